This is an optimization exercise on Yosys and OpenROAD, whose aim is small area and a short achievable clock period, not a production implementation.
At most, simulation tests tie the RTL to the original design; equivalence was not proved.
The runs stand in the order in which they began. Some may have run side by side, so a run need not build on the results above it, and the first need not be the original design.
Some runs may be left out. An edit can pass the tests and still lose a function that they never use.
Only the layout flow was run in runs 2 to 11, 14 to 16 and 23; the RTL was not checked for function there.
Power figures rest on the tool's default switching activity, not on a simulated workload.

File: flow/design.v
module PulseSignal #(
    parameter int DELAY = 1,
    parameter bit RZ    = 1   
)
(
    input  logic clk,
    input  logic ena,
    input  logic rst_n,
    output logic dout
);
    localparam int CNTWIDTH = $clog2(DELAY + 2);
    logic [CNTWIDTH-1:0] count;
    always_ff @(posedge clk) begin
        if (!rst_n) begin
            count <= '0;
            dout  <= 1'b0;
        end
        else if (ena) begin
            if (count <= DELAY)
                count <= count + 1'b1;
            if (count == DELAY)
                dout <= 1'b1;          
            else if (RZ && (count > DELAY))
                dout <= 1'b0;          
        end
    end
endmodule
module CIC_Decimation #(
    parameter int WIDTH_IN  = 16,
    parameter int NUM_STAGE = 5,
    parameter int MAX_RATE  = 16,
    parameter int WIDTH_OUT = WIDTH_IN + NUM_STAGE * $clog2(MAX_RATE)
)
(
    input  clk, ena, rst_n,
    input  logic signed [WIDTH_IN-1:0]  din_odd, din_even,
    input  [7:0] rate,
    output logic signed [WIDTH_OUT-1:0] dout,
    output vld, rdy
);
    generate
        if (NUM_STAGE < 1) begin : gen_error_NUM_STAGE
            initial begin
                $error("NUM_STAGE must be > 0");
            end
        end
    endgenerate
    localparam int BITEXTENSION = WIDTH_IN + NUM_STAGE * $clog2(MAX_RATE);
    logic signed  [BITEXTENSION-1:0] acc_stage_integrator   [NUM_STAGE];
    logic signed  [BITEXTENSION-1:0] integrator_stage_i_odd [NUM_STAGE];
    logic signed  [BITEXTENSION-1:0] integrator_stage_i_eve [NUM_STAGE];
    logic signed  [BITEXTENSION-1:0] integrator_stage_o_odd [NUM_STAGE];
    logic signed  [BITEXTENSION-1:0] integrator_stage_o_eve [NUM_STAGE];
    logic signed  [BITEXTENSION-1:0] integrator_o_eve, integrator_o_odd;
    assign integrator_stage_i_odd[0] = {{(BITEXTENSION-WIDTH_IN){din_odd [WIDTH_IN-1]}}, din_odd };
    assign integrator_stage_i_eve[0] = {{(BITEXTENSION-WIDTH_IN){din_even[WIDTH_IN-1]}}, din_even};
    genvar i;
    generate
        for (i=1; i<NUM_STAGE; i++) begin : gen_wiring_integrator_stage_out_in
            assign integrator_stage_i_odd[i] = integrator_stage_o_odd[i-1];
            assign integrator_stage_i_eve[i] = integrator_stage_o_eve[i-1];
        end
    endgenerate
    generate
        for (i=0; i<NUM_STAGE; i++) begin : gen_integrator_stage
            assign integrator_stage_o_eve[i] = acc_stage_integrator[i]  +integrator_stage_i_eve[i];
            assign integrator_stage_o_odd[i] = integrator_stage_o_eve[i]+integrator_stage_i_odd[i];
            always_ff @(posedge clk) begin
                if (!rst_n) begin
                    acc_stage_integrator[i] <= '0;
                end
                else if (ena) begin
                    acc_stage_integrator[i] <= integrator_stage_o_odd[i];
                end
            end
        end
    endgenerate
    assign integrator_o_eve = integrator_stage_o_eve[NUM_STAGE-1];
    assign integrator_o_odd = integrator_stage_o_odd[NUM_STAGE-1];
    logic integrator_o_rdy;
    PulseSignal #(.DELAY(NUM_STAGE), .RZ(0))
        u_pulse_signal (.clk(clk), .ena(ena), .rst_n(rst_n), .dout(integrator_o_rdy));
    logic downsample_i_ena;
    assign downsample_i_ena = ena & integrator_o_rdy;
    logic [8:0] count_down;
    logic down_valid;
    logic signed [BITEXTENSION-1:0] down_o;
    logic [8:0] next_count_down;
    assign next_count_down = count_down + 2;
    always_ff @(posedge clk) begin
        if (!rst_n) begin
            count_down  <= 9'd0;
            down_valid  <= 1'b0;
            down_o      <= '0;
        end
        else if (downsample_i_ena) begin
            if (count_down == 0) begin
                down_o      <= integrator_stage_o_eve[NUM_STAGE-1];
                down_valid  <= 1;
            end
            else if (next_count_down > rate) begin
                down_valid <= 1;
                down_o     <= integrator_stage_o_odd[NUM_STAGE-1];
            end
            else
                down_valid <= 0;
            if (next_count_down >= rate)
                count_down <= next_count_down - rate;
            else
                count_down <= next_count_down;
        end
        else
            down_valid <= 0;
    end
    logic signed  [BITEXTENSION-1:0] acc_stage_comb[NUM_STAGE];
    logic signed  [BITEXTENSION-1:0] comb_stage_i  [NUM_STAGE];
    logic signed  [BITEXTENSION-1:0] comb_stage_o  [NUM_STAGE];
    logic signed  [BITEXTENSION-1:0] comb_o;
    logic                            comb_valid;
    logic                            comb_o_rdy;
    assign comb_stage_i[0] = down_o;
    generate
        for (i=1; i<NUM_STAGE; i++) begin : gen_wiring_comb_stage_out_in
            assign comb_stage_i[i] = comb_stage_o[i-1];
        end
        for (i=0; i<NUM_STAGE; i++) begin : gen_comb_stage
            assign comb_stage_o[i] = comb_stage_i[i] - acc_stage_comb[i];
            always_ff @(posedge clk) begin
                if (~rst_n) begin
                    acc_stage_comb[i] <= '0;
                end
                else if (down_valid) begin
                    acc_stage_comb[i] <= comb_stage_i[i];
                end
            end
        end
    endgenerate
    assign comb_o = comb_stage_o[NUM_STAGE-1];
    PulseSignal #(.DELAY(NUM_STAGE), .RZ(0))
        u_pulse_signal_comb (.clk(clk), .ena(down_valid), .rst_n(rst_n), .dout(comb_o_rdy));
    assign comb_valid = comb_o_rdy & down_valid;
    assign dout = comb_o;
    assign vld  = comb_valid;
    assign rdy  = comb_o_rdy;
endmodule
File: flow/constraint.sdc
create_clock -name core_clock -period 14.0 [get_ports {clk}]
set_input_delay 2.8000 -clock core_clock [delete_from_list [all_inputs] [get_ports {clk}]]
set_output_delay 2.8000 -clock core_clock [all_outputs]
set_load 0.01 [all_outputs]
File: flow/run.sh
#!/bin/bash
# synth_recipe.tcl (not shown) runs the flow's synth.tcl, then flattens the netlist and writes it again
# the make line also repeats each setting of config.mk as NAME=value (left out here)
make -C /OpenROAD-flow-scripts/flow DESIGN_CONFIG=/design/flow/config.mk WORK_HOME=/design/flow/orfs CLKGATE_MAP_FILE= SYNTH_SCRIPT=/design/flow/synth_recipe.tcl finish
File: flow/config.mk
export PLATFORM = sky130hd
export DESIGN_NAME = CIC_Decimation
export DESIGN_NICKNAME = CIC_Decimation
export VERILOG_FILES = /design/flow/design.v
export SDC_FILE = /design/flow/constraint.sdc
export NUM_CORES = 4
export LEC_CHECK = 0
export CAP_MARGIN = 20
export CORE_MARGIN = 2
export CORE_UTILIZATION = 40
export SLEW_MARGIN = 20
==> metrics.md, run 1 <==
| Metric | Value |
|---|---|
| Largest net degree at the start of global routing | `161` |
| Sequential share of the synthesized area | `0.207` |
| Layout Cells excl Fill | `6438` |
| Worst Path Required | `14520 ps` |
| Simple-gate share of the synthesized area | `0.168` |
| PortBufs | `80` |
| Root Driver | `clkbuf_16` |
| Critical path start-end classification | `input pin to flop` |
| GP Congestion | `0.891` |
| Clock tree buffer depth | `3` |
| Compound-Gate Fraction of Synth Area | `0.206` |
| Ys Warns | `10` |
| Final slew viol count | `0` |
| DP Cell Count | `6329` |
| Worst reg2reg path depth | `54` |
| Worst Skew | `28.8 ps` |
| Asr flop ratio synth | `0` |
| CP Capture Type | `flop` |
| Largest family of logic cells by synthesized area | `compound AO/OA/AOI/OAI gates` |
| Clock Latency Late Sink | `640 ps` |
| Vias in the first global route | `32600` |
| Synthesized area per cell | `8.00 µm²` |
| Final hold viol count | `0` |
| Synth Register Bits | `414` |
| DR WL/cell | `14.1 µm` |
| Vias | `33900` |
| Clock Pin Slew Worst Setup and Hold Paths | `60 ps` |
| Distinct cells, synth | `105` |
| Max-Cap Viols | `0` |
| Adder-cell share of the synthesized area | `0.180` |
| Gr ovfl total | `0` |
| Worst Path Max Fanout | `5` |
| Core footprint | `0.0996 mm²` |
| Top Ports | `81` |
| Antenna-violating nets left | `0` |
| Xor/xnor share of the synthesized area | `0.116` |
| Slew HR | `0.210` |
| # diodes | `0` |
| Mux cell area share after synthesis | `0.0776` |
| Crit path top cell by count | `a21oi_1` |
| Area growth syn-to-layout | `11.6%` |
| WL final | `91.0 mm` |
| # clock sinks | `414` |
| Hold crit path type | `flop to flop` |
| Most common cell after layout, fill and taps aside | `nor2_1` |
| CP arrival | `13790 ps` |
| Initial antenna violation count | `0` |
| Total die area | `0.103 mm²` |
| CTS tree | `built` |
| Initial Utilization | `0.402` |
| Post-synth EDFFs | `0` |
| Synth Flop Type | `dfxtp_1` |
| H-Tree Depth | `2` |
| Hold Path Depth | `2` |
| Crit share post-route | `0.948` |
| Residual DRC count | `0` |
| Rows | `116` |
| DR pass1 iterations | `5` |
| Die height | `320 µm` |
| Chip width | `320 µm` |
| Max stage delay on crit path | `410 ps` |
| All-Layer GR Usage | `0.175` |
| Fin area | `0.0447 mm²` |
| Outcome | `timing/DRC/antenna clean` |
| Minimum clock period | `13270 ps` |
| DP Area | `0.0426 mm²` |
| Post-Syn Area | `0.0400 mm²` |
| Highest-delay cell along the critical path | `clkdlybuf4s50_1` |
| First-pass GRT wire length | `155 mm` |
| Share of layout cells above drive strength 1 | `0.0586` |
| Most frequent cells in the layout | `685 x nor2_1, 547 x ha_1, 413 x dfxtp_1` |
| Mapped Nets | `5610` |
| Fmax | `0.0753 GHz` |
| Post-Syn Instances | `5002` |
| Hpwl dp | `69.5 mm` |
| Clock buffers created by TritonCTS | `53` |
| Final setup fails | `0` |
| Vias per Instance | `5.26` |
| DRT iter0 DRCs | `1375` |
| CTS Hold Bufs | `0` |
| Worst Setup Start Kind | `input pin` |
| Worst slew pin tran | `1180 ps` |
| Nets | `5705` |
-- area by class of cell --
type	instances	area [µm²]
Clock buffer	73	1520
Clock inverter	25	253
Fill cell	9894	54900
Inverter	356	1340
Multi-Input combinational cell	4112	30200
Sequential cell	414	8290
Tap cell	1298	1620
Timing Repair Buffer	160	1450
-- sequential cells by signal, summed over array words and instances, names as in the netlist --
register and flops:
acc_stage_comb 180, acc_stage_integrator 180, down_o 36, count_down 9, down_valid 1, u_pulse_signal.dout 1
u_pulse_signal.count 3, u_pulse_signal_comb.count 3, u_pulse_signal_comb.dout 1
-- kinds of logic after synthesis --
| family | count (synthesis) |
|---|---|
| simple gates | 1489 |
| fa+ha+maj | 566 |
| flops | 414 |
| xor+xnor | 508 |
| mux | 310 |
| compound gates | 1239 |
| buf+inv | 476 |
-- per-layer routing --
metal | up-vias | global-route usage | share of wire
met5 | - | 0 | 0
met4 | 0 | 0.0326 | 0.014
met3 | 100 | 0.0189 | 0.030
met2 | 424 | 0.297 | 0.44
met1 | 15400 | 0.241 | 0.51
li1 | 18000 | - | -
-- final timing paths --
check | from | to | slack, ps
max | din_even[0] | down_o[35]$_SDFFE_PN0P_ | 730
min | acc_stage_comb[2][26]$_SDFFE_PN0P_ | acc_stage_comb[2][26]$_SDFFE_PN0P_ | 470
max reg2reg | acc_stage_integrator[0][0]$_SDFFE_PN0P_ | down_o[35]$_SDFFE_PN0P_ | 3020
min reg2reg | acc_stage_comb[2][26]$_SDFFE_PN0P_ | acc_stage_comb[2][26]$_SDFFE_PN0P_ | 470
-- synth_stat cells, drive strengths merged, types with 50 or more instances --
cell type / instances / area (µm²)
xnor2: 351 / 3090
dfxtp: 414 / 8290
nor3: 119 / 601
inv: 356 / 1340
nand3: 80 / 400
a211oi: 69 / 528
ha: 549 / 6870
a31oi: 53 / 398
a21oi: 407 / 2060
mux2i: 309 / 3090
a21o: 144 / 1080
o21a: 50 / 375
xor2: 144 / 1270
nor2: 689 / 2590
o21ai: 198 / 1020
clkbuf: 95 / 357
o21bai: 62 / 465
nor2b: 53 / 332
nand2b: 52 / 325
nand2: 290 / 1090
-- critical path: cells and delay by family --
kind | cells | cell delay, ps
AOI/OAI and AO/OA | 28 | 5000
adders and majority gates | 7 | 2230
and+or+nand+nor | 12 | 2140
xor gates and xnor gates | 5 | 980
buffers and inverters | 2 | 510
muxes | 1 | 150
-- repair_timing --
action,in CTS,in global routing
buffers inserted,0,11
pin swaps,0,14
setup endpoints to repair,2,20
resized for setup,2,56
-- through the flow --
stage          worst slack [ps]  utilization  hold slack [ps]  TNS (ps)
4_1_cts                    88.3        0.445              473         0
6_report                    728        0.449              471         0
3_3_place_gp              -51.3        0.428              459      -150
2_1_floorplan              1210            -              445         0
3_5_place_dp               -206        0.428              459      -769
5_1_grt                   -60.1        0.449              485     -82.3
Power of run 1 is not shown: default switching activity piles up to over one toggle a cycle in this logic, so the estimate is an artifact.
==> inputs of run 2 (changes only) <==
==> flow/design.v (replaced) <==
module PulseSignal #(
    parameter int DELAY = 1,
    parameter bit RZ    = 1   
)
(
    input  logic clk,
    input  logic ena,
    input  logic rst_n,
    output logic dout
);
    localparam int CNTWIDTH = $clog2(DELAY + 2);
    logic [CNTWIDTH-1:0] count;
    always_ff @(posedge clk) begin
        if (!rst_n) begin
            count <= '0;
            dout  <= 1'b0;
        end
        else if (ena) begin
            if (count <= DELAY)
                count <= count + 1'b1;
            if (count == DELAY)
                dout <= 1'b1;          
            else if (RZ && (count > DELAY))
                dout <= 1'b0;          
        end
    end
endmodule
module CIC_Decimation #(
    parameter int WIDTH_IN  = 16,
    parameter int NUM_STAGE = 5,
    parameter int MAX_RATE  = 16,
    parameter int WIDTH_OUT = WIDTH_IN + NUM_STAGE * $clog2(MAX_RATE)
)
(
    input  clk, ena, rst_n,
    input  logic signed [WIDTH_IN-1:0]  din_odd, din_even,
    input  [7:0] rate,
    output logic signed [WIDTH_OUT-1:0] dout,
    output vld, rdy
);
    localparam int BW = WIDTH_OUT;              
    localparam int NST = NUM_STAGE;             
    localparam int SW = 6;                      
    localparam int NS = (BW + SW - 1) / SW;     
    localparam logic [NST-1:0] CPIPE = 5'b11010;
    localparam int NCG = $countones(CPIPE);     
    localparam int NV = NST + NS + 1;
    logic [NV-1:0] tok;
    always_ff @(posedge clk) begin
        if (!rst_n) tok <= '0;
        else        tok <= {tok[NV-2:0], ena};
    end
    logic [WIDTH_IN-1:0] xe_d [NS];    
    logic [WIDTH_IN-1:0] xo_d [NS];
    always_ff @(posedge clk) begin
        xe_d[0] <= din_even;
        xo_d[0] <= din_odd;
        for (int k = 1; k < NS; k++) begin
            xe_d[k] <= xe_d[k-1];
            xo_d[k] <= xo_d[k-1];
        end
    end
    logic [BW-1:0] xe_s, xo_s;
    always_comb begin
        for (int b = 0; b < BW; b++) begin
            xe_s[b] = xe_d[b / SW][(b < WIDTH_IN) ? b : WIDTH_IN-1];
            xo_s[b] = xo_d[b / SW][(b < WIDTH_IN) ? b : WIDTH_IN-1];
        end
    end
    logic [BW-1:0] acc [NST];    
    logic [BW-1:0] evn [NST];    
    logic [BW-1:0] i_a [NST], i_b [NST], i_e [NST], i_o [NST];
    logic [NS-1:0] ce_q [NST], co_q [NST];    
    logic [NS:0]   ce_c [NST], co_c [NST];    
    logic [NS-1:0] sel_e;
    logic [BW-1:0] dn;           
    genvar i, j, b;
    generate
        for (i = 0; i < NST; i++) begin : g_int
            if (i == 0) begin : g_in
                assign i_a[i] = xe_s;
                assign i_b[i] = xo_s;
            end else begin : g_mid
                assign i_a[i] = evn[i-1];
                assign i_b[i] = acc[i-1];
            end
            for (j = 0; j < NS; j++) begin : g_sl
                localparam int LO = j * SW;
                localparam int HI = ((j + 1) * SW < BW ? (j + 1) * SW : BW) - 1;
                logic [HI-LO+1:0] ce, co;
                assign ce[0] = (j == 0) ? 1'b0 : ce_q[i][j-1];
                assign co[0] = (j == 0) ? 1'b0 : co_q[i][j-1];
                for (b = LO; b <= HI; b++) begin : g_b
                    assign i_e[i][b]    = acc[i][b] ^ i_a[i][b] ^ ce[b-LO];
                    assign ce[b-LO+1]   = (acc[i][b] & i_a[i][b]) | (acc[i][b] & ce[b-LO]) | (i_a[i][b] & ce[b-LO]);
                    assign i_o[i][b]    = i_e[i][b] ^ i_b[i][b] ^ co[b-LO];
                    assign co[b-LO+1]   = (i_e[i][b] & i_b[i][b]) | (i_e[i][b] & co[b-LO]) | (i_b[i][b] & co[b-LO]);
                end
                if (j < NS - 1) begin : g_cq
                    always_ff @(posedge clk) begin
                        ce_q[i][j] <= ce[HI-LO+1];
                        co_q[i][j] <= co[HI-LO+1];
                    end
                end
                always_ff @(posedge clk) begin
                    if (!rst_n)
                        acc[i][HI:LO] <= '0;
                    else if (tok[i+j])
                        acc[i][HI:LO] <= i_o[i][HI:LO];
                end
                if (i < NST - 1) begin : g_ev
                    always_ff @(posedge clk) evn[i][HI:LO] <= i_e[i][HI:LO];
                end else begin : g_dn
                    always_ff @(posedge clk)
                        dn[HI:LO] <= sel_e[j] ? i_e[i][HI:LO] : i_o[i][HI:LO];
                end
            end
        end
    endgenerate
    logic [4:0] rate_q;
    always_ff @(posedge clk) rate_q <= rate[4:0];
    logic       ctl_tok;
    assign ctl_tok = tok[NST-1];
    logic [2:0] pcnt;            
    logic [2:0] dcnt;            
    logic [4:0] cd;              
    logic [5:0] cd2;
    logic       take_e, take_o, take;
    assign cd2    = {1'b0, cd} + 6'd2;
    assign take_e = ctl_tok && (pcnt == 3'd6) && (cd == 5'd0);
    assign take_o = ctl_tok && (pcnt == 3'd6) && (cd != 5'd0) && (cd2 > {1'b0, rate_q});
    assign take   = take_e | take_o;
    always_ff @(posedge clk) begin
        if (!rst_n) begin
            pcnt <= '0;
            dcnt <= '0;
            cd   <= '0;
        end else if (ctl_tok) begin
            if (pcnt != 3'd6) pcnt <= pcnt + 3'd1;
            if (take && dcnt != 3'd6) dcnt <= dcnt + 3'd1;
            if (pcnt == 3'd6)
                cd <= (cd2 >= {1'b0, rate_q}) ? 5'(cd2 - {1'b0, rate_q}) : cd2[4:0];
        end
    end
    logic [NS-1:0] sel_q;
    always_ff @(posedge clk) sel_q <= {sel_q[NS-2:0], take_e};
    assign sel_e = {sel_q[NS-2:0], take_e};
    localparam int ND = NS + NCG - 1;
    logic [ND-1:0] dtok, otok;
    always_ff @(posedge clk) begin
        if (!rst_n) begin
            dtok <= '0;
            otok <= '0;
        end else begin
            dtok <= {dtok[ND-2:0], take};
            otok <= {otok[ND-2:0], take && (dcnt == 3'd6)};
        end
    end
    logic [BW-1:0] c_x [NST], c_y [NST], c_d [NST];
    logic [BW-1:0] c_p [NST];           
    logic [NS-1:0] cc_q [NST];
    generate
        for (i = 0; i < NST; i++) begin : g_comb
            if (i == 0) begin : g_in
                assign c_x[i] = dn;
            end else if (CPIPE[i-1]) begin : g_reg
                assign c_x[i] = c_p[i-1];
            end else begin : g_wire
                assign c_x[i] = c_y[i-1];
            end
            localparam int CG = $countones(CPIPE & ((5'd1 << i) - 5'd1));
            for (j = 0; j < NS; j++) begin : g_sl
                localparam int LO = j * SW;
                localparam int HI = ((j + 1) * SW < BW ? (j + 1) * SW : BW) - 1;
                logic [HI-LO+1:0] cc;
                assign cc[0] = (j == 0) ? 1'b1 : cc_q[i][j-1];
                for (b = LO; b <= HI; b++) begin : g_b
                    assign c_y[i][b]  = c_x[i][b] ^ ~c_d[i][b] ^ cc[b-LO];
                    assign cc[b-LO+1] = (c_x[i][b] & ~c_d[i][b]) | (c_x[i][b] & cc[b-LO]) | (~c_d[i][b] & cc[b-LO]);
                end
                if (j < NS - 1) begin : g_cq
                    always_ff @(posedge clk) cc_q[i][j] <= cc[HI-LO+1];
                end
                always_ff @(posedge clk)
                    if (dtok[j + CG]) c_d[i][HI:LO] <= c_x[i][HI:LO];
                if (CPIPE[i] && i < NST - 1) begin : g_p
                    always_ff @(posedge clk) c_p[i][HI:LO] <= c_y[i][HI:LO];
                end
            end
        end
    endgenerate
    logic [BW-1:0] dq;
    generate
        for (j = 0; j < NS; j++) begin : g_dsk
            localparam int LO = j * SW;
            localparam int HI = ((j + 1) * SW < BW ? (j + 1) * SW : BW) - 1;
            localparam int DL = NS - 1 - j;
            if (DL == 0) begin : g_0
                assign dq[HI:LO] = c_y[NST-1][HI:LO];
            end else begin : g_n
                logic [HI-LO:0] sh [DL];
                always_ff @(posedge clk) begin
                    sh[0] <= c_y[NST-1][HI:LO];
                    for (int k = 1; k < DL; k++) sh[k] <= sh[k-1];
                end
                assign dq[HI:LO] = sh[DL-1];
            end
        end
    endgenerate
    logic vld_q, rdy_q;
    logic [BW-1:0] dout_q;
    always_ff @(posedge clk) begin
        dout_q <= dq;
        if (!rst_n) begin
            vld_q <= 1'b0;
            rdy_q <= 1'b0;
        end else begin
            vld_q <= otok[ND-1];
            rdy_q <= rdy_q | otok[ND-1];
        end
    end
    assign dout = dout_q;
    assign vld  = vld_q;
    assign rdy  = rdy_q;
endmodule
==> run 2 against run 1 <==
Net effect: critical path type unchanged; sequential share of layout area grew 29 points; worst hold slack worse by 150 ps; first-iteration DRC count down 55%; synthesized area is 6.7% lower; die area decreased by 6.6%; critical path depth down 50; fmax grew to 2.9 times the previous value; clock-buffer cell count grew 71.
==> metrics.md, run 2 <==
| Metric | Value |
|---|---|
| Outcome | `timing/DRC/antenna clean` |
| Nets | `3412 (-40%)` |
| Setup TNS | `0 ps (unchanged)` |
| DR WL/cell | `12.4 µm (-12%)` |
| Area growth syn-to-layout | `14.5%` |
| Worst setup startpoint | `rst_n` |
| Clock Pin Slew Worst Setup and Hold Paths | `60 ps (about the same)` |
| Antenna-violating nets left | `0 (unchanged)` |
| Clock buffers created by TritonCTS | `97 (+83%)` |
| Final hold viol count | `0 (unchanged)` |
| Top Metal Used | `met4` |
| Top flop regs | `acc x180, c_d x180, evn x144` |
| Crit path max-delay family | `buffers and inverters` |
| Hpwl dp | `37.1 mm (-47%)` |
| Peak supply drop | `0.104 mV` |
| Distinct cells, synth | `47 (-55%)` |
| Top Ports | `81 (unchanged)` |
| First-pass GRT wire length | `93.0 mm (-40%)` |
| CTS tree | `built` |
| Worst Path Buf+Inv | `4 (+2)` |
| Asr flop ratio synth | `0 (unchanged)` |
| Min Hold Slack | `323 ps (-148 ps)` |
| Synth Flop Type | `dfxtp_1` |
| Worst Path Required | `14480 ps (-40 ps)` |
| Mapped Nets | `3283 (-41%)` |
| H-Tree Depth | `3 (+1)` |
| Worst Setup Start Kind | `input pin` |
| CTS Hold Bufs | `0 (unchanged)` |
| Slew HR | `0.349 (+0.139)` |
| Post-synth top area share | `0.401 (+0.194)` |
| Initial antenna violation count | `1 (+1)` |
| P per Cell Area | `183 mW/mm²` |
| Gr ovfl total | `0 (unchanged)` |
| Largest net degree at the start of global routing | `120 (-25%)` |
| Fmax | `0.220 GHz (+190%)` |
| Die height | `310 µm (-3.3%)` |
| Vias | `17600 (-48%)` |
| Postcts setup bufs | `0 (unchanged)` |
| Rows | `112 (-3.4%)` |
| Leading area contributor after synthesis | `dfxtp_1` |
| DRT iter0 DRCs | `616 (-55%)` |
| Crit share post-route | `0.325 (-0.623)` |
| Clock Latency Late Sink | `630 ps (about the same)` |
| GP Congestion | `0.745 (-16%)` |
| Xor/xnor share of the synthesized area | `0.0251 (-0.0913)` |
| Leak Pwr | `17.8 nW` |
| Crit-path cells | `buf_2, buf_4, inv_6, buf_4, nor2_1` |
| Place WS | `8800 ps (+9000 ps)` |
| Most frequent cells in the layout | `745 x dfxtp_1, 441 x fa_1, 408 x inv_1` |
| Worst Skew | `19.7 ps (-9.09 ps)` |
| Simple-gate share of the synthesized area | `0.0395 (-0.129)` |
| Vias per Instance | `4.23 (-20%)` |
| Synth Register Bits | `928 (+120%)` |
| Worst reg2reg path depth | `12 (-78%)` |
| All-Layer GR Usage | `0.116 (-0.0594)` |
| Most common cell in the synthesized netlist | `dfxtp_1` |
| CP Capture Type | `flop` |
| Met2 Routed Length | `24.8 mm (-38%)` |
| RSZ-0062 raised after global routing | `no` |
| M1 WL | `23.6 mm (-49%)` |
| WL met3 | `2.15 mm (-23%)` |
| Post-Syn Instances | `2704 (-46%)` |
| Flop2flop setup slack | `10210 ps (+7190 ps)` |
| Highest-delay cell along the critical path | `inv_6` |
| Crit path top cell by count | `buf_4` |
| Post-CTS Resized | `0 (-2)` |
| CP arrival | `5030 ps (-8760 ps)` |
| Share of layout cells above drive strength 1 | `0.0739 (+0.0153)` |
| Clock tree buffer depth | `3 (unchanged)` |
| Adder-cell share of the synthesized area | `0.268 (+0.0882)` |
| Final setup margin | `9460 ps (+8730 ps)` |
| Max-Cap Viols | `0 (unchanged)` |
| # clock sinks | `928 (+120%)` |
| Max stage delay on crit path | `770 ps (+360 ps)` |
| Hold Crit Start | `g_dsk[3].g_n.sh[0][1]$_DFF_P_` |
| DR pass1 iterations | `7 (+2)` |
| Synthesized area per cell | `13.8 µm² (+73%)` |
| Worst slew pin tran | `976 ps (-208 ps)` |
| Largest cells by area after synthesis | `dfxtp_1 40%, fa_1 24%, edfxtp_1 14%` |
| Commonest cells in the synthesized netlist | `748 x dfxtp_1, 441 x fa_1, 408 x inv_1` |
| Mux cell area share after synthesis | `0.0478 (-0.0297)` |
| Chip width | `310 µm (-3.3%)` |
| Critical path start-end classification | `input pin to flop` |
| Post-Syn Area | `0.0374 mm² (-6.7%)` |
| Hold Path Depth | `0 (-2)` |
| Minimum clock period | `4540 ps (-8730 ps)` |
| Post-synth EDFFs | `180 (+180)` |
| # diodes | `0 (unchanged)` |
| Worst Path Max Fanout | `119 (+114)` |
| Root Driver | `clkbuf_16` |
| Hold Path End | `g_dsk[3].g_n.sh[1][1]$_DFF_P_` |
| Sequential share of the synthesized area | `0.546 (+0.338)` |
| Most common cell after layout, fill and taps aside | `dfxtp_1` |
| Compound-Gate Fraction of Synth Area | `0.0268 (-0.179)` |
| Core footprint | `0.0929 mm² (-6.7%)` |
| Reg2reg end | `acc[0][35]$_SDFFE_PN0P_` |
| Final slew viol count | `0 (unchanged)` |
| Hold crit path type | `flop to flop` |
| Initial Utilization | `0.402 (about the same)` |
| PortBufs | `77 (-3.8%)` |
| Total die area | `0.0958 mm² (-6.6%)` |
| Vias in the first global route | `19900 (-39%)` |
| Worst reg2reg startpoint | `xe_d[5][15]$_DFF_P_` |
| Largest family of logic cells by synthesized area | `adder cells` |
| Final setup fails | `0 (unchanged)` |
| Residual DRC count | `0 (unchanged)` |
| WL final | `51.8 mm (-43%)` |
| Ys Warns | `21 (+11)` |
-- run 2: cell types whose count changed in the layout (fill, tap and decap cells not counted), sizes merged, moves of 180 or more --
cell | previous run | this run
fa | 16 | 441
xnor2 | 351 | 78
nor2 | 689 | 214
a21oi | 407 | 46
ha | 549 | 95
edfxtp | 0 | 180
dfxtp | 414 | 748
nand2 | 290 | 26
-- run 2: how the worst max path moves through the flow --
stage / cells past startpoint / slack, ps / end
after floorplan: 4 / 10390 / acc[0][35]$_SDFFE_PN0P_
after global placement: 5 / 8900 / cd[4]$_SDFFE_PN0P_
after detailed placement: 5 / 8800 / acc[0][3]$_SDFFE_PN0P_
after CTS: 5 / 9500 / acc[0][3]$_SDFFE_PN0P_
after global routing: 5 / 9300 / acc[0][3]$_SDFFE_PN0P_
final: 5 / 9460 / acc[0][3]$_SDFFE_PN0P_
-- run 2: cells by family after synthesis --
| kind of cell | count (synthesis) |
|---|---|
| fa+ha+maj | 536 |
| xor+xnor | 107 |
| compound gates | 161 |
| simple gates | 331 |
| flops | 928 |
| buf+inv | 467 |
| mux | 174 |
-- run 2: routing by layer --
metal,vias to the layer above,GRT usage
met5,-,0
met3,103,0.0264
met4,0,0.0377
li1,8798,-
met2,241,0.197
met1,8468,0.146
-- run 2: stage by stage --
stage | utilization | cell area, µm² | total power (W) | instances
global placement | 0.426 | 39600 | 0.00530 | 3988
CTS | 0.460 | 42800 | 0.00797 | 4164
floorplan | - | 37400 | 0.00490 | 2704
finish | 0.460 | 42800 | 0.00781 | 4164
global route | 0.460 | 42800 | 0.00840 | 4164
detailed placement | 0.426 | 39600 | 0.00541 | 3988
-- run 2: layout make-up --
type | count | area (µm²)
inverter | 409 | 1540
clock inverter | 32 | 285
sequential | 928 | 20400
timing repair buffer | 88 | 848
fill | 8165 | 50100
multi-input combinational | 1309 | 15200
tap | 1254 | 1570
clock buffer | 144 | 2930
-- run 2: worst register-to-register path: cells and delay by family (launching register included) --
kind	cells	cell delay, ps
flops	1	350
fa+ha+maj	6	2570
simple gates	2	220
buf+inv	1	80
xor+xnor	3	440
-- run 2: where the power goes --
| group | internal (W) | switching, W | leakage, nW |
|---|---|---|---|
| combinational | 0.000848 | 0.000882 | 8.33 |
| clock | 0.00150 | 0.00102 | 1.60 |
| sequential | 0.00335 | 0.000208 | 7.83 |
| total | 0.00571 | 0.00211 | 17.8 |
==> inputs of run 3 (changes only) <==
--- a/flow/design.v
+++ b/flow/design.v
@@ -46,6 +46,8 @@
     localparam int NCG = $countones(CPIPE);     
     localparam int NV = NST + NS + 1;
     logic [NV-1:0] tok;
+    logic clr_q;
+    always_ff @(posedge clk) clr_q <= !rst_n;
     always_ff @(posedge clk) begin
         if (!rst_n) tok <= '0;
         else        tok <= {tok[NV-2:0], ena};
@@ -91,10 +93,15 @@
                 assign ce[0] = (j == 0) ? 1'b0 : ce_q[i][j-1];
                 assign co[0] = (j == 0) ? 1'b0 : co_q[i][j-1];
                 for (b = LO; b <= HI; b++) begin : g_b
-                    assign i_e[i][b]    = acc[i][b] ^ i_a[i][b] ^ ce[b-LO];
-                    assign ce[b-LO+1]   = (acc[i][b] & i_a[i][b]) | (acc[i][b] & ce[b-LO]) | (i_a[i][b] & ce[b-LO]);
-                    assign i_o[i][b]    = i_e[i][b] ^ i_b[i][b] ^ co[b-LO];
-                    assign co[b-LO+1]   = (i_e[i][b] & i_b[i][b]) | (i_e[i][b] & co[b-LO]) | (i_b[i][b] & co[b-LO]);
+                    if (b == 0) begin : g_h
+                        assign i_e[i][b]    = acc[i][b] ^ i_a[i][b];
+                        assign ce[b-LO+1]   = acc[i][b] & i_a[i][b];
+                        assign i_o[i][b]    = i_e[i][b] ^ i_b[i][b];
+                        assign co[b-LO+1]   = i_e[i][b] & i_b[i][b];
+                    end else begin : g_f
+                        cic_fa u_fe (.a(acc[i][b]), .b(i_a[i][b]), .c(ce[b-LO]), .s(i_e[i][b]), .co(ce[b-LO+1]));
+                        cic_fa u_fo (.a(i_e[i][b]), .b(i_b[i][b]), .c(co[b-LO]), .s(i_o[i][b]), .co(co[b-LO+1]));
+                    end
                 end
                 if (j < NS - 1) begin : g_cq
                     always_ff @(posedge clk) begin
@@ -103,7 +110,7 @@
                     end
                 end
                 always_ff @(posedge clk) begin
-                    if (!rst_n)
+                    if (clr_q)
                         acc[i][HI:LO] <= '0;
                     else if (tok[i+j])
                         acc[i][HI:LO] <= i_o[i][HI:LO];
@@ -175,8 +182,12 @@
                 logic [HI-LO+1:0] cc;
                 assign cc[0] = (j == 0) ? 1'b1 : cc_q[i][j-1];
                 for (b = LO; b <= HI; b++) begin : g_b
-                    assign c_y[i][b]  = c_x[i][b] ^ ~c_d[i][b] ^ cc[b-LO];
-                    assign cc[b-LO+1] = (c_x[i][b] & ~c_d[i][b]) | (c_x[i][b] & cc[b-LO]) | (~c_d[i][b] & cc[b-LO]);
+                    if (b == 0) begin : g_h
+                        assign c_y[i][b]  = c_x[i][b] ^ c_d[i][b];
+                        assign cc[b-LO+1] = c_x[i][b] | ~c_d[i][b];
+                    end else begin : g_f
+                        cic_fa u_fc (.a(c_x[i][b]), .b(~c_d[i][b]), .c(cc[b-LO]), .s(c_y[i][b]), .co(cc[b-LO+1]));
+                    end
                 end
                 if (j < NS - 1) begin : g_cq
                     always_ff @(posedge clk) cc_q[i][j] <= cc[HI-LO+1];
@@ -223,3 +234,10 @@
     assign vld  = vld_q;
     assign rdy  = rdy_q;
 endmodule
+module cic_fa (
+    input  logic a, b, c,
+    output logic s, co
+);
+    assign s  = a ^ b ^ c;
+    assign co = (a & b) | (a & c) | (b & c);
+endmodule
--- a/flow/config.mk
+++ b/flow/config.mk
@@ -9,3 +9,5 @@
 export CORE_MARGIN = 2
 export CORE_UTILIZATION = 40
 export SLEW_MARGIN = 20
+export SYNTH_HIERARCHICAL = 1
+export SYNTH_MINIMUM_KEEP_SIZE = 0
==> run 3 against run 2 <==
Net effect: largest power group unchanged; non-clock buffer count unchanged; combinational power decreased by 28%; clock power about the same; critical path depth decreased by 4; still clean; highest routed layer unchanged.
==> metrics.md, run 3 <==
| Metric | Value |
|---|---|
| Worst Setup Start Kind | `flop` |
| P per Cell Area | `180 mW/mm² (-1.5%)` |
| Root Driver | `clkbuf_16` |
| Post-Syn Instances | `2223 (-18%)` |
| Flop2flop setup slack | `9980 ps (-230 ps)` |
| Internal power | `0.00552 W (-3.3%)` |
| Max-Cap Viols | `0 (unchanged)` |
| Synth Flop Type | `dfxtp_1` |
| Initial Utilization | `0.404 (+0.00163)` |
| Top flop regs | `acc x180, c_d x180, evn x144` |
| Minimum clock period | `4310 ps (-238 ps)` |
| Leak Pwr | `16.6 nW (-6.5%)` |
| Final setup fails | `0 (unchanged)` |
| PortBufs | `77 (unchanged)` |
| Fmax | `0.232 GHz (+5.5%)` |
| Total power | `0.00739 W (-5.4%)` |
| Fin area | `0.0411 mm² (-3.9%)` |
| Min Hold Slack | `309 ps (-13.8 ps)` |
| CP Capture Type | `output port` |
| GP Congestion | `0.718 (-3.6%)` |
| Vias | `15300 (-13%)` |
| Clock buffers created by TritonCTS | `97 (unchanged)` |
| Reg2reg end | `acc[0][29]$_SDFFE_PP0P_` |
| DR WL/cell | `13.0 µm (+4.9%)` |
| Top Ports | `81 (unchanged)` |
| Hpwl dp | `33.3 mm (-10%)` |
| Die height | `303 µm (-2.2%)` |
| Worst reg2reg startpoint | `xe_d[4][15]$_DFF_P_` |
| Post-Syn Area | `0.0357 mm² (-4.3%)` |
| Share of layout cells above drive strength 1 | `0.0854 (+0.0115)` |
| Crit-path cells | `clkdlybuf4s50_1` |
| Clock Pin Slew Worst Setup and Hold Paths | `60 ps (about the same)` |
| Postcts setup bufs | `0 (unchanged)` |
| Clock tree buffer depth | `3 (unchanged)` |
| DP Cell Count | `3421 (-14%)` |
| CTS Hold Bufs | `0 (unchanged)` |
| Largest net degree at the start of global routing | `93 (-23%)` |
| # diodes | `0 (unchanged)` |
| Total die area | `0.0917 mm² (-4.3%)` |
| Max stage delay on crit path | `540 ps (-230 ps)` |
| Mapped Nets | `2817 (-14%)` |
| Final slew viol count | `0 (unchanged)` |
| Worst Path Required | `11200 ps (-3280 ps)` |
| WL final | `47.0 mm (-9.3%)` |
| Worst Path Max Fanout | `2 (-98%)` |
| First-pass GRT wire length | `83.9 mm (-9.8%)` |
| Sequential share of the synthesized area | `0.571 (+0.0254)` |
| RSZ-0062 raised after global routing | `no` |
| Core footprint | `0.0885 mm² (-4.7%)` |
| Initial antenna violation count | `1 (unchanged)` |
| Residual DRC count | `0 (unchanged)` |
| Synthesized area per cell | `16.1 µm² (+16%)` |
| CP arrival | `1510 ps (-3520 ps)` |
| Multi-input logic area | `0.0144 mm² (-5.6%)` |
| Chip width | `303 µm (-2.2%)` |
| Gr ovfl total | `0 (unchanged)` |
| Largest cells by area after synthesis | `dfxtp_1 42%, fa_1 29%, edfxtp_1 15%` |
| Area growth syn-to-layout | `15.0%` |
| Hold Path End | `g_dsk[1].g_n.sh[2][4]$_DFF_P_` |
| Worst reg2reg path depth | `9 (-3)` |
| Post-synth EDFFs | `180 (unchanged)` |
| DP Area | `0.0378 mm² (-4.4%)` |
| Highest-delay cell along the critical path | `clkdlybuf4s50_1` |
| H-Tree Depth | `3 (unchanged)` |
| # clock sinks | `929 (+0.11%)` |
| Commonest cells in the synthesized netlist | `749 x dfxtp_1, 526 x fa_1, 197 x inv_1` |
| Post-synth top area share | `0.420 (+0.0188)` |
| Seq pwr share | `0.486 (+0.030)` |
| Worst Skew | `25.2 ps (+5.48 ps)` |
| Final hold viol count | `0 (unchanged)` |
| Ys Warns | `47 (+120%)` |
| CTS tree | `built` |
| Asr flop ratio synth | `0 (unchanged)` |
| Distinct cells, synth | `47 (unchanged)` |
| Most common cell after layout, fill and taps aside | `dfxtp_1` |
| Leading area contributor after synthesis | `dfxtp_1` |
| Critical path start-end classification | `flop to output port` |
| DR pass1 iterations | `20 (+13)` |
| DRT iter0 DRCs | `726 (+18%)` |
| Crit path max-delay family | `buffers and inverters` |
| Worst slew pin tran | `1020 ps (+41.0 ps)` |
| Hold Path Depth | `0 (unchanged)` |
| Worst Path Buf+Inv | `1 (-3)` |
| Gate power share | `0.169 (-0.052)` |
| Sw frac | `0.254 (-0.0160)` |
| Vias per Instance | `4.25 (+0.39%)` |
| Post-CTS Resized | `0 (unchanged)` |
| Vias in the first global route | `17300 (-13%)` |
| Clock Latency Late Sink | `640 ps (about the same)` |
| Peak supply drop | `0.0931 mV (-11%)` |
| Switching Power | `0.00187 W (-11%)` |
| Crit share post-route | `0.308 (-0.0170)` |
| Most frequent cells in the layout | `744 x dfxtp_1, 526 x fa_1, 197 x inv_1` |
| Outcome | `timing/DRC/antenna clean` |
| Fillers | `7486 (-8.3%)` |
| FF+latch area | `0.0204 mm² (+0.12%)` |
| Setup TNS | `0 ps (unchanged)` |
| Nets | `2950 (-14%)` |
| Layout Cells excl Fill | `3601 (-14%)` |
| Most common cell in the synthesized netlist | `dfxtp_1` |
| Clock power share | `0.346 (+0.023)` |
| Antenna-violating nets left | `0 (unchanged)` |
| Slew HR | `0.322 (-0.0273)` |
| Hold Crit Start | `g_dsk[1].g_n.sh[1][4]$_DFF_P_` |
| All-Layer GR Usage | `0.111 (-0.00523)` |
| Rows | `109 (-2.7%)` |
| Hold crit path type | `flop to flop` |
| Synth Register Bits | `929 (+0.11%)` |
==> run 3: changes by cell type after synthesis, moves of 10 or more <==
cell and change:
inv_1 -211, fa_1 +85, xnor2_1 -75, ha_1 -70, mux2i_1 +46, a21oi_1 -40, o21ai_0 -37, a211oi_1 -34
nor2_1 -30, nand2b_1 -28, xor2_1 -26, nand2_1 -20, o21bai_1 -10
==> run 3: modules after synthesis (local to each module, per instance) <==
module          copies in the design  flip-flops and latches  cell area [µm²]  cells inside
CIC_Decimation                     1                     929            25200          1698
cic_fa                           525                       0             20.0             1
==> run 3: logic make-up after synthesis <==
family,count (synthesis),share of synthesized area
AND/OR/NAND/NOR,241,0.0296
flip-flops,929,0.571
multiplexers,220,0.0629
buffers and inverters,252,0.0271
AO/OA/AOI/OAI,24,0.00459
adder cells (fa/ha/maj),551,0.303
XOR/XNOR,6,0.00147
==> run 3: routing by layer <==
layer	vias up	global-route usage	share of wire
li1	7353	-	-
met1	7642	0.150	0.46
met2	201	0.175	0.48
met4	0	0.0411	0.025
met3	92	0.0242	0.039
met5	-	0	0
==> run 3: cell type report <==
cell class | count | area share
Tap cell | 1165 | 0.0355
Clock buffer | 143 | 0.0705
Multi-Input combinational cell | 1042 | 0.349
Sequential cell | 929 | 0.496
Inverter | 198 | 0.0181
Clock inverter | 36 | 0.00901
Timing Repair Buffer | 88 | 0.0211
==> run 3: worst max-delay path by stage <==
stage,from,endpoint,slack [ps],cells after the start
floorplan,xe_d[3][15]$_DFF_P_,acc[0][23]$_SDFFE_PP0P_,10280,9
global placement,rst_n,dcnt[1]$_SDFFE_PN0P_,9460,4
detailed placement,rst_n,cd[0]$_SDFFE_PN0P_,9360,4
CTS,dout_q[27]$_DFF_P_,dout[27],9600,1
global route,rdy_q$_SDFF_PN0_,rdy,9600,1
finish,rdy_q$_SDFF_PN0_,rdy,9690,1
==> run 3: through the flow <==
step	utilization	worst slack, ps
after floorplan	-	10280
after global placement	0.427	9460
after detailed placement	0.427	9360
after CTS	0.464	9600
after global routing	0.464	9600
final	0.464	9690
==> run 3: power by group through the flow <==
stage | Clock [W] | Combinational, W | Sequential [W]
finish | 0.00255 | 0.00125 | 0.00359
global route | 0.00276 | 0.00149 | 0.00366
CTS | 0.00265 | 0.00130 | 0.00361
detailed placement | 0 | 0.00128 | 0.00367
global placement | 0 | 0.00121 | 0.00366
floorplan | 0 | 0.000877 | 0.00363
==> inputs of run 4 (changes only) <==
--- a/flow/config.mk
+++ b/flow/config.mk
@@ -7,7 +7,8 @@
 export LEC_CHECK = 0
 export CAP_MARGIN = 20
 export CORE_MARGIN = 2
-export CORE_UTILIZATION = 40
+export CORE_UTILIZATION = 70
+export CTS_BUF_LIST = sky130_fd_sc_hd__clkbuf_4 sky130_fd_sc_hd__clkbuf_8
 export SLEW_MARGIN = 20
 export SYNTH_HIERARCHICAL = 1
 export SYNTH_MINIMUM_KEEP_SIZE = 0
==> run 4 against run 3 <==
Net effect: sequential power about the same; first-iteration DRC count decreased by 13%; highest routed layer unchanged; largest power group unchanged; still clean; cell area decreased by 1.8%; worst hold slack gained 10 ps; global-route usage is 8.7 points higher; clock-buffer cell count up 85; fmax decreased by 2.9%.
==> metrics.md, run 4 <==
| Metric | Value |
|---|---|
| Outcome | `timing/DRC/antenna clean` |
| Initial antenna violation count | `0 (-1)` |
| Vias | `15600 (+1.7%)` |
| Crit path max-delay family | `buffers and inverters` |
| Max-Cap Viols | `0 (unchanged)` |
| Share of layout cells above drive strength 1 | `0.126 (+0.0405)` |
| Final setup margin | `9560 ps (-129 ps)` |
| Largest cells by area after synthesis | `dfxtp_1 42%, fa_1 29%, edfxtp_1 15%` |
| Synth Register Bits | `929 (unchanged)` |
| Gr ovfl total | `0 (unchanged)` |
| Worst Path Required | `11200 ps (about the same)` |
| Hold crit path type | `flop to flop` |
| Worst Path Buf+Inv | `1 (unchanged)` |
| Core footprint | `0.0503 mm² (-43%)` |
| H-Tree Depth | `4 (+1)` |
| Top flop regs | `acc x180, c_d x180, evn x144` |
| Seq pwr share | `0.499 (+0.013)` |
| CTS Hold Bufs | `0 (unchanged)` |
| RSZ-0062 raised after global routing | `no` |
| Critical path start-end classification | `flop to output port` |
| Rows | `82 (-25%)` |
| Top Ports | `81 (unchanged)` |
| Worst Setup Start Kind | `flop` |
| Synthesized area per cell | `16.1 µm² (unchanged)` |
| DR WL/cell | `14.4 µm (+10%)` |
| DP Cell Count | `2928 (-14%)` |
| Antenna-violating nets left | `0 (unchanged)` |
| CP arrival | `1640 ps (+130 ps)` |
| Clock Latency Late Sink | `770 ps (+130 ps)` |
| Clock Pin Slew Worst Setup and Hold Paths | `60 ps (about the same)` |
| Met2 GRT Util | `0.304 (+0.129)` |
| Total die area | `0.0529 mm² (-42%)` |
| Fmax | `0.225 GHz (-2.9%)` |
| DRT iter0 DRCs | `628 (-13%)` |
| Internal power | `0.00536 W (-2.8%)` |
| Distinct cells, synth | `47 (unchanged)` |
| Most common cell in the synthesized netlist | `dfxtp_1` |
| Asr flop ratio synth | `0 (unchanged)` |
| Leading area contributor after synthesis | `dfxtp_1` |
| Switching Power | `0.00184 W (-1.9%)` |
| WL final | `46.0 mm (-2.1%)` |
| PortBufs | `77 (unchanged)` |
| DR pass1 iterations | `4 (-80%)` |
| Nets | `2995 (+1.5%)` |
| Setup TNS | `0 ps (unchanged)` |
| Clock power share | `0.327 (-0.019)` |
| Vias per Instance | `4.87 (+15%)` |
| Post-layout util | `0.803 (+0.338)` |
| First-pass GRT wire length | `84.0 mm (about the same)` |
| Crit share post-route | `0.317 (+0.00921)` |
| Most frequent cells in the layout | `745 x dfxtp_1, 526 x fa_1, 197 x inv_1` |
| Commonest cells in the synthesized netlist | `749 x dfxtp_1, 526 x fa_1, 197 x inv_1` |
| Final hold viol count | `0 (unchanged)` |
| Leak Pwr | `16.7 nW (+0.27%)` |
| Most common cell after layout, fill and taps aside | `dfxtp_1` |
| Peak supply drop | `0.131 mV (+41%)` |
| Die height | `230 µm (-24%)` |
| Met1 Use GR | `0.278 (+0.128)` |
| Post-CTS Resized | `0 (unchanged)` |
| All-Layer GR Usage | `0.197 (+0.0867)` |
| Ys Warns | `47 (unchanged)` |
| Highest-delay cell along the critical path | `clkdlybuf4s50_1` |
| Layout Cells excl Fill | `3190 (-11%)` |
| # diodes | `0 (unchanged)` |
| Post-synth top area share | `0.420 (unchanged)` |
| # clock sinks | `929 (unchanged)` |
| Crit-path cells | `clkdlybuf4s50_1` |
| Clock buffers created by TritonCTS | `143 (+47%)` |
| Final slew viol count | `0 (unchanged)` |
| Post-Syn Instances | `2223 (unchanged)` |
| Max stage delay on crit path | `540 ps (about the same)` |
| Synth Flop Type | `dfxtp_1` |
| Root Driver | `clkbuf_8` |
| Sw frac | `0.255 (+0.00175)` |
| Mapped Nets | `2817 (unchanged)` |
| Global-route met3 utilization | `0.0441 (+0.0199)` |
| Largest net degree at the start of global routing | `96 (+3.2%)` |
| Clock tree buffer depth | `3 (unchanged)` |
| GP Congestion | `0.757 (+5.5%)` |
| CTS tree | `built` |
| Post-synth EDFFs | `180 (unchanged)` |
| CP Capture Type | `output port` |
| Final setup fails | `0 (unchanged)` |
| Place WS | `9510 ps (+141 ps)` |
| Hpwl dp | `33.0 mm (-0.90%)` |
| Grt peak-use layer | `met2` |
| Worst slew pin tran | `1120 ps (+103 ps)` |
| Post-Syn Area | `0.0357 mm² (unchanged)` |
| Initial Utilization | `0.711 (+0.307)` |
| Worst Path Max Fanout | `2 (unchanged)` |
| Sequential share of the synthesized area | `0.571 (unchanged)` |
| Vias in the first global route | `17700 (+2.5%)` |
| Slew HR | `0.253 (-0.0688)` |
| Residual DRC count | `0 (unchanged)` |
| P per Cell Area | `178 mW/mm² (-0.77%)` |
| Fillers | `2762 (-63%)` |
| Minimum clock period | `4440 ps (+129 ps)` |
| Gate power share | `0.174 (+0.005)` |
| Chip width | `230 µm (-24%)` |
| Postcts setup bufs | `0 (unchanged)` |
| Area growth syn-to-layout | `13.0%` |
| Worst Skew | `28.5 ps (+3.34 ps)` |
[run 4: cell counts after synthesis]
Identical to the previous run, type by type.
[run 4: area by class of cell]
class | count | area, µm² | share of cell area
inverters | 198 | 743 | 0.0184
well taps | 672 | 841 | 0.0208
repair buffers | 87 | 846 | 0.0210
flip-flops and latches | 929 | 20400 | 0.506
clock inverters | 34 | 308 | 0.00763
multi-input cells | 1042 | 14400 | 0.356
clock buffers | 228 | 2850 | 0.0706
[run 4: logic make-up after synthesis]
kind of cell    share of synthesized area
flops                               0.571
mux                                0.0629
xor+xnor                          0.00147
buf+inv                            0.0271
simple gates                       0.0296
fa+ha+maj                           0.303
compound gates                    0.00459
[run 4: power groups by stage]
stage	clock [W]	combinational, W	sequential, W
after floorplan	0	0.000877	0.00363
after global placement	0	0.00118	0.00364
after detailed placement	0	0.00129	0.00367
after CTS	0.00242	0.00130	0.00361
after global routing	0.00255	0.00149	0.00366
final	0.00235	0.00125	0.00359
[run 4: path summary, 6_finish.rpt]
kind / cells past startpoint / slack (ps) / from / end
setup / recovery: 1 / 9560 / rdy_q$_SDFF_PN0_ / rdy
hold / removal: 0 / 320 / g_dsk[3].g_n.sh[0][3]$_DFF_P_ / g_dsk[3].g_n.sh[1][3]$_DFF_P_
setup reg to reg: 9 / 9990 / xe_d[4][15]$_DFF_P_ / acc[0][29]$_SDFFE_PP0P_
hold reg to reg: 0 / 320 / g_dsk[3].g_n.sh[0][3]$_DFF_P_ / g_dsk[3].g_n.sh[1][3]$_DFF_P_
[run 4: metrics by stage]
| step | total power, W | hold WS (ps) | area [µm²] |
|---|---|---|---|
| global placement | 0.00482 | 310 | 37200 |
| detailed placement | 0.00495 | 312 | 37200 |
| floorplan | 0.00451 | 310 | 35700 |
| CTS | 0.00733 | 321 | 40400 |
| finish | 0.00720 | 320 | 40400 |
| global route | 0.00769 | 325 | 40400 |
[run 4: per-module statistics from Yosys (local to each module, per instance)]
module / cell area (µm²) / cells inside / flops+latches / copies in the design
cic_fa: 20.0 / 1 / 0 / 525
CIC_Decimation: 25200 / 1698 / 929 / 1
[run 4: metal layers]
layer  up-vias  part of all wire
met5         -                 0
met4         0             0.023
met3        93             0.034
met2       207              0.48
met1      7786              0.46
li1       7465                 -
==> inputs of run 5 (changes only) <==
--- a/flow/config.mk
+++ b/flow/config.mk
@@ -8,7 +8,8 @@
 export CAP_MARGIN = 20
 export CORE_MARGIN = 2
 export CORE_UTILIZATION = 70
-export CTS_BUF_LIST = sky130_fd_sc_hd__clkbuf_4 sky130_fd_sc_hd__clkbuf_8
+export CTS_CLUSTER_DIAMETER = 60
+export CTS_CLUSTER_SIZE = 30
 export SLEW_MARGIN = 20
 export SYNTH_HIERARCHICAL = 1
 export SYNTH_MINIMUM_KEEP_SIZE = 0
==> run 5 against run 4 <==
Net effect: sequential share of layout area grew 1.9 points; final cell count shrank 5.5%; clock skew shrank 12 ps; sequential power is essentially flat; largest power group unchanged; highest routed layer unchanged.
==> metrics.md, run 5 <==
| Metric | Value |
|---|---|
| Post-Syn Instances | `2223 (unchanged)` |
| Vias | `14900 (-3.9%)` |
| Chip width | `230 µm (unchanged)` |
| Hpwl dp | `33.0 mm (unchanged)` |
| Worst Path Max Fanout | `2 (unchanged)` |
| Adder-cell share of the synthesized area | `0.303 (unchanged)` |
| Mux cell area share after synthesis | `0.0629 (unchanged)` |
| Highest-delay cell along the critical path | `clkdlybuf4s50_1` |
| Largest net degree at the start of global routing | `96 (unchanged)` |
| Clock tree buffer depth | `3 (unchanged)` |
| Residual DRC count | `0 (unchanged)` |
| Most common cell in the synthesized netlist | `dfxtp_1` |
| All-Layer GR Usage | `0.189 (-0.00794)` |
| CP Capture Type | `output port` |
| Synth Flop Type | `dfxtp_1` |
| Synthesized area per cell | `16.1 µm² (unchanged)` |
| Max stage delay on crit path | `540 ps (about the same)` |
| Hold crit path type | `flop to flop` |
| Total die area | `0.0529 mm² (unchanged)` |
| Post-Syn Area | `0.0357 mm² (unchanged)` |
| Die height | `230 µm (unchanged)` |
| Fin area | `0.0389 mm² (-3.7%)` |
| Clock buffers created by TritonCTS | `48 (-66%)` |
| Peak supply drop | `0.137 mV (+4.4%)` |
| Switching Power | `0.00176 W (-4.4%)` |
| Crit path max-delay family | `buffers and inverters` |
| Met2 Routed Length | `21.6 mm (-2.0%)` |
| WL final | `45.0 mm (-2.1%)` |
| Simple-gate share of the synthesized area | `0.0296 (unchanged)` |
| Post-synth top area share | `0.420 (unchanged)` |
| Fmax | `0.234 GHz (+3.6%)` |
| Vias per Instance | `4.95 (+1.6%)` |
| Share of layout cells above drive strength 1 | `0.0597 (-0.0662)` |
| Gr ovfl total | `0 (unchanged)` |
| Leading area contributor after synthesis | `dfxtp_1` |
| Internal power | `0.00471 W (-12%)` |
| Worst Skew | `16.4 ps (-12.1 ps)` |
| CTS tree | `built` |
| Compound-Gate Fraction of Synth Area | `0.00459 (unchanged)` |
| Final hold viol count | `0 (unchanged)` |
| CP arrival | `1480 ps (-160 ps)` |
| Core footprint | `0.0503 mm² (unchanged)` |
| Post-synth EDFFs | `180 (unchanged)` |
| DR WL/cell | `14.9 µm (+3.6%)` |
| Most common cell after layout, fill and taps aside | `dfxtp_1` |
| DP Area | `0.0372 mm² (unchanged)` |
| # diodes | `0 (unchanged)` |
| First-pass GRT wire length | `81.8 mm (-2.5%)` |
| Crit share post-route | `0.306 (-0.0109)` |
| Worst Path Required | `11200 ps (about the same)` |
| Worst Setup Start Kind | `flop` |
| Distinct cells, synth | `47 (unchanged)` |
| Clock Latency Late Sink | `610 ps (-160 ps)` |
| Worst slew pin tran | `1100 ps (-22.3 ps)` |
| Mapped Nets | `2817 (unchanged)` |
| Seq pwr share | `0.555 (+0.056)` |
| Sw frac | `0.272 (+0.0166)` |
| Antenna-violating nets left | `0 (unchanged)` |
| P per Cell Area | `166 mW/mm² (-6.8%)` |
| PortBufs | `77 (unchanged)` |
| Sequential share of the synthesized area | `0.571 (unchanged)` |
| Largest family of logic cells by synthesized area | `adder cells` |
| Vias in the first global route | `16700 (-5.6%)` |
| Top flop regs | `acc x180, c_d x180, evn x144` |
| GP Congestion | `0.757 (unchanged)` |
| Xor/xnor share of the synthesized area | `0.00147 (unchanged)` |
| Nets | `2900 (-3.2%)` |
| Gate power share | `0.196 (+0.022)` |
| Postcts setup bufs | `0 (unchanged)` |
| Most frequent cells in the layout | `745 x dfxtp_1, 526 x fa_1, 197 x inv_1` |
| Minimum clock period | `4280 ps (-153 ps)` |
| RSZ-0062 raised after global routing | `no` |
| DRT iter0 DRCs | `697 (+11%)` |
| Root Driver | `clkbuf_16` |
| Top Metal Used | `met4` |
| Post-layout util | `0.773 (-0.0296)` |
| Ys Warns | `47 (unchanged)` |
| Final setup fails | `0 (unchanged)` |
| # clock sinks | `929 (unchanged)` |
| Rows | `82 (unchanged)` |
| Synth Register Bits | `929 (unchanged)` |
| Worst Path Buf+Inv | `1 (unchanged)` |
| M1 WL | `21.1 mm (-0.62%)` |
| Commonest cells in the synthesized netlist | `749 x dfxtp_1, 526 x fa_1, 197 x inv_1` |
| Setup TNS | `0 ps (unchanged)` |
| Top Ports | `81 (unchanged)` |
| Clock power share | `0.249 (-0.078)` |
| Outcome | `timing/DRC/antenna clean` |
| Slew HR | `0.268 (+0.0149)` |
| WL met3 | `1.27 mm (-19%)` |
| DR pass1 iterations | `4 (unchanged)` |
| Post-CTS Resized | `0 (unchanged)` |
| Max-Cap Viols | `0 (unchanged)` |
| Largest cells by area after synthesis | `dfxtp_1 42%, fa_1 29%, edfxtp_1 15%` |
| Leak Pwr | `15.8 nW (-5.3%)` |
| Initial Utilization | `0.711 (unchanged)` |
| Initial antenna violation count | `0 (unchanged)` |
| Critical path start-end classification | `flop to output port` |
| Clock Pin Slew Worst Setup and Hold Paths | `100 ps (+40 ps)` |
| CTS Hold Bufs | `0 (unchanged)` |
| Area growth syn-to-layout | `8.79%` |
| Asr flop ratio synth | `0 (unchanged)` |
| Crit-path cells | `clkdlybuf4s50_1` |
| Final slew viol count | `0 (unchanged)` |
| H-Tree Depth | `2 (-2)` |
==> run 5: changes by cell type in the layout (fill, tap and decap cells not counted), moves of 3 or more <==
cell	previous run	this run
bufinv_16	4	1
clkbuf_4	46	0
clkbuf_16	0	49
clkinv_2	15	0
clkinv_4	0	3
clkinv_8	0	9
inv_12	0	3
clkbuf_8	182	1
clkbuf_1	0	4
inv_8	0	7
==> run 5: stage by stage <==
| step | hold WS (ps) | power [W] | cells | worst slack, ps |
|---|---|---|---|---|
| after floorplan | 310 | 0.00451 | 2223 | 10280 |
| after global placement | 310 | 0.00482 | 2928 | 9560 |
| after detailed placement | 312 | 0.00495 | 2928 | 9510 |
| after CTS | 333 | 0.00657 | 3016 | 9650 |
| after global routing | 333 | 0.00691 | 3016 | 9640 |
| final | 330 | 0.00647 | 3016 | 9720 |
==> run 5: final cells by class <==
class	instances	area, µm²
clock inverters	34	414
multi-input cells	1042	14400
well taps	672	841
repair buffers	87	846
clock buffers	54	1250
fillers	2942	11400
flip-flops and latches	929	20400
inverters	198	743
==> run 5: worst paths after layout <==
check / start / depth (start not counted) / end / slack (ps)
hold reg to reg: g_dsk[1].g_n.sh[3][5]$_DFF_P_ / 0 / dout_q[11]$_DFF_P_ / 330
hold / removal: g_dsk[1].g_n.sh[3][5]$_DFF_P_ / 0 / dout_q[11]$_DFF_P_ / 330
setup / recovery: rdy_q$_SDFF_PN0_ / 1 / rdy / 9720
setup reg to reg: xe_d[4][15]$_DFF_P_ / 9 / acc[0][29]$_SDFFE_PP0P_ / 9960
==> run 5: cell families (layout without fill, tap and decap cells) <==
group | Yosys count | in the layout
compound gates | 24 | 24
simple gates | 241 | 241
buf+inv | 252 | 373
mux | 220 | 220
xor+xnor | 6 | 6
fa+ha+maj | 551 | 551
flops | 929 | 929
==> run 5: power groups by stage <==
stage / combinational, W / sequential, W / clock [W]
3_3_place_gp: 0.00118 / 0.00364 / 0
4_1_cts: 0.00131 / 0.00360 / 0.00166
6_report: 0.00127 / 0.00359 / 0.00161
5_1_grt: 0.00150 / 0.00365 / 0.00176
2_1_floorplan: 0.000877 / 0.00363 / 0
3_5_place_dp: 0.00129 / 0.00367 / 0
==> run 5: per-layer routing <==
metal  global-route usage  up-vias
met5                    0        -
met4               0.0504        0
met3               0.0279       69
met2                0.301      136
met1                0.281     7529
li1                     -     7207
==> run 5: per-module statistics from Yosys, one instance, submodules excluded <==
module | times used | cells inside
CIC_Decimation | 1 | 1698
cic_fa | 525 | 1
==> inputs of run 6 (changes only) <==
--- a/flow/config.mk
+++ b/flow/config.mk
@@ -8,8 +8,9 @@
 export CAP_MARGIN = 20
 export CORE_MARGIN = 2
 export CORE_UTILIZATION = 70
-export CTS_CLUSTER_DIAMETER = 60
-export CTS_CLUSTER_SIZE = 30
+export CTS_BUF_LIST = sky130_fd_sc_hd__clkbuf_8 sky130_fd_sc_hd__clkbuf_16
+export CTS_CLUSTER_DIAMETER = 50
+export CTS_CLUSTER_SIZE = 20
 export SLEW_MARGIN = 20
 export SYNTH_HIERARCHICAL = 1
 export SYNTH_MINIMUM_KEEP_SIZE = 0
==> run 6 against run 5 <==
Net effect: sequential power about the same; combinational power about the same; sequential cell count unchanged; critical path depth unchanged; cell area increased by 1.6%; global-route usage increased by 0.58 points; fmax increased by 0.24%; setup slack improved by 10 ps; largest cell class unchanged; via count increased by 1.3%; utilization increased by 1.2 points; clock power increased by 22%; highest routed layer unchanged.
==> metrics.md, run 6 <==
| Metric | Value |
|---|---|
| Worst Path Required | `11200 ps (about the same)` |
| H-Tree Depth | `3 (+1)` |
| Rows | `82 (unchanged)` |
| Hpwl dp | `33.0 mm (unchanged)` |
| Worst Path Buf+Inv | `1 (unchanged)` |
| Crit share post-route | `0.305 (-0.000736)` |
| Leak Pwr | `16.2 nW (+2.4%)` |
| Post-synth EDFFs | `180 (unchanged)` |
| Asr flop ratio synth | `0 (unchanged)` |
| Max stage delay on crit path | `540 ps (about the same)` |
| Initial Utilization | `0.711 (unchanged)` |
| Commonest cells in the synthesized netlist | `749 x dfxtp_1, 526 x fa_1, 197 x inv_1` |
| Clock Latency Late Sink | `590 ps (-20 ps)` |
| Top Ports | `81 (unchanged)` |
| Synth Flop Type | `dfxtp_1` |
| Multi-input logic area | `0.0144 mm² (unchanged)` |
| Chip width | `230 µm (unchanged)` |
| Fillers | `2851 (-3.1%)` |
| Gr ovfl total | `0 (unchanged)` |
| Max-Cap Viols | `0 (unchanged)` |
| Residual DRC count | `0 (unchanged)` |
| Final slew viol count | `0 (unchanged)` |
| Postcts setup bufs | `0 (unchanged)` |
| Vias in the first global route | `17100 (+2.0%)` |
| Most frequent cells in the layout | `745 x dfxtp_1, 526 x fa_1, 209 x inv_1` |
| Setup TNS | `0 ps (unchanged)` |
| Post-CTS Resized | `0 (unchanged)` |
| Leading area contributor after synthesis | `dfxtp_1` |
| WL final | `45.9 mm (+2.1%)` |
| Highest-delay cell along the critical path | `clkdlybuf4s50_1` |
| Hold crit path type | `flop to flop` |
| Most common cell after layout, fill and taps aside | `dfxtp_1` |
| Final hold viol count | `0 (unchanged)` |
| Vias per Instance | `4.97 (+0.23%)` |
| Largest cells by area after synthesis | `dfxtp_1 42%, fa_1 29%, edfxtp_1 15%` |
| Largest net degree at the start of global routing | `96 (unchanged)` |
| Post-synth top area share | `0.420 (unchanged)` |
| Clock buffers created by TritonCTS | `67 (+40%)` |
| Fmax | `0.234 GHz (+0.24%)` |
| # diodes | `0 (unchanged)` |
| Crit path max-delay family | `buffers and inverters` |
| Ys Warns | `47 (unchanged)` |
| Worst slew pin tran | `1120 ps (+21.3 ps)` |
| Minimum clock period | `4270 ps (-10.3 ps)` |
| Top flop regs | `acc x180, c_d x180, evn x144` |
| Most common cell in the synthesized netlist | `dfxtp_1` |
| Clock Pin Slew Worst Setup and Hold Paths | `80 ps (-20 ps)` |
| Clock tree buffer depth | `3 (unchanged)` |
| GP Congestion | `0.757 (unchanged)` |
| CP arrival | `1470 ps (about the same)` |
| Area growth syn-to-layout | `10.5%` |
| Worst Skew | `18.1 ps (+1.68 ps)` |
| Total die area | `0.0529 mm² (unchanged)` |
| Peak supply drop | `0.119 mV (-13%)` |
| Critical path start-end classification | `flop to output port` |
| Final setup fails | `0 (unchanged)` |
| Die height | `230 µm (unchanged)` |
| Distinct cells, synth | `47 (unchanged)` |
| Synthesized area per cell | `16.1 µm² (unchanged)` |
| Post-Syn Instances | `2223 (unchanged)` |
| Initial antenna violation count | `0 (unchanged)` |
| FF+latch area | `0.0204 mm² (unchanged)` |
| CTS Hold Bufs | `0 (unchanged)` |
| Vias | `15100 (+1.3%)` |
| Outcome | `timing/DRC/antenna clean` |
| DRT iter0 DRCs | `683 (-2.0%)` |
| Synth Register Bits | `929 (unchanged)` |
| First-pass GRT wire length | `83.7 mm (+2.2%)` |
| Slew HR | `0.254 (-0.0142)` |
| Crit-path cells | `clkdlybuf4s50_1` |
| Nets | `2919 (+0.66%)` |
| Root Driver | `clkbuf_16` |
| Post-Syn Area | `0.0357 mm² (unchanged)` |
| PortBufs | `77 (unchanged)` |
| P per Cell Area | `173 mW/mm² (+4.0%)` |
| DR WL/cell | `15.1 µm (+0.95%)` |
| Worst Path Max Fanout | `2 (unchanged)` |
| CP Capture Type | `output port` |
| Sequential share of the synthesized area | `0.571 (unchanged)` |
| # clock sinks | `929 (unchanged)` |
| Share of layout cells above drive strength 1 | `0.0698 (+0.0101)` |
| RSZ-0062 raised after global routing | `no` |
| Antenna-violating nets left | `0 (unchanged)` |
| Core footprint | `0.0503 mm² (unchanged)` |
| Worst Setup Start Kind | `flop` |
| All-Layer GR Usage | `0.195 (+0.00580)` |
| Post-layout util | `0.785 (+0.0122)` |
| Mapped Nets | `2817 (unchanged)` |
| DR pass1 iterations | `4 (unchanged)` |
| CTS tree | `built` |
run 6: cell types whose count changed in the layout (fill, tap and decap cells not counted), moves of 2 or more:
cell	change
clkinv_2	+3
inv_8	-2
clkbuf_8	+5
clkinv_8	-7
clkinvlp_4	-3
clkbuf_16	+25
inv_12	-3
inv_1	+12
inv_4	+3
clkbuf_1	-4
inv_6	+4
run 6: routing by layer:
| metal | wire [µm] | up-vias | track usage |
|---|---|---|---|
| met2 | 22500 | 147 | 0.313 |
| met1 | 21400 | 7658 | 0.283 |
| met5 | 0 | - | 0 |
| met3 | 1280 | 70 | 0.0305 |
| met4 | 818 | 0 | 0.0571 |
| li1 | - | 7264 | - |
run 6: cell families (layout without fill, tap and decap cells):
kind of cell | Yosys count | after routing | share of synthesized area
AO/OA/AOI/OAI | 24 | 24 | 0.00459
XOR/XNOR | 6 | 6 | 0.00147
adder cells (fa/ha/maj) | 551 | 551 | 0.303
buffers and inverters | 252 | 406 | 0.0271
flip-flops | 929 | 929 | 0.571
multiplexers | 220 | 220 | 0.0629
AND/OR/NAND/NOR | 241 | 241 | 0.0296
run 6: power breakdown:
part / internal (W) / switching, W / total (W) / leakage [nW]
Combinational: 0.000657 / 0.000616 / 0.00127 / 7.15
Sequential: 0.00334 / 0.000256 / 0.00359 / 7.84
Clock: 0.00105 / 0.000919 / 0.00197 / 1.17
Total: 0.00504 / 0.00179 / 0.00683 / 16.2
run 6: final cells by class:
type                            count  area share
Sequential cell                   929       0.517
Multi-Input combinational cell   1042       0.364
Clock buffer                       80      0.0490
Timing Repair Buffer               87      0.0214
Tap cell                          672      0.0213
Inverter                          198      0.0188
Clock inverter                     41     0.00878
run 6: modules after synthesis, one instance, submodules excluded:
module | copies in the design | flip-flops and latches | cells | cell area [µm²]
CIC_Decimation | 1 | 929 | 1698 | 25200
cic_fa | 525 | 0 | 1 | 20.0
run 6: per-stage QoR:
| step | hold WS [ps] | worst slack [ps] | instance area (µm²) | cells | power, W |
|---|---|---|---|---|---|
| 4_1_cts | 317 | 9670 | 39500 | 3049 | 0.00695 |
| 5_1_grt | 324 | 9660 | 39500 | 3049 | 0.00729 |
| 6_report | 316 | 9730 | 39500 | 3049 | 0.00683 |
| 3_5_place_dp | 312 | 9510 | 37200 | 2928 | 0.00495 |
| 3_3_place_gp | 310 | 9560 | 37200 | 2928 | 0.00482 |
| 2_1_floorplan | 310 | 10280 | 35700 | 2223 | 0.00451 |
run 6: final timing paths:
path,to,startpoint,slack (ps),cells after the start
min reg2reg,g_dsk[2].g_n.sh[1][3]$_DFF_P_,g_dsk[2].g_n.sh[0][3]$_DFF_P_,320,0
max reg2reg,acc[0][29]$_SDFFE_PP0P_,xe_d[4][15]$_DFF_P_,9980,9
min,g_dsk[2].g_n.sh[1][3]$_DFF_P_,g_dsk[2].g_n.sh[0][3]$_DFF_P_,320,0
max,rdy,rdy_q$_SDFF_PN0_,9730,1
==> inputs of run 7 (changes only) <==
==> flow/flow/run.sh (new file) <==
#!/bin/bash
# The standard layout (standard.sh), with the input and output port
# buffers made of sky130_fd_sc_hd__buf_2 instead of the cell buffer_ports
# picks by default. make's output goes to standard.log; ORFS keeps each
# tool's own log under orfs/logs/.
set -euo pipefail
export BUFFER_PORTS_ARGS="-buffer_cell sky130_fd_sc_hd__buf_2"
bash standard.sh > standard.log 2>&1
==> flow/standard.sh (new file) <==
#!/bin/bash
# synth_recipe.tcl (not shown) runs the flow's synth.tcl, then flattens the netlist and writes it again
# the make line also repeats each setting of config.mk as NAME=value (left out here)
make -C /OpenROAD-flow-scripts/flow DESIGN_CONFIG=/design/flow/config.mk WORK_HOME=/design/flow/orfs CLKGATE_MAP_FILE= SYNTH_SCRIPT=/design/flow/synth_recipe.tcl "${@:-finish}"
--- a/flow/config.mk
+++ b/flow/config.mk
@@ -8,9 +8,8 @@
 export CAP_MARGIN = 20
 export CORE_MARGIN = 2
 export CORE_UTILIZATION = 70
-export CTS_BUF_LIST = sky130_fd_sc_hd__clkbuf_8 sky130_fd_sc_hd__clkbuf_16
-export CTS_CLUSTER_DIAMETER = 50
-export CTS_CLUSTER_SIZE = 20
+export CTS_CLUSTER_DIAMETER = 60
+export CTS_CLUSTER_SIZE = 30
 export SLEW_MARGIN = 20
 export SYNTH_HIERARCHICAL = 1
 export SYNTH_MINIMUM_KEEP_SIZE = 0
removed: flow/run.sh
==> run 7 against run 6 <==
Net effect: cell area fell by 2.5%; still clean; critical path depth up 8; synthesized area did not move; fmax increased by 6.4%; critical path type is now flop to flop; synthesized cell count is the same; sequential share of layout area is 1.3 points higher; non-clock buffer count down 1.
==> metrics.md, run 7 <==
| Metric | Value |
|---|---|
| Core footprint | `0.0503 mm² (unchanged)` |
| Vias per Instance | `4.95 (-0.25%)` |
| Fmax | `0.249 GHz (+6.4%)` |
| Root Driver | `clkbuf_16` |
| CTS Hold Bufs | `0 (unchanged)` |
| Mapped Nets | `2817 (unchanged)` |
| Post-synth EDFFs | `180 (unchanged)` |
| RSZ-0062 raised after global routing | `no` |
| Top Ports | `81 (unchanged)` |
| Leak Pwr | `15.8 nW (-2.2%)` |
| Post-CTS Resized | `0 (unchanged)` |
| Synth Register Bits | `929 (unchanged)` |
| Synth Flop Type | `dfxtp_1` |
| Synthesized area per cell | `16.1 µm² (unchanged)` |
| Max-Cap Viols | `0 (unchanged)` |
| Crit share post-route | `0.287 (-0.0184)` |
| Multi-input logic area | `0.0144 mm² (unchanged)` |
| Worst Skew | `27.2 ps (+9.10 ps)` |
| Leading area contributor after synthesis | `dfxtp_1` |
| Total die area | `0.0529 mm² (unchanged)` |
| Global-route met3 utilization | `0.0268 (-0.00372)` |
| Most common cell in the synthesized netlist | `dfxtp_1` |
| Final setup fails | `0 (unchanged)` |
| Nets | `2898 (-0.72%)` |
| DRT iter0 DRCs | `642 (-6.0%)` |
| Initial Utilization | `0.711 (unchanged)` |
| Rows | `82 (unchanged)` |
| H-Tree Depth | `2 (-1)` |
| Setup TNS | `0 ps (unchanged)` |
| # diodes | `0 (unchanged)` |
| Critical path start-end classification | `flop to flop` |
| Most common cell after layout, fill and taps aside | `dfxtp_1` |
| Top flop regs | `acc x180, c_d x180, evn x144` |
| Clock Latency Late Sink | `620 ps (+30 ps)` |
| Asr flop ratio synth | `0 (unchanged)` |
| Hold Crit Start | `g_dsk[0].g_n.sh[0][3]$_DFF_P_` |
| FF+latch area | `0.0204 mm² (about the same)` |
| Peak supply drop | `0.122 mV (+2.3%)` |
| Worst Path Required | `14450 ps (+3250 ps)` |
| Final slew viol count | `0 (unchanged)` |
| Most frequent cells in the layout | `744 x dfxtp_1, 526 x fa_1, 197 x inv_1` |
| Vias in the first global route | `16800 (-1.5%)` |
| Clock tree buffer depth | `3 (unchanged)` |
| Minimum clock period | `4010 ps (-258 ps)` |
| Sequential share of the synthesized area | `0.571 (unchanged)` |
| Worst reg2reg path depth | `9 (unchanged)` |
| Worst Path Max Fanout | `7 (+5)` |
| Outcome | `timing/DRC/antenna clean` |
| Met1 Use GR | `0.277 (-0.00643)` |
| Antenna-violating nets left | `0 (unchanged)` |
| P per Cell Area | `167 mW/mm² (-3.8%)` |
| PortBufs | `77 (unchanged)` |
| Worst slew pin tran | `1030 ps (-88.6 ps)` |
| Worst setup startpoint | `xe_d[4][15]$_DFF_P_` |
| CTS tree | `built` |
| DR pass1 iterations | `4 (unchanged)` |
| Post-synth top area share | `0.420 (unchanged)` |
| Clock Pin Slew Worst Setup and Hold Paths | `100 ps (+20 ps)` |
| Final setup margin | `9990 ps (+258 ps)` |
| Distinct cells, synth | `47 (unchanged)` |
| Chip width | `230 µm (unchanged)` |
| Share of layout cells above drive strength 1 | `0.0935 (+0.0237)` |
| Met2 GRT Util | `0.303 (-0.0101)` |
| Slew HR | `0.313 (+0.0591)` |
| DR WL/cell | `14.9 µm (-0.79%)` |
| Initial antenna violation count | `0 (unchanged)` |
| All-Layer GR Usage | `0.188 (-0.00722)` |
| Grt peak-use layer | `met2` |
| Ys Warns | `47 (unchanged)` |
| Post-Syn Instances | `2223 (unchanged)` |
| Residual DRC count | `0 (unchanged)` |
| # clock sinks | `929 (unchanged)` |
| CP Capture Type | `flop` |
| Largest cells by area after synthesis | `dfxtp_1 42%, fa_1 29%, edfxtp_1 15%` |
| First-pass GRT wire length | `81.3 mm (-2.8%)` |
| CP arrival | `4460 ps (+2990 ps)` |
| Clock buffers created by TritonCTS | `47 (-30%)` |
| Final hold viol count | `0 (unchanged)` |
| Worst Setup Start Kind | `flop` |
| Place WS | `9410 ps (-95.5 ps)` |
| Worst reg2reg startpoint | `xe_d[4][15]$_DFF_P_` |
| Fillers | `3013 (+5.7%)` |
| WL final | `45.1 mm (-1.9%)` |
| Gr ovfl total | `0 (unchanged)` |
| Post-Syn Area | `0.0357 mm² (unchanged)` |
| Largest net degree at the start of global routing | `94 (-2.1%)` |
| Hold Path Depth | `0 (unchanged)` |
| Vias | `14900 (-1.4%)` |
| Hpwl dp | `32.9 mm (-0.24%)` |
| Area growth syn-to-layout | `7.69%` |
| GP Congestion | `0.758 (about the same)` |
| Commonest cells in the synthesized netlist | `749 x dfxtp_1, 526 x fa_1, 197 x inv_1` |
| Hold crit path type | `flop to flop` |
| Postcts setup bufs | `0 (unchanged)` |
| Die height | `230 µm (unchanged)` |
run 7: power breakdown:
| part | leakage [nW] | switching [W] | internal, W |
|---|---|---|---|
| registers | 7.84 | 0.000256 | 0.00333 |
| clock network | 0.805 | 0.000903 | 0.000710 |
| logic | 7.15 | 0.000612 | 0.000595 |
run 7: worst paths after layout:
check | end | slack, ps
min reg2reg | g_dsk[0].g_n.sh[1][3]$_DFF_P_ | 330
min | g_dsk[0].g_n.sh[1][3]$_DFF_P_ | 330
max reg2reg | acc[0][29]$_SDFFE_PP0P_ | 9990
max | acc[0][29]$_SDFFE_PP0P_ | 9990
run 7: layout make-up:
type / instances / share of cell area
Clock buffer: 52 / 0.0324
Sequential cell: 929 / 0.530
Tap cell: 672 / 0.0219
Multi-Input combinational cell: 1042 / 0.373
Timing Repair Buffer: 86 / 0.0118
Clock inverter: 35 / 0.0110
Inverter: 198 / 0.0193
run 7: logic make-up after synthesis:
logic type	share of synthesized area
AO/OA/AOI/OAI	0.00459
multiplexers	0.0629
XOR/XNOR	0.00147
adder cells (fa/ha/maj)	0.303
buffers and inverters	0.0271
flip-flops	0.571
AND/OR/NAND/NOR	0.0296
run 7: metrics by stage:
stage	util	cells	total power (W)	hold WS, ps	cell area, µm²
after global placement	0.732	2927	0.00476	309	36800
final	0.765	3014	0.00641	326	38500
after global routing	0.765	3014	0.00686	335	38500
after floorplan	-	2223	0.00451	310	35700
after CTS	0.765	3014	0.00652	327	38500
after detailed placement	0.732	2927	0.00490	312	36800
run 7: modules after synthesis (local to each module, per instance):
module,cells,flops+latches
CIC_Decimation,1698,929
cic_fa,1,0
run 7: layer usage:
metal / vias to the layer above / wire length (µm)
li1: 7202 / -
met1: 7521 / 21400
met2: 139 / 21500
met3: 66 / 1280
met4: 0 / 858
met5: - / 0
run 7: worst max-delay path, stage by stage, from the launching register on:
cell and delay (ps):
dfxtp_1 590, fa_1 540, fa_1 460, fa_1 400, fa_1 410, fa_1 420
fa_1 400, fa_1 430, mux2i_1 140, nor2_1 60
==> inputs of run 8 (changes only) <==
==> flow/run.sh (new file) <==
#!/bin/bash
# synth_recipe.tcl (not shown) runs the flow's synth.tcl, then flattens the netlist and writes it again
# the make line also repeats each setting of config.mk as NAME=value (left out here)
make -C /OpenROAD-flow-scripts/flow DESIGN_CONFIG=/design/flow/config.mk WORK_HOME=/design/flow/orfs CLKGATE_MAP_FILE= SYNTH_SCRIPT=/design/flow/synth_recipe.tcl finish
--- a/flow/config.mk
+++ b/flow/config.mk
@@ -8,8 +8,8 @@
 export CAP_MARGIN = 20
 export CORE_MARGIN = 2
 export CORE_UTILIZATION = 70
-export CTS_CLUSTER_DIAMETER = 60
-export CTS_CLUSTER_SIZE = 30
+export CTS_CLUSTER_DIAMETER = 80
+export CTS_CLUSTER_SIZE = 40
 export SLEW_MARGIN = 20
 export SYNTH_HIERARCHICAL = 1
 export SYNTH_MINIMUM_KEEP_SIZE = 0
removed: flow/flow/run.sh
removed: flow/standard.sh
==> run 8 against run 7 <==
Net effect: register-to-register slack about the same; via count down 0.86%; cell area about the same; critical path depth down 8; setup slack worse by 280 ps; utilization about the same; routed wire length down 2.7%; first-iteration DRC count up 16%; combinational power up 3%; sequential share of layout area about the same; critical path type is now flop to output port.
==> metrics.md, run 8 <==
| Metric | Value |
|---|---|
| All-Layer GR Usage | `0.185 (-0.00249)` |
| Worst slew pin tran | `1130 ps (+102 ps)` |
| Ys Warns | `47 (unchanged)` |
| Crit share post-route | `0.307 (+0.0199)` |
| Chip width | `230 µm (unchanged)` |
| Distinct cells, synth | `47 (unchanged)` |
| Worst Setup Start Kind | `flop` |
| GP Congestion | `0.757 (about the same)` |
| Post-CTS Resized | `0 (unchanged)` |
| Post-synth top area share | `0.420 (unchanged)` |
| FF+latch area | `0.0204 mm² (about the same)` |
| Highest-delay cell along the critical path | `clkdlybuf4s50_1` |
| Leading area contributor after synthesis | `dfxtp_1` |
| Die height | `230 µm (unchanged)` |
| Vias in the first global route | `16500 (-1.8%)` |
| Crit path max-delay family | `buffers and inverters` |
| DR WL/cell | `14.6 µm (-2.1%)` |
| Largest cells by area after synthesis | `dfxtp_1 42%, fa_1 29%, edfxtp_1 15%` |
| Slew HR | `0.245 (-0.0682)` |
| Rows | `82 (unchanged)` |
| Worst Path Buf+Inv | `1 (+1)` |
| P per Cell Area | `162 mW/mm² (-2.6%)` |
| CP arrival | `1490 ps (-2970 ps)` |
| Reg2reg end | `acc[0][29]$_SDFFE_PP0P_` |
| Most frequent cells in the layout | `745 x dfxtp_1, 526 x fa_1, 197 x inv_1` |
| Core footprint | `0.0503 mm² (unchanged)` |
| Worst Path Required | `11200 ps (-3250 ps)` |
| Hold Path End | `g_dsk[2].g_n.sh[1][3]$_DFF_P_` |
| Flop2flop setup slack | `9990 ps (about the same)` |
| Vias | `14800 (-0.86%)` |
| Leak Pwr | `15.6 nW (-1.1%)` |
| Clock buffers created by TritonCTS | `36 (-23%)` |
| Top flop regs | `acc x180, c_d x180, evn x144` |
| Post-layout util | `0.765 (about the same)` |
| DRT iter0 DRCs | `747 (+16%)` |
| Largest net degree at the start of global routing | `96 (+2.1%)` |
| Post-Syn Area | `0.0357 mm² (unchanged)` |
| Final setup margin | `9710 ps (-279 ps)` |
| Worst reg2reg startpoint | `xe_d[4][15]$_DFF_P_` |
| Post-Syn Instances | `2223 (unchanged)` |
| CTS Hold Bufs | `0 (unchanged)` |
| Final setup fails | `0 (unchanged)` |
| Nets | `2888 (-0.35%)` |
| Hold Path Depth | `0 (unchanged)` |
| Final hold viol count | `0 (unchanged)` |
| Worst reg2reg path depth | `9 (unchanged)` |
| Max stage delay on crit path | `540 ps (-50 ps)` |
| Outcome | `timing/DRC/antenna clean` |
| Area growth syn-to-layout | `7.70% (about the same)` |
| Clock tree buffer depth | `3 (unchanged)` |
| Clock Pin Slew Worst Setup and Hold Paths | `120 ps (+20 ps)` |
| Worst Skew | `17.6 ps (-9.57 ps)` |
| Commonest cells in the synthesized netlist | `749 x dfxtp_1, 526 x fa_1, 197 x inv_1` |
| Top Ports | `81 (unchanged)` |
| PortBufs | `77 (unchanged)` |
| Sequential share of the synthesized area | `0.571 (unchanged)` |
| Peak supply drop | `0.145 mV (+19%)` |
| Multi-input logic area | `0.0144 mm² (unchanged)` |
| Fmax | `0.233 GHz (-6.5%)` |
| Residual DRC count | `0 (unchanged)` |
| Place WS | `9510 ps (+95.5 ps)` |
| Gr ovfl total | `0 (unchanged)` |
| Share of layout cells above drive strength 1 | `0.0517 (-0.0418)` |
| Root Driver | `clkbuf_16` |
| Max-Cap Viols | `0 (unchanged)` |
| Initial Utilization | `0.711 (unchanged)` |
| Final slew viol count | `0 (unchanged)` |
| Synth Flop Type | `dfxtp_1` |
| Total power | `0.00624 W (-2.6%)` |
| Mapped Nets | `2817 (unchanged)` |
| Hold crit path type | `flop to flop` |
| Postcts setup bufs | `0 (unchanged)` |
| DR pass1 iterations | `4 (unchanged)` |
| Antenna-violating nets left | `0 (unchanged)` |
| RSZ-0062 raised after global routing | `no` |
| CP Capture Type | `output port` |
| Hpwl dp | `33.0 mm (+0.24%)` |
| Crit-path cells | `clkdlybuf4s50_1` |
| H-Tree Depth | `2 (unchanged)` |
| Asr flop ratio synth | `0 (unchanged)` |
| Most common cell after layout, fill and taps aside | `dfxtp_1` |
| Total die area | `0.0529 mm² (unchanged)` |
| Setup TNS | `0 ps (unchanged)` |
| # clock sinks | `929 (unchanged)` |
| Critical path start-end classification | `flop to output port` |
| Synthesized area per cell | `16.1 µm² (unchanged)` |
| Initial antenna violation count | `0 (unchanged)` |
| Most common cell in the synthesized netlist | `dfxtp_1` |
| First-pass GRT wire length | `80.4 mm (-1.1%)` |
| Worst Path Max Fanout | `2 (-5)` |
| WL final | `43.8 mm (-2.7%)` |
| Vias per Instance | `4.94 (-0.17%)` |
| Post-synth EDFFs | `180 (unchanged)` |
| Fillers | `2981 (-1.1%)` |
| Clock Latency Late Sink | `590 ps (-30 ps)` |
| Synth Register Bits | `929 (unchanged)` |
| CTS tree | `built` |
| Minimum clock period | `4290 ps (+279 ps)` |
| Hold Crit Start | `g_dsk[2].g_n.sh[0][3]$_DFF_P_` |
-- run 8: cell counts after synthesis --
No cell type changed its count.
-- run 8: area by class of cell --
cell class,count,share of cell area
Tap cell,672,0.0219
Inverter,198,0.0193
Clock inverter,24,0.00836
Timing Repair Buffer,87,0.0220
Clock buffer,40,0.0249
Antenna cell,1,0.0000650
Multi-Input combinational cell,1042,0.373
Sequential cell,929,0.530
-- run 8: metrics by stage --
stage,std cells,hold WS [ps],instance area (µm²)
5_1_grt,2992,337,38500
2_1_floorplan,2223,310,35700
6_report,2993,330,38500
4_1_cts,2992,338,38500
3_3_place_gp,2928,310,37200
3_5_place_dp,2928,312,37200
-- run 8: logic make-up after synthesis --
group | Yosys count | synth area share
simple gates | 241 | 0.0296
mux | 220 | 0.0629
compound gates | 24 | 0.00459
buf+inv | 252 | 0.0271
flops | 929 | 0.571
fa+ha+maj | 551 | 0.303
xor+xnor | 6 | 0.00147
-- run 8: worst max path at each step --
stage,startpoint,endpoint,cells after the start
floorplan,xe_d[3][15]$_DFF_P_,acc[0][23]$_SDFFE_PP0P_,9
global placement,rst_n,dcnt[1]$_SDFFE_PN0P_,4
detailed placement,rst_n,cd[0]$_SDFFE_PN0P_,4
CTS,rdy_q$_SDFF_PN0_,rdy,1
global route,rdy_q$_SDFF_PN0_,rdy,1
finish,rdy_q$_SDFF_PN0_,rdy,1
-- run 8: where the power goes --
part | internal [W] | switching (W) | leakage, nW
logic | 0.000649 | 0.000603 | 7.15
clock network | 0.000567 | 0.000838 | 0.627
registers | 0.00333 | 0.000251 | 7.84
total | 0.00455 | 0.00169 | 15.6
-- run 8: Yosys stat by module, one instance, submodules excluded --
module / copies in the design / cells inside / flip-flops and latches
CIC_Decimation: 1 / 1698 / 929
cic_fa: 525 / 1 / 0
-- run 8: metal layers --
metal,vias to the layer above,GRT usage,routed length [µm]
met5,-,0,0
met1,7465,0.280,20900
li1,7177,-,-
met3,45,0.0242,1060
met2,112,0.295,21100
met4,0,0.0442,758
==> inputs of run 9 (changes only) <==
--- a/flow/design.v
+++ b/flow/design.v
@@ -46,11 +46,15 @@
     localparam int NCG = $countones(CPIPE);     
     localparam int NV = NST + NS + 1;
     logic [NV-1:0] tok;
-    logic clr_q;
-    always_ff @(posedge clk) clr_q <= !rst_n;
-    always_ff @(posedge clk) begin
-        if (!rst_n) tok <= '0;
-        else        tok <= {tok[NV-2:0], ena};
+    logic rst_q, clr_q;
+    always_ff @(posedge clk) begin
+        rst_q <= rst_n;
+        clr_q <= !rst_n;
+    end
+    always_ff @(posedge clk) begin
+        tok[0] <= ena & rst_n;
+        if (!rst_q) tok[NV-1:1] <= '0;
+        else        tok[NV-1:1] <= tok[NV-2:0];
     end
     logic [WIDTH_IN-1:0] xe_d [NS];    
     logic [WIDTH_IN-1:0] xo_d [NS];
@@ -138,7 +142,7 @@
     assign take_o = ctl_tok && (pcnt == 3'd6) && (cd != 5'd0) && (cd2 > {1'b0, rate_q});
     assign take   = take_e | take_o;
     always_ff @(posedge clk) begin
-        if (!rst_n) begin
+        if (!rst_q) begin
             pcnt <= '0;
             dcnt <= '0;
             cd   <= '0;
@@ -155,7 +159,7 @@
     localparam int ND = NS + NCG - 1;
     logic [ND-1:0] dtok, otok;
     always_ff @(posedge clk) begin
-        if (!rst_n) begin
+        if (!rst_q) begin
             dtok <= '0;
             otok <= '0;
         end else begin
@@ -226,8 +230,8 @@
             vld_q <= 1'b0;
             rdy_q <= 1'b0;
         end else begin
-            vld_q <= otok[ND-1];
-            rdy_q <= rdy_q | otok[ND-1];
+            vld_q <= otok[ND-1] & rst_q;
+            rdy_q <= rdy_q | (otok[ND-1] & rst_q);
         end
     end
     assign dout = dout_q;
==> flow/flow/run.sh (new file) <==
#!/bin/bash
# The standard layout (standard.sh), with the input and output port
# buffers made of sky130_fd_sc_hd__buf_2 instead of the cell buffer_ports
# picks by default. make's output goes to standard.log; ORFS keeps each
# tool's own log under orfs/logs/.
set -euo pipefail
export BUFFER_PORTS_ARGS="-buffer_cell sky130_fd_sc_hd__buf_2"
bash standard.sh > standard.log 2>&1
==> flow/standard.sh (new file) <==
#!/bin/bash
# synth_recipe.tcl (not shown) runs the flow's synth.tcl, then flattens the netlist and writes it again
# the make line also repeats each setting of config.mk as NAME=value (left out here)
make -C /OpenROAD-flow-scripts/flow DESIGN_CONFIG=/design/flow/config.mk WORK_HOME=/design/flow/orfs CLKGATE_MAP_FILE= SYNTH_SCRIPT=/design/flow/synth_recipe.tcl "${@:-finish}"
--- a/flow/config.mk
+++ b/flow/config.mk
@@ -8,8 +8,8 @@
 export CAP_MARGIN = 20
 export CORE_MARGIN = 2
 export CORE_UTILIZATION = 70
-export CTS_CLUSTER_DIAMETER = 80
-export CTS_CLUSTER_SIZE = 40
+export CTS_CLUSTER_DIAMETER = 60
+export CTS_CLUSTER_SIZE = 30
 export SLEW_MARGIN = 20
 export SYNTH_HIERARCHICAL = 1
 export SYNTH_MINIMUM_KEEP_SIZE = 0
removed: flow/run.sh
==> run 9 against run 8 <==
Net effect: still clean on timing, DRC and antenna; setup slack better by 300 ps; clock power up 21%; critical path depth up 8; clock-buffer cell count up 16; non-clock buffer count up 1; synthesized area about the same.
==> metrics.md, run 9 <==
| Metric | Value |
|---|---|
| Outcome | `timing/DRC/antenna clean` |
| Synthesized area per cell | `16.1 µm² (about the same)` |
| Leak Pwr | `15.9 nW (+1.8%)` |
| Vias in the first global route | `16700 (+1.1%)` |
| Top flop regs | `acc x180, c_d x180, evn x144` |
| Sequential share of the synthesized area | `0.571 (about the same)` |
| Final slew viol count | `0 (unchanged)` |
| Die height | `230 µm (about the same)` |
| Setup TNS | `0 ps (unchanged)` |
| Crit share post-route | `0.285 (-0.0217)` |
| Vias | `15000 (+1.2%)` |
| # diodes | `0 (-1)` |
| Min Hold Slack | `325 ps (-4.49 ps)` |
| CP Capture Type | `flop` |
| Rows | `82 (unchanged)` |
| Clock Pin Slew Worst Setup and Hold Paths | `100 ps (-20 ps)` |
| Antenna-violating nets left | `0 (unchanged)` |
| Gr ovfl total | `0 (unchanged)` |
| Largest net degree at the start of global routing | `104 (+8.3%)` |
| Post-Syn Area | `0.0358 mm² (about the same)` |
| Area growth syn-to-layout | `8.10%` |
| Post-Syn Instances | `2225 (+0.090%)` |
| Synth Register Bits | `930 (+0.11%)` |
| Worst reg2reg startpoint | `xe_d[3][15]$_DFF_P_` |
| Postcts setup bufs | `0 (unchanged)` |
| Asr flop ratio synth | `0 (unchanged)` |
| Final setup fails | `0 (unchanged)` |
| Fillers | `2972 (-0.30%)` |
| FF+latch area | `0.0204 mm² (about the same)` |
| Share of layout cells above drive strength 1 | `0.0937 (+0.0420)` |
| Worst Setup Start Kind | `flop` |
| Distinct cells, synth | `46 (-2.1%)` |
| Most common cell in the synthesized netlist | `dfxtp_1` |
| Top Ports | `81 (unchanged)` |
| H-Tree Depth | `2 (unchanged)` |
| CTS Hold Bufs | `0 (unchanged)` |
| Nets | `2903 (+0.52%)` |
| CP arrival | `4450 ps (+2960 ps)` |
| First-pass GRT wire length | `80.7 mm (+0.35%)` |
| Total die area | `0.0529 mm² (about the same)` |
| Clock tree buffer depth | `3 (unchanged)` |
| CTS tree | `built` |
| RSZ-0062 raised after global routing | `no` |
| Fmax | `0.251 GHz (+7.6%)` |
| Multi-input logic area | `0.0144 mm² (about the same)` |
| Worst Skew | `20.9 ps (+3.27 ps)` |
| All-Layer GR Usage | `0.187 (+0.00116)` |
| Peak supply drop | `0.123 mV (-15%)` |
| Post-synth top area share | `0.420 (about the same)` |
| DR pass1 iterations | `4 (unchanged)` |
| Most frequent cells in the layout | `746 x dfxtp_1, 526 x fa_1, 199 x inv_1` |
| Core footprint | `0.0503 mm² (unchanged)` |
| Leading area contributor after synthesis | `dfxtp_1` |
| Chip width | `230 µm (about the same)` |
| Clock Latency Late Sink | `610 ps (+20 ps)` |
| Initial antenna violation count | `0 (unchanged)` |
| Hold Crit Start | `g_dsk[0].g_n.sh[0][3]$_DFF_P_` |
| GP Congestion | `0.750 (-0.96%)` |
| WL final | `45.0 mm (+2.6%)` |
| Slew HR | `0.259 (+0.0145)` |
| Hpwl dp | `33.4 mm (+1.1%)` |
| Highest-delay cell along the critical path | `dfxtp_1` |
| Most common cell after layout, fill and taps aside | `dfxtp_1` |
| PortBufs | `77 (unchanged)` |
| Worst Path Max Fanout | `7 (+5)` |
| Worst slew pin tran | `1110 ps (-23.2 ps)` |
| DR WL/cell | `14.9 µm (+1.7%)` |
| Max stage delay on crit path | `590 ps (+50 ps)` |
| DRT iter0 DRCs | `580 (-22%)` |
| Synth Flop Type | `dfxtp_1` |
| Mapped Nets | `2819 (+0.071%)` |
| Crit-path cells | `fa_1, fa_1, fa_1, fa_1, fa_1, fa_1, fa_1, mux2i_1, nor2_1` |
| Minimum clock period | `3990 ps (-303 ps)` |
| Post-synth EDFFs | `180 (unchanged)` |
| Worst setup startpoint | `xe_d[3][15]$_DFF_P_` |
| Post-CTS Resized | `0 (unchanged)` |
| Vias per Instance | `4.96 (+0.35%)` |
| Max-Cap Viols | `0 (unchanged)` |
| P per Cell Area | `169 mW/mm² (+4.2%)` |
| Critical path start-end classification | `flop to flop` |
| Crit path top cell by count | `fa_1` |
| # clock sinks | `930 (+0.11%)` |
| Final hold viol count | `0 (unchanged)` |
| Hold crit path type | `flop to flop` |
| Worst Path Required | `14460 ps (+3260 ps)` |
| Initial Utilization | `0.711 (about the same)` |
| Commonest cells in the synthesized netlist | `750 x dfxtp_1, 526 x fa_1, 199 x inv_1` |
| Ys Warns | `47 (unchanged)` |
| Root Driver | `clkbuf_16` |
| Clock buffers created by TritonCTS | `48 (+33%)` |
| Largest cells by area after synthesis | `dfxtp_1 42%, fa_1 29%, edfxtp_1 15%` |
| Residual DRC count | `0 (unchanged)` |
## run 9: layout make-up
type                       instances  share of cell area
timing repair buffer              88              0.0124
tap                              672              0.0218
multi-input combinational       1042               0.372
clock buffer                      56              0.0337
clock inverter                    32              0.0127
sequential                       930               0.528
inverter                         199              0.0193
## run 9: per-module statistics from Yosys (local to each module, per instance)
module | cells | flip-flops and latches | copies in the design
CIC_Decimation | 1700 | 930 | 1
cic_fa | 1 | 0 | 525
## run 9: worst max-delay path, delay by kind of cell (launching register included)
kind / cells / cell delay [ps]
fa+ha+maj: 7 / 3050
flops: 1 / 590
mux: 1 / 160
simple gates: 1 / 60
## run 9: path summary, 6_finish.rpt
kind,end,slack [ps],depth (start not counted)
hold / removal,g_dsk[0].g_n.sh[1][3]$_DFF_P_,330,0
setup reg to reg,acc[0][23]$_SDFFE_PP0P_,10010,9
setup / recovery,acc[0][23]$_SDFFE_PP0P_,10010,9
hold reg to reg,g_dsk[0].g_n.sh[1][3]$_DFF_P_,330,0
## run 9: through the flow
stage / cells / instance area, µm² / setup WS (ps) / total power, W / utilization
finish: 3019 / 38700 / 10010 / 0.00653 / 0.769
floorplan: 2225 / 35800 / 10280 / 0.00455 / -
detailed placement: 2930 / 36800 / 10010 / 0.00494 / 0.733
global placement: 2930 / 36800 / 10130 / 0.00481 / 0.733
global route: 3019 / 38700 / 9830 / 0.00698 / 0.769
CTS: 3018 / 38600 / 9990 / 0.00664 / 0.768
## run 9: cells by family (layout without fill, tap and decap cells)
kind of cell	count (synthesis)	count (layout)	synth area share
AO/OA/AOI/OAI	25	25	0.00472
buffers and inverters	253	375	0.0272
multiplexers	220	220	0.0629
adder cells (fa/ha/maj)	551	551	0.303
flip-flops	930	930	0.571
AND/OR/NAND/NOR	240	240	0.0294
XOR/XNOR	6	6	0.00147
## run 9: per-layer routing
| layer | global-route usage | up-vias | share of wire |
|---|---|---|---|
| li1 | - | 7201 | - |
| met1 | 0.274 | 7591 | 0.47 |
| met2 | 0.304 | 130 | 0.48 |
| met3 | 0.0295 | 58 | 0.029 |
| met4 | 0.0381 | 0 | 0.017 |
| met5 | 0 | - | 0 |
## run 9: power by group
part / internal [W] / switching (W)
clock: 0.000813 / 0.000892
combinational: 0.000605 / 0.000620
sequential: 0.00335 / 0.000257
total: 0.00476 / 0.00177
==> inputs of run 10 (changes only) <==
--- a/flow/design.v
+++ b/flow/design.v
@@ -40,9 +40,9 @@
 );
     localparam int BW = WIDTH_OUT;              
     localparam int NST = NUM_STAGE;             
-    localparam int SW = 6;                      
-    localparam int NS = (BW + SW - 1) / SW;     
-    localparam logic [NST-1:0] CPIPE = 5'b11010;
+    localparam int NS = 7;                      
+    localparam logic [8*(NS+1)-1:0] SB = {8'd36, 8'd31, 8'd26, 8'd21, 8'd16, 8'd11, 8'd6, 8'd0};
+    localparam logic [NST-1:0] CPIPE = 5'b10100;
     localparam int NCG = $countones(CPIPE);     
     localparam int NV = NST + NS + 1;
     logic [NV-1:0] tok;
@@ -67,12 +67,15 @@
         end
     end
     logic [BW-1:0] xe_s, xo_s;
-    always_comb begin
-        for (int b = 0; b < BW; b++) begin
-            xe_s[b] = xe_d[b / SW][(b < WIDTH_IN) ? b : WIDTH_IN-1];
-            xo_s[b] = xo_d[b / SW][(b < WIDTH_IN) ? b : WIDTH_IN-1];
-        end
-    end
+    genvar i, j, b;
+    generate
+        for (j = 0; j < NS; j++) begin : g_isk
+            for (b = SB[8*j +: 8]; b < SB[8*(j+1) +: 8]; b++) begin : g_b
+                assign xe_s[b] = xe_d[j][(b < WIDTH_IN) ? b : WIDTH_IN-1];
+                assign xo_s[b] = xo_d[j][(b < WIDTH_IN) ? b : WIDTH_IN-1];
+            end
+        end
+    endgenerate
     logic [BW-1:0] acc [NST];    
     logic [BW-1:0] evn [NST];    
     logic [BW-1:0] i_a [NST], i_b [NST], i_e [NST], i_o [NST];
@@ -80,7 +83,6 @@
     logic [NS:0]   ce_c [NST], co_c [NST];    
     logic [NS-1:0] sel_e;
     logic [BW-1:0] dn;           
-    genvar i, j, b;
     generate
         for (i = 0; i < NST; i++) begin : g_int
             if (i == 0) begin : g_in
@@ -91,8 +93,8 @@
                 assign i_b[i] = acc[i-1];
             end
             for (j = 0; j < NS; j++) begin : g_sl
-                localparam int LO = j * SW;
-                localparam int HI = ((j + 1) * SW < BW ? (j + 1) * SW : BW) - 1;
+                localparam int LO = SB[8*j +: 8];
+                localparam int HI = SB[8*(j+1) +: 8] - 1;
                 logic [HI-LO+1:0] ce, co;
                 assign ce[0] = (j == 0) ? 1'b0 : ce_q[i][j-1];
                 assign co[0] = (j == 0) ? 1'b0 : co_q[i][j-1];
@@ -181,8 +183,8 @@
             end
             localparam int CG = $countones(CPIPE & ((5'd1 << i) - 5'd1));
             for (j = 0; j < NS; j++) begin : g_sl
-                localparam int LO = j * SW;
-                localparam int HI = ((j + 1) * SW < BW ? (j + 1) * SW : BW) - 1;
+                localparam int LO = SB[8*j +: 8];
+                localparam int HI = SB[8*(j+1) +: 8] - 1;
                 logic [HI-LO+1:0] cc;
                 assign cc[0] = (j == 0) ? 1'b1 : cc_q[i][j-1];
                 for (b = LO; b <= HI; b++) begin : g_b
@@ -207,8 +209,8 @@
     logic [BW-1:0] dq;
     generate
         for (j = 0; j < NS; j++) begin : g_dsk
-            localparam int LO = j * SW;
-            localparam int HI = ((j + 1) * SW < BW ? (j + 1) * SW : BW) - 1;
+            localparam int LO = SB[8*j +: 8];
+            localparam int HI = SB[8*(j+1) +: 8] - 1;
             localparam int DL = NS - 1 - j;
             if (DL == 0) begin : g_0
                 assign dq[HI:LO] = c_y[NST-1][HI:LO];
==> run 10 against run 9 <==
Net effect: utilization fell by 0.082 points; global-route usage is 0.57 points higher; sequential cell count increased by 6; fmax grew 3.0%; via count rose by 0.83%; still clean on timing, DRC and antenna.
==> metrics.md, run 10 <==
| Metric | Value |
|---|---|
| Synth Flop Type | `dfxtp_1` |
| Post-Syn Area | `0.0359 mm² (+0.29%)` |
| Clock buffers created by TritonCTS | `48 (unchanged)` |
| Clock tree buffer depth | `3 (unchanged)` |
| Distinct cells, synth | `46 (unchanged)` |
| Top Ports | `81 (unchanged)` |
| Final slew viol count | `0 (unchanged)` |
| CP Capture Type | `output port` |
| Critical path start-end classification | `flop to output port` |
| Rows | `82 (unchanged)` |
| Leading area contributor after synthesis | `dfxtp_1` |
| Crit path max-delay family | `flip-flops` |
| Crit share post-route | `0.277 (-0.00838)` |
| All-Layer GR Usage | `0.192 (+0.00567)` |
| Core footprint | `0.0504 mm² (+0.20%)` |
| Post-CTS Resized | `0 (unchanged)` |
| Vias in the first global route | `16900 (+1.4%)` |
| Most frequent cells in the layout | `750 x dfxtp_1, 526 x fa_1, 198 x inv_1` |
| DR WL/cell | `15.2 µm (+1.8%)` |
| Total die area | `0.0530 mm² (+0.28%)` |
| Largest cells by area after synthesis | `dfxtp_1 42%, fa_1 29%, edfxtp_1 15%` |
| Initial antenna violation count | `0 (unchanged)` |
| Worst Setup Start Kind | `flop` |
| Hold Path End | `g_dsk[0].g_n.sh[1][3]$_DFF_P_` |
| # diodes | `0 (unchanged)` |
| First-pass GRT wire length | `83.1 mm (+2.9%)` |
| Hold crit path type | `flop to flop` |
| RSZ-0062 raised after global routing | `no` |
| P per Cell Area | `172 mW/mm² (+1.6%)` |
| CTS tree | `built` |
| Share of layout cells above drive strength 1 | `0.0936 (-0.000120)` |
| Hold Path Depth | `0 (unchanged)` |
| CP arrival | `1070 ps (-3380 ps)` |
| Area growth syn-to-layout | `7.90%` |
| DR pass1 iterations | `6 (+2)` |
| Post-layout util | `0.768 (-0.000821)` |
| Clock Latency Late Sink | `610 ps (about the same)` |
| Max-Cap Viols | `0 (unchanged)` |
| Residual DRC count | `0 (unchanged)` |
| Commonest cells in the synthesized netlist | `756 x dfxtp_1, 526 x fa_1, 198 x inv_1` |
| CTS Hold Bufs | `0 (unchanged)` |
| Top flop regs | `acc x180, c_d x180, evn x144` |
| Fin area | `0.0387 mm² (about the same)` |
| Fmax | `0.258 GHz (+3.0%)` |
| Worst Path Buf+Inv | `1 (+1)` |
| Antenna-violating nets left | `0 (unchanged)` |
| Final setup fails | `0 (unchanged)` |
| Hold Crit Start | `g_dsk[0].g_n.sh[0][3]$_DFF_P_` |
| Setup TNS | `0 ps (unchanged)` |
| # clock sinks | `936 (+0.65%)` |
| Worst Path Required | `11200 ps (-3260 ps)` |
| Synthesized area per cell | `16.1 µm² (+0.24%)` |
| Max stage delay on crit path | `340 ps (-250 ps)` |
| Initial Utilization | `0.712 (about the same)` |
| Most common cell in the synthesized netlist | `dfxtp_1` |
| Post-synth top area share | `0.422 (+0.00215)` |
| Gr ovfl total | `0 (unchanged)` |
| Worst slew pin tran | `982 ps (-128 ps)` |
| Most common cell after layout, fill and taps aside | `dfxtp_1` |
| Outcome | `timing/DRC/antenna clean` |
| Largest net degree at the start of global routing | `78 (-25%)` |
| Worst Path Max Fanout | `1 (-6)` |
| Hpwl dp | `33.6 mm (+0.66%)` |
| Reg2reg end | `c_p[2][5]$_DFF_P_` |
| Worst reg2reg startpoint | `dn[0]$_DFF_P_` |
| Root Driver | `clkbuf_16` |
| DP Area | `0.0369 mm² (+0.30%)` |
| Vias | `15100 (+0.83%)` |
| Synth Register Bits | `936 (+0.65%)` |
| Leak Pwr | `15.9 nW (about the same)` |
| Final hold viol count | `0 (unchanged)` |
| Die height | `230 µm (+0.14%)` |
| Mapped Nets | `2820 (+0.035%)` |
| Place WS | `10200 ps (+181 ps)` |
| H-Tree Depth | `2 (unchanged)` |
| Peak supply drop | `0.153 mV (+24%)` |
| Sequential share of the synthesized area | `0.573 (+0.00172)` |
| Worst Skew | `26.6 ps (+5.66 ps)` |
| Final setup margin | `10130 ps (+117 ps)` |
| Post-synth EDFFs | `180 (unchanged)` |
| PortBufs | `77 (unchanged)` |
| Crit-path cells | `buf_2` |
| Vias per Instance | `5.00 (+0.73%)` |
| Highest-delay cell along the critical path | `dfxtp_1` |
| Slew HR | `0.345 (+0.0856)` |
| Flop2flop setup slack | `10190 ps (+180 ps)` |
| Stages on the worst setup path | `1 (-8)` |
| Clock Pin Slew Worst Setup and Hold Paths | `100 ps (about the same)` |
| Chip width | `230 µm (+0.14%)` |
| Min Hold Slack | `329 ps (+3.66 ps)` |
| Asr flop ratio synth | `0 (unchanged)` |
| WL final | `45.8 mm (+1.9%)` |
| Worst reg2reg path depth | `10 (+1)` |
| Postcts setup bufs | `0 (unchanged)` |
| GP Congestion | `0.756 (+0.76%)` |
| Post-Syn Instances | `2226 (+0.045%)` |
| Ys Warns | `49 (+4.3%)` |
| Nets | `2907 (+0.14%)` |
| Minimum clock period | `3870 ps (-117 ps)` |
| DRT iter0 DRCs | `695 (+20%)` |
-- run 10: Yosys stat by module, one instance, submodules excluded --
module | flip-flops and latches | cells inside | area, µm² | copies in the design
CIC_Decimation | 936 | 1701 | 25300 | 1
cic_fa | 0 | 1 | 20.0 | 525
-- run 10: how the worst max path moves through the flow --
| stage | startpoint | end | slack [ps] |
|---|---|---|---|
| floorplan | c_d[0][0]$_DFFE_PP_ | c_p[2][5]$_DFF_P_ | 10320 |
| global placement | dn[0]$_DFF_P_ | c_p[2][5]$_DFF_P_ | 10220 |
| detailed placement | dn[0]$_DFF_P_ | c_p[2][5]$_DFF_P_ | 10200 |
| CTS | dout_q[0]$_DFF_P_ | dout[0] | 10070 |
| global route | dn[0]$_DFF_P_ | c_p[2][5]$_DFF_P_ | 10020 |
| finish | dout_q[0]$_DFF_P_ | dout[0] | 10130 |
-- run 10: cell families after synthesis --
kind of cell	share of synthesized area
DFF	0.573
adders and majority gates	0.302
buffers and inverters	0.0265
and+or+nand+nor	0.0293
muxes	0.0627
AOI/OAI and AO/OA	0.00485
xor gates and xnor gates	0.00147
-- run 10: area by class of cell --
type,instances,area [µm²]
Sequential cell,936,20500
Inverter,198,743
Clock buffer,55,1310
Tap cell,672,841
Multi-Input combinational cell,1043,14400
Fill cell,2951,11700
Clock inverter,32,424
Timing Repair Buffer,86,453
-- run 10: where the power goes --
group / total (W) / internal [W] / switching (W)
combinational: 0.00139 / 0.000676 / 0.000714
clock: 0.00167 / 0.000751 / 0.000918
sequential: 0.00359 / 0.00336 / 0.000225
-- run 10: metrics by stage --
step	power [W]	cells
3_3_place_gp	0.00491	2935
5_1_grt	0.00711	3022
3_5_place_dp	0.00507	2935
4_1_cts	0.00676	3022
2_1_floorplan	0.00465	2226
6_report	0.00665	3022
-- run 10: per-layer routing --
metal  global-route usage  share of wire
met1                0.286           0.48
met2                0.309           0.48
met3               0.0246          0.026
met4               0.0484          0.019
met5                    0              0
==> inputs of run 11 (changes only) <==
--- a/flow/design.v
+++ b/flow/design.v
@@ -41,7 +41,7 @@
     localparam int BW = WIDTH_OUT;              
     localparam int NST = NUM_STAGE;             
     localparam int NS = 7;                      
-    localparam logic [8*(NS+1)-1:0] SB = {8'd36, 8'd31, 8'd26, 8'd21, 8'd16, 8'd11, 8'd6, 8'd0};
+    localparam logic [8*(NS+1)-1:0] SB = {8'd36, 8'd30, 8'd25, 8'd20, 8'd15, 8'd10, 8'd5, 8'd0};
     localparam logic [NST-1:0] CPIPE = 5'b10100;
     localparam int NCG = $countones(CPIPE);     
     localparam int NV = NST + NS + 1;
==> run 11 against run 10 <==
Net effect: combinational power fell by 4%; critical endpoint is now c_p[2][35]$_DFF_P_; non-clock buffer count fell by 1; utilization fell by 0.26 points; power fell by 2.1%; setup slack got worse by 210 ps; synthesized area fell by 0.14%; worst hold slack got worse by 12 ps; global-route usage fell by 0.24 points; fmax fell by 5.2%.
==> metrics.md, run 11 <==
| Metric | Value |
|---|---|
| Commonest cells in the synthesized netlist | `754 x dfxtp_1, 526 x fa_1, 198 x inv_1` |
| Hold Crit Start | `xe_d[1][14]$_DFF_P_` |
| Die height | `230 µm (about the same)` |
| Ys Warns | `49 (unchanged)` |
| H-Tree Depth | `2 (unchanged)` |
| Synthesized area per cell | `16.1 µm² (about the same)` |
| Total die area | `0.0530 mm² (-0.13%)` |
| Clock Latency Late Sink | `620 ps (about the same)` |
| Setup TNS | `0 ps (unchanged)` |
| Final setup fails | `0 (unchanged)` |
| Worst reg2reg startpoint | `c_d[0][30]$_DFFE_PP_` |
| Post-CTS Resized | `0 (unchanged)` |
| Post-Syn Instances | `2224 (-0.090%)` |
| Final slew viol count | `0 (unchanged)` |
| Initial Utilization | `0.711 (-0.000969)` |
| Leak Pwr | `15.8 nW (-0.43%)` |
| Peak supply drop | `0.130 mV (-15%)` |
| Residual DRC count | `0 (unchanged)` |
| DRT iter0 DRCs | `648 (-6.8%)` |
| Distinct cells, synth | `45 (-2.2%)` |
| Critical path start-end classification | `flop to flop` |
| Mapped Nets | `2818 (-0.071%)` |
| Chip width | `230 µm (about the same)` |
| Share of layout cells above drive strength 1 | `0.0908 (-0.00279)` |
| Final hold viol count | `0 (unchanged)` |
| Minimum clock period | `4090 ps (+214 ps)` |
| WL final | `45.4 mm (-0.90%)` |
| Nets | `2903 (-0.14%)` |
| # diodes | `0 (unchanged)` |
| Worst slew pin tran | `1110 ps (+126 ps)` |
| Asr flop ratio synth | `0 (unchanged)` |
| Root Driver | `clkbuf_16` |
| Max-Cap Viols | `0 (unchanged)` |
| Synth Register Bits | `934 (-0.21%)` |
| Synth Flop Type | `dfxtp_1` |
| DR WL/cell | `15.0 µm (-0.73%)` |
| Leading area contributor after synthesis | `dfxtp_1` |
| Worst setup startpoint | `c_d[0][30]$_DFFE_PP_` |
| Crit share post-route | `0.292 (+0.0153)` |
| Top Ports | `81 (unchanged)` |
| Hold crit path type | `flop to flop` |
| Gr ovfl total | `0 (unchanged)` |
| # clock sinks | `934 (-0.21%)` |
| Clock Pin Slew Worst Setup and Hold Paths | `100 ps (about the same)` |
| Area growth syn-to-layout | `7.68%` |
| Most common cell in the synthesized netlist | `dfxtp_1` |
| Antenna-violating nets left | `0 (unchanged)` |
| Worst Skew | `34.1 ps (+7.48 ps)` |
| Post-Syn Area | `0.0358 mm² (-0.14%)` |
| Postcts setup bufs | `0 (unchanged)` |
| Largest net degree at the start of global routing | `95 (+22%)` |
| Hpwl dp | `33.0 mm (-1.9%)` |
| P per Cell Area | `169 mW/mm² (-1.7%)` |
| Top flop regs | `acc x180, c_d x180, evn x144` |
| Clock buffers created by TritonCTS | `47 (-2.1%)` |
| Worst Path Max Fanout | `2 (+1)` |
| Slew HR | `0.261 (-0.0833)` |
| CP Capture Type | `flop` |
| Most common cell after layout, fill and taps aside | `dfxtp_1` |
| CTS tree | `built` |
| CTS Hold Bufs | `0 (unchanged)` |
| Min Hold Slack | `317 ps (-12.4 ps)` |
| CP arrival | `4590 ps (+3520 ps)` |
| Vias per Instance | `4.99 (-0.17%)` |
| Largest cells by area after synthesis | `dfxtp_1 42%, fa_1 29%, edfxtp_1 15%` |
| Post-synth top area share | `0.422 (-0.000543)` |
| Worst Path Required | `14500 ps (+3300 ps)` |
| Vias | `15100 (-0.33%)` |
| Clock tree buffer depth | `3 (unchanged)` |
| Rows | `82 (unchanged)` |
| Vias in the first global route | `16900 (-0.25%)` |
| Most frequent cells in the layout | `748 x dfxtp_1, 526 x fa_1, 198 x inv_1` |
| All-Layer GR Usage | `0.190 (-0.00245)` |
| GP Congestion | `0.756 (about the same)` |
| RSZ-0062 raised after global routing | `no` |
| Worst Setup Start Kind | `flop` |
| Fmax | `0.245 GHz (-5.2%)` |
| DR pass1 iterations | `4 (-2)` |
| PortBufs | `77 (unchanged)` |
| Outcome | `timing/DRC/antenna clean` |
| Initial antenna violation count | `0 (unchanged)` |
| Core footprint | `0.0504 mm² (unchanged)` |
| First-pass GRT wire length | `82.2 mm (-1.0%)` |
| Sequential share of the synthesized area | `0.572 (about the same)` |
| Post-synth EDFFs | `180 (unchanged)` |
-- run 11: power by group --
part	switching, W	leakage [nW]	total, W	internal (W)
registers	0.000217	7.88	0.00355	0.00333
clock network	0.000905	0.797	0.00162	0.000716
logic	0.000690	7.15	0.00134	0.000647
-- run 11: cell families (layout without fill, tap and decap cells) --
kind of cell | Yosys count | after routing | share of synthesized area
flops | 934 | 934 | 0.572
mux | 220 | 220 | 0.0628
compound gates | 26 | 26 | 0.00482
simple gates | 240 | 240 | 0.0294
xor+xnor | 6 | 6 | 0.00147
fa+ha+maj | 551 | 551 | 0.303
buf+inv | 247 | 368 | 0.0263
-- run 11: final timing paths --
path	to	cells after the start	slack (ps)
hold / removal	xe_d[2][14]$_DFF_P_	0	320
setup / recovery	c_p[2][35]$_DFF_P_	9	9910
hold reg to reg	xe_d[2][14]$_DFF_P_	0	320
setup reg to reg	c_p[2][35]$_DFF_P_	9	9910
-- run 11: area by class of cell --
cell class,instances,area (µm²)
flip-flops and latches,934,20500
repair buffers,85,445
well taps,672,841
clock inverters,31,397
multi-input cells,1043,14400
clock buffers,54,1250
inverters,198,743
fillers,2912,11800
-- run 11: metal layers --
metal  track usage  wire length (µm)  up-vias
li1              -                 -     7195
met1         0.283             21700     7647
met2         0.301             21500      140
met3        0.0260              1160       73
met4        0.0512               968        0
met5             0                 0        -
-- run 11: modules after synthesis (local to each module, per instance) --
module | cells inside | flops+latches
cic_fa | 1 | 0
CIC_Decimation | 1699 | 934
-- run 11: stage by stage --
step                      utilization  area [µm²]  cells  setup WS, ps  power (W)
after floorplan                     -       35800   2224         10100    0.00457
after global routing            0.765       38600   3017          9770    0.00697
after detailed placement        0.732       36900   2932          9930    0.00498
final                           0.765       38600   3017          9910    0.00651
after CTS                       0.765       38600   3017          9880    0.00662
after global placement          0.732       36900   2932         10010    0.00482
-- run 11: critical path, cell delays in order, from the launching register on --
cell and delay [ps]:
edfxtp_1 390, inv_1 90, fa_1 460, fa_1 450, fa_1 500, fa_1 470, fa_1 400, fa_1 390
fa_1 400, fa_1 440
==> inputs of run 12 (changes only) <==
--- a/flow/design.v
+++ b/flow/design.v
@@ -41,9 +41,9 @@
     localparam int BW = WIDTH_OUT;              
     localparam int NST = NUM_STAGE;             
     localparam int NS = 7;                      
-    localparam logic [8*(NS+1)-1:0] SB = {8'd36, 8'd30, 8'd25, 8'd20, 8'd15, 8'd10, 8'd5, 8'd0};
+    localparam logic [8*(NS+1)-1:0] SB = {8'd36, 8'd31, 8'd26, 8'd21, 8'd16, 8'd11, 8'd6, 8'd0};
     localparam logic [NST-1:0] CPIPE = 5'b10100;
-    localparam int NCG = $countones(CPIPE);     
+    localparam int NCG = CPIPE[0] + CPIPE[1] + CPIPE[2] + CPIPE[3] + CPIPE[4];   
     localparam int NV = NST + NS + 1;
     logic [NV-1:0] tok;
     logic rst_q, clr_q;
@@ -181,7 +181,7 @@
             end else begin : g_wire
                 assign c_x[i] = c_y[i-1];
             end
-            localparam int CG = $countones(CPIPE & ((5'd1 << i) - 5'd1));
+            localparam int CG = (i > 0 ? CPIPE[0] : 0) + (i > 1 ? CPIPE[1] : 0) + (i > 2 ? CPIPE[2] : 0) + (i > 3 ? CPIPE[3] : 0);
             for (j = 0; j < NS; j++) begin : g_sl
                 localparam int LO = SB[8*j +: 8];
                 localparam int HI = SB[8*(j+1) +: 8] - 1;
==> run 12 against run 11 <==
Net effect: routed wire length rose by 0.90%; register-to-register slack improved by 280 ps; cell area rose by 0.34%; highest routed layer unchanged; largest power group unchanged; power rose by 2.1%; sequential cell count rose by 2; final cell count rose by 0.17%; synthesized area rose by 0.14%; via count rose by 0.33%; clock skew fell by 7.5 ps.
==> metrics.md, run 12 <==
| Metric | Value |
|---|---|
| Flop2flop setup slack | `10190 ps (+280 ps)` |
| Clock Pin Slew Worst Setup and Hold Paths | `100 ps (about the same)` |
| Hold Path Depth | `0 (unchanged)` |
| Die height | `230 µm (about the same)` |
| Multi-input logic area | `0.0144 mm² (about the same)` |
| Clock buffers created by TritonCTS | `48 (+2.1%)` |
| Largest cells by area after synthesis | `dfxtp_1 42%, fa_1 29%, edfxtp_1 15%` |
| Hold Crit Start | `g_dsk[0].g_n.sh[0][3]$_DFF_P_` |
| Most frequent cells in the layout | `750 x dfxtp_1, 526 x fa_1, 198 x inv_1` |
| Vias | `15100 (+0.33%)` |
| GP Congestion | `0.756 (about the same)` |
| Asr flop ratio synth | `0 (unchanged)` |
| Chip width | `230 µm (about the same)` |
| Largest net degree at the start of global routing | `78 (-18%)` |
| Total die area | `0.0530 mm² (+0.13%)` |
| Worst Setup Start Kind | `flop` |
| Minimum clock period | `3870 ps (-214 ps)` |
| Most common cell in the synthesized netlist | `dfxtp_1` |
| Worst slew pin tran | `982 ps (-126 ps)` |
| Max-Cap Viols | `0 (unchanged)` |
| P per Cell Area | `172 mW/mm² (+1.8%)` |
| Synth Flop Type | `dfxtp_1` |
| Gr ovfl total | `0 (unchanged)` |
| PortBufs | `77 (unchanged)` |
| Worst Path Buf+Inv | `1 (unchanged)` |
| DR WL/cell | `15.2 µm (+0.74%)` |
| Clock Latency Late Sink | `610 ps (about the same)` |
| Clock tree buffer depth | `3 (unchanged)` |
| CP Capture Type | `output port` |
| Final hold viol count | `0 (unchanged)` |
| Worst reg2reg path depth | `10 (+1)` |
| Residual DRC count | `0 (unchanged)` |
| Commonest cells in the synthesized netlist | `756 x dfxtp_1, 526 x fa_1, 198 x inv_1` |
| Reg2reg end | `c_p[2][5]$_DFF_P_` |
| Initial antenna violation count | `0 (unchanged)` |
| Antenna-violating nets left | `0 (unchanged)` |
| Ys Warns | `49 (unchanged)` |
| Critical path start-end classification | `flop to output port` |
| Leak Pwr | `15.9 nW (+0.43%)` |
| Min Hold Slack | `329 ps (+12.4 ps)` |
| Mapped Nets | `2820 (+0.071%)` |
| Final slew viol count | `0 (unchanged)` |
| CTS tree | `built` |
| FF+latch area | `0.0205 mm² (+0.20%)` |
| First-pass GRT wire length | `83.1 mm (+1.0%)` |
| Worst Path Required | `11200 ps (-3300 ps)` |
| Post-synth top area share | `0.422 (+0.000543)` |
| Root Driver | `clkbuf_16` |
| Hpwl dp | `33.6 mm (+2.0%)` |
| Hold crit path type | `flop to flop` |
| Vias in the first global route | `16900 (+0.25%)` |
| Met2 Routed Length | `22.0 mm (+2.2%)` |
| Post-CTS Resized | `0 (unchanged)` |
| H-Tree Depth | `2 (unchanged)` |
| Worst Path Max Fanout | `1 (-1)` |
| Rows | `82 (unchanged)` |
| Post-Syn Area | `0.0359 mm² (+0.14%)` |
| M1 WL | `21.8 mm (+0.24%)` |
| Fillers | `2951 (+1.3%)` |
| Fmax | `0.258 GHz (+5.5%)` |
| Final setup fails | `0 (unchanged)` |
| Crit-path cells | `buf_2` |
| # diodes | `0 (unchanged)` |
| Post-layout util | `0.768 (+0.00263)` |
| Area growth syn-to-layout | `7.90%` |
| Vias per Instance | `5.00 (+0.17%)` |
| DP Cell Count | `2935 (+0.10%)` |
| Core footprint | `0.0504 mm² (unchanged)` |
| CTS Hold Bufs | `0 (unchanged)` |
| DRT iter0 DRCs | `695 (+7.3%)` |
| Initial Utilization | `0.712 (+0.000969)` |
| Sequential share of the synthesized area | `0.573 (about the same)` |
| Postcts setup bufs | `0 (unchanged)` |
| Post-synth EDFFs | `180 (unchanged)` |
| Leading area contributor after synthesis | `dfxtp_1` |
| Hold Path End | `g_dsk[0].g_n.sh[1][3]$_DFF_P_` |
| Nets | `2907 (+0.14%)` |
| Crit share post-route | `0.277 (-0.0153)` |
| Slew HR | `0.345 (+0.0833)` |
| Outcome | `timing/DRC/antenna clean` |
| DR pass1 iterations | `6 (+2)` |
| Share of layout cells above drive strength 1 | `0.0936 (+0.00279)` |
| # clock sinks | `936 (+0.21%)` |
| Top Ports | `81 (unchanged)` |
| Worst reg2reg startpoint | `dn[0]$_DFF_P_` |
| Crit path max-delay family | `flip-flops` |
| CP arrival | `1070 ps (-3520 ps)` |
| Top Metal Used | `met4` |
| Synth Register Bits | `936 (+0.21%)` |
| Synthesized area per cell | `16.1 µm² (about the same)` |
| Worst Skew | `26.6 ps (-7.48 ps)` |
| WL final | `45.8 mm (+0.90%)` |
| Max stage delay on crit path | `340 ps (-160 ps)` |
| Highest-delay cell along the critical path | `dfxtp_1` |
| Most common cell after layout, fill and taps aside | `dfxtp_1` |
| Post-Syn Instances | `2226 (+0.090%)` |
| Distinct cells, synth | `46 (+2.2%)` |
| Setup TNS | `0 ps (unchanged)` |
| Layout Cells excl Fill | `3022 (+0.17%)` |
| All-Layer GR Usage | `0.192 (+0.00245)` |
| WL met3 | `1.17 mm (+0.60%)` |
| RSZ-0062 raised after global routing | `no` |
| Top flop regs | `acc x180, c_d x180, evn x144` |
| Peak supply drop | `0.153 mV (+17%)` |
-- run 12: cell types whose count changed after synthesis, sizes merged --
cell	previous run	this run
dfxtp	754	756
clkbuf	35	37
buf	14	12
-- run 12: layer usage --
layer	GRT usage	vias up
li1	-	7229
met5	0	-
met4	0.0484	0
met3	0.0246	60
met1	0.286	7674
met2	0.309	142
-- run 12: kinds of logic (layout without fill, tap and decap cells) --
| logic type | after synthesis | count (layout) | synth area share |
|---|---|---|---|
| multiplexers | 220 | 220 | 0.0627 |
| adder cells (fa/ha/maj) | 551 | 551 | 0.302 |
| AO/OA/AOI/OAI | 26 | 26 | 0.00485 |
| buffers and inverters | 247 | 371 | 0.0265 |
| AND/OR/NAND/NOR | 240 | 240 | 0.0293 |
| flip-flops | 936 | 936 | 0.573 |
| XOR/XNOR | 6 | 6 | 0.00147 |
-- run 12: layout make-up --
type / instances / area share
clock buffers: 55 / 0.0339
clock inverters: 32 / 0.0110
inverters: 198 / 0.0192
multi-input cells: 1043 / 0.371
flip-flops and latches: 936 / 0.531
well taps: 672 / 0.0217
repair buffers: 86 / 0.0117
-- run 12: Yosys stat by module, one instance, submodules excluded --
module	times used	area (µm²)	cells inside	flip-flops and latches
cic_fa	525	20.0	1	0
CIC_Decimation	1	25300	1701	936
-- run 12: report_power, final --
group          switching [W]  leakage [nW]  internal, W
Clock               0.000918         0.843     0.000751
Combinational       0.000714          7.15     0.000676
Sequential          0.000225          7.90      0.00336
Total                0.00186          15.9      0.00479
-- run 12: worst max path at each step --
stage / startpoint / to / slack (ps) / depth (start not counted)
2_1_floorplan: c_d[0][0]$_DFFE_PP_ / c_p[2][5]$_DFF_P_ / 10320 / 9
3_3_place_gp: dn[0]$_DFF_P_ / c_p[2][5]$_DFF_P_ / 10220 / 10
3_5_place_dp: dn[0]$_DFF_P_ / c_p[2][5]$_DFF_P_ / 10200 / 10
4_1_cts: dout_q[0]$_DFF_P_ / dout[0] / 10070 / 1
5_1_grt: dn[0]$_DFF_P_ / c_p[2][5]$_DFF_P_ / 10020 / 10
6_report: dout_q[0]$_DFF_P_ / dout[0] / 10130 / 1
-- run 12: through the flow --
stage	power [W]	area [µm²]	worst slack (ps)
CTS	0.00676	38700	10070
global placement	0.00491	36900	10220
detailed placement	0.00507	36900	10200
global route	0.00711	38700	10020
finish	0.00665	38700	10130
floorplan	0.00465	35900	10320
==> inputs of run 13 (changes only) <==
==> flow/flow/run.sh (replaced) <==
#!/bin/bash
# The standard layout (standard.sh), with two changes to how the layout
# is made: the input and output port buffers are sky130_fd_sc_hd__buf_2
# instead of the cell buffer_ports picks by default, and clock tree synthesis
# inserts no dummy loads. make's output goes to standard.log; ORFS keeps each
# tool's own log under orfs/logs/.
set -euo pipefail
export BUFFER_PORTS_ARGS="-buffer_cell sky130_fd_sc_hd__buf_2"
export CTS_ARGS="-sink_clustering_enable -repair_clock_nets -sink_clustering_size 30 -sink_clustering_max_diameter 60 -dont_use_dummy_load"
bash standard.sh > standard.log 2>&1
==> run 13 against run 12 <==
Net effect: largest cell class unchanged; routed wire length down 1.3%; critical path type unchanged; sequential cell count unchanged; clock power down 17%; combinational power about the same; cell area down 1.4%; die area unchanged; setup slack worse by 9.3 ps; critical endpoint is now dout[11].
==> metrics.md, run 13 <==
| Metric | Value |
|---|---|
| Post-Syn Area | `0.0359 mm² (unchanged)` |
| Gr ovfl total | `0 (unchanged)` |
| Post-Syn Instances | `2226 (unchanged)` |
| Max-Cap Viols | `0 (unchanged)` |
| Antenna-violating nets left | `0 (unchanged)` |
| Distinct cells, synth | `46 (unchanged)` |
| Commonest cells in the synthesized netlist | `756 x dfxtp_1, 526 x fa_1, 198 x inv_1` |
| GP Congestion | `0.756 (unchanged)` |
| DR WL/cell | `15.2 µm (about the same)` |
| H-Tree Depth | `2 (unchanged)` |
| Ys Warns | `49 (unchanged)` |
| Vias in the first global route | `16700 (-1.0%)` |
| Most common cell after layout, fill and taps aside | `dfxtp_1` |
| Worst Setup Start Kind | `flop` |
| Residual DRC count | `0 (unchanged)` |
| First-pass GRT wire length | `81.9 mm (-1.4%)` |
| Area growth syn-to-layout | `6.41%` |
| DP Cell Count | `2935 (unchanged)` |
| Worst Path Max Fanout | `1 (unchanged)` |
| # diodes | `0 (unchanged)` |
| Fmax | `0.258 GHz (-0.24%)` |
| Most common cell in the synthesized netlist | `dfxtp_1` |
| Top Ports | `81 (unchanged)` |
| Leak Pwr | `15.6 nW (-1.6%)` |
| Max stage delay on crit path | `340 ps (about the same)` |
| Crit share post-route | `0.277 (+0.000664)` |
| All-Layer GR Usage | `0.189 (-0.00293)` |
| PortBufs | `77 (unchanged)` |
| Highest-delay cell along the critical path | `dfxtp_1` |
| Leading area contributor after synthesis | `dfxtp_1` |
| DRT iter0 DRCs | `704 (+1.3%)` |
| RSZ-0062 raised after global routing | `no` |
| Final hold viol count | `0 (unchanged)` |
| Synth Flop Type | `dfxtp_1` |
| Crit-path cells | `buf_2` |
| Crit path max-delay family | `flip-flops` |
| Worst Skew | `51.9 ps (+25.3 ps)` |
| Worst Path Buf+Inv | `1 (unchanged)` |
| Hpwl dp | `33.6 mm (unchanged)` |
| Setup TNS | `0 ps (unchanged)` |
| Worst Path Required | `11200 ps (about the same)` |
| CTS tree | `built` |
| Largest cells by area after synthesis | `dfxtp_1 42%, fa_1 29%, edfxtp_1 15%` |
| Post-CTS Resized | `0 (unchanged)` |
| CP Capture Type | `output port` |
| Hold crit path type | `flop to flop` |
| Initial antenna violation count | `0 (unchanged)` |
| Peak supply drop | `0.152 mV (-0.21%)` |
| Die height | `230 µm (unchanged)` |
| Core footprint | `0.0504 mm² (unchanged)` |
| Final setup fails | `0 (unchanged)` |
| Postcts setup bufs | `0 (unchanged)` |
| Total die area | `0.0530 mm² (unchanged)` |
| Asr flop ratio synth | `0 (unchanged)` |
| Critical path start-end classification | `flop to output port` |
| Share of layout cells above drive strength 1 | `0.0792 (-0.0144)` |
| Largest net degree at the start of global routing | `78 (unchanged)` |
| Clock buffers created by TritonCTS | `48 (unchanged)` |
| Place WS | `10200 ps (unchanged)` |
| Post-synth EDFFs | `180 (unchanged)` |
| Layout Cells excl Fill | `2983 (-1.3%)` |
| Final slew viol count | `0 (unchanged)` |
| Worst slew pin tran | `981 ps (-0.626 ps)` |
| Outcome | `timing/DRC/antenna clean` |
| Nets | `2907 (unchanged)` |
| Clock Latency Late Sink | `610 ps (about the same)` |
| Slew HR | `0.345 (+0.000418)` |
| Initial Utilization | `0.712 (unchanged)` |
| Clock Pin Slew Worst Setup and Hold Paths | `100 ps (about the same)` |
| Stages on the worst setup path | `1 (unchanged)` |
| WL final | `45.2 mm (-1.3%)` |
| Top flop regs | `acc x180, c_d x180, evn x144` |
| Most frequent cells in the layout | `750 x dfxtp_1, 526 x fa_1, 198 x inv_1` |
| Root Driver | `clkbuf_16` |
| Vias | `14900 (-1.1%)` |
| Min Hold Slack | `301 ps (-28.2 ps)` |
| Mapped Nets | `2820 (unchanged)` |
| Clock tree buffer depth | `3 (unchanged)` |
| Final setup margin | `10120 ps (-9.30 ps)` |
| Sequential share of the synthesized area | `0.573 (unchanged)` |
| CP arrival | `1080 ps (about the same)` |
| Synth Register Bits | `936 (unchanged)` |
| Post-synth top area share | `0.422 (unchanged)` |
| P per Cell Area | `166 mW/mm² (-3.1%)` |
| Synthesized area per cell | `16.1 µm² (unchanged)` |
| Hold Path Depth | `0 (unchanged)` |
| Chip width | `230 µm (unchanged)` |
| Rows | `82 (unchanged)` |
| # clock sinks | `936 (unchanged)` |
| CTS Hold Bufs | `0 (unchanged)` |
| Worst reg2reg path depth | `10 (unchanged)` |
| DR pass1 iterations | `4 (-2)` |
| Vias per Instance | `5.01 (+0.21%)` |
| Minimum clock period | `3880 ps (+9.30 ps)` |
==> run 13: cell count changes in the layout (fill, tap and decap cells not counted), sizes merged <==
| cell | delta |
|---|---|
| bufinv | -1 |
| clkbuf | -7 |
| clkinv | -13 |
| inv | -17 |
| clkinvlp | -1 |
==> run 13: logic make-up after synthesis <==
group | count (synthesis) | synth area share
multiplexers | 220 | 0.0627
AND/OR/NAND/NOR | 240 | 0.0293
AO/OA/AOI/OAI | 26 | 0.00485
flip-flops | 936 | 0.573
XOR/XNOR | 6 | 0.00147
adder cells (fa/ha/maj) | 551 | 0.302
buffers and inverters | 247 | 0.0265
==> run 13: per-module statistics from Yosys (local to each module, per instance) <==
module / cells inside / cell area, µm² / times used / flops+latches
cic_fa: 1 / 20.0 / 525 / 0
CIC_Decimation: 1701 / 25300 / 1 / 936
==> run 13: per-layer routing <==
layer / global-route usage / vias to the layer above / part of all wire
met5: 0 / - / 0
met4: 0.0470 / 0 / 0.019
met3: 0.0250 / 65 / 0.026
met2: 0.302 / 127 / 0.47
met1: 0.283 / 7570 / 0.48
li1: - / 7179 / -
==> run 13: path summary, 6_finish.rpt <==
| path | start | endpoint | slack (ps) |
|---|---|---|---|
| setup / recovery | dout_q[11]$_DFF_P_ | dout[11] | 10120 |
| hold / removal | g_dsk[0].g_n.sh[0][3]$_DFF_P_ | g_dsk[0].g_n.sh[1][3]$_DFF_P_ | 300 |
| setup reg to reg | dn[0]$_DFF_P_ | c_p[2][5]$_DFF_P_ | 10180 |
| hold reg to reg | g_dsk[0].g_n.sh[0][3]$_DFF_P_ | g_dsk[0].g_n.sh[1][3]$_DFF_P_ | 300 |
==> run 13: where the power goes <==
part	switching (W)	internal [W]	total, W
Combinational	0.000710	0.000674	0.00138
Clock	0.000768	0.000611	0.00138
Sequential	0.000225	0.00336	0.00359
Total	0.00170	0.00465	0.00635
==> run 13: worst reg2reg max path: cells and delay by family (launching register included) <==
| family | cells | cell delay [ps] |
|---|---|---|
| adder cells (fa/ha/maj) | 8 | 3230 |
| buffers and inverters | 2 | 120 |
| flip-flops | 1 | 350 |
==> run 13: area by class of cell <==
type                    instances  area, µm²
fillers                      2994      12200
multi-input cells            1043      14400
flip-flops and latches        936      20500
repair buffers                 86        453
clock buffers                  48       1200
inverters                     198        743
well taps                     672        841
==> run 13: through the flow <==
step,utilization,cell area (µm²),power (W)
global placement,0.733,36900,0.00491
global route,0.757,38200,0.00681
finish,0.757,38200,0.00635
floorplan,-,35900,0.00465
CTS,0.757,38100,0.00646
detailed placement,0.733,36900,0.00507
==> inputs of run 14 (changes only) <==
--- a/flow/design.v
+++ b/flow/design.v
@@ -42,8 +42,9 @@
     localparam int NST = NUM_STAGE;             
     localparam int NS = 7;                      
     localparam logic [8*(NS+1)-1:0] SB = {8'd36, 8'd31, 8'd26, 8'd21, 8'd16, 8'd11, 8'd6, 8'd0};
-    localparam logic [NST-1:0] CPIPE = 5'b10100;
-    localparam int NCG = CPIPE[0] + CPIPE[1] + CPIPE[2] + CPIPE[3] + CPIPE[4];   
+    localparam int NCB = NST - 1;
+    localparam logic [NCB-1:0] CPIPE = 4'b1010;
+    localparam int NCG = CPIPE[0] + CPIPE[1] + CPIPE[2] + CPIPE[3];   
     localparam int NV = NST + NS + 1;
     logic [NV-1:0] tok;
     logic rst_q, clr_q;
@@ -81,7 +82,7 @@
     logic [BW-1:0] i_a [NST], i_b [NST], i_e [NST], i_o [NST];
     logic [NS-1:0] ce_q [NST], co_q [NST];    
     logic [NS:0]   ce_c [NST], co_c [NST];    
-    logic [NS-1:0] sel_e;
+    logic [NS-1:0] sel_e, sel_o;
     logic [BW-1:0] dn;           
     generate
         for (i = 0; i < NST; i++) begin : g_int
@@ -115,11 +116,21 @@
                         co_q[i][j] <= co[HI-LO+1];
                     end
                 end
-                always_ff @(posedge clk) begin
-                    if (clr_q)
-                        acc[i][HI:LO] <= '0;
-                    else if (tok[i+j])
-                        acc[i][HI:LO] <= i_o[i][HI:LO];
+                if (i < NST - 1) begin : g_acc
+                    always_ff @(posedge clk) begin
+                        if (clr_q)
+                            acc[i][HI:LO] <= '0;
+                        else if (tok[i+j])
+                            acc[i][HI:LO] <= i_o[i][HI:LO];
+                    end
+                end else begin : g_dump
+                    always_ff @(posedge clk) begin
+                        if (clr_q)
+                            acc[i][HI:LO] <= '0;
+                        else if (tok[i+j])
+                            acc[i][HI:LO] <= sel_e[j] ? i_b[i][HI:LO] :
+                                             sel_o[j] ? '0 : i_o[i][HI:LO];
+                    end
                 end
                 if (i < NST - 1) begin : g_ev
                     always_ff @(posedge clk) evn[i][HI:LO] <= i_e[i][HI:LO];
@@ -155,9 +166,13 @@
                 cd <= (cd2 >= {1'b0, rate_q}) ? 5'(cd2 - {1'b0, rate_q}) : cd2[4:0];
         end
     end
-    logic [NS-1:0] sel_q;
-    always_ff @(posedge clk) sel_q <= {sel_q[NS-2:0], take_e};
+    logic [NS-1:0] sel_q, selo_q;
+    always_ff @(posedge clk) begin
+        sel_q  <= {sel_q[NS-2:0], take_e};
+        selo_q <= {selo_q[NS-2:0], take_o};
+    end
     assign sel_e = {sel_q[NS-2:0], take_e};
+    assign sel_o = {selo_q[NS-2:0], take_o};
     localparam int ND = NS + NCG - 1;
     logic [ND-1:0] dtok, otok;
     always_ff @(posedge clk) begin
@@ -169,11 +184,11 @@
             otok <= {otok[ND-2:0], take && (dcnt == 3'd6)};
         end
     end
-    logic [BW-1:0] c_x [NST], c_y [NST], c_d [NST];
-    logic [BW-1:0] c_p [NST];           
-    logic [NS-1:0] cc_q [NST];
-    generate
-        for (i = 0; i < NST; i++) begin : g_comb
+    logic [BW-1:0] c_x [NCB], c_y [NCB], c_d [NCB];
+    logic [BW-1:0] c_p [NCB];           
+    logic [NS-1:0] cc_q [NCB];
+    generate
+        for (i = 0; i < NCB; i++) begin : g_comb
             if (i == 0) begin : g_in
                 assign c_x[i] = dn;
             end else if (CPIPE[i-1]) begin : g_reg
@@ -181,7 +196,7 @@
             end else begin : g_wire
                 assign c_x[i] = c_y[i-1];
             end
-            localparam int CG = (i > 0 ? CPIPE[0] : 0) + (i > 1 ? CPIPE[1] : 0) + (i > 2 ? CPIPE[2] : 0) + (i > 3 ? CPIPE[3] : 0);
+            localparam int CG = (i > 0 ? CPIPE[0] : 0) + (i > 1 ? CPIPE[1] : 0) + (i > 2 ? CPIPE[2] : 0);
             for (j = 0; j < NS; j++) begin : g_sl
                 localparam int LO = SB[8*j +: 8];
                 localparam int HI = SB[8*(j+1) +: 8] - 1;
@@ -200,7 +215,7 @@
                 end
                 always_ff @(posedge clk)
                     if (dtok[j + CG]) c_d[i][HI:LO] <= c_x[i][HI:LO];
-                if (CPIPE[i] && i < NST - 1) begin : g_p
+                if (CPIPE[i] && i < NCB - 1) begin : g_p
                     always_ff @(posedge clk) c_p[i][HI:LO] <= c_y[i][HI:LO];
                 end
             end
@@ -213,11 +228,11 @@
             localparam int HI = SB[8*(j+1) +: 8] - 1;
             localparam int DL = NS - 1 - j;
             if (DL == 0) begin : g_0
-                assign dq[HI:LO] = c_y[NST-1][HI:LO];
+                assign dq[HI:LO] = c_y[NCB-1][HI:LO];
             end else begin : g_n
                 logic [HI-LO:0] sh [DL];
                 always_ff @(posedge clk) begin
-                    sh[0] <= c_y[NST-1][HI:LO];
+                    sh[0] <= c_y[NCB-1][HI:LO];
                     for (int k = 1; k < DL; k++) sh[k] <= sh[k-1];
                 end
                 assign dq[HI:LO] = sh[DL-1];
==> run 14 against run 13 <==
Net effect: still clean; non-clock buffer count decreased by 2; final cell count decreased by 1.7%; sequential share of layout area decreased by 0.35 points; synthesized area fell by 4.5%; largest cell class unchanged; highest routed layer unchanged.
==> metrics.md, run 14 <==
| Metric | Value |
|---|---|
| Outcome | `timing/DRC/antenna clean` |
| Synth Register Bits | `900 (-3.8%)` |
| Post-synth top area share | `0.442 (+0.0200)` |
| Most common cell after layout, fill and taps aside | `dfxtp_1` |
| CTS tree | `built` |
| CP arrival | `1070 ps (about the same)` |
| Multi-input logic area | `0.0139 mm² (-3.0%)` |
| Chip width | `225 µm (-2.2%)` |
| Reg2reg end | `acc[4][5]$_SDFFE_PP0P_` |
| Top Ports | `81 (unchanged)` |
| Peak supply drop | `0.120 mV (-21%)` |
| Commonest cells in the synthesized netlist | `756 x dfxtp_1, 491 x fa_1, 184 x nor2_1` |
| # clock sinks | `900 (-3.8%)` |
| Worst Path Max Fanout | `2 (+1)` |
| Fillers | `3008 (+0.47%)` |
| Distinct cells, synth | `47 (+2.2%)` |
| Top flop regs | `acc x180, c_d x144, evn x144` |
| Clock buffers created by TritonCTS | `46 (-4.2%)` |
| All-Layer GR Usage | `0.197 (+0.00725)` |
| Flop2flop setup slack | `10460 ps (+280 ps)` |
| Hpwl dp | `33.2 mm (-1.3%)` |
| Highest-delay cell along the critical path | `dfxtp_1` |
| FF+latch area | `0.0195 mm² (-5.3%)` |
| Clock Latency Late Sink | `590 ps (-20 ps)` |
| Post-CTS Resized | `0 (unchanged)` |
| Initial antenna violation count | `0 (unchanged)` |
| Clock tree buffer depth | `3 (unchanged)` |
| First-pass GRT wire length | `80.7 mm (-1.5%)` |
| Total die area | `0.0507 mm² (-4.4%)` |
| CTS Hold Bufs | `0 (unchanged)` |
| H-Tree Depth | `2 (unchanged)` |
| Area growth syn-to-layout | `6.24%` |
| Slew HR | `0.300 (-0.0454)` |
| Vias per Instance | `5.14 (+2.5%)` |
| GP Congestion | `0.769 (+1.7%)` |
| Initial Utilization | `0.704 (-0.00806)` |
| Largest cells by area after synthesis | `dfxtp_1 44%, fa_1 29%, edfxtp_1 13%` |
| WL final | `45.1 mm (-0.24%)` |
| Mapped Nets | `2797 (-0.82%)` |
| Final hold viol count | `0 (unchanged)` |
| Crit share post-route | `0.276 (-0.00100)` |
| Core footprint | `0.0486 mm² (-3.4%)` |
| Leak Pwr | `15.0 nW (-4.3%)` |
| Share of layout cells above drive strength 1 | `0.0649 (-0.0143)` |
| Worst Path Buf+Inv | `1 (unchanged)` |
| P per Cell Area | `159 mW/mm² (-4.3%)` |
| Setup TNS | `0 ps (unchanged)` |
| Hold Crit Start | `g_dsk[4].g_n.sh[0][2]$_DFF_P_` |
| Rows | `81 (-1.2%)` |
| Leading area contributor after synthesis | `dfxtp_1` |
| Most common cell in the synthesized netlist | `dfxtp_1` |
| Post-Syn Instances | `2239 (+0.58%)` |
| Crit-path cells | `buf_2` |
| Asr flop ratio synth | `0 (unchanged)` |
| DP Cell Count | `2886 (-1.7%)` |
| CP Capture Type | `output port` |
| Hold Path Depth | `0 (unchanged)` |
| Residual DRC count | `0 (unchanged)` |
| RSZ-0062 raised after global routing | `no` |
| Worst reg2reg startpoint | `acc[4][0]$_SDFFE_PP0P_` |
| # diodes | `0 (unchanged)` |
| Worst slew pin tran | `1050 ps (+68.1 ps)` |
| Worst reg2reg path depth | `9 (-1)` |
| Total power | `0.00579 W (-8.8%)` |
| Post-synth EDFFs | `144 (-20%)` |
| Hold crit path type | `flop to flop` |
| Gr ovfl total | `0 (unchanged)` |
| Max reg flops | `180` |
| Top reg by flops | `acc` |
| Vias in the first global route | `16500 (-1.5%)` |
| Synthesized area per cell | `15.3 µm² (-5.1%)` |
| Largest net degree at the start of global routing | `96 (+23%)` |
| Most frequent cells in the layout | `755 x dfxtp_1, 491 x fa_1, 184 x nor2_1` |
| Hold Path End | `g_dsk[4].g_n.sh[1][2]$_DFF_P_` |
| Antenna-violating nets left | `0 (unchanged)` |
| Die height | `225 µm (-2.2%)` |
| Minimum clock period | `3870 ps (-14.0 ps)` |
| DR pass1 iterations | `7 (+3)` |
| DR WL/cell | `15.4 µm (+1.5%)` |
| DP Area | `0.0352 mm² (-4.7%)` |
| Layout Cells excl Fill | `2932 (-1.7%)` |
| Max-Cap Viols | `0 (unchanged)` |
| Final slew viol count | `0 (unchanged)` |
| Clock Pin Slew Worst Setup and Hold Paths | `100 ps (about the same)` |
| Worst Skew | `54.9 ps (+3.01 ps)` |
| Vias | `15100 (+0.78%)` |
| Sequential share of the synthesized area | `0.568 (-0.00442)` |
| Max stage delay on crit path | `340 ps (about the same)` |
| PortBufs | `77 (unchanged)` |
| Post-Syn Area | `0.0342 mm² (-4.5%)` |
| Critical path start-end classification | `flop to output port` |
| Fmax | `0.259 GHz (+0.36%)` |
| DRT iter0 DRCs | `748 (+6.3%)` |
| Worst Path Required | `11200 ps (about the same)` |
| Worst Setup Start Kind | `flop` |
| Fin area | `0.0364 mm² (-4.7%)` |
| Ys Warns | `49 (unchanged)` |
| Postcts setup bufs | `0 (unchanged)` |
| Root Driver | `clkbuf_16` |
| Synth Flop Type | `dfxtp_1` |
| Crit path max-delay family | `flip-flops` |
| Final setup fails | `0 (unchanged)` |
| Nets | `2870 (-1.3%)` |
[run 14: cell count changes after synthesis, moves of 7 or more]
cell and delta:
nand2_1 +71, mux2i_1 -38, edfxtp_1 -36, fa_1 -35
inv_1 -35, o21ai_0 +25, mux2_2 -22, o211ai_1 +22
nand2b_1 +21, a22oi_1 +9, a31oi_1 +9, a211oi_1 +7
clkbuf_1 +7
[run 14: worst max-delay path by stage]
stage                                 startpoint       endpoint  slack [ps]  depth (start not counted)
final                           rdy_q$_SDFF_PN0_            rdy       10130                          1
after global routing           dout_q[5]$_DFF_P_        dout[5]       10060                          1
after CTS                      dout_q[5]$_DFF_P_        dout[5]       10080                          1
after detailed placement  acc[4][0]$_SDFFE_PP0P_  dn[5]$_DFF_P_       10450                          8
after global placement    acc[4][0]$_SDFFE_PP0P_  dn[5]$_DFF_P_       10520                          8
after floorplan           acc[4][0]$_SDFFE_PP0P_  dn[5]$_DFF_P_       10650                          8
[run 14: routing by layer]
| metal | GRT usage | wire [µm] | share of wire | up-vias |
|---|---|---|---|---|
| li1 | - | - | - | 7237 |
| met1 | 0.301 | 21700 | 0.48 | 7575 |
| met2 | 0.303 | 21100 | 0.47 | 185 |
| met3 | 0.0258 | 1370 | 0.030 | 61 |
| met4 | 0.0562 | 944 | 0.021 | 0 |
| met5 | 0 | 0 | 0 | - |
[run 14: where the power goes]
part           internal (W)  total [W]  switching, W
registers           0.00318    0.00340      0.000218
logic              0.000519    0.00107      0.000553
clock network      0.000585    0.00132      0.000736
total               0.00428    0.00579       0.00151
[run 14: final cells by class]
class	instances	share of cell area
tap	622	0.0214
sequential	900	0.535
timing repair buffer	84	0.0120
clock buffer	46	0.0316
inverter	163	0.0168
multi-input combinational	1117	0.383
[run 14: per-module statistics from Yosys, one instance, submodules excluded]
| module | copies in the design | cells |
|---|---|---|
| cic_fa | 490 | 1 |
| CIC_Decimation | 1 | 1749 |
[run 14: cell families (layout without fill, tap and decap cells)]
kind of cell	after synthesis	in the layout	share of synthesized area
compound gates	106	106	0.0211
flops	900	900	0.568
mux	160	160	0.0473
simple gates	331	331	0.0414
xor+xnor	5	5	0.00128
fa+ha+maj	515	515	0.296
buf+inv	222	293	0.0247
[run 14: stage by stage]
| step | util | setup slack (ps) | hold slack, ps |
|---|---|---|---|
| 5_1_grt | 0.748 | 10060 | 294 |
| 3_5_place_dp | 0.724 | 10450 | 312 |
| 2_1_floorplan | - | 10650 | 310 |
| 4_1_cts | 0.748 | 10080 | 295 |
| 3_3_place_gp | 0.724 | 10520 | 310 |
| 6_report | 0.748 | 10130 | 299 |
==> inputs of run 15 (changes only) <==
--- a/flow/flow/run.sh
+++ b/flow/flow/run.sh
@@ -6,5 +6,5 @@
 # tool's own log under orfs/logs/.
 set -euo pipefail
 export BUFFER_PORTS_ARGS="-buffer_cell sky130_fd_sc_hd__buf_2"
-export CTS_ARGS="-sink_clustering_enable -repair_clock_nets -sink_clustering_size 30 -sink_clustering_max_diameter 60 -dont_use_dummy_load"
+export CTS_ARGS="-sink_clustering_enable -repair_clock_nets -sink_clustering_size 30 -sink_clustering_max_diameter 60 -dont_use_dummy_load -sink_clustering_levels 1"
 bash standard.sh > standard.log 2>&1
==> run 15 against run 14 <==
Net effect: worst hold slack stayed put; critical path type unchanged; cell area is the same; first-iteration DRC count unchanged; sequential cell count did not move; setup slack did not move; power unchanged; largest cell class unchanged; combinational power barely moved; critical path depth is the same.
==> metrics.md, run 15 <==
| Metric | Value |
|---|---|
| Hpwl dp | `33.2 mm (unchanged)` |
| GP Congestion | `0.769 (unchanged)` |
| Core footprint | `0.0486 mm² (unchanged)` |
| Minimum clock period | `3870 ps (unchanged)` |
| Postcts setup bufs | `0 (unchanged)` |
| DR pass1 iterations | `7 (unchanged)` |
| Most frequent cells in the layout | `755 x dfxtp_1, 491 x fa_1, 184 x nor2_1` |
| PortBufs | `77 (unchanged)` |
| Die height | `225 µm (unchanged)` |
| Rows | `81 (unchanged)` |
| # diodes | `0 (unchanged)` |
| WL final | `45.1 mm (unchanged)` |
| Initial Utilization | `0.704 (unchanged)` |
| Vias per Instance | `5.14 (unchanged)` |
| Crit-path cells | `buf_2` |
| Commonest cells in the synthesized netlist | `756 x dfxtp_1, 491 x fa_1, 184 x nor2_1` |
| Worst Path Buf+Inv | `1 (unchanged)` |
| Chip width | `225 µm (unchanged)` |
| Post-Syn Area | `0.0342 mm² (unchanged)` |
| Final setup fails | `0 (unchanged)` |
| Final slew viol count | `0 (unchanged)` |
| Post-Syn Instances | `2239 (unchanged)` |
| P per Cell Area | `159 mW/mm² (unchanged)` |
| Slew HR | `0.300 (unchanged)` |
| Antenna-violating nets left | `0 (unchanged)` |
| Post-synth top area share | `0.442 (unchanged)` |
| Highest-delay cell along the critical path | `dfxtp_1` |
| Vias in the first global route | `16500 (unchanged)` |
| Final hold viol count | `0 (unchanged)` |
| Sequential share of the synthesized area | `0.568 (unchanged)` |
| Root Driver | `clkbuf_16` |
| Most common cell after layout, fill and taps aside | `dfxtp_1` |
| Hold crit path type | `flop to flop` |
| Largest net degree at the start of global routing | `96 (unchanged)` |
| CP Capture Type | `output port` |
| Worst Path Required | `11200 ps (about the same)` |
| Peak supply drop | `0.120 mV (unchanged)` |
| Crit path max-delay family | `flip-flops` |
| Max reg flops | `180 (unchanged)` |
| Outcome | `timing/DRC/antenna clean` |
| Synthesized area per cell | `15.3 µm² (unchanged)` |
| CTS tree | `built` |
| Residual DRC count | `0 (unchanged)` |
| Max stage delay on crit path | `340 ps (about the same)` |
| DP Area | `0.0352 mm² (unchanged)` |
| Largest cells by area after synthesis | `dfxtp_1 44%, fa_1 29%, edfxtp_1 13%` |
| Synth Flop Type | `dfxtp_1` |
| Fin area | `0.0364 mm² (unchanged)` |
| Clock buffers created by TritonCTS | `46 (unchanged)` |
| Initial antenna violation count | `0 (unchanged)` |
| H-Tree Depth | `2 (unchanged)` |
| Worst reg2reg startpoint | `acc[4][0]$_SDFFE_PP0P_` |
| Setup TNS | `0 ps (unchanged)` |
| Vias | `15100 (unchanged)` |
| Worst Skew | `54.9 ps (unchanged)` |
| Crit share post-route | `0.276 (unchanged)` |
| CP arrival | `1070 ps (about the same)` |
| Final setup margin | `10130 ps (unchanged)` |
| Clock Pin Slew Worst Setup and Hold Paths | `100 ps (about the same)` |
| Worst slew pin tran | `1050 ps (unchanged)` |
| CTS Hold Bufs | `0 (unchanged)` |
| Leading area contributor after synthesis | `dfxtp_1` |
| Top reg by flops | `acc` |
| Place WS | `10450 ps (unchanged)` |
| Reg2reg end | `acc[4][5]$_SDFFE_PP0P_` |
| Critical path start-end classification | `flop to output port` |
| Synth Register Bits | `900 (unchanged)` |
| Top Ports | `81 (unchanged)` |
| Flop2flop setup slack | `10460 ps (about the same)` |
| Hold Path Depth | `0 (unchanged)` |
| Distinct cells, synth | `47 (unchanged)` |
| Top flop regs | `acc x180, c_d x144, evn x144` |
| Hold Crit Start | `g_dsk[4].g_n.sh[0][2]$_DFF_P_` |
| Clock tree buffer depth | `3 (unchanged)` |
| Most common cell in the synthesized netlist | `dfxtp_1` |
| Post-synth EDFFs | `144 (unchanged)` |
| Worst Setup Start Kind | `flop` |
| Ys Warns | `49 (unchanged)` |
| Hold Path End | `g_dsk[4].g_n.sh[1][2]$_DFF_P_` |
| Asr flop ratio synth | `0 (unchanged)` |
| RSZ-0062 raised after global routing | `no` |
| Area growth syn-to-layout | `6.24% (unchanged)` |
| # clock sinks | `900 (unchanged)` |
| DR WL/cell | `15.4 µm (unchanged)` |
| DRT iter0 DRCs | `748 (unchanged)` |
| Share of layout cells above drive strength 1 | `0.0649 (unchanged)` |
| Clock Latency Late Sink | `590 ps (about the same)` |
| All-Layer GR Usage | `0.197 (unchanged)` |
| Fmax | `0.259 GHz (unchanged)` |
| Nets | `2870 (unchanged)` |
| Worst reg2reg path depth | `9 (unchanged)` |
| Post-CTS Resized | `0 (unchanged)` |
| Gr ovfl total | `0 (unchanged)` |
| Leak Pwr | `15.0 nW (unchanged)` |
| First-pass GRT wire length | `80.7 mm (unchanged)` |
| Mapped Nets | `2797 (unchanged)` |
| Total die area | `0.0507 mm² (unchanged)` |
| Max-Cap Viols | `0 (unchanged)` |
| Worst Path Max Fanout | `2 (unchanged)` |
run 15: cell counts after synthesis:
No cell type changed its count.
run 15: per-stage QoR:
stage	hold slack, ps	power, W	cells	utilization
after floorplan	310	0.00422	2239	-
after global placement	310	0.00445	2886	0.724
after detailed placement	312	0.00456	2886	0.724
after CTS	295	0.00589	2932	0.748
after global routing	294	0.00620	2932	0.748
final	299	0.00579	2932	0.748
run 15: how the worst max path moves through the flow:
stage / end / cells past startpoint / slack, ps / from
floorplan: dn[5]$_DFF_P_ / 8 / 10650 / acc[4][0]$_SDFFE_PP0P_
global placement: dn[5]$_DFF_P_ / 8 / 10520 / acc[4][0]$_SDFFE_PP0P_
detailed placement: dn[5]$_DFF_P_ / 8 / 10450 / acc[4][0]$_SDFFE_PP0P_
CTS: dout[5] / 1 / 10080 / dout_q[5]$_DFF_P_
global route: dout[5] / 1 / 10060 / dout_q[5]$_DFF_P_
finish: rdy / 1 / 10130 / rdy_q$_SDFF_PN0_
run 15: logic make-up (layout without fill, tap and decap cells):
logic type	Yosys count	in the layout	synth area share
DFF	900	900	0.568
and+or+nand+nor	331	331	0.0414
muxes	160	160	0.0473
AOI/OAI and AO/OA	106	106	0.0211
adders and majority gates	515	515	0.296
xor gates and xnor gates	5	5	0.00128
buffers and inverters	222	293	0.0247
run 15: layer usage:
layer	wire (µm)	global-route usage	part of all wire
met2	21100	0.303	0.47
met3	1370	0.0258	0.030
met5	0	0	0
met1	21700	0.301	0.48
met4	944	0.0562	0.021
run 15: final cells by class:
type	instances	area (µm²)
Fill cell	3008	12300
Inverter	163	612
Timing Repair Buffer	84	438
Tap cell	622	778
Sequential cell	900	19500
Clock buffer	46	1150
Multi-Input combinational cell	1117	13900
run 15: Yosys stat by module, one instance, submodules excluded:
| module | cells inside | cell area, µm² | times used |
|---|---|---|---|
| CIC_Decimation | 1749 | 24400 | 1 |
| cic_fa | 1 | 20.0 | 490 |
run 15: power breakdown:
| part | internal, W | leakage [nW] | switching [W] |
|---|---|---|---|
| combinational | 0.000519 | 6.83 | 0.000553 |
| clock | 0.000585 | 0.567 | 0.000736 |
| sequential | 0.00318 | 7.57 | 0.000218 |
| total | 0.00428 | 15.0 | 0.00151 |
==> inputs of run 16 (changes only) <==
--- a/flow/design.v
+++ b/flow/design.v
@@ -125,9 +125,7 @@
                     end
                 end else begin : g_dump
                     always_ff @(posedge clk) begin
-                        if (clr_q)
-                            acc[i][HI:LO] <= '0;
-                        else if (tok[i+j])
+                        if (tok[i+j])
                             acc[i][HI:LO] <= sel_e[j] ? i_b[i][HI:LO] :
                                              sel_o[j] ? '0 : i_o[i][HI:LO];
                     end
@@ -142,11 +140,10 @@
         end
     endgenerate
     logic [4:0] rate_q;
-    always_ff @(posedge clk) rate_q <= rate[4:0];
+    assign rate_q = rate[4:0];
     logic       ctl_tok;
     assign ctl_tok = tok[NST-1];
     logic [2:0] pcnt;            
-    logic [2:0] dcnt;            
     logic [4:0] cd;              
     logic [5:0] cd2;
     logic       take_e, take_o, take;
@@ -157,11 +154,9 @@
     always_ff @(posedge clk) begin
         if (!rst_q) begin
             pcnt <= '0;
-            dcnt <= '0;
             cd   <= '0;
         end else if (ctl_tok) begin
             if (pcnt != 3'd6) pcnt <= pcnt + 3'd1;
-            if (take && dcnt != 3'd6) dcnt <= dcnt + 3'd1;
             if (pcnt == 3'd6)
                 cd <= (cd2 >= {1'b0, rate_q}) ? 5'(cd2 - {1'b0, rate_q}) : cd2[4:0];
         end
@@ -174,15 +169,10 @@
     assign sel_e = {sel_q[NS-2:0], take_e};
     assign sel_o = {selo_q[NS-2:0], take_o};
     localparam int ND = NS + NCG - 1;
-    logic [ND-1:0] dtok, otok;
-    always_ff @(posedge clk) begin
-        if (!rst_q) begin
-            dtok <= '0;
-            otok <= '0;
-        end else begin
-            dtok <= {dtok[ND-2:0], take};
-            otok <= {otok[ND-2:0], take && (dcnt == 3'd6)};
-        end
+    logic [ND-1:0] dtok;
+    always_ff @(posedge clk) begin
+        if (!rst_q) dtok <= '0;
+        else        dtok <= {dtok[ND-2:0], take};
     end
     logic [BW-1:0] c_x [NCB], c_y [NCB], c_d [NCB];
     logic [BW-1:0] c_p [NCB];           
@@ -239,6 +229,13 @@
             end
         end
     endgenerate
+    logic [2:0] ocnt;
+    logic       out_ok;
+    assign out_ok = dtok[ND-1] && (ocnt == 3'd6);
+    always_ff @(posedge clk) begin
+        if (!rst_q) ocnt <= '0;
+        else if (dtok[ND-1] && ocnt != 3'd6) ocnt <= ocnt + 3'd1;
+    end
     logic vld_q, rdy_q;
     logic [BW-1:0] dout_q;
     always_ff @(posedge clk) begin
@@ -247,8 +244,8 @@
             vld_q <= 1'b0;
             rdy_q <= 1'b0;
         end else begin
-            vld_q <= otok[ND-1] & rst_q;
-            rdy_q <= rdy_q | (otok[ND-1] & rst_q);
+            vld_q <= out_ok & rst_q;
+            rdy_q <= rdy_q | (out_ok & rst_q);
         end
     end
     assign dout = dout_q;
--- a/flow/flow/run.sh
+++ b/flow/flow/run.sh
@@ -6,5 +6,5 @@
 # tool's own log under orfs/logs/.
 set -euo pipefail
 export BUFFER_PORTS_ARGS="-buffer_cell sky130_fd_sc_hd__buf_2"
-export CTS_ARGS="-sink_clustering_enable -repair_clock_nets -sink_clustering_size 30 -sink_clustering_max_diameter 60 -dont_use_dummy_load -sink_clustering_levels 1"
+export CTS_ARGS="-sink_clustering_enable -repair_clock_nets -sink_clustering_size 30 -sink_clustering_max_diameter 60 -dont_use_dummy_load"
 bash standard.sh > standard.log 2>&1
==> run 16 against run 15 <==
Net effect: still clean on timing, DRC and antenna; first-iteration DRC count shrank 20%; global-route usage shrank 0.89 points; synthesized cell count shrank 5.1%; sequential power grew 1%; clock-buffer cell count grew 1; setup slack lost 480 ps; non-clock buffer count shrank 2; register-to-register slack lost 100 ps; power grew 5.0%; fmax shrank 11%; utilization grew 0.70 points; largest cell class unchanged; highest routed layer unchanged.
==> metrics.md, run 16 <==
| Metric | Value |
|---|---|
| CTS tree | `built` |
| Post-CTS Resized | `0 (unchanged)` |
| Nets | `2766 (-3.6%)` |
| Rows | `80 (-1.2%)` |
| Minimum clock period | `4340 ps (+476 ps)` |
| Mapped Nets | `2682 (-4.1%)` |
| Die height | `224 µm (-0.53%)` |
| Worst Path Max Fanout | `7 (+5)` |
| WL final | `42.7 mm (-5.3%)` |
| Place WS | `9040 ps (-1410 ps)` |
| Worst slew pin tran | `1040 ps (-10.3 ps)` |
| Residual DRC count | `0 (unchanged)` |
| DR WL/cell | `15.1 µm (-1.5%)` |
| Max reg flops | `180 (unchanged)` |
| Chip width | `224 µm (-0.53%)` |
| Worst Skew | `56.9 ps (+2.00 ps)` |
| Met1 Use GR | `0.291 (-0.0100)` |
| Top Ports | `81 (unchanged)` |
| Distinct cells, synth | `48 (+2.1%)` |
| # diodes | `0 (unchanged)` |
| Final slew viol count | `0 (unchanged)` |
| Most frequent cells in the layout | `704 x dfxtp_1, 491 x fa_1, 180 x edfxtp_1` |
| Vias in the first global route | `15500 (-6.3%)` |
| Leading area contributor after synthesis | `dfxtp_1` |
| Worst Setup Start Kind | `input pin` |
| Core footprint | `0.0477 mm² (-1.9%)` |
| Post-Syn Instances | `2124 (-5.1%)` |
| Post-synth EDFFs | `180 (+25%)` |
| Worst Path Required | `14440 ps (+3240 ps)` |
| Vias per Instance | `5.08 (-1.1%)` |
| Largest net degree at the start of global routing | `98 (+2.1%)` |
| Global-route met3 utilization | `0.0235 (-0.00234)` |
| CTS Hold Bufs | `0 (unchanged)` |
| P per Cell Area | `169 mW/mm² (+6.0%)` |
| Share of layout cells above drive strength 1 | `0.0725 (+0.00759)` |
| Antenna-violating nets left | `0 (unchanged)` |
| Most common cell in the synthesized netlist | `dfxtp_1` |
| PortBufs | `77 (unchanged)` |
| GP Congestion | `0.774 (+0.66%)` |
| Largest cells by area after synthesis | `dfxtp_1 42%, fa_1 29%, edfxtp_1 16%` |
| Initial Utilization | `0.709 (+0.00555)` |
| Final hold viol count | `0 (unchanged)` |
| Post-synth top area share | `0.418 (-0.0241)` |
| Asr flop ratio synth | `0 (unchanged)` |
| Commonest cells in the synthesized netlist | `707 x dfxtp_1, 491 x fa_1, 180 x edfxtp_1` |
| CP Capture Type | `flop` |
| Worst reg2reg startpoint | `acc[4][0]$_DFFE_PP_` |
| Post-Syn Area | `0.0339 mm² (-1.1%)` |
| Sequential share of the synthesized area | `0.578 (+0.00915)` |
| Hpwl dp | `32.6 mm (-1.6%)` |
| Clock Pin Slew Worst Setup and Hold Paths | `100 ps (about the same)` |
| # clock sinks | `887 (-1.4%)` |
| RSZ-0062 raised after global routing | `no` |
| Synthesized area per cell | `15.9 µm² (+4.3%)` |
| Top reg by flops | `acc` |
| Root Driver | `clkbuf_16` |
| Slew HR | `0.307 (+0.00781)` |
| First-pass GRT wire length | `75.9 mm (-5.9%)` |
| H-Tree Depth | `2 (unchanged)` |
| Gr ovfl total | `0 (unchanged)` |
| Total die area | `0.0502 mm² (-1.1%)` |
| Postcts setup bufs | `0 (unchanged)` |
| Clock Latency Late Sink | `610 ps (+20 ps)` |
| Hold crit path type | `flop to flop` |
| Outcome | `timing/DRC/antenna clean` |
| Final setup fails | `0 (unchanged)` |
| Fmax | `0.230 GHz (-11%)` |
| Top flop regs | `acc x180, c_d x144, evn x144` |
| All-Layer GR Usage | `0.188 (-0.00893)` |
| Ys Warns | `49 (unchanged)` |
| Hold Crit Start | `g_dsk[0].g_n.sh[0][4]$_DFF_P_` |
| Synth Flop Type | `dfxtp_1` |
| Crit share post-route | `0.310 (+0.0340)` |
| Peak supply drop | `0.108 mV (-10%)` |
| Synth Register Bits | `887 (-1.4%)` |
| Clock buffers created by TritonCTS | `47 (+2.2%)` |
| Leak Pwr | `14.7 nW (-1.6%)` |
| DRT iter0 DRCs | `597 (-20%)` |
| Most common cell after layout, fill and taps aside | `dfxtp_1` |
| DR pass1 iterations | `4 (-3)` |
| Initial antenna violation count | `0 (unchanged)` |
| CP arrival | `4790 ps (+3720 ps)` |
| Grt peak-use layer | `met1` |
| Clock tree buffer depth | `3 (unchanged)` |
| Vias | `14300 (-4.9%)` |
| Setup TNS | `0 ps (unchanged)` |
| Critical path start-end classification | `input pin to flop` |
| Area growth syn-to-layout | `6.39%` |
| Met2 GRT Util | `0.288 (-0.0151)` |
| Max-Cap Viols | `0 (unchanged)` |
| Worst setup startpoint | `rate[0]` |
| Final setup margin | `9660 ps (-476 ps)` |
==> run 16: cell types whose count changed after synthesis, sizes merged, moves of 9 or more <==
cell and change:
dfxtp -49, edfxtp +36, nor2 -25, o211ai -22, a22o +15, clkbuf -14
nand2 -9
==> run 16: metrics by stage <==
step | total power (W) | instances | hold slack [ps] | instance area [µm²] | util
after global routing | 0.00653 | 2821 | 325 | 36000 | 0.755
after floorplan | 0.00447 | 2124 | 310 | 33900 | -
after CTS | 0.00619 | 2821 | 316 | 36000 | 0.755
final | 0.00608 | 2821 | 318 | 36000 | 0.755
after global placement | 0.00473 | 2774 | 310 | 34900 | 0.730
after detailed placement | 0.00487 | 2774 | 312 | 34900 | 0.730
==> run 16: path summary, 6_finish.rpt <==
kind	endpoint	slack, ps	depth (start not counted)
worst max-delay path	acc[4][0]$_DFFE_PP_	9660	9
worst max register to register	acc[4][5]$_DFFE_PP_	10360	8
worst min-delay path	g_dsk[0].g_n.sh[1][4]$_DFF_P_	320	0
worst min register to register	g_dsk[0].g_n.sh[1][4]$_DFF_P_	320	0
==> run 16: routing by layer <==
| layer | routed length, µm | vias up |
|---|---|---|
| met1 | 21100 | 7234 |
| met2 | 19800 | 130 |
| met5 | 0 | - |
| li1 | - | 6894 |
| met3 | 1010 | 64 |
| met4 | 901 | 0 |
==> run 16: worst max-delay path: stages <==
cell      delay, ps
buf_2            80
ha_1            150
inv_1            50
fa_1            420
a211oi_2        240
nor2_1          100
o22a_1          220
o31ai_2         490
a22o_2          230
==> run 16: modules after synthesis, one instance, submodules excluded <==
| module | flip-flops and latches | times used |
|---|---|---|
| cic_fa | 0 | 490 |
| CIC_Decimation | 887 | 1 |
==> run 16: layout make-up <==
| type | instances | area, µm² |
|---|---|---|
| Clock buffer | 47 | 1180 |
| Fill cell | 2931 | 11700 |
| Inverter | 161 | 604 |
| Multi-Input combinational cell | 1029 | 13500 |
| Sequential cell | 887 | 19600 |
| Tap cell | 615 | 769 |
| Timing Repair Buffer | 82 | 423 |
==> run 16: kinds of logic (layout without fill, tap and decap cells) <==
group,Yosys count,after routing,synth area share
flip-flops,887,887,0.578
XOR/XNOR,6,6,0.00155
AO/OA/AOI/OAI,61,61,0.0127
buffers and inverters,208,290,0.0241
multiplexers,162,162,0.0488
adder cells (fa/ha/maj),515,515,0.299
AND/OR/NAND/NOR,285,285,0.0362
==> run 16: where the power goes <==
part	internal (W)	leakage (nW)	total, W	switching (W)
registers	0.00322	7.50	0.00345	0.000228
logic	0.000643	6.65	0.00131	0.000671
clock network	0.000597	0.579	0.00132	0.000723
total	0.00446	14.7	0.00608	0.00162
==> inputs of run 17 (changes only) <==
--- a/flow/design.v
+++ b/flow/design.v
@@ -140,9 +140,9 @@
         end
     endgenerate
     logic [4:0] rate_q;
-    assign rate_q = rate[4:0];
+    always_ff @(posedge clk) rate_q <= rate[4:0];
     logic       ctl_tok;
-    assign ctl_tok = tok[NST-1];
+    assign ctl_tok = tok[NST-2];
     logic [2:0] pcnt;            
     logic [4:0] cd;              
     logic [5:0] cd2;
@@ -166,13 +166,13 @@
         sel_q  <= {sel_q[NS-2:0], take_e};
         selo_q <= {selo_q[NS-2:0], take_o};
     end
-    assign sel_e = {sel_q[NS-2:0], take_e};
-    assign sel_o = {selo_q[NS-2:0], take_o};
+    assign sel_e = sel_q;
+    assign sel_o = selo_q;
     localparam int ND = NS + NCG - 1;
     logic [ND-1:0] dtok;
     always_ff @(posedge clk) begin
         if (!rst_q) dtok <= '0;
-        else        dtok <= {dtok[ND-2:0], take};
+        else        dtok <= {dtok[ND-2:0], (sel_q[0] | selo_q[0]) & tok[NST-1]};
     end
     logic [BW-1:0] c_x [NCB], c_y [NCB], c_d [NCB];
     logic [BW-1:0] c_p [NCB];           
==> run 17 against run 16 <==
Net effect: highest routed layer unchanged; cell area increased by 0.44%; largest power group unchanged; clock power about the same; utilization increased by 0.17 points; still clean; non-clock buffer count increased by 1; synthesized cell count increased by 1.1%; critical path depth decreased by 8; synthesized area increased by 0.38%.
==> metrics.md, run 17 <==
| Metric | Value |
|---|---|
| DR pass1 iterations | `5 (+1)` |
| CP Capture Type | `output port` |
| Mapped Nets | `2705 (+0.86%)` |
| Top flop regs | `acc x180, c_d x144, evn x144` |
| Area growth syn-to-layout | `6.45% (about the same)` |
| Final slew viol count | `0 (unchanged)` |
| Largest cells by area after synthesis | `dfxtp_1 42%, fa_1 29%, edfxtp_1 16%` |
| WL final | `43.6 mm (+2.1%)` |
| Commonest cells in the synthesized netlist | `714 x dfxtp_1, 491 x fa_1, 180 x edfxtp_1` |
| Distinct cells, synth | `46 (-4.2%)` |
| Top reg by flops | `acc` |
| Layout Cells excl Fill | `2847 (+0.92%)` |
| Synth Register Bits | `894 (+0.79%)` |
| Max stage delay on crit path | `340 ps (-150 ps)` |
| Max-Cap Viols | `0 (unchanged)` |
| Worst slew pin tran | `1020 ps (-13.9 ps)` |
| Synthesized area per cell | `15.8 µm² (-0.69%)` |
| CTS Hold Bufs | `0 (unchanged)` |
| Die height | `224 µm (+0.19%)` |
| Clock Pin Slew Worst Setup and Hold Paths | `100 ps (about the same)` |
| Post-synth top area share | `0.420 (+0.00254)` |
| Top Ports | `81 (unchanged)` |
| Highest-delay cell along the critical path | `dfxtp_1` |
| Gr ovfl total | `0 (unchanged)` |
| Most common cell after layout, fill and taps aside | `dfxtp_1` |
| Clock buffers created by TritonCTS | `47 (unchanged)` |
| DP Cell Count | `2799 (+0.90%)` |
| Most frequent cells in the layout | `712 x dfxtp_1, 491 x fa_1, 180 x edfxtp_1` |
| All-Layer GR Usage | `0.191 (+0.00347)` |
| Asr flop ratio synth | `0 (unchanged)` |
| Total power | `0.00611 W (+0.41%)` |
| Nets | `2791 (+0.90%)` |
| Chip width | `224 µm (+0.19%)` |
| Clock tree buffer depth | `3 (unchanged)` |
| # clock sinks | `894 (+0.79%)` |
| Most common cell in the synthesized netlist | `dfxtp_1` |
| H-Tree Depth | `2 (unchanged)` |
| Fillers | `2953 (+0.75%)` |
| RSZ-0062 raised after global routing | `no` |
| CP arrival | `1080 ps (-3710 ps)` |
| Peak supply drop | `0.145 mV (+35%)` |
| Fmax | `0.258 GHz (+12%)` |
| Synth Flop Type | `dfxtp_1` |
| Antenna-violating nets left | `0 (unchanged)` |
| Rows | `80 (unchanged)` |
| Worst Setup Start Kind | `flop` |
| Crit path max-delay family | `flip-flops` |
| Ys Warns | `49 (unchanged)` |
| Vias per Instance | `5.11 (+0.62%)` |
| Vias in the first global route | `16000 (+3.2%)` |
| Final setup fails | `0 (unchanged)` |
| Max reg flops | `180 (unchanged)` |
| Final setup margin | `10120 ps (+467 ps)` |
| Leading area contributor after synthesis | `dfxtp_1` |
| Outcome | `timing/DRC/antenna clean` |
| Total die area | `0.0503 mm² (+0.38%)` |
| Worst Path Buf+Inv | `1 (-1)` |
| Vias | `14500 (+1.5%)` |
| CTS tree | `built` |
| DR WL/cell | `15.3 µm (+1.2%)` |
| Worst Path Max Fanout | `2 (-5)` |
| Postcts setup bufs | `0 (unchanged)` |
| Minimum clock period | `3880 ps (-467 ps)` |
| Slew HR | `0.316 (+0.00831)` |
| Crit-path cells | `buf_2` |
| DRT iter0 DRCs | `630 (+5.5%)` |
| Critical path start-end classification | `flop to output port` |
| GP Congestion | `0.768 (-0.78%)` |
| Post-Syn Area | `0.0340 mm² (+0.38%)` |
| Crit share post-route | `0.277 (-0.0333)` |
| Core footprint | `0.0478 mm² (+0.21%)` |
| Leak Pwr | `14.8 nW (+0.54%)` |
| Root Driver | `clkbuf_16` |
| Setup TNS | `0 ps (unchanged)` |
| Initial Utilization | `0.710 (+0.00121)` |
| Sequential share of the synthesized area | `0.579 (+0.00193)` |
| Post-Syn Instances | `2147 (+1.1%)` |
| Final hold viol count | `0 (unchanged)` |
| Worst Skew | `51.9 ps (-5.00 ps)` |
| Post-CTS Resized | `0 (unchanged)` |
| Initial antenna violation count | `1 (+1)` |
| Place WS | `10340 ps (+1300 ps)` |
| Hold crit path type | `flop to flop` |
| Share of layout cells above drive strength 1 | `0.0650 (-0.00754)` |
| First-pass GRT wire length | `77.7 mm (+2.4%)` |
| Residual DRC count | `0 (unchanged)` |
| Worst Path Required | `11200 ps (-3240 ps)` |
| PortBufs | `77 (unchanged)` |
| P per Cell Area | `169 mW/mm² (about the same)` |
| Largest net degree at the start of global routing | `74 (-24%)` |
| Clock Latency Late Sink | `610 ps (about the same)` |
| Post-synth EDFFs | `180 (unchanged)` |
| Hpwl dp | `32.8 mm (+0.47%)` |
-- run 17: cell types whose count changed in the layout (fill, tap and decap cells not counted), sizes merged, moves of 5 or more --
cell / before / now
nand2: 68 / 82
nand2b: 21 / 27
dfxtp: 707 / 714
o21ai: 24 / 30
a22o: 15 / 10
nor2: 160 / 155
mux2: 16 / 10
-- run 17: cell type report --
type / count / area [µm²] / share of cell area
clock buffers: 47 / 1180 / 0.0325
flip-flops and latches: 894 / 19700 / 0.544
well taps: 615 / 769 / 0.0213
multi-input cells: 1045 / 13500 / 0.373
repair buffers: 83 / 430 / 0.0119
diodes: 1 / 2.50 / 0.0000692
inverters: 162 / 608 / 0.0168
-- run 17: path summary, 6_finish.rpt --
kind              depth (start not counted)                  end           startpoint  slack, ps
setup / recovery                          1                  rdy     rdy_q$_SDFF_PN0_      10120
setup reg to reg                          8  acc[4][5]$_DFFE_PP_  acc[4][0]$_DFFE_PP_      10330
hold / removal                            0  xe_d[2][11]$_DFF_P_  xe_d[1][11]$_DFF_P_        310
hold reg to reg                           0  xe_d[2][11]$_DFF_P_  xe_d[1][11]$_DFF_P_        310
-- run 17: per-module statistics from Yosys, one instance, submodules excluded --
| module | times used | cell area, µm² | flops+latches | cells |
|---|---|---|---|---|
| CIC_Decimation | 1 | 24200 | 894 | 1657 |
| cic_fa | 490 | 20.0 | 0 | 1 |
-- run 17: kinds of logic after synthesis --
| logic type | after synthesis | synth area share |
|---|---|---|
| AO/OA/AOI/OAI | 68 | 0.0136 |
| multiplexers | 154 | 0.0457 |
| AND/OR/NAND/NOR | 303 | 0.0385 |
| buffers and inverters | 208 | 0.0235 |
| adder cells (fa/ha/maj) | 515 | 0.298 |
| flip-flops | 894 | 0.579 |
| XOR/XNOR | 5 | 0.00129 |
-- run 17: metal layers --
metal  wire [µm]  share of wire  GRT usage
met5           0              0          0
met4         891          0.020     0.0534
met3        1280          0.029     0.0250
met2       20300           0.47      0.295
met1       21200           0.48      0.294
-- run 17: through the flow --
stage	hold WS [ps]	cell area (µm²)	util
6_report	310	36200	0.756
3_5_place_dp	312	35000	0.732
5_1_grt	312	36200	0.756
2_1_floorplan	310	34000	-
4_1_cts	312	36200	0.756
3_3_place_gp	310	35000	0.732
-- run 17: power breakdown --
part | switching, W | internal (W)
clock network | 0.000726 | 0.000598
registers | 0.000225 | 0.00324
logic | 0.000685 | 0.000634
-- run 17: worst register-to-register path: cells and delay by family (launching register included) --
family | cells | cell delay, ps
flops | 1 | 370
fa+ha+maj | 7 | 2850
compound gates | 1 | 200
==> inputs of run 18 (changes only) <==
--- a/flow/flow/run.sh
+++ b/flow/flow/run.sh
@@ -6,5 +6,5 @@
 # tool's own log under orfs/logs/.
 set -euo pipefail
 export BUFFER_PORTS_ARGS="-buffer_cell sky130_fd_sc_hd__buf_2"
-export CTS_ARGS="-sink_clustering_enable -repair_clock_nets -sink_clustering_size 30 -sink_clustering_max_diameter 60 -dont_use_dummy_load"
+export CTS_ARGS="-sink_clustering_enable -repair_clock_nets -sink_clustering_size 20 -sink_clustering_max_diameter 40 -dont_use_dummy_load"
 bash standard.sh > standard.log 2>&1
==> run 18 against run 17 <==
Net effect: worst hold slack worse by 6.3 ps; sequential share of layout area down 1.7 points; fmax decreased by 0.60%; die area stayed put; first-iteration DRC count increased by 7.8%; combinational power barely moved; clock power is 53% higher; synthesized cell count did not move; routed wire length is 5.6% higher; critical endpoint is now dout[13]; largest cell class unchanged; largest power group unchanged.
==> metrics.md, run 18 <==
| Metric | Value |
|---|---|
| Core footprint | `0.0478 mm² (unchanged)` |
| Most frequent cells in the layout | `712 x dfxtp_1, 491 x fa_1, 180 x edfxtp_1` |
| Most common cell in the synthesized netlist | `dfxtp_1` |
| Sequential share of the synthesized area | `0.579 (unchanged)` |
| Fillers | `2772 (-6.1%)` |
| PortBufs | `77 (unchanged)` |
| Clock tree buffer depth | `3 (unchanged)` |
| Synth Flop Type | `dfxtp_1` |
| Final slew viol count | `0 (unchanged)` |
| Area growth syn-to-layout | `9.91%` |
| Antenna-violating nets left | `0 (unchanged)` |
| Initial Utilization | `0.710 (unchanged)` |
| DRT iter0 DRCs | `679 (+7.8%)` |
| Clock power share | `0.295 (+0.078)` |
| GP Congestion | `0.768 (unchanged)` |
| Crit path max-delay family | `flip-flops` |
| Share of layout cells above drive strength 1 | `0.0843 (+0.0193)` |
| Total die area | `0.0503 mm² (unchanged)` |
| Post-synth EDFFs | `180 (unchanged)` |
| Hpwl dp | `32.8 mm (unchanged)` |
| Slew HR | `0.329 (+0.0129)` |
| Top reg by flops | `acc` |
| Largest cells by area after synthesis | `dfxtp_1 42%, fa_1 29%, edfxtp_1 16%` |
| CP arrival | `1100 ps (+20 ps)` |
| Vias in the first global route | `16700 (+4.4%)` |
| Worst Path Required | `11200 ps (about the same)` |
| Post-Syn Area | `0.0340 mm² (unchanged)` |
| FF+latch area | `0.0197 mm² (unchanged)` |
| Max-Cap Viols | `0 (unchanged)` |
| # clock sinks | `894 (unchanged)` |
| Worst Path Max Fanout | `1 (-1)` |
| Asr flop ratio synth | `0 (unchanged)` |
| CTS Hold Bufs | `0 (unchanged)` |
| Clock Pin Slew Worst Setup and Hold Paths | `70 ps (-30 ps)` |
| Hold crit path type | `flop to flop` |
| Minimum clock period | `3900 ps (+23.5 ps)` |
| Setup TNS | `0 ps (unchanged)` |
| WL final | `46.1 mm (+5.6%)` |
| Root Driver | `clkbuf_16` |
| Worst slew pin tran | `1010 ps (-19.4 ps)` |
| Post-layout util | `0.781 (+0.0246)` |
| Post-Syn Instances | `2147 (unchanged)` |
| Ys Warns | `49 (unchanged)` |
| Chip width | `224 µm (unchanged)` |
| Worst Path Buf+Inv | `1 (unchanged)` |
| Largest net degree at the start of global routing | `74 (unchanged)` |
| Vias | `14800 (+1.9%)` |
| Crit-path cells | `buf_2` |
| Multi-input logic area | `0.0135 mm² (unchanged)` |
| RSZ-0062 raised after global routing | `no` |
| CP Capture Type | `output port` |
| Gate power share | `0.195 (-0.021)` |
| Highest-delay cell along the critical path | `dfxtp_1` |
| Die height | `224 µm (unchanged)` |
| DR pass1 iterations | `5 (unchanged)` |
| Vias per Instance | `5.12 (+0.29%)` |
| Synthesized area per cell | `15.8 µm² (unchanged)` |
| First-pass GRT wire length | `81.6 mm (+5.0%)` |
| Final hold viol count | `0 (unchanged)` |
| Gr ovfl total | `0 (unchanged)` |
| Max reg flops | `180 (unchanged)` |
| Crit share post-route | `0.279 (+0.00168)` |
| Distinct cells, synth | `46 (unchanged)` |
| Mapped Nets | `2705 (unchanged)` |
| Worst Setup Start Kind | `flop` |
| Max stage delay on crit path | `350 ps (about the same)` |
| CTS tree | `built` |
| Seq pwr share | `0.509 (-0.058)` |
| Fmax | `0.256 GHz (-0.60%)` |
| Final setup fails | `0 (unchanged)` |
| H-Tree Depth | `3 (+1)` |
| Sw frac | `0.260 (-0.00770)` |
| Post-CTS Resized | `0 (unchanged)` |
| Top flop regs | `acc x180, c_d x144, evn x144` |
| Most common cell after layout, fill and taps aside | `dfxtp_1` |
| Peak supply drop | `0.120 mV (-17%)` |
| All-Layer GR Usage | `0.203 (+0.0122)` |
| Worst Skew | `37.1 ps (-14.8 ps)` |
| Postcts setup bufs | `0 (unchanged)` |
| Residual DRC count | `0 (unchanged)` |
| Clock buffers created by TritonCTS | `94 (+100%)` |
| Initial antenna violation count | `1 (unchanged)` |
| Synth Register Bits | `894 (unchanged)` |
| Clock Latency Late Sink | `620 ps (about the same)` |
| Commonest cells in the synthesized netlist | `714 x dfxtp_1, 491 x fa_1, 180 x edfxtp_1` |
| Post-synth top area share | `0.420 (unchanged)` |
| Top Ports | `81 (unchanged)` |
| Leading area contributor after synthesis | `dfxtp_1` |
| P per Cell Area | `183 mW/mm² (+8.3%)` |
| Leak Pwr | `15.4 nW (+3.9%)` |
| Rows | `80 (unchanged)` |
| Critical path start-end classification | `flop to output port` |
| Nets | `2838 (+1.7%)` |
| Switching Power | `0.00178 W (+8.7%)` |
| DR WL/cell | `15.9 µm (+3.9%)` |
| Internal power | `0.00506 W (+13%)` |
| Outcome | `timing/DRC/antenna clean` |
-- run 18: path summary, 6_finish.rpt --
kind | slack [ps] | cells after the start | from | endpoint
min reg2reg | 300 | 0 | g_dsk[3].g_n.sh[0][4]$_DFF_P_ | g_dsk[3].g_n.sh[1][4]$_DFF_P_
max | 10100 | 1 | dout_q[13]$_DFF_P_ | dout[13]
min | 300 | 0 | g_dsk[3].g_n.sh[0][4]$_DFF_P_ | g_dsk[3].g_n.sh[1][4]$_DFF_P_
max reg2reg | 10320 | 8 | acc[4][0]$_DFFE_PP_ | acc[4][5]$_DFFE_PP_
-- run 18: area by class of cell --
class / instances / area share
Sequential cell: 894 / 0.527
Multi-Input combinational cell: 1045 / 0.361
Tap cell: 615 / 0.0206
Inverter: 162 / 0.0163
Antenna cell: 1 / 0.0000670
Timing Repair Buffer: 83 / 0.0115
Clock buffer: 94 / 0.0630
-- run 18: metal layers --
metal / up-vias / wire length [µm] / global-route usage
li1: 7075 / - / -
met1: 7438 / 21500 / 0.298
met2: 225 / 21900 / 0.318
met3: 88 / 1620 / 0.0402
met4: 0 / 1030 / 0.0594
met5: - / 0 / 0
-- run 18: through the flow --
step	hold WS [ps]	instances	cell area, µm²	setup slack [ps]	total power, W
after global routing	308	2893	37400	10010	0.00729
after floorplan	310	2147	34000	10520	0.00447
after detailed placement	312	2799	35000	10340	0.00488
final	303	2894	37400	10100	0.00683
after CTS	303	2893	37400	10000	0.00695
after global placement	310	2799	35000	10420	0.00474
-- run 18: logic make-up (layout without fill, tap and decap cells) --
family,after synthesis,in the layout,synth area share
AND/OR/NAND/NOR,303,303,0.0385
flip-flops,894,894,0.579
buffers and inverters,208,339,0.0235
adder cells (fa/ha/maj),515,515,0.298
multiplexers,154,154,0.0457
AO/OA/AOI/OAI,68,68,0.0136
XOR/XNOR,5,5,0.00129
other,0,1,0
-- run 18: modules after synthesis, one instance, submodules excluded --
module | cells | copies in the design | cell area, µm² | flops+latches
cic_fa | 1 | 490 | 20.0 | 0
CIC_Decimation | 1657 | 1 | 24200 | 894
-- run 18: power groups by stage --
stage | registers [W] | clock network (W) | logic [W]
3_5_place_dp | 0.00354 | 0 | 0.00134
5_1_grt | 0.00354 | 0.00216 | 0.00159
6_report | 0.00348 | 0.00202 | 0.00133
3_3_place_gp | 0.00352 | 0 | 0.00122
2_1_floorplan | 0.00351 | 0 | 0.000963
4_1_cts | 0.00350 | 0.00207 | 0.00138
==> inputs of run 19 (changes only) <==
--- a/flow/flow/run.sh
+++ b/flow/flow/run.sh
@@ -6,5 +6,5 @@
 # tool's own log under orfs/logs/.
 set -euo pipefail
 export BUFFER_PORTS_ARGS="-buffer_cell sky130_fd_sc_hd__buf_2"
-export CTS_ARGS="-sink_clustering_enable -repair_clock_nets -sink_clustering_size 20 -sink_clustering_max_diameter 40 -dont_use_dummy_load"
+export CTS_ARGS="-sink_clustering_enable -repair_clock_nets -sink_clustering_size 30 -sink_clustering_max_diameter 60 -dont_use_dummy_load -no_insertion_delay"
 bash standard.sh > standard.log 2>&1
==> run 19 against run 18 <==
Net effect: critical path depth unchanged; routed wire length shrank 5.3%; synthesized cell count stayed put; still clean; final cell count is 1.6% lower; via count decreased by 1.9%; worst hold slack better by 6.3 ps; combinational power about the same; largest cell class unchanged; clock skew grew 15 ps; sequential share of layout area increased by 1.7 points; highest routed layer unchanged; clock-buffer cell count fell by 47; register-to-register slack about the same; power is 11% lower.
==> metrics.md, run 19 <==
| Metric | Value |
|---|---|
| Distinct cells, synth | `46 (unchanged)` |
| Clock power share | `0.217 (-0.078)` |
| Post-synth top area share | `0.420 (unchanged)` |
| Vias per Instance | `5.11 (-0.29%)` |
| Synth Register Bits | `894 (unchanged)` |
| Sequential share of the synthesized area | `0.579 (unchanged)` |
| Switching Power | `0.00164 W (-8.0%)` |
| Synth Flop Type | `dfxtp_1` |
| Clock Pin Slew Worst Setup and Hold Paths | `100 ps (+30 ps)` |
| Post-Syn Instances | `2147 (unchanged)` |
| Worst reg2reg path depth | `8 (unchanged)` |
| # clock sinks | `894 (unchanged)` |
| Flop2flop setup slack | `10330 ps (about the same)` |
| Fmax | `0.258 GHz (+0.60%)` |
| Rows | `80 (unchanged)` |
| Setup TNS | `0 ps (unchanged)` |
| Critical path start-end classification | `flop to output port` |
| Hold Path Depth | `0 (unchanged)` |
| GP Congestion | `0.768 (unchanged)` |
| Die height | `224 µm (unchanged)` |
| Post-Syn Area | `0.0340 mm² (unchanged)` |
| Crit share post-route | `0.277 (-0.00168)` |
| Worst Setup Start Kind | `flop` |
| Final slew viol count | `0 (unchanged)` |
| Synthesized area per cell | `15.8 µm² (unchanged)` |
| Final hold viol count | `0 (unchanged)` |
| Seq pwr share | `0.567 (+0.058)` |
| Worst Path Required | `11200 ps (about the same)` |
| Leading area contributor after synthesis | `dfxtp_1` |
| Worst Path Max Fanout | `2 (+1)` |
| Largest cells by area after synthesis | `dfxtp_1 42%, fa_1 29%, edfxtp_1 16%` |
| Hold crit path type | `flop to flop` |
| Reg2reg end | `acc[4][5]$_DFFE_PP_` |
| Chip width | `224 µm (unchanged)` |
| Max stage delay on crit path | `340 ps (about the same)` |
| Total die area | `0.0503 mm² (unchanged)` |
| Hpwl dp | `32.8 mm (unchanged)` |
| Worst Skew | `51.9 ps (+14.8 ps)` |
| Post-CTS Resized | `0 (unchanged)` |
| Outcome | `timing/DRC/antenna clean` |
| Core footprint | `0.0478 mm² (unchanged)` |
| Top Ports | `81 (unchanged)` |
| Crit-path cells | `buf_2` |
| First-pass GRT wire length | `77.7 mm (-4.7%)` |
| Post-synth EDFFs | `180 (unchanged)` |
| Max reg flops | `180 (unchanged)` |
| PortBufs | `77 (unchanged)` |
| Mapped Nets | `2705 (unchanged)` |
| Worst Path Buf+Inv | `1 (unchanged)` |
| Largest net degree at the start of global routing | `74 (unchanged)` |
| Postcts setup bufs | `0 (unchanged)` |
| Initial Utilization | `0.710 (unchanged)` |
| Min Hold Slack | `310 ps (+6.33 ps)` |
| Area growth syn-to-layout | `6.45%` |
| RSZ-0062 raised after global routing | `no` |
| CP Capture Type | `output port` |
| DRT iter0 DRCs | `630 (-7.2%)` |
| Most common cell in the synthesized netlist | `dfxtp_1` |
| CTS tree | `built` |
| Worst slew pin tran | `1020 ps (+19.4 ps)` |
| Residual DRC count | `0 (unchanged)` |
| Commonest cells in the synthesized netlist | `714 x dfxtp_1, 491 x fa_1, 180 x edfxtp_1` |
| Sw frac | `0.268 (+0.00770)` |
| Nets | `2791 (-1.7%)` |
| Most common cell after layout, fill and taps aside | `dfxtp_1` |
| Share of layout cells above drive strength 1 | `0.0650 (-0.0193)` |
| Ys Warns | `49 (unchanged)` |
| DR pass1 iterations | `5 (unchanged)` |
| H-Tree Depth | `2 (-1)` |
| Hold Path End | `xe_d[2][11]$_DFF_P_` |
| Clock Latency Late Sink | `610 ps (about the same)` |
| Highest-delay cell along the critical path | `dfxtp_1` |
| DR WL/cell | `15.3 µm (-3.7%)` |
| Gate power share | `0.216 (+0.021)` |
| Internal power | `0.00447 W (-12%)` |
| Final setup fails | `0 (unchanged)` |
| Worst reg2reg startpoint | `acc[4][0]$_DFFE_PP_` |
| Initial antenna violation count | `1 (unchanged)` |
| Top reg by flops | `acc` |
| Hold Crit Start | `xe_d[1][11]$_DFF_P_` |
| Vias | `14500 (-1.9%)` |
| DP Area | `0.0350 mm² (unchanged)` |
| Fin area | `0.0362 mm² (-3.1%)` |
| All-Layer GR Usage | `0.191 (-0.0122)` |
| Asr flop ratio synth | `0 (unchanged)` |
| Most frequent cells in the layout | `712 x dfxtp_1, 491 x fa_1, 180 x edfxtp_1` |
| Crit path max-delay family | `flip-flops` |
| Top flop regs | `acc x180, c_d x144, evn x144` |
| CTS Hold Bufs | `0 (unchanged)` |
| CP arrival | `1080 ps (-20 ps)` |
| P per Cell Area | `169 mW/mm² (-7.7%)` |
| WL final | `43.6 mm (-5.3%)` |
| Max-Cap Viols | `0 (unchanged)` |
| Leak Pwr | `14.8 nW (-3.8%)` |
| Root Driver | `clkbuf_16` |
| Vias in the first global route | `16000 (-4.2%)` |
| Antenna-violating nets left | `0 (unchanged)` |
| Peak supply drop | `0.145 mV (+21%)` |
| Gr ovfl total | `0 (unchanged)` |
| Clock tree buffer depth | `3 (unchanged)` |
| Minimum clock period | `3880 ps (-23.5 ps)` |
| Slew HR | `0.316 (-0.0129)` |
| Clock buffers created by TritonCTS | `47 (-50%)` |
[run 19: cell types whose count changed in the layout (fill, tap and decap cells not counted)]
cell       previous run  this run
clkbuf_16            94        47
[run 19: stage by stage]
stage,setup slack (ps),instances,util,power (W)
after detailed placement,10340,2799,0.732,0.00488
final,10120,2847,0.756,0.00611
after floorplan,10520,2147,-,0.00447
after CTS,10070,2846,0.756,0.00622
after global placement,10420,2799,0.732,0.00474
after global routing,10050,2846,0.756,0.00655
[run 19: cells by family (layout without fill, tap and decap cells)]
| group | after synthesis | after routing | synth area share |
|---|---|---|---|
| AO/OA/AOI/OAI | 68 | 68 | 0.0136 |
| XOR/XNOR | 5 | 5 | 0.00129 |
| adder cells (fa/ha/maj) | 515 | 515 | 0.298 |
| buffers and inverters | 208 | 292 | 0.0235 |
| flip-flops | 894 | 894 | 0.579 |
| multiplexers | 154 | 154 | 0.0457 |
| other | 0 | 1 | 0 |
| AND/OR/NAND/NOR | 303 | 303 | 0.0385 |
[run 19: final cells by class]
class / count / area (µm²)
flip-flops and latches: 894 / 19700
multi-input cells: 1045 / 13500
fillers: 2953 / 11700
clock buffers: 47 / 1180
well taps: 615 / 769
inverters: 162 / 608
repair buffers: 83 / 430
diodes: 1 / 2.50
[run 19: worst max path at each step]
stage / end / depth (start not counted) / startpoint / slack, ps
floorplan: acc[4][5]$_DFFE_PP_ / 8 / acc[4][0]$_DFFE_PP_ / 10520
global placement: acc[4][5]$_DFFE_PP_ / 8 / acc[4][0]$_DFFE_PP_ / 10420
detailed placement: acc[4][5]$_DFFE_PP_ / 8 / acc[4][0]$_DFFE_PP_ / 10340
CTS: rdy / 1 / rdy_q$_SDFF_PN0_ / 10070
global route: rdy / 1 / rdy_q$_SDFF_PN0_ / 10050
finish: rdy / 1 / rdy_q$_SDFF_PN0_ / 10120
[run 19: per-layer routing]
layer,wire [µm],track usage
met1,21200,0.294
met3,1280,0.0250
met4,891,0.0534
met5,0,0
met2,20300,0.295
[run 19: power by group through the flow]
| stage | registers (W) | logic (W) | clock network (W) |
|---|---|---|---|
| finish | 0.00347 | 0.00132 | 0.00132 |
| global route | 0.00353 | 0.00157 | 0.00145 |
| CTS | 0.00348 | 0.00137 | 0.00137 |
| detailed placement | 0.00354 | 0.00134 | 0 |
| global placement | 0.00352 | 0.00122 | 0 |
| floorplan | 0.00351 | 0.000963 | 0 |
[run 19: per-module statistics from Yosys (local to each module, per instance)]
module	cell area (µm²)	flops+latches	copies in the design
cic_fa	20.0	0	490
CIC_Decimation	24200	894	1
==> inputs of run 20 (changes only) <==
--- a/flow/flow/run.sh
+++ b/flow/flow/run.sh
@@ -6,5 +6,6 @@
 # tool's own log under orfs/logs/.
 set -euo pipefail
 export BUFFER_PORTS_ARGS="-buffer_cell sky130_fd_sc_hd__buf_2"
-export CTS_ARGS="-sink_clustering_enable -repair_clock_nets -sink_clustering_size 30 -sink_clustering_max_diameter 60 -dont_use_dummy_load -no_insertion_delay"
+export CTS_ARGS="-sink_clustering_enable -repair_clock_nets -sink_clustering_size 30 -sink_clustering_max_diameter 60 -dont_use_dummy_load"
+export SETUP_SLACK_MARGIN=10.3
 bash standard.sh > standard.log 2>&1
==> run 20 against run 19 <==
Net effect: utilization grew 0.29 points; non-clock buffer count increased by 1; clock skew hardly changed; combinational power is essentially flat; global-route usage about the same; critical path depth unchanged; routed wire length rose by 0.35%; sequential share of layout area decreased by 0.15 points; critical endpoint is now vld; largest cell class unchanged.
==> metrics.md, run 20 <==
| Metric | Value |
|---|---|
| Outcome | `timing/DRC/antenna clean` |
| Internal power | `0.00450 W (+0.72%)` |
| Vias per Instance | `5.11 (about the same)` |
| Worst reg2reg startpoint | `acc[4][0]$_DFFE_PP_` |
| Post-Syn Area | `0.0340 mm² (unchanged)` |
| Synth Register Bits | `894 (unchanged)` |
| Min Hold Slack | `310 ps (+0.0170 ps)` |
| Most frequent cells in the layout | `695 x dfxtp_1, 486 x fa_1, 180 x edfxtp_1` |
| Crit path max-delay family | `flip-flops` |
| P per Cell Area | `169 mW/mm² (+0.27%)` |
| Max-Cap Viols | `0 (unchanged)` |
| First-pass GRT wire length | `77.8 mm (about the same)` |
| Final setup fails | `0 (unchanged)` |
| PortBufs | `77 (unchanged)` |
| Top reg by flops | `acc` |
| Crit share post-route | `0.275 (-0.00151)` |
| Worst Path Max Fanout | `1 (-1)` |
| WL final | `43.8 mm (+0.35%)` |
| Highest-delay cell along the critical path | `dfxtp_2` |
| Hpwl dp | `32.8 mm (unchanged)` |
| Worst Skew | `52.4 ps (+0.456 ps)` |
| Stages on the worst setup path | `1 (unchanged)` |
| Total die area | `0.0503 mm² (unchanged)` |
| Vias in the first global route | `16000 (+0.081%)` |
| Sw frac | `0.267 (-0.000424)` |
| CTS tree | `built` |
| Clock Latency Late Sink | `610 ps (about the same)` |
| Final slew viol count | `0 (unchanged)` |
| DP Cell Count | `2799 (unchanged)` |
| Max reg flops | `180 (unchanged)` |
| Synthesized area per cell | `15.8 µm² (unchanged)` |
| GP Congestion | `0.768 (unchanged)` |
| Largest cells by area after synthesis | `dfxtp_1 42%, fa_1 29%, edfxtp_1 16%` |
| CP arrival | `1060 ps (-20 ps)` |
| Rows | `80 (unchanged)` |
| Seq pwr share | `0.566 (about the same)` |
| Global-route met3 utilization | `0.0250 (unchanged)` |
| Clock power share | `0.215 (-0.002)` |
| Nets | `2792 (+0.036%)` |
| Simple-gate share of the synthesized area | `0.0385 (unchanged)` |
| DR WL/cell | `15.4 µm (+0.35%)` |
| Worst Path Buf+Inv | `1 (unchanged)` |
| Leading area contributor after synthesis | `dfxtp_1` |
| Most common cell in the synthesized netlist | `dfxtp_1` |
| H-Tree Depth | `2 (unchanged)` |
| Die height | `224 µm (unchanged)` |
| Mapped Nets | `2705 (unchanged)` |
| # clock sinks | `894 (unchanged)` |
| Area growth syn-to-layout | `6.86%` |
| Share of layout cells above drive strength 1 | `0.0753 (+0.0103)` |
| Max stage delay on crit path | `320 ps (-20 ps)` |
| # diodes | `0 (-1)` |
| Worst reg2reg path depth | `8 (unchanged)` |
| Mux cell area share after synthesis | `0.0457 (unchanged)` |
| Reg2reg end | `acc[4][5]$_DFFE_PP_` |
| Capture point of the worst path | `vld` |
| Leak Pwr | `14.8 nW (+0.22%)` |
| Asr flop ratio synth | `0 (unchanged)` |
| Initial antenna violation count | `1 (unchanged)` |
| Gr ovfl total | `0 (unchanged)` |
| Worst slew pin tran | `1030 ps (+0.632 ps)` |
| DR pass1 iterations | `5 (unchanged)` |
| Met1 Use GR | `0.294 (unchanged)` |
| Core footprint | `0.0478 mm² (unchanged)` |
| Layout Cells excl Fill | `2847 (unchanged)` |
| Residual DRC count | `0 (unchanged)` |
| Crit-path cells | `buf_2` |
| Largest family of logic cells by synthesized area | `adder cells` |
| Met2 GRT Util | `0.296 (+0.000399)` |
| All-Layer GR Usage | `0.191 (about the same)` |
| Final hold viol count | `0 (unchanged)` |
| Grt peak-use layer | `met2` |
| Critical path start-end classification | `flop to output port` |
| Setup TNS | `0 ps (unchanged)` |
| Chip width | `224 µm (unchanged)` |
| Compound-Gate Fraction of Synth Area | `0.0136 (unchanged)` |
| Slew HR | `0.315 (-0.000422)` |
| CP Capture Type | `output port` |
| Switching Power | `0.00164 W (+0.50%)` |
| Xor/xnor share of the synthesized area | `0.00129 (unchanged)` |
| Post-synth top area share | `0.420 (unchanged)` |
| Post-layout util | `0.759 (+0.00290)` |
| Post-Syn Instances | `2147 (unchanged)` |
| Clock buffers created by TritonCTS | `47 (unchanged)` |
| Top Ports | `81 (unchanged)` |
| Post-synth EDFFs | `180 (unchanged)` |
| Minimum clock period | `3860 ps (-21.2 ps)` |
| Worst Path Required | `11200 ps (about the same)` |
| Adder-cell share of the synthesized area | `0.298 (unchanged)` |
| Root Driver | `clkbuf_16` |
| Synth Flop Type | `dfxtp_1` |
| Distinct cells, synth | `46 (unchanged)` |
| Fmax | `0.259 GHz (+0.55%)` |
| Top flop regs | `acc x180, c_d x144, evn x144` |
| Antenna-violating nets left | `0 (unchanged)` |
| Ys Warns | `49 (unchanged)` |
| Gate power share | `0.219 (+0.003)` |
| Commonest cells in the synthesized netlist | `714 x dfxtp_1, 491 x fa_1, 180 x edfxtp_1` |
| Vias | `14500 (-0.041%)` |
| Sequential share of the synthesized area | `0.579 (unchanged)` |
| Flop2flop setup slack | `10370 ps (+40 ps)` |
| Largest net degree at the start of global routing | `74 (unchanged)` |
| Most common cell after layout, fill and taps aside | `dfxtp_1` |
| Worst Setup Start Kind | `flop` |
| Clock Pin Slew Worst Setup and Hold Paths | `100 ps (about the same)` |
| Clock tree buffer depth | `3 (unchanged)` |
| Worst setup startpoint | `vld_q$_SDFF_PN0_` |
| Initial Utilization | `0.710 (unchanged)` |
| RSZ-0062 raised after global routing | `yes` |
| DRT iter0 DRCs | `599 (-4.9%)` |
| Hold crit path type | `flop to flop` |
| Peak supply drop | `0.146 mV (about the same)` |
==> run 20: worst min-delay path by stage <==
stage / start / endpoint / slack (ps) / cells past startpoint
3_5_place_dp: g_dsk[5].g_n.sh[0][2]$_DFF_P_ / dout_q[28]$_DFF_P_ / 310 / 0
6_report: xe_d[1][11]$_DFF_P_ / xe_d[2][11]$_DFF_P_ / 310 / 0
3_3_place_gp: xo_d[0][11]$_DFF_P_ / xo_d[1][11]$_DFF_P_ / 310 / 0
5_1_grt: xe_d[1][11]$_DFF_P_ / xe_d[2][11]$_DFF_P_ / 310 / 0
4_1_cts: xe_d[1][11]$_DFF_P_ / xe_d[2][11]$_DFF_P_ / 310 / 0
2_1_floorplan: g_dsk[0].g_n.sh[5][0]$_DFF_P_ / dout_q[0]$_DFF_P_ / 310 / 0
==> run 20: metal layers <==
layer / part of all wire / routed length [µm]
met5: 0 / 0
met2: 0.47 / 20500
met1: 0.48 / 21200
met4: 0.020 / 896
met3: 0.029 / 1260
==> run 20: per-module statistics from Yosys (local to each module, per instance) <==
module | cell area [µm²] | cells inside | copies in the design
CIC_Decimation | 24200 | 1657 | 1
cic_fa | 20.0 | 1 | 490
==> run 20: layout make-up <==
type,count,area [µm²]
Sequential cell,894,19700
Multi-Input combinational cell,1045,13500
Fill cell,2921,11500
Clock buffer,47,1180
Tap cell,615,769
Inverter,162,608
Timing Repair Buffer,84,538
==> run 20: cells by family (layout without fill, tap and decap cells) <==
group | count (synthesis) | in the layout
adder cells (fa/ha/maj) | 515 | 515
AND/OR/NAND/NOR | 303 | 303
AO/OA/AOI/OAI | 68 | 68
flip-flops | 894 | 894
buffers and inverters | 208 | 293
multiplexers | 154 | 154
XOR/XNOR | 5 | 5
==> run 20: power groups by stage <==
stage | combinational (W) | sequential [W] | clock, W
2_1_floorplan | 0.000963 | 0.00351 | 0
3_3_place_gp | 0.00122 | 0.00352 | 0
3_5_place_dp | 0.00134 | 0.00354 | 0
4_1_cts | 0.00137 | 0.00349 | 0.00137
5_1_grt | 0.00160 | 0.00354 | 0.00145
6_report | 0.00135 | 0.00348 | 0.00132
==> run 20: what timing repair did <==
item | in CTS | in global routing
cloned | 0 | 0
pin swaps | 0 | 0
setup endpoints to repair | 38 | 40
gates resized for setup | 8 | 30
buffers inserted | 1 | 0
hold buffers | 0 | 0
==> run 20: stage by stage <==
stage,cell area [µm²],setup WS [ps],total power [W]
finish,36300,10140,0.00615
floorplan,34000,10520,0.00447
global placement,35000,10420,0.00474
global route,36300,10090,0.00659
detailed placement,35000,10340,0.00488
CTS,36200,10100,0.00623
==> inputs of run 21 (changes only) <==
--- a/flow/flow/run.sh
+++ b/flow/flow/run.sh
@@ -7,5 +7,5 @@
 set -euo pipefail
 export BUFFER_PORTS_ARGS="-buffer_cell sky130_fd_sc_hd__buf_2"
 export CTS_ARGS="-sink_clustering_enable -repair_clock_nets -sink_clustering_size 30 -sink_clustering_max_diameter 60 -dont_use_dummy_load"
-export SETUP_SLACK_MARGIN=10.3
+export SETUP_SLACK_MARGIN=10.6
 bash standard.sh > standard.log 2>&1
==> run 21 against run 20 <==
Net effect: synthesized area did not move; synthesized cell count did not move; routed wire length rose by 2.9%; power rose by 1.6%; sequential cell count did not move; global-route usage rose by 0.10 points; sequential share of layout area fell by 0.76 points; critical path depth did not move; sequential power barely moved; clock power barely moved; still clean; largest cell class unchanged; non-clock buffer count rose by 24.
==> metrics.md, run 21 <==
| Metric | Value |
|---|---|
| Crit share post-route | `0.274 (-0.00103)` |
| DP Cell Count | `2799 (unchanged)` |
| Rows | `80 (unchanged)` |
| Worst Skew | `46.3 ps (-6.04 ps)` |
| Switching Power | `0.00167 W (+1.6%)` |
| Clock buffers created by TritonCTS | `48 (+2.1%)` |
| Total power | `0.00625 W (+1.6%)` |
| Sequential share of the synthesized area | `0.579 (unchanged)` |
| Max reg flops | `180 (unchanged)` |
| Minimum clock period | `3840 ps (-14.4 ps)` |
| Initial antenna violation count | `2 (+1)` |
| Highest-delay cell along the critical path | `dfxtp_2` |
| DRT iter0 DRCs | `700 (+17%)` |
| Fmax | `0.260 GHz (+0.37%)` |
| Vias in the first global route | `16000 (+0.42%)` |
| Gr ovfl total | `0 (unchanged)` |
| Outcome | `timing/DRC/antenna clean` |
| Min Hold Slack | `294 ps (-15.5 ps)` |
| DR pass1 iterations | `5 (unchanged)` |
| GP Congestion | `0.768 (about the same)` |
| Nets | `2817 (+0.90%)` |
| Seq pwr share | `0.558 (-0.008)` |
| Stages on the worst setup path | `1 (unchanged)` |
| Largest net degree at the start of global routing | `74 (unchanged)` |
| Top reg by flops | `acc` |
| Vias per Instance | `5.15 (+0.81%)` |
| Asr flop ratio synth | `0 (unchanged)` |
| Leak Pwr | `14.8 nW (-0.33%)` |
| Sw frac | `0.267 (about the same)` |
| Peak supply drop | `0.117 mV (-20%)` |
| Worst Path Max Fanout | `2 (+1)` |
| Post-synth EDFFs | `180 (unchanged)` |
| Most frequent cells in the layout | `664 x dfxtp_1, 350 x fa_1, 180 x edfxtp_1` |
| Synthesized area per cell | `15.8 µm² (unchanged)` |
| WL met3 | `1.40 mm (+11%)` |
| Top Metal Used | `met4` |
| Worst Path Required | `11200 ps (about the same)` |
| Synth Flop Type | `dfxtp_1` |
| Residual DRC count | `0 (unchanged)` |
| Total die area | `0.0503 mm² (unchanged)` |
| Top Ports | `81 (unchanged)` |
| Die height | `224 µm (unchanged)` |
| Clock Pin Slew Worst Setup and Hold Paths | `90 ps (about the same)` |
| Antenna-violating nets left | `0 (unchanged)` |
| Hold Path Depth | `0 (unchanged)` |
| First-pass GRT wire length | `78.2 mm (+0.50%)` |
| Most common cell in the synthesized netlist | `dfxtp_1` |
| Gate power share | `0.227 (+0.008)` |
| Root Driver | `clkbuf_16` |
| Largest cells by area after synthesis | `dfxtp_1 42%, fa_1 29%, edfxtp_1 16%` |
| Setup TNS | `0 ps (unchanged)` |
| Final slew viol count | `0 (unchanged)` |
| Core footprint | `0.0478 mm² (unchanged)` |
| Worst slew pin tran | `1040 ps (+11.0 ps)` |
| RSZ-0062 raised after global routing | `yes` |
| P per Cell Area | `169 mW/mm² (-0.13%)` |
| Post-synth top area share | `0.420 (unchanged)` |
| Met2 Routed Length | `21.3 mm (+4.1%)` |
| Synth Register Bits | `894 (unchanged)` |
| Clock power share | `0.215 (about the same)` |
| CTS tree | `built` |
| Final hold viol count | `0 (unchanged)` |
| Leading area contributor after synthesis | `dfxtp_1` |
| Top flop regs | `acc x180, c_d x144, evn x144` |
| Worst Setup Start Kind | `flop` |
| Fin area | `0.0369 mm² (+1.7%)` |
| Crit path max-delay family | `flip-flops` |
| Mapped Nets | `2705 (unchanged)` |
| Ys Warns | `49 (unchanged)` |
| Commonest cells in the synthesized netlist | `714 x dfxtp_1, 491 x fa_1, 180 x edfxtp_1` |
| DP Area | `0.0350 mm² (about the same)` |
| WL final | `45.1 mm (+2.9%)` |
| Max stage delay on crit path | `330 ps (about the same)` |
| Post-Syn Area | `0.0340 mm² (unchanged)` |
| CTS Hold Bufs | `0 (unchanged)` |
| DR WL/cell | `15.7 µm (+2.0%)` |
| PortBufs | `77 (unchanged)` |
| Clock tree buffer depth | `3 (unchanged)` |
| Most common cell after layout, fill and taps aside | `dfxtp_1` |
| CP arrival | `1040 ps (-20 ps)` |
| Hold crit path type | `flop to flop` |
| Vias | `14800 (+1.7%)` |
| Slew HR | `0.308 (-0.00733)` |
| Final setup fails | `0 (unchanged)` |
| # diodes | `0 (unchanged)` |
| Area growth syn-to-layout | `8.69%` |
| CP Capture Type | `output port` |
| Internal power | `0.00458 W (+1.6%)` |
| Crit-path cells | `buf_6` |
| Post-Syn Instances | `2147 (unchanged)` |
| Share of layout cells above drive strength 1 | `0.160 (+0.0847)` |
| M1 WL | `21.3 mm (+0.67%)` |
| Clock Latency Late Sink | `610 ps (about the same)` |
| # clock sinks | `894 (unchanged)` |
| Initial Utilization | `0.710 (unchanged)` |
| Worst Path Buf+Inv | `1 (unchanged)` |
| Critical path start-end classification | `flop to output port` |
| Layout Cells excl Fill | `2872 (+0.88%)` |
| Distinct cells, synth | `46 (unchanged)` |
| Hpwl dp | `32.8 mm (+0.22%)` |
| Worst reg2reg path depth | `8 (unchanged)` |
| All-Layer GR Usage | `0.192 (+0.00102)` |
| H-Tree Depth | `2 (unchanged)` |
| Max-Cap Viols | `0 (unchanged)` |
| Chip width | `224 µm (unchanged)` |
-- run 21: cell types whose count changed in the layout (fill, tap and decap cells not counted) --
cell / previous run / this run
fa_1: 486 / 350
fa_2: 5 / 141
dfxtp_1: 695 / 664
buf_4: 7 / 31
dfxtp_2: 18 / 42
dfxtp_4: 1 / 8
buf_2: 61 / 59
buf_6: 16 / 18
clkbuf_16: 47 / 48
ha_1: 24 / 23
ha_2: 0 / 1
mux2_2: 10 / 9
mux2_4: 0 / 1
-- run 21: power by group through the flow --
stage	Sequential [W]	Clock [W]	Combinational [W]
after floorplan	0.00351	0	0.000967
after global placement	0.00352	0	0.00123
after detailed placement	0.00354	0	0.00134
after CTS	0.00349	0.00138	0.00141
after global routing	0.00355	0.00147	0.00167
final	0.00348	0.00134	0.00142
-- run 21: final timing paths --
path	start	endpoint	slack (ps)
worst min-delay path	g_dsk[2].g_n.sh[0][4]$_DFF_P_	g_dsk[2].g_n.sh[1][4]$_DFF_P_	290
worst max-delay path	rdy_q$_SDFF_PN0_	rdy	10160
worst min register to register	g_dsk[2].g_n.sh[0][4]$_DFF_P_	g_dsk[2].g_n.sh[1][4]$_DFF_P_	290
worst max register to register	acc[4][0]$_DFFE_PP_	acc[4][5]$_DFFE_PP_	10590
-- run 21: metrics by stage --
| stage | worst slack (ps) | util |
|---|---|---|
| 2_1_floorplan | 10600 | - |
| 3_3_place_gp | 10470 | 0.732 |
| 3_5_place_dp | 10440 | 0.732 |
| 4_1_cts | 10110 | 0.763 |
| 5_1_grt | 10110 | 0.772 |
| 6_report | 10160 | 0.772 |
-- run 21: cell type report --
| class | instances | area [µm²] |
|---|---|---|
| timing repair buffer | 108 | 731 |
| clock buffer | 48 | 1200 |
| multi-input combinational | 1045 | 13900 |
| fill | 2811 | 10900 |
| sequential | 894 | 19800 |
| inverter | 162 | 608 |
| tap | 615 | 769 |
-- run 21: per-module statistics from Yosys, one instance, submodules excluded --
module,flops+latches,times used,cells inside,cell area [µm²]
CIC_Decimation,894,1,1657,24200
cic_fa,0,490,1,20.0
-- run 21: what timing repair did --
item / 4_1_cts / 5_1_grt
pin swaps: 52 / 52
resized for setup: 72 / 135
endpoints found under the setup margin: 62 / 79
setup buffers: 14 / 11
hold endpoints to repair: 0 / 0
-- run 21: cell families after synthesis --
kind of cell,Yosys count,share of synthesized area
and+or+nand+nor,303,0.0385
AOI/OAI and AO/OA,68,0.0136
adders and majority gates,515,0.298
buffers and inverters,208,0.0235
DFF,894,0.579
muxes,154,0.0457
xor gates and xnor gates,5,0.00129
-- run 21: layer usage --
| layer | global-route usage | vias up |
|---|---|---|
| met3 | 0.0256 | 80 |
| met1 | 0.291 | 7472 |
| li1 | - | 7042 |
| met5 | 0 | - |
| met2 | 0.299 | 190 |
| met4 | 0.0575 | 0 |
==> inputs of run 22 (changes only) <==
--- a/flow/flow/run.sh
+++ b/flow/flow/run.sh
@@ -7,5 +7,4 @@
 set -euo pipefail
 export BUFFER_PORTS_ARGS="-buffer_cell sky130_fd_sc_hd__buf_2"
 export CTS_ARGS="-sink_clustering_enable -repair_clock_nets -sink_clustering_size 30 -sink_clustering_max_diameter 60 -dont_use_dummy_load"
-export SETUP_SLACK_MARGIN=10.6
 bash standard.sh > standard.log 2>&1
--- a/flow/config.mk
+++ b/flow/config.mk
@@ -7,7 +7,7 @@
 export LEC_CHECK = 0
 export CAP_MARGIN = 20
 export CORE_MARGIN = 2
-export CORE_UTILIZATION = 70
+export CORE_UTILIZATION = 85
 export CTS_CLUSTER_DIAMETER = 60
 export CTS_CLUSTER_SIZE = 30
 export SLEW_MARGIN = 20
==> run 22 against run 21 <==
Net effect: via count up 12%; non-clock buffer count decreased by 25; synthesized cell count did not move; critical path type unchanged; critical path depth stayed put; cell area fell by 2.8%.
==> metrics.md, run 22 <==
| Metric | Value |
|---|---|
| GP Congestion | `0.755 (-1.7%)` |
| Flop2flop setup slack | `10250 ps (-340 ps)` |
| Clock buffers created by TritonCTS | `41 (-15%)` |
| Worst Setup Start Kind | `flop` |
| DR pass1 iterations | `7 (+2)` |
| Clock power share | `0.200 (-0.015)` |
| Antenna-violating nets left | `0 (unchanged)` |
| Total power | `0.00643 W (+3.0%)` |
| Place WS | `10320 ps (-120 ps)` |
| Most frequent cells in the layout | `712 x dfxtp_1, 491 x fa_1, 180 x edfxtp_1` |
| Post-Syn Area | `0.0340 mm² (unchanged)` |
| Top flop regs | `acc x180, c_d x144, evn x144` |
| Ys Warns | `49 (unchanged)` |
| All-Layer GR Usage | `0.353 (+0.161)` |
| Vias | `16600 (+12%)` |
| CTS Hold Bufs | `0 (unchanged)` |
| DP Cell Count | `2709 (-3.2%)` |
| CP arrival | `1080 ps (+40 ps)` |
| Slew HR | `0.258 (-0.0498)` |
| Share of layout cells above drive strength 1 | `0.0625 (-0.0975)` |
| Fmax | `0.258 GHz (-1.1%)` |
| Max stage delay on crit path | `350 ps (+20 ps)` |
| H-Tree Depth | `2 (unchanged)` |
| Vias in the first global route | `19000 (+19%)` |
| Sw frac | `0.300 (+0.0328)` |
| Post-Syn Instances | `2147 (unchanged)` |
| Crit-path cells | `buf_2` |
| Final setup margin | `10120 ps (-40.9 ps)` |
| Synth Flop Type | `dfxtp_1` |
| DRT iter0 DRCs | `1545 (+120%)` |
| Top reg by flops | `acc` |
| Setup TNS | `0 ps (unchanged)` |
| Sequential share of the synthesized area | `0.579 (unchanged)` |
| P per Cell Area | `179 mW/mm² (+5.9%)` |
| Min Hold Slack | `313 ps (+18.4 ps)` |
| CP Capture Type | `output port` |
| Final setup fails | `0 (unchanged)` |
| Nets | `2785 (-1.1%)` |
| Commonest cells in the synthesized netlist | `714 x dfxtp_1, 491 x fa_1, 180 x edfxtp_1` |
| Post-synth top area share | `0.420 (unchanged)` |
| Postcts setup bufs | `0 (-14)` |
| RSZ-0062 raised after global routing | `no` |
| Worst Path Max Fanout | `1 (-1)` |
| Most common cell after layout, fill and taps aside | `dfxtp_1` |
| Worst Path Required | `11200 ps (about the same)` |
| # clock sinks | `894 (unchanged)` |
| WL final | `67.9 mm (+51%)` |
| Root Driver | `clkbuf_16` |
| Crit share post-route | `0.277 (+0.00292)` |
| Minimum clock period | `3880 ps (+40.9 ps)` |
| Gate power share | `0.253 (+0.026)` |
| Clock Latency Late Sink | `610 ps (about the same)` |
| Core footprint | `0.0396 mm² (-17%)` |
| Layout Cells excl Fill | `2750 (-4.2%)` |
| Leading area contributor after synthesis | `dfxtp_1` |
| Critical path start-end classification | `flop to output port` |
| Stages on the worst setup path | `1 (unchanged)` |
| Hold Path Depth | `0 (unchanged)` |
| # diodes | `0 (unchanged)` |
| Worst Path Buf+Inv | `1 (unchanged)` |
| Gr ovfl total | `0 (unchanged)` |
| Hpwl dp | `41.4 mm (+26%)` |
| Chip width | `204 µm (-9.1%)` |
| Peak supply drop | `0.117 mV (+0.35%)` |
| Crit path max-delay family | `flip-flops` |
| Switching Power | `0.00193 W (+16%)` |
| First-pass GRT wire length | `109 mm (+39%)` |
| Max reg flops | `180 (unchanged)` |
| CTS tree | `built` |
| Die height | `204 µm (-9.1%)` |
| Initial Utilization | `0.858 (+0.147)` |
| Largest net degree at the start of global routing | `78 (+5.4%)` |
| Worst slew pin tran | `1110 ps (+74.6 ps)` |
| Hold crit path type | `flop to flop` |
| Vias per Instance | `6.04 (+17%)` |
| Mapped Nets | `2705 (unchanged)` |
| Rows | `73 (-8.8%)` |
| Largest cells by area after synthesis | `dfxtp_1 42%, fa_1 29%, edfxtp_1 16%` |
| Fillers | `1204 (-57%)` |
| Top Ports | `81 (unchanged)` |
| Total die area | `0.0416 mm² (-17%)` |
| Final slew viol count | `0 (unchanged)` |
| Clock tree buffer depth | `3 (unchanged)` |
| Post-CTS Resized | `0 (-100%)` |
| Highest-delay cell along the critical path | `dfxtp_1` |
| Final hold viol count | `0 (unchanged)` |
| Outcome | `timing/DRC/antenna clean` |
| Asr flop ratio synth | `0 (unchanged)` |
| Worst reg2reg path depth | `7 (-1)` |
| Leak Pwr | `14.7 nW (-0.38%)` |
| Initial antenna violation count | `1 (-1)` |
| Area growth syn-to-layout | `5.67%` |
| Post-synth EDFFs | `180 (unchanged)` |
| Seq pwr share | `0.547 (-0.011)` |
| Internal power | `0.00450 W (-1.6%)` |
| Distinct cells, synth | `46 (unchanged)` |
| Most common cell in the synthesized netlist | `dfxtp_1` |
| Worst Skew | `39.4 ps (-6.91 ps)` |
| Clock Pin Slew Worst Setup and Hold Paths | `100 ps (about the same)` |
| DR WL/cell | `24.7 µm (+57%)` |
| Synthesized area per cell | `15.8 µm² (unchanged)` |
| PortBufs | `77 (unchanged)` |
| Max-Cap Viols | `0 (unchanged)` |
| Synth Register Bits | `894 (unchanged)` |
| Residual DRC count | `0 (unchanged)` |
## run 22: cell counts after synthesis
Identical to the previous run, type by type.
## run 22: final timing paths
| path | start | endpoint |
|---|---|---|
| worst max-delay path | dout_q[15]$_DFF_P_ | dout[15] |
| worst max register to register | acc[4][16]$_DFFE_PP_ | acc[4][20]$_DFFE_PP_ |
| worst min-delay path | xe_d[0][12]$_DFF_P_ | xe_d[1][12]$_DFF_P_ |
| worst min register to register | xe_d[0][12]$_DFF_P_ | xe_d[1][12]$_DFF_P_ |
## run 22: logic make-up (layout without fill, tap and decap cells)
kind of cell    Yosys count  after routing  synth area share
fa+ha+maj               515            515             0.298
simple gates            303            303            0.0385
mux                     154            154            0.0457
compound gates           68             68            0.0136
xor+xnor                  5              5           0.00129
buf+inv                 208            286            0.0235
flops                   894            894             0.579
## run 22: metrics by stage
| stage | area, µm² | util |
|---|---|---|
| finish | 35900 | 0.906 |
| global route | 35900 | 0.906 |
| CTS | 35900 | 0.906 |
| detailed placement | 34900 | 0.880 |
| global placement | 34900 | 0.880 |
| floorplan | 34000 | - |
## run 22: layout make-up
cell class | count | area, µm² | share of cell area
clock buffer | 41 | 1030 | 0.0286
timing repair buffer | 83 | 430 | 0.0120
multi-input combinational | 1045 | 13500 | 0.376
tap | 525 | 657 | 0.0183
inverter | 162 | 608 | 0.0169
sequential | 894 | 19700 | 0.549
## run 22: power groups by stage
| stage | registers [W] | clock network (W) | logic (W) |
|---|---|---|---|
| after global placement | 0.00352 | 0 | 0.00120 |
| after detailed placement | 0.00356 | 0 | 0.00145 |
| after CTS | 0.00353 | 0.00129 | 0.00163 |
| final | 0.00352 | 0.00128 | 0.00163 |
| after global routing | 0.00357 | 0.00137 | 0.00177 |
| after floorplan | 0.00351 | 0 | 0.000963 |
## run 22: per-module statistics from Yosys (local to each module, per instance)
module	cells inside	copies in the design	cell area (µm²)	flip-flops and latches
cic_fa	1	490	20.0	0
CIC_Decimation	1657	1	24200	894
## run 22: per-layer routing
layer,vias up,GRT usage,part of all wire
met1,8691,0.447,0.36
met2,739,0.626,0.54
met5,-,0,0.00040
met4,4,0.141,0.043
met3,235,0.0499,0.054
li1,6938,-,-
==> inputs of run 23 (changes only) <==
--- a/flow/design.v
+++ b/flow/design.v
@@ -40,8 +40,8 @@
 );
     localparam int BW = WIDTH_OUT;              
     localparam int NST = NUM_STAGE;             
-    localparam int NS = 7;                      
-    localparam logic [8*(NS+1)-1:0] SB = {8'd36, 8'd31, 8'd26, 8'd21, 8'd16, 8'd11, 8'd6, 8'd0};
+    localparam int NS = 6;                      
+    localparam logic [8*(NS+1)-1:0] SB = {8'd36, 8'd30, 8'd24, 8'd18, 8'd12, 8'd6, 8'd0};
     localparam int NCB = NST - 1;
     localparam logic [NCB-1:0] CPIPE = 4'b1010;
     localparam int NCG = CPIPE[0] + CPIPE[1] + CPIPE[2] + CPIPE[3];   
--- a/flow/config.mk
+++ b/flow/config.mk
@@ -7,7 +7,7 @@
 export LEC_CHECK = 0
 export CAP_MARGIN = 20
 export CORE_MARGIN = 2
-export CORE_UTILIZATION = 85
+export CORE_UTILIZATION = 70
 export CTS_CLUSTER_DIAMETER = 60
 export CTS_CLUSTER_SIZE = 30
 export SLEW_MARGIN = 20
==> run 23 against run 22 <==
Net effect: still clean; clock skew rose by 8.8 ps; combinational power decreased by 15%; setup slack got worse by 92 ps; clock-buffer cell count rose by 2; sequential share of layout area decreased by 1.3 points; sequential power fell by 5.7%; via count is 15% lower; clock power down 4%; largest cell class unchanged.
==> metrics.md, run 23 <==
| Metric | Value |
|---|---|
| Outcome | `timing/DRC/antenna clean` |
| Postcts setup bufs | `0 (unchanged)` |
| DR WL/cell | `15.2 µm (-38%)` |
| Fillers | `2850 (+140%)` |
| WL final | `42.4 mm (-37%)` |
| CP arrival | `4410 ps (+3330 ps)` |
| FF+latch area | `0.0188 mm² (-4.3%)` |
| # diodes | `0 (unchanged)` |
| Synthesized area per cell | `15.8 µm² (-0.50%)` |
| Worst Setup Start Kind | `flop` |
| Post-synth EDFFs | `180 (unchanged)` |
| Final setup fails | `0 (unchanged)` |
| Worst slew pin tran | `1070 ps (-45.3 ps)` |
| Vias per Instance | `5.08 (-16%)` |
| Fin area | `0.0352 mm² (-2.1%)` |
| Vias | `14100 (-15%)` |
| DR pass1 iterations | `17 (+10)` |
| P per Cell Area | `169 mW/mm² (-5.8%)` |
| Gate power share | `0.232 (-0.021)` |
| Critical path start-end classification | `flop to flop` |
| Leak Pwr | `14.4 nW (-2.3%)` |
| H-Tree Depth | `2 (unchanged)` |
| Top flop regs | `acc x180, c_d x144, evn x144` |
| Area growth syn-to-layout | `6.25%` |
| Clock Pin Slew Worst Setup and Hold Paths | `100 ps (about the same)` |
| RSZ-0062 raised after global routing | `no` |
| Mapped Nets | `2660 (-1.7%)` |
| DP Area | `0.0341 mm² (-2.3%)` |
| Post-Syn Instances | `2102 (-2.1%)` |
| Top reg by flops | `acc` |
| Chip width | `222 µm (+8.6%)` |
| Share of layout cells above drive strength 1 | `0.0675 (+0.00502)` |
| Distinct cells, synth | `45 (-2.2%)` |
| Rows | `79 (+8.2%)` |
| Nets | `2738 (-1.7%)` |
| Clock Latency Late Sink | `600 ps (about the same)` |
| Hpwl dp | `32.0 mm (-23%)` |
| # clock sinks | `851 (-4.8%)` |
| First-pass GRT wire length | `75.7 mm (-30%)` |
| Worst Path Required | `14440 ps (+3240 ps)` |
| Antenna-violating nets left | `0 (unchanged)` |
| Largest net degree at the start of global routing | `103 (+32%)` |
| Ys Warns | `47 (-4.1%)` |
| Most common cell in the synthesized netlist | `dfxtp_1` |
| Final slew viol count | `0 (unchanged)` |
| Post-Syn Area | `0.0331 mm² (-2.6%)` |
| Peak supply drop | `0.138 mV (+17%)` |
| Switching Power | `0.00163 W (-16%)` |
| Internal power | `0.00431 W (-4.3%)` |
| Vias in the first global route | `15500 (-19%)` |
| Minimum clock period | `3980 ps (+92.2 ps)` |
| Post-CTS Resized | `0 (unchanged)` |
| Multi-input logic area | `0.0135 mm² (-0.24%)` |
| Gr ovfl total | `0 (unchanged)` |
| Most frequent cells in the layout | `666 x dfxtp_1, 491 x fa_1, 180 x edfxtp_1` |
| Place WS | `10010 ps (-316 ps)` |
| Synth Flop Type | `dfxtp_1` |
| Commonest cells in the synthesized netlist | `671 x dfxtp_1, 491 x fa_1, 180 x edfxtp_1` |
| Sequential share of the synthesized area | `0.569 (-0.0106)` |
| DRT iter0 DRCs | `617 (-60%)` |
| All-Layer GR Usage | `0.190 (-0.163)` |
| Max reg flops | `180 (unchanged)` |
| Worst Skew | `48.2 ps (+8.80 ps)` |
| Die height | `222 µm (+8.6%)` |
| Leading area contributor after synthesis | `dfxtp_1` |
| Seq pwr share | `0.560 (+0.013)` |
| Max-Cap Viols | `0 (unchanged)` |
| Largest cells by area after synthesis | `dfxtp_1 41%, fa_1 30%, edfxtp_1 16%` |
| GP Congestion | `0.731 (-3.1%)` |
| Final setup margin | `10020 ps (-92.2 ps)` |
| Core footprint | `0.0467 mm² (+18%)` |
| Min Hold Slack | `298 ps (-14.4 ps)` |
| Initial antenna violation count | `0 (-1)` |
| CTS Hold Bufs | `0 (unchanged)` |
| Worst Path Max Fanout | `7 (+6)` |
| Synth Register Bits | `851 (-4.8%)` |
| Top Ports | `81 (unchanged)` |
| Clock power share | `0.208 (+0.008)` |
| Most common cell after layout, fill and taps aside | `dfxtp_1` |
| Root Driver | `clkbuf_16` |
| Asr flop ratio synth | `0 (unchanged)` |
| Slew HR | `0.289 (+0.0312)` |
| Hold crit path type | `flop to flop` |
| Clock buffers created by TritonCTS | `43 (+4.9%)` |
| Residual DRC count | `0 (unchanged)` |
| Fmax | `0.252 GHz (-2.3%)` |
| Post-synth top area share | `0.406 (-0.0148)` |
| CP Capture Type | `flop` |
| Final hold viol count | `0 (unchanged)` |
| Setup TNS | `0 ps (unchanged)` |
| Initial Utilization | `0.710 (-0.148)` |
| PortBufs | `77 (unchanged)` |
| Crit share post-route | `0.284 (+0.00659)` |
| CTS tree | `built` |
| Clock tree buffer depth | `3 (unchanged)` |
| Sw frac | `0.274 (-0.0260)` |
| Total die area | `0.0491 mm² (+18%)` |
-- run 23: cell types whose count changed in the layout (fill, tap and decap cells not counted), moves of 2 or more --
| cell | change |
|---|---|
| dfxtp_1 | -46 |
| dfxtp_2 | +3 |
| and2_1 | -2 |
| clkbuf_16 | +2 |
-- run 23: area by class of cell --
type                    instances  share of cell area
clock buffers                  43              0.0306
inverters                     162              0.0173
multi-input cells            1039               0.383
flip-flops and latches        851               0.536
well taps                     607              0.0216
repair buffers                 83              0.0122
-- run 23: layer usage --
layer  global-route usage  routed length, µm  vias to the layer above
met3               0.0337               1440                       47
met2                0.292              19700                      166
li1                     -                  -                     6807
met4               0.0442                648                        0
met5                    0                  0                        -
met1                0.292              20600                     7123
-- run 23: kinds of logic after synthesis --
| family | count (synthesis) | synth area share |
|---|---|---|
| xor+xnor | 5 | 0.00132 |
| simple gates | 298 | 0.0387 |
| flops | 851 | 0.569 |
| fa+ha+maj | 515 | 0.306 |
| mux | 155 | 0.0473 |
| buf+inv | 212 | 0.0246 |
| compound gates | 66 | 0.0134 |
-- run 23: worst max-delay path, stage by stage, from the launching register on --
cell,delay [ps]
dfxtp_1,590
fa_1,540
fa_1,460
fa_1,390
fa_1,400
fa_1,390
fa_1,390
fa_1,430
mux2i_1,160
nor2_1,60
-- run 23: power groups by stage --
stage / combinational, W / sequential [W] / clock (W)
5_1_grt: 0.00165 / 0.00338 / 0.00136
4_1_cts: 0.00143 / 0.00334 / 0.00128
6_report: 0.00138 / 0.00332 / 0.00123
2_1_floorplan: 0.00102 / 0.00336 / 0
3_3_place_gp: 0.00128 / 0.00337 / 0
3_5_place_dp: 0.00140 / 0.00339 / 0
-- run 23: final timing paths --
kind | from | to | slack [ps] | cells after the start
worst min register to register | xo_d[0][11]$_DFF_P_ | xo_d[1][11]$_DFF_P_ | 300 | 0
worst min-delay path | xo_d[0][11]$_DFF_P_ | xo_d[1][11]$_DFF_P_ | 300 | 0
worst max register to register | xe_d[4][15]$_DFF_P_ | acc[0][29]$_SDFFE_PP0P_ | 10020 | 9
worst max-delay path | xe_d[4][15]$_DFF_P_ | acc[0][29]$_SDFFE_PP0P_ | 10020 | 9
-- run 23: per-stage QoR --
| stage | power, W | utilization | cells |
|---|---|---|---|
| floorplan | 0.00438 | - | 2102 |
| finish | 0.00594 | 0.754 | 2785 |
| detailed placement | 0.00479 | 0.731 | 2742 |
| global route | 0.00639 | 0.754 | 2785 |
| global placement | 0.00465 | 0.731 | 2742 |
| CTS | 0.00605 | 0.754 | 2785 |
-- run 23: modules after synthesis (local to each module, per instance) --
module | flops+latches | copies in the design
CIC_Decimation | 851 | 1
cic_fa | 0 | 490
==> inputs of run 24 (changes only) <==
--- a/flow/design.v
+++ b/flow/design.v
@@ -40,8 +40,8 @@
 );
     localparam int BW = WIDTH_OUT;              
     localparam int NST = NUM_STAGE;             
-    localparam int NS = 6;                      
-    localparam logic [8*(NS+1)-1:0] SB = {8'd36, 8'd30, 8'd24, 8'd18, 8'd12, 8'd6, 8'd0};
+    localparam int NS = 7;                      
+    localparam logic [8*(NS+1)-1:0] SB = {8'd36, 8'd31, 8'd26, 8'd21, 8'd16, 8'd11, 8'd6, 8'd0};
     localparam int NCB = NST - 1;
     localparam logic [NCB-1:0] CPIPE = 4'b1010;
     localparam int NCG = CPIPE[0] + CPIPE[1] + CPIPE[2] + CPIPE[3];   
--- a/flow/flow/run.sh
+++ b/flow/flow/run.sh
@@ -6,5 +6,5 @@
 # tool's own log under orfs/logs/.
 set -euo pipefail
 export BUFFER_PORTS_ARGS="-buffer_cell sky130_fd_sc_hd__buf_2"
-export CTS_ARGS="-sink_clustering_enable -repair_clock_nets -sink_clustering_size 30 -sink_clustering_max_diameter 60 -dont_use_dummy_load"
+export CTS_ARGS="-sink_clustering_enable -repair_clock_nets -sink_clustering_size 30 -sink_clustering_max_diameter 60 -dont_use_dummy_load -apply_ndr full"
 bash standard.sh > standard.log 2>&1
--- a/flow/config.mk
+++ b/flow/config.mk
@@ -7,7 +7,7 @@
 export LEC_CHECK = 0
 export CAP_MARGIN = 20
 export CORE_MARGIN = 2
-export CORE_UTILIZATION = 70
+export CORE_UTILIZATION = 85
 export CTS_CLUSTER_DIAMETER = 60
 export CTS_CLUSTER_SIZE = 30
 export SLEW_MARGIN = 20
==> run 24 against run 23 <==
Net effect: fmax is 2.4% higher; combinational power is 18% higher; critical path type is now flop to output port; global-route usage is 16 points higher; sequential share of layout area is 1.3 points higher; still clean; critical endpoint is now dout[15]; final cell count is 1.3% lower; critical path depth is 8 lower; utilization is 15 points higher; largest power group unchanged.
==> metrics.md, run 24 <==
| Metric | Value |
|---|---|
| Worst Path Max Fanout | `1 (-6)` |
| Worst Path Required | `11200 ps (-3240 ps)` |
| Root Driver | `clkbuf_16` |
| Top flop regs | `acc x180, c_d x144, evn x144` |
| Final setup fails | `0 (unchanged)` |
| CP Capture Type | `output port` |
| Post-Syn Instances | `2147 (+2.1%)` |
| Largest cells by area after synthesis | `dfxtp_1 42%, fa_1 29%, edfxtp_1 16%` |
| Core footprint | `0.0396 mm² (-15%)` |
| Most common cell in the synthesized netlist | `dfxtp_1` |
| Total die area | `0.0416 mm² (-15%)` |
| DP Area | `0.0349 mm² (+2.3%)` |
| Final slew viol count | `0 (unchanged)` |
| Post-synth EDFFs | `180 (unchanged)` |
| Synth Register Bits | `894 (+5.1%)` |
| GP Congestion | `0.755 (+3.2%)` |
| Fmax | `0.258 GHz (+2.4%)` |
| Gr ovfl total | `0 (unchanged)` |
| Clock tree buffer depth | `3 (unchanged)` |
| Setup TNS | `0 ps (unchanged)` |
| Leading area contributor after synthesis | `dfxtp_1` |
| Most frequent cells in the layout | `712 x dfxtp_1, 491 x fa_1, 180 x edfxtp_1` |
| WL final | `67.9 mm (+60%)` |
| Final hold viol count | `0 (unchanged)` |
| Clock Pin Slew Worst Setup and Hold Paths | `100 ps (about the same)` |
| Synthesized area per cell | `15.8 µm² (+0.50%)` |
| Critical path start-end classification | `flop to output port` |
| Share of layout cells above drive strength 1 | `0.0625 (-0.00502)` |
| Multi-input logic area | `0.0135 mm² (+0.24%)` |
| Peak supply drop | `0.117 mV (-15%)` |
| Initial antenna violation count | `1 (+1)` |
| Crit share post-route | `0.277 (-0.00659)` |
| Switching Power | `0.00193 W (+19%)` |
| All-Layer GR Usage | `0.353 (+0.163)` |
| Highest-delay cell along the critical path | `dfxtp_1` |
| Clock power share | `0.200 (-0.008)` |
| Internal power | `0.00450 W (+4.5%)` |
| Worst reg2reg startpoint | `acc[4][16]$_DFFE_PP_` |
| Top Ports | `81 (unchanged)` |
| Max reg flops | `180 (unchanged)` |
| Flop2flop setup slack | `10250 ps (+230 ps)` |
| FF+latch area | `0.0197 mm² (+4.5%)` |
| Rows | `73 (-7.6%)` |
| # diodes | `0 (unchanged)` |
| Post-layout util | `0.906 (+0.152)` |
| Vias in the first global route | `19000 (+23%)` |
| Worst setup startpoint | `dout_q[15]$_DFF_P_` |
| Initial Utilization | `0.858 (+0.148)` |
| CTS tree | `built` |
| Worst slew pin tran | `1110 ps (+45.3 ps)` |
| Commonest cells in the synthesized netlist | `714 x dfxtp_1, 491 x fa_1, 180 x edfxtp_1` |
| Worst Skew | `39.4 ps (-8.80 ps)` |
| RSZ-0062 raised after global routing | `no` |
| DR WL/cell | `24.7 µm (+62%)` |
| Seq pwr share | `0.547 (-0.013)` |
| Worst reg2reg path depth | `7 (-2)` |
| Minimum clock period | `3880 ps (-92.2 ps)` |
| Clock Latency Late Sink | `610 ps (about the same)` |
| Clock buffers created by TritonCTS | `41 (-4.7%)` |
| Top reg by flops | `acc` |
| Stages on the worst setup path | `1 (-8)` |
| Sw frac | `0.300 (+0.0260)` |
| DRT iter0 DRCs | `1545 (+150%)` |
| Most common cell after layout, fill and taps aside | `dfxtp_1` |
| Chip width | `204 µm (-7.9%)` |
| Post-synth top area share | `0.420 (+0.0148)` |
| Crit-path cells | `buf_2` |
| Capture point of the worst path | `dout[15]` |
| Post-Syn Area | `0.0340 mm² (+2.7%)` |
| DR pass1 iterations | `7 (-10)` |
| Postcts setup bufs | `0 (unchanged)` |
| Vias per Instance | `6.04 (+19%)` |
| Nets | `2785 (+1.7%)` |
| CP arrival | `1080 ps (-3330 ps)` |
| Distinct cells, synth | `46 (+2.2%)` |
| Gate power share | `0.253 (+0.021)` |
| Max stage delay on crit path | `350 ps (-240 ps)` |
| Fin area | `0.0359 mm² (+2.1%)` |
| CTS Hold Bufs | `0 (unchanged)` |
| H-Tree Depth | `2 (unchanged)` |
| Ys Warns | `49 (+4.3%)` |
| Vias | `16600 (+17%)` |
| Largest net degree at the start of global routing | `78 (-24%)` |
| Antenna-violating nets left | `0 (unchanged)` |
| Worst Setup Start Kind | `flop` |
| Residual DRC count | `0 (unchanged)` |
| Leak Pwr | `14.7 nW (+2.3%)` |
| Die height | `204 µm (-7.9%)` |
| Post-CTS Resized | `0 (unchanged)` |
| Reg2reg end | `acc[4][20]$_DFFE_PP_` |
| First-pass GRT wire length | `109 mm (+43%)` |
| PortBufs | `77 (unchanged)` |
| Sequential share of the synthesized area | `0.579 (+0.0106)` |
| P per Cell Area | `179 mW/mm² (+6.1%)` |
| # clock sinks | `894 (+5.1%)` |
| Synth Flop Type | `dfxtp_1` |
| Hold crit path type | `flop to flop` |
| Max-Cap Viols | `0 (unchanged)` |
| Hpwl dp | `41.4 mm (+29%)` |
| Area growth syn-to-layout | `5.67%` |
| Crit path max-delay family | `flip-flops` |
| Outcome | `timing/DRC/antenna clean` |
| Slew HR | `0.258 (-0.0312)` |
| Asr flop ratio synth | `0 (unchanged)` |
| Fillers | `1204 (-58%)` |
| Mapped Nets | `2705 (+1.7%)` |
| Worst Path Buf+Inv | `1 (+1)` |
==> run 24: stage by stage <==
step           instances  setup slack, ps  power [W]  hold slack (ps)
2_1_floorplan       2147            10520    0.00447              310
3_3_place_gp        2709            10430    0.00472              310
3_5_place_dp        2709            10320    0.00501              312
4_1_cts             2750            10080    0.00645              317
5_1_grt             2750            10070    0.00671              320
6_report            2750            10120    0.00643              313
==> run 24: area by class of cell <==
cell class	count	area share
sequential	894	0.549
multi-input combinational	1045	0.376
tap	525	0.0183
inverter	162	0.0169
clock buffer	41	0.0286
timing repair buffer	83	0.0120
==> run 24: logic make-up (layout without fill, tap and decap cells) <==
logic type | count (synthesis) | count (layout) | synth area share
DFF | 894 | 894 | 0.579
adders and majority gates | 515 | 515 | 0.298
and+or+nand+nor | 303 | 303 | 0.0385
buffers and inverters | 208 | 286 | 0.0235
muxes | 154 | 154 | 0.0457
AOI/OAI and AO/OA | 68 | 68 | 0.0136
xor gates and xnor gates | 5 | 5 | 0.00129
==> run 24: power by group through the flow <==
stage	clock network (W)	registers, W	logic, W
after floorplan	0	0.00351	0.000963
after global placement	0	0.00352	0.00120
after detailed placement	0	0.00356	0.00145
after CTS	0.00129	0.00353	0.00163
after global routing	0.00137	0.00357	0.00177
final	0.00128	0.00352	0.00163
==> run 24: per-module statistics from Yosys (local to each module, per instance) <==
| module | cell area (µm²) | cells inside |
|---|---|---|
| cic_fa | 20.0 | 1 |
| CIC_Decimation | 24200 | 1657 |
==> run 24: metal layers <==
| metal | track usage | up-vias | part of all wire | routed length (µm) |
|---|---|---|---|---|
| met4 | 0.141 | 4 | 0.043 | 2930 |
| met5 | 0 | - | 0.00040 | 27 |
| met1 | 0.447 | 8691 | 0.36 | 24500 |
| met2 | 0.626 | 739 | 0.54 | 36700 |
| li1 | - | 6938 | - | - |
| met3 | 0.0499 | 235 | 0.054 | 3690 |
==> run 24: worst register-to-register path, delay by kind of cell, from the launching register on <==
kind / cells / cell delay, ps
AO/OA/AOI/OAI: 1 / 230
flip-flops: 1 / 430
adder cells (fa/ha/maj): 6 / 2860
==> run 24: how the worst min path moves through the flow <==
stage                                  startpoint                             to  slack, ps  cells past startpoint
finish                        xe_d[0][12]$_DFF_P_            xe_d[1][12]$_DFF_P_        310                      0
global route        g_dsk[4].g_n.sh[1][2]$_DFF_P_             dout_q[23]$_DFF_P_        320                      0
CTS                 g_dsk[4].g_n.sh[1][2]$_DFF_P_             dout_q[23]$_DFF_P_        320                      0
detailed placement  g_dsk[0].g_n.sh[1][4]$_DFF_P_  g_dsk[0].g_n.sh[2][4]$_DFF_P_        310                      0
global placement              xo_d[0][11]$_DFF_P_            xo_d[1][11]$_DFF_P_        310                      0
floorplan           g_dsk[0].g_n.sh[5][0]$_DFF_P_              dout_q[0]$_DFF_P_        310                      0

## what the ideal ports hide
In the flow no input, the clock included, has a driving cell. The finished layouts below were timed again as built, in two steps. Step 1 assumes that a clkbuf_16 drives the clock port and a buf_2 every other input. Step 2 also shifts input and output timing later by t, the mid clock arrival at the registers, as if the neighbouring blocks saw the same clock. a / b / c = ideal ports / drivers / drivers and shift; a / b = the first two.
run	t, ns	slack for setup (ns)	hold WS [ns]	worst setup path at the end	latest minus earliest clock arrival (ns)
run 1	0.689	0.728 / 0.767 / 0.078	0.471 / 0.471 / 0.471	input to register	0.030 / 0.030
run 2	0.690	9.456 / 9.501 / 8.811	0.323 / 0.323 / 0.323	input to register	0.026 / 0.026
run 3	0.692	9.694 / 9.634 / 9.455	0.309 / 0.309 / 0.309	input to register	0.027 / 0.028
run 4	0.814	9.565 / 9.510 / 9.512	0.320 / 0.320 / 0.320	input to register	0.034 / 0.034
run 5	0.661	9.717 / 9.655 / 9.522	0.330 / 0.330 / 0.330	input to register	0.021 / 0.022
run 6	0.649	9.728 / 9.665 / 9.512	0.316 / 0.316 / 0.316	input to register	0.022 / 0.022
run 7	0.664	9.986 / 9.986 / 9.414	0.326 / 0.326 / 0.326	input to register	0.032 / 0.032
run 8	0.647	9.707 / 9.643 / 9.546	0.330 / 0.330 / 0.330	input to register	0.022 / 0.021
run 9	0.659	10.010 / 10.010 / 10.010	0.325 / 0.325 / 0.325	register to register	0.029 / 0.029
run 10	0.660	10.127 / 10.066 / 10.192	0.329 / 0.329 / 0.329	register to register	0.029 / 0.028
run 11	0.662	9.913 / 9.913 / 9.913	0.317 / 0.317 / 0.317	register to register	0.036 / 0.036
run 12	0.660	10.127 / 10.066 / 10.192	0.329 / 0.329 / 0.329	register to register	0.029 / 0.028
run 13	0.645	10.118 / 10.056 / 10.177	0.301 / 0.301 / 0.301	register to register	0.053 / 0.053
run 14	0.635	10.132 / 10.071 / 10.457	0.299 / 0.299 / 0.299	register to register	0.075 / 0.075
run 15	0.635	10.132 / 10.071 / 10.457	0.299 / 0.299 / 0.299	register to register	0.075 / 0.075
run 16	0.642	9.656 / 9.692 / 9.050	0.318 / 0.318 / 0.318	input to register	0.057 / 0.058
run 17	0.638	10.122 / 10.065 / 10.326	0.310 / 0.310 / 0.310	register to register	0.054 / 0.054
run 18	0.661	10.099 / 10.038 / 10.318	0.303 / 0.303 / 0.303	register to register	0.047 / 0.047
run 19	0.638	10.122 / 10.065 / 10.326	0.310 / 0.310 / 0.310	register to register	0.054 / 0.054
run 20	0.638	10.144 / 10.086 / 10.370	0.310 / 0.310 / 0.310	register to register	0.054 / 0.054
run 21	0.647	10.158 / 10.099 / 10.442	0.294 / 0.294 / 0.294	input to register	0.051 / 0.051
run 22	0.647	10.117 / 10.055 / 10.246	0.313 / 0.313 / 0.313	register to register	0.045 / 0.045
run 23	0.634	10.025 / 10.025 / 10.025	0.298 / 0.298 / 0.298	register to register	0.051 / 0.052
run 24	0.647	10.117 / 10.055 / 10.246	0.313 / 0.313 / 0.313	register to register	0.045 / 0.045
After both steps every run listed still meets setup and hold. For run 1, which loses most, drivers alone change the setup slack by +0.039 ns; drivers and shift together by -0.650 ns.
